Background: an optimization exercise with open tools, aiming at small area and a short achievable clock period. Do not read the settings as production practice. Function was checked by simulation only, so behaviour that the tests miss may differ from the original. The runs stand in the order in which they began. Some may have run side by side, so a run need not build on the results above it, and the first need not be the original design. Some runs may be left out. An edit can pass the tests and still lose a function that they never use. No activity file was given, so power comes from the tool's default toggle rates.

$ cat design/flow/design.v
module dataplane_top #(
    parameter DATA_WIDTH = 64
)(
    input  logic                    clk,
    input  logic                    rst_n,
    input  logic [31:0]             AWADDR,
    input  logic [ 2:0]             AWPROT,
    input  logic                    AWVALID,
    output logic                    AWREADY,
    input  logic [31:0]             WDATA,
    input  logic [ 3:0]             WSTRB,
    input  logic                    WVALID,
    output logic                    WREADY,
    input  logic                    BREADY,
    output logic                    BVALID,
    output logic [ 1:0]             BRESP,
    input  logic [31:0]             ARADDR,
    input  logic [ 2:0]             ARPROT,
    input  logic                    ARVALID,
    output logic                    ARREADY,
    input  logic                    RREADY,
    output logic                    RVALID,
    output logic [31:0]             RDATA,
    output logic [ 1:0]             RRESP,
    input  logic                    tvalid,
    input  logic [DATA_WIDTH-1:0]   tdata,
    input  logic [DATA_WIDTH/8-1:0] tkeep,
    input  logic                    tlast,
    output logic                    tready
);
assign tready = 1'b1;
assign BRESP  = 2'b00;
assign RRESP  = 2'b00;
logic        we_r;       
logic        wdone_r;    
logic        w_ctrl;     
logic        w_ok;       
logic [31:0] wdata_r;
wire         awv   = ~AWREADY;
wire         wdv   = ~WREADY;
wire         wdone = we_r & wdone_r;
always_ff @(posedge clk or negedge rst_n) begin
    if (!rst_n) begin
        AWREADY <= 1'b1;
        WREADY  <= 1'b1;
        BVALID  <= 1'b0;
        we_r    <= 1'b0;
        wdone_r <= 1'b0;
    end
    else begin
        if (AWVALID && AWREADY) AWREADY <= 1'b0;
        if (WVALID && WREADY)   WREADY  <= 1'b0;
        if (wdone && awv && wdv) begin
            BVALID  <= 1'b1;
            AWREADY <= 1'b1;
            WREADY  <= 1'b1;
            we_r    <= 1'b0;
        end
        if (BVALID && BREADY) BVALID <= 1'b0;
        if (awv && wdv && !wdone) we_r <= 1'b1;
        wdone_r <= we_r & w_ok;
    end
end
always_ff @(posedge clk) begin
    if (AWVALID && AWREADY) begin
        w_ctrl <= (AWADDR[31:30] == 2'b00) && (AWADDR[5:2] == 4'h1);
        w_ok   <= (AWADDR[31:30] != 2'b11);
    end
    if (WVALID && WREADY) wdata_r <= WDATA;
end
logic        rv;
logic [63:0] rd;
logic [7:0]  rk;
logic        rl;
always_ff @(posedge clk or negedge rst_n) begin
    if (!rst_n) rv <= 1'b0;
    else        rv <= tvalid;
end
always_ff @(posedge clk) begin
    rd <= tdata;
    rk <= tkeep;
    rl <= tlast;
end
logic       in_pkt;
logic [6:0] off;         
wire        sop = rv & ~in_pkt;
wire [6:0]  B   = sop ? 7'd0 : off;
logic [3:0] n;
logic [2:0] q [0:7];     
always_comb begin
    q[0] = 3'd0;
    for (int l = 1; l < 8; l++) q[l] = q[l-1] + {2'b00, rk[l-1]};
    n = {1'b0, q[7]} + {3'b000, rk[7]};
end
wire [7:0] cur = {1'b0, B} + {4'b0000, n};
always_ff @(posedge clk or negedge rst_n) begin
    if (!rst_n) begin
        in_pkt <= 1'b0;
        off    <= 7'd0;
    end
    else if (rv) begin
        in_pkt <= ~rl;
        off    <= (B[6:5] == 2'b11) ? B : cur[6:0];
    end
end
logic [7:0] D [0:7];
always_comb begin
    for (int s = 0; s < 8; s++) begin
        D[s] = 8'h00;
        for (int l = 0; l < 8; l++)
            if (rk[l] && ((B[2:0] + q[l]) == s[2:0])) D[s] = D[s] | rd[l*8 +: 8];
    end
end
function automatic logic in_beat(input logic [7:0] p, input logic [6:0] b, input logic [7:0] c);
    in_beat = ({1'b0, b} <= p) && (p < c);
endfunction
logic [7:0]  eth_s [0:13];
logic [3:0]  ihl_s;
logic [7:0]  proto_s;
logic [31:0] sip_s, dip_s;
logic [15:0] udp_src_s, udp_dst_s, tcp_src_s, tcp_dst_s;
wire [3:0] ihl_eff = (ihl_s >= 4'd5) ? ihl_s : 4'd5;
wire [7:0] l4_base = 8'd14 + {2'b00, ihl_eff, 2'b00};
always_ff @(posedge clk) begin
    if (rv) begin
        for (int p = 0; p < 14; p++)
            if (in_beat(8'(p), B, cur)) eth_s[p] <= D[p % 8];
        if (in_beat(8'd14, B, cur)) ihl_s   <= D[6][3:0];
        if (in_beat(8'd23, B, cur)) proto_s <= D[7];
        for (int k = 0; k < 4; k++) begin
            if (in_beat(8'(26 + k), B, cur)) sip_s[(3-k)*8 +: 8] <= D[(26 + k) % 8];
            if (in_beat(8'(30 + k), B, cur)) dip_s[(3-k)*8 +: 8] <= D[(30 + k) % 8];
        end
    end
end
logic [7:0] l4b [0:3];
logic [3:0] l4en;
always_comb begin
    for (int k = 0; k < 4; k++) begin
        l4b[k]  = D[(6 + k + (ihl_eff[0] ? 4 : 0)) % 8];
        l4en[k] = rv && in_beat(l4_base + 8'(k), B, cur);
    end
end
always_ff @(posedge clk or negedge rst_n) begin
    if (!rst_n) begin
        udp_src_s <= '0;
        udp_dst_s <= '0;
        tcp_src_s <= '0;
        tcp_dst_s <= '0;
    end
    else begin
        if (proto_s == 8'd6) begin
            if (l4en[0]) tcp_src_s[15:8] <= l4b[0];
            if (l4en[1]) tcp_src_s[7:0]  <= l4b[1];
            if (l4en[2]) tcp_dst_s[15:8] <= l4b[2];
            if (l4en[3]) tcp_dst_s[7:0]  <= l4b[3];
        end
        if (proto_s == 8'd17) begin
            if (l4en[0]) udp_src_s[15:8] <= l4b[0];
            if (l4en[1]) udp_src_s[7:0]  <= l4b[1];
            if (l4en[2]) udp_dst_s[15:8] <= l4b[2];
            if (l4en[3]) udp_dst_s[7:0]  <= l4b[3];
        end
    end
end
wire       eth_rdy = (off >= 7'd14);
wire       ip_now  = ({1'b0, off} >= l4_base);
wire       l4_now  = ((proto_s == 8'd6)  && ({1'b0, off} >= l4_base + 8'd20)) ||
                     ((proto_s == 8'd17) && ({1'b0, off} >= l4_base + 8'd8));
logic      ip_rdy, l4_d, l4_rdy;
always_ff @(posedge clk or negedge rst_n) begin
    if (!rst_n) begin
        ip_rdy <= 1'b0;
        l4_d   <= 1'b0;
        l4_rdy <= 1'b0;
    end
    else begin
        ip_rdy <= ip_now;
        l4_d   <= l4_now;
        l4_rdy <= l4_d;
    end
end
logic ec, ic, uc, ks, is4, vfk;
wire  gen = ec && is4 && ic && uc && !ks;
always_ff @(posedge clk or negedge rst_n) begin
    if (!rst_n) begin
        ec  <= 1'b0;
        ic  <= 1'b0;
        uc  <= 1'b0;
        ks  <= 1'b0;
        is4 <= 1'b0;
        vfk <= 1'b0;
    end
    else begin
        vfk <= gen;
        if (ec && !is4) begin
            ec <= 1'b0;
            ic <= 1'b0;
            uc <= 1'b0;
        end
        if (eth_rdy && !ec) begin
            is4 <= ({eth_s[12], eth_s[13]} == 16'h0800);
            ec  <= 1'b1;
        end
        if (ip_rdy && ec && !ic) ic <= 1'b1;
        if (l4_rdy && ic && !uc) uc <= 1'b1;
        if (gen) ks <= 1'b1;
        if (!eth_rdy) begin
            ec <= 1'b0;
            ic <= 1'b0;
            uc <= 1'b0;
            ks <= 1'b0;
        end
    end
end
logic [31:0] ctrl;
logic [47:0] rf_dmac, rf_smac;
logic [15:0] rf_et;
logic [31:0] rf_sip, rf_dip;
logic [7:0]  rf_pr;
logic [31:0] rf_udp, rf_tcp;
logic [31:0] fk_sip, fk_dip;
logic [15:0] fk_sp, fk_dp;
logic        fk_tcp, fk_udp;
always_ff @(posedge clk or negedge rst_n) begin
    if (!rst_n) begin
        ctrl    <= '0;
        rf_dmac <= '0;
        rf_smac <= '0;
        rf_et   <= '0;
        rf_sip  <= '0;
        rf_dip  <= '0;
        rf_pr   <= '0;
        rf_udp  <= '0;
        rf_tcp  <= '0;
        fk_sip  <= '0;
        fk_dip  <= '0;
        fk_sp   <= '0;
        fk_dp   <= '0;
        fk_tcp  <= 1'b0;
        fk_udp  <= 1'b0;
    end
    else begin
        if (eth_rdy) begin
            rf_dmac <= {eth_s[0], eth_s[1], eth_s[2], eth_s[3], eth_s[4], eth_s[5]};
            rf_smac <= {eth_s[6], eth_s[7], eth_s[8], eth_s[9], eth_s[10], eth_s[11]};
            rf_et   <= {eth_s[12], eth_s[13]};
        end
        if (ip_rdy) begin
            rf_sip <= sip_s;
            rf_dip <= dip_s;
            rf_pr  <= proto_s;
        end
        if (l4_rdy) begin
            rf_udp <= {udp_src_s, udp_dst_s};
            rf_tcp <= {tcp_src_s, tcp_dst_s};
        end
        if (vfk) begin
            fk_sip <= sip_s;
            fk_dip <= dip_s;
            fk_udp <= (proto_s == 8'd17);
            fk_tcp <= (proto_s != 8'd17);
            fk_sp  <= (proto_s == 8'd17) ? udp_src_s : tcp_src_s;
            fk_dp  <= (proto_s == 8'd17) ? udp_dst_s : tcp_dst_s;
        end
        if (we_r && w_ctrl) ctrl <= wdata_r;
    end
end
wire [127:0] fk = {24'h0, fk_sip, fk_dip, fk_sp, fk_dp,
                   3'b000, fk_udp, 1'b0, fk_tcp, fk_tcp, fk_udp};
logic       re_r, rdone_r;
logic [3:0] raddr;
logic [31:0] rdata_r;
logic [31:0] rmux;
always_comb begin
    case (raddr)
        4'h0: rmux = 32'hDEADBEEF;
        4'h1: rmux = ctrl;
        4'h2: rmux = rf_dmac[31:0];
        4'h3: rmux = {16'h0, rf_dmac[47:32]};
        4'h4: rmux = rf_smac[31:0];
        4'h5: rmux = {16'h0, rf_smac[47:32]};
        4'h6: rmux = {16'h0, rf_et};
        4'h7: rmux = rf_sip;
        4'h8: rmux = rf_dip;
        4'h9: rmux = {24'h0, rf_pr};
        4'ha: rmux = rf_udp;
        4'hb: rmux = rf_tcp;
        4'hc: rmux = fk[31:0];
        4'hd: rmux = fk[63:32];
        4'he: rmux = fk[95:64];
        default: rmux = fk[127:96];
    endcase
end
always_ff @(posedge clk or negedge rst_n) begin
    if (!rst_n) begin
        ARREADY <= 1'b1;
        RVALID  <= 1'b0;
        RDATA   <= 32'b0;
        re_r    <= 1'b0;
        rdone_r <= 1'b0;
    end
    else begin
        re_r    <= ARVALID && ARREADY;
        rdone_r <= re_r;
        if (ARVALID && ARREADY) ARREADY <= 1'b0;
        if (rdone_r) begin
            RDATA  <= rdata_r;
            RVALID <= 1'b1;
        end
        if (RVALID && RREADY) begin
            RVALID  <= 1'b0;
            ARREADY <= 1'b1;
        end
    end
end
always_ff @(posedge clk) begin
    if (ARVALID && ARREADY) raddr <= ARADDR[5:2];
    rdata_r <= rmux;
end
endmodule
$ cat design/flow/constraint.sdc
create_clock -name core_clock -period 15.0 [get_ports {clk}]
set_input_delay 3.0000 -clock core_clock [delete_from_list [all_inputs] [get_ports {clk}]]
set_output_delay 3.0000 -clock core_clock [all_outputs]
set_load 0.01 [all_outputs]
$ cat design/flow/run.sh
#!/bin/bash
# synth_recipe.tcl (not shown) runs the flow's synth.tcl, then flattens the netlist and writes it again
# the make line also repeats each setting of config.mk as NAME=value (left out here)
make -C /OpenROAD-flow-scripts/flow DESIGN_CONFIG=/design/flow/config.mk WORK_HOME=/design/flow/orfs CLKGATE_MAP_FILE= SYNTH_SCRIPT=/design/flow/synth_recipe.tcl finish
$ cat design/flow/config.mk
export PLATFORM = sky130hd
export DESIGN_NAME = dataplane_top
export DESIGN_NICKNAME = dataplane_top
export VERILOG_FILES = /design/flow/design.v
export SDC_FILE = /design/flow/constraint.sdc
export NUM_CORES = 4
export LEC_CHECK = 0
export CAP_MARGIN = 20
export CORE_MARGIN = 2
export CORE_UTILIZATION = 25
export SLEW_MARGIN = 20
==> results of run 1 <==
==> per-stage QoR <==
| step | setup WS (ns) | hold slack, ns | utilization | power [W] | instance area [µm²] |
|---|---|---|---|---|---|
| final | 8.62 | 0.340 | 0.297 | 0.00956 | 43900 |
| after global placement | 8.71 | 0.333 | 0.278 | 0.00726 | 41000 |
| after floorplan | 9.86 | 0.331 | - | 0.00555 | 37100 |
| after CTS | 8.65 | 0.340 | 0.297 | 0.00949 | 43800 |
| after global routing | 8.41 | 0.355 | 0.297 | 0.00996 | 43900 |
| after detailed placement | 8.71 | 0.337 | 0.278 | 0.00730 | 41000 |
==> final cells by class <==
type,count,area share
clock buffer,120,0.0547
antenna,2,0.000114
tap,1930,0.0551
timing repair buffer,239,0.0506
clock inverter,36,0.0103
inverter,53,0.00454
multi-input combinational,2077,0.336
sequential,832,0.489
==> placed cells by master, fill, tap and decap left out, types with 79 or more instances in the layout <==
| cell | Yosys | final |
|---|---|---|
| nor2_1 | 114 | 105 |
| dfrtp_1 | 498 | 495 |
| clkbuf_16 | 0 | 85 |
| edfxtp_1 | 226 | 226 |
| a22oi_1 | 84 | 84 |
| dfxtp_1 | 105 | 105 |
| clkdlybuf4s50_1 | 0 | 158 |
| buf_4 | 6 | 79 |
| nand3_1 | 128 | 128 |
| nand2_1 | 518 | 518 |
| a221oi_1 | 79 | 79 |
| a21oi_1 | 101 | 94 |
| mux2_2 | 350 | 350 |
==> power breakdown <==
group | switching, W | leakage (nW) | internal, W
Sequential | 0.000459 | 9.49 | 0.00316
Combinational | 0.00258 | 7.59 | 0.00118
Clock | 0.000960 | 1.38 | 0.00122
==> sequential cells by signal, summed over array words and instances (netlist names), 16 cells and up <==
signal	cells
eth_s	112
rd	64
rf_dmac	48
rf_smac	48
RDATA	32
ctrl	32
dip_s	32
fk_dip	32
fk_sip	32
rdata_r	32
rf_dip	32
rf_sip	32
rf_tcp	32
rf_udp	32
sip_s	32
wdata_r	32
fk_dp	16
fk_sp	16
rf_et	16
tcp_dst_s	16
tcp_src_s	16
udp_dst_s	16
udp_src_s	16
==> synthesized netlist by cell type (all sizes together), types with 6 or more instances <==
| cell | number | area, µm² |
|---|---|---|
| a211oi | 16 | 120 |
| a21o | 20 | 150 |
| a21oi | 101 | 505 |
| a221o | 8 | 80.1 |
| a221oi | 79 | 692 |
| a222oi | 35 | 350 |
| a22o | 40 | 350 |
| a22oi | 84 | 631 |
| a311oi | 6 | 52.6 |
| a31oi | 34 | 213 |
| a32oi | 64 | 561 |
| and2 | 37 | 231 |
| and3 | 20 | 125 |
| and4 | 11 | 96.3 |
| buf | 67 | 309 |
| clkbuf | 164 | 616 |
| dfrtp | 498 | 12500 |
| dfxtp | 105 | 2100 |
| edfxtp | 226 | 6790 |
| fa | 9 | 180 |
| ha | 58 | 726 |
| inv | 53 | 199 |
| mux2 | 350 | 3940 |
| mux2i | 38 | 380 |
| nand2 | 518 | 1940 |
| nand2b | 23 | 144 |
| nand3 | 128 | 641 |
| nand4 | 38 | 238 |
| nor2 | 115 | 439 |
| nor2b | 21 | 131 |
| nor3 | 39 | 205 |
| nor3b | 10 | 75.1 |
| nor4 | 7 | 43.8 |
| o211ai | 7 | 52.6 |
| o21ai | 47 | 235 |
| o22a | 9 | 78.8 |
| o2bb2ai | 9 | 78.8 |
| or3 | 8 | 50.1 |
| xnor2 | 9 | 86.3 |
| xnor3 | 6 | 138 |
==> cells by family after synthesis <==
| kind of cell | Yosys count |
|---|---|
| multiplexers | 388 |
| other | 2 |
| buffers and inverters | 284 |
| XOR/XNOR | 20 |
| flip-flops | 832 |
| AND/OR/NAND/NOR | 992 |
| AO/OA/AOI/OAI | 605 |
| adder cells (fa/ha/maj) | 67 |
==> worst max-delay path by stage <==
stage	to	slack, ns	depth (start not counted)
after floorplan	udp_src_s[0]	9.86	20
after global placement	tcp_src_s[1]	8.71	18
after detailed placement	tcp_src_s[4]	8.71	18
after CTS	tcp_src_s[0]	8.65	18
after global routing	tcp_src_s[4]	8.41	18
final	tcp_src_s[5]	8.62	18
==> layer usage <==
| metal | vias to the layer above | track usage | part of all wire |
|---|---|---|---|
| li1 | 12000 | - | - |
| met1 | 14300 | 0.258 | 0.44 |
| met2 | 1493 | 0.274 | 0.44 |
| met3 | 231 | 0.0430 | 0.094 |
| met4 | 6 | 0.0456 | 0.028 |
| met5 | - | 0 | 0.00029 |
==> worst max-delay path, cell delays in order, from the launching register on <==
cell      delay, ns
dfxtp_1        0.52
fa_1           0.51
ha_1           0.21
ha_1           0.29
ha_1           0.34
ha_1           0.21
xnor3_2        0.44
xor2_1         0.17
ha_1           0.41
o21ai_0        0.17
nand2_1        0.13
xnor2_1        0.47
inv_1          0.28
ha_1           0.36
nor2b_1        0.12
o21ai_0        0.10
o311ai_0       0.60
or3_1          0.53
mux2_2         0.39
==> metrics.md, run 1 <==
| Metric | Value |
|---|---|
| Synth Area in Adders | 0.0244 |
| Storage element area | ~0.021 mm² |
| Yosys warns | 5 |
| H-tree levels | 3 |
| Avg Cell Area, Syn | approximately 12 µm² |
| HPWL Detailed | between 100000 and 150000 µm |
| Power per cell area | ~220 mW/mm² |
| R2r endpoint | tcp_src_s[5] |
| Hold path depth | 0 |
| Core area | approximately 0.15 mm² |
| Max IR drop VDD | 0.102 mV |
| Synth Register Bits | approximately 830 |
| Mux cell area share after synthesis | 0.116 |
| Hold Buf Count CTS | 0 |
| Synth cell types | roughly 80 |
| I/O pins | ~230 |
| Maximum buffer depth of the clock tree | 3 |
| Dpl cells | a little over 5000 |
| Worst-Skew Late Latency | 0.70 ns |
| Initial antenna violation count | 10 |
| Synthesized cell area | between 0.03 and 0.04 mm² |
| Reg2reg start | rk[2] |
| Worst-margin pin slew | 1.26 ns |
| First-pass GRT wire length | about 200000 µm |
| Routed vias/inst | ~5.3 |
| Vias | ~28000 |
| Slew HR | 0.157 |
| Worst R2R Path Depth | 18 |
| TritonRoute pass-1 iters | 6 |
| Largest net degree at the start of global routing | 102 |
| Worst hold path startpoint | l4_d |
| Post-CTS sizing | 0 |
| Final setup violation count | 0 |
| CTS tree | done |
| Final Non-Filler Cells | between 5000 and 6000 |
| Hold EP | l4_rdy |
| CTS Sinks | between 800 and 900 |
| DRT Wirelength | 140000 µm |
| FF-to-FF setup slack | ~8.6 ns |
| Syn-to-layout area delta | 18.2% |
| Synth Area in XOR/XNOR | 0.00762 |
| Main combinational cell family by area after synthesis | compound AO/OA/AOI/OAI gates |
| Final hold violation count | 0 |
| Layout cells sized above 1 | 0.185 |
| Std cell rows | 141 |
| WP data arrival | ~6.9 ns |
| Port buffer count | about 160 |
| Final Max Tran Viols | 0 |
| Multi-input gate area | 0.0147 mm² |
| Die H | just under 400 µm |
| Compound-Gate Fraction of Synth Area | 0.123 |
| Setup tns final | 0 ns |
| RSZ-0062 raised after global routing | no |
| Max Fclk | 0.157 GHz |
| Initial core utilization | 0.252 |
| Nets | between 3000 and 4000 |
| Final setup skew | between 0.04 and 0.05 ns |
| CTS clock-pin slew for the worst setup and hold paths | about 0.070 ns |
| Most used DFF post-synth | dfrtp_1 |
| GR Util All Layers | 0.181 |
| Pleak | about 18 nW |
| Max Cap Viol | 0 |
| Post-CTS Setup Bufs | 0 |
| Vias in the first global route | 26800 |
| Startpoint types | flip-flop |
| Tightest Hold Check Type | reg -> reg |
| Critical path required time | approximately 16 ns |
| Crit-path max FO | 8 |
| Clock root cell | clkbuf_16 |
| DRT iter0 DRCs | between 3000 and 4000 |
| Final Critical Period | 6.38 ns |
| TritonCTS Buffers | 83 |
| Post-synth EDFFs | between 200 and 250 |
| Crit path kind | reg -> reg |
| Post-synthesis sequential area ratio | 0.577 |
| Setup crit start | rk[2] |
| Total grt overflow | 0 |
| Ys async rst share | 0.602 |
| Die ar. | about 0.15 mm² |
| Die W | 389 µm |
| # fillers | 15100 |
| Drt wl/cell | around 27 µm |
| Synth Area in Simple Gates | 0.121 |
| Routability cong. | 0.929 |
| Routed Antenna Nets | 0 |
| Remaining DRCs | 0 |
| CP endpoint kind | flip-flop |
| Status | complete, no violations |
| Period Utilization, post-route | 0.425 |
| Syn Inst Count | 3190 |
==> run 2: changes to the inputs <==
==> design/flow/design.v (replaced) <==
module dataplane_top #(
    parameter DATA_WIDTH = 64
)(
    input  logic                    clk,
    input  logic                    rst_n,
    input  logic [31:0]             AWADDR,
    input  logic [ 2:0]             AWPROT,
    input  logic                    AWVALID,
    output logic                    AWREADY,
    input  logic [31:0]             WDATA,
    input  logic [ 3:0]             WSTRB,
    input  logic                    WVALID,
    output logic                    WREADY,
    input  logic                    BREADY,
    output logic                    BVALID,
    output logic [ 1:0]             BRESP,
    input  logic [31:0]             ARADDR,
    input  logic [ 2:0]             ARPROT,
    input  logic                    ARVALID,
    output logic                    ARREADY,
    input  logic                    RREADY,
    output logic                    RVALID,
    output logic [31:0]             RDATA,
    output logic [ 1:0]             RRESP,
    input  logic                    tvalid,
    input  logic [DATA_WIDTH-1:0]   tdata,
    input  logic [DATA_WIDTH/8-1:0] tkeep,
    input  logic                    tlast,
    output logic                    tready
);
assign tready = 1'b1;
assign BRESP  = 2'b00;
assign RRESP  = 2'b00;
logic        we_r;       
logic        wdone_r;    
logic        w_ctrl;     
logic        w_ok;       
logic [31:0] wdata_r;
logic        awv, wdv;   
wire         wdone = we_r & wdone_r;
always_ff @(posedge clk or negedge rst_n) begin
    if (!rst_n) begin
        AWREADY <= 1'b1;
        WREADY  <= 1'b1;
        awv     <= 1'b0;
        wdv     <= 1'b0;
        BVALID  <= 1'b0;
        we_r    <= 1'b0;
        wdone_r <= 1'b0;
    end
    else begin
        if (AWVALID && !awv) begin
            AWREADY <= 1'b0;
            awv     <= 1'b1;
        end
        if (WVALID && !wdv) begin
            WREADY <= 1'b0;
            wdv    <= 1'b1;
        end
        if (wdone && awv && wdv) begin
            BVALID  <= 1'b1;
            AWREADY <= 1'b1;
            WREADY  <= 1'b1;
            awv     <= 1'b0;
            wdv     <= 1'b0;
            we_r    <= 1'b0;
        end
        if (BVALID && BREADY) BVALID <= 1'b0;
        if (awv && wdv && !wdone) we_r <= 1'b1;
        wdone_r <= we_r & w_ok;
    end
end
always_ff @(posedge clk) begin
    if (!awv) begin
        w_ctrl <= (AWADDR[31:30] == 2'b00) && (AWADDR[5:2] == 4'h1);
        w_ok   <= (AWADDR[31:30] != 2'b11);
    end
    if (!wdv) wdata_r <= WDATA;
end
logic        rv;
logic [63:0] rd;
logic        rl;
logic [7:0]  f [0:7];
function automatic logic [2:0] oh2(input logic [1:0] x);
    oh2 = {x[1] & x[0], x[1] ^ x[0], ~x[1] & ~x[0]};
endfunction
function automatic logic [8:0] ohc(input logic [8:0] a, input logic [8:0] b);
    ohc = '0;
    for (int i = 0; i < 9; i++)
        for (int j = 0; j < 9; j++)
            if (i + j < 9) ohc[i + j] = ohc[i + j] | (a[i] & b[j]);
endfunction
logic [8:0] pc [0:7];    
logic [7:0] fin [0:7];
always_comb begin
    logic [8:0] k0, k2, k4, k6, p4;
    k0 = {6'b0, oh2(tkeep[1:0])};
    k2 = {6'b0, oh2(tkeep[3:2])};
    k4 = {6'b0, oh2(tkeep[5:4])};
    k6 = {7'b0, tkeep[6], ~tkeep[6]};
    p4 = ohc(k0, k2);
    pc[0] = 9'd1;
    pc[1] = {7'b0, tkeep[0], ~tkeep[0]};
    pc[2] = k0;
    pc[3] = ohc(k0, {7'b0, tkeep[2], ~tkeep[2]});
    pc[4] = p4;
    pc[5] = ohc(p4, {7'b0, tkeep[4], ~tkeep[4]});
    pc[6] = ohc(p4, k4);
    pc[7] = ohc(pc[6], k6);
    for (int l = 0; l < 8; l++) fin[l] = pc[l][7:0] & {8{tkeep[l]}};
end
always_ff @(posedge clk or negedge rst_n) begin
    if (!rst_n) rv <= 1'b0;
    else        rv <= tvalid;
end
always_ff @(posedge clk) begin
    rd <= tdata;
    rl <= tlast;
    for (int l = 0; l < 8; l++) f[l] <= fin[l];
end
logic [3:0] ohi;
logic [7:0] olo;
wire        sop = (ohi == 4'd0) && olo[0];
logic [9:1] T;
logic [8:1] N;
always_comb begin
    T[9] = 1'b0;
    for (int k = 1; k <= 8; k++) begin
        T[k] = 1'b0;
        for (int l = k - 1; l < 8; l++) T[k] = T[k] | f[l][k-1];
    end
    for (int k = 1; k <= 8; k++) N[k] = T[k] & ~T[k+1];
end
logic [7:0] sv;
logic [7:0] sel [0:7];
logic [7:0] D [0:7];
logic [7:0] olo_nx;
logic       ocy;
always_comb begin
    for (int s = 0; s < 8; s++) begin
        sv[s] = 1'b0;
        for (int lo = 0; lo < 8; lo++)
            if (olo[lo]) sv[s] = sv[s] | T[((s - lo + 8) % 8) + 1];
        for (int l = 0; l < 8; l++) begin
            sel[s][l] = 1'b0;
            for (int j = 0; j <= l; j++)
                sel[s][l] = sel[s][l] | (f[l][j] & olo[(s - j + 8) % 8]);
        end
        D[s] = 8'h00;
        for (int l = 0; l < 8; l++)
            D[s] = D[s] | (rd[l*8 +: 8] & {8{sel[s][l]}});
        olo_nx[s] = 1'b0;
        for (int k = 1; k <= 8; k++)
            olo_nx[s] = olo_nx[s] | (N[k] & olo[(s - k + 16) % 8]);
    end
    ocy = 1'b0;
    for (int lo = 0; lo < 8; lo++) ocy = ocy | (olo[lo] & T[8 - lo]);
end
always_ff @(posedge clk or negedge rst_n) begin
    if (!rst_n) begin
        ohi <= 4'd0;
        olo <= 8'd1;
    end
    else if (rv) begin
        if (rl) begin
            ohi <= 4'd0;
            olo <= 8'd1;
        end
        else if (ohi[3:2] != 2'b11) begin
            ohi <= ohi + {3'b000, ocy};
            olo <= olo_nx;
        end
    end
end
function automatic logic cov(input logic [6:0] p, input logic [3:0] hi, input logic [7:0] lo,
                             input logic [7:0] v);
    logic le, gt;
    le = 1'b0;
    gt = 1'b0;
    for (int i = 0; i < 8; i++) begin
        if (i <= p[2:0]) le = le | lo[i];
        else             gt = gt | lo[i];
    end
    cov = v[p[2:0]] && (((hi == p[6:3]) && le) || ((hi + 4'd1 == p[6:3]) && gt));
endfunction
logic [7:0]  eth_s [0:13];
logic [3:0]  ihl_s;
logic [7:0]  proto_s;
logic [31:0] sip_s, dip_s;
logic [15:0] udp_src_s, udp_dst_s, tcp_src_s, tcp_dst_s;
wire [3:0] ihl_eff = (ihl_s >= 4'd5) ? ihl_s : 4'd5;
wire [6:0] l4_base = 7'd14 + {1'b0, ihl_eff, 2'b00};
wire       p6      = (proto_s == 8'd6);
wire       p17     = (proto_s == 8'd17);
always_ff @(posedge clk) begin
    if (rv) begin
        for (int p = 0; p < 14; p++)
            if (cov(7'(p), ohi, olo, sv)) eth_s[p] <= D[p % 8];
        if (cov(7'd14, ohi, olo, sv)) ihl_s   <= D[6][3:0];
        if (cov(7'd23, ohi, olo, sv)) proto_s <= D[7];
        for (int k = 0; k < 4; k++) begin
            if (cov(7'(26 + k), ohi, olo, sv)) sip_s[(3-k)*8 +: 8] <= D[(26 + k) % 8];
            if (cov(7'(30 + k), ohi, olo, sv)) dip_s[(3-k)*8 +: 8] <= D[(30 + k) % 8];
        end
    end
end
logic [7:0] l4b [0:3];
logic [3:0] l4en;
always_comb begin
    for (int k = 0; k < 4; k++) begin
        l4b[k]  = D[(6 + k + (ihl_eff[0] ? 4 : 0)) % 8];
        l4en[k] = rv && cov(l4_base + 7'(k), ohi, olo, sv);
    end
end
always_ff @(posedge clk or negedge rst_n) begin
    if (!rst_n) begin
        udp_src_s <= '0;
        udp_dst_s <= '0;
        tcp_src_s <= '0;
        tcp_dst_s <= '0;
    end
    else begin
        if (p6) begin
            if (l4en[0]) tcp_src_s[15:8] <= l4b[0];
            if (l4en[1]) tcp_src_s[7:0]  <= l4b[1];
            if (l4en[2]) tcp_dst_s[15:8] <= l4b[2];
            if (l4en[3]) tcp_dst_s[7:0]  <= l4b[3];
        end
        if (p17) begin
            if (l4en[0]) udp_src_s[15:8] <= l4b[0];
            if (l4en[1]) udp_src_s[7:0]  <= l4b[1];
            if (l4en[2]) udp_dst_s[15:8] <= l4b[2];
            if (l4en[3]) udp_dst_s[7:0]  <= l4b[3];
        end
    end
end
logic      eth_rdy, ip_now, l4_now;
logic      ip_rdy, l4_d, l4_rdy;
always_ff @(posedge clk or negedge rst_n) begin
    if (!rst_n) begin
        eth_rdy <= 1'b0;
        ip_now  <= 1'b0;
        l4_now  <= 1'b0;
        ip_rdy  <= 1'b0;
        l4_d    <= 1'b0;
        l4_rdy  <= 1'b0;
    end
    else begin
        if (rv) begin
            eth_rdy <= (eth_rdy & ~sop) | cov(7'd13, ohi, olo, sv);
            ip_now  <= (ip_now & ~sop) | cov(l4_base - 7'd1, ohi, olo, sv);
            l4_now  <= (l4_now & ~sop) | (p6 & cov(l4_base + 7'd19, ohi, olo, sv)) |
                                         (p17 & cov(l4_base + 7'd7, ohi, olo, sv));
        end
        ip_rdy <= ip_now;
        l4_d   <= l4_now;
        l4_rdy <= l4_d;
    end
end
logic ec, ic, uc, ks, is4, vfk;
wire  gen = ec && is4 && ic && uc && !ks;
always_ff @(posedge clk or negedge rst_n) begin
    if (!rst_n) begin
        ec  <= 1'b0;
        ic  <= 1'b0;
        uc  <= 1'b0;
        ks  <= 1'b0;
        is4 <= 1'b0;
        vfk <= 1'b0;
    end
    else begin
        vfk <= gen;
        if (eth_rdy && !ec) begin
            is4 <= ({eth_s[12], eth_s[13]} == 16'h0800);
            ec  <= 1'b1;
        end
        if (ip_rdy && ec && !ic) ic <= 1'b1;
        if (l4_rdy && ic && !uc) uc <= 1'b1;
        if (gen) ks <= 1'b1;
        if (!eth_rdy) begin
            ec <= 1'b0;
            ic <= 1'b0;
            uc <= 1'b0;
            ks <= 1'b0;
        end
    end
end
logic [31:0] ctrl;
logic [47:0] rf_dmac, rf_smac;
logic [15:0] rf_et;
logic [31:0] rf_sip, rf_dip;
logic [7:0]  rf_pr;
logic [31:0] rf_udp, rf_tcp;
logic [31:0] fk_sip, fk_dip;
logic [15:0] fk_sp, fk_dp;
logic        fk_udp;
logic        v_ctrl, v_eth, v_ip, v_l4, v_fk;
always_ff @(posedge clk or negedge rst_n) begin
    if (!rst_n) begin
        v_ctrl <= 1'b0;
        v_eth  <= 1'b0;
        v_ip   <= 1'b0;
        v_l4   <= 1'b0;
        v_fk   <= 1'b0;
    end
    else begin
        if (we_r && w_ctrl) v_ctrl <= 1'b1;
        if (eth_rdy)        v_eth  <= 1'b1;
        if (ip_rdy)         v_ip   <= 1'b1;
        if (l4_rdy)         v_l4   <= 1'b1;
        if (vfk)            v_fk   <= 1'b1;
    end
end
always_ff @(posedge clk) begin
    if (eth_rdy) begin
        rf_dmac <= {eth_s[0], eth_s[1], eth_s[2], eth_s[3], eth_s[4], eth_s[5]};
        rf_smac <= {eth_s[6], eth_s[7], eth_s[8], eth_s[9], eth_s[10], eth_s[11]};
        rf_et   <= {eth_s[12], eth_s[13]};
    end
    if (ip_rdy) begin
        rf_sip <= sip_s;
        rf_dip <= dip_s;
        rf_pr  <= proto_s;
    end
    if (l4_rdy) begin
        rf_udp <= {udp_src_s, udp_dst_s};
        rf_tcp <= {tcp_src_s, tcp_dst_s};
    end
    if (vfk) begin
        fk_sip <= sip_s;
        fk_dip <= dip_s;
        fk_udp <= (proto_s == 8'd17);
        fk_sp  <= (proto_s == 8'd17) ? udp_src_s : tcp_src_s;
        fk_dp  <= (proto_s == 8'd17) ? udp_dst_s : tcp_dst_s;
    end
    if (we_r && w_ctrl) ctrl <= wdata_r;
end
wire [127:0] fk = {24'h0, fk_sip, fk_dip, fk_sp, fk_dp,
                   3'b000, fk_udp, 1'b0, ~fk_udp, ~fk_udp, fk_udp};
logic       re_r, rdone_r;
logic       arv;         
logic [3:0] raddr;
logic [31:0] rdata_r;
logic [31:0] rmux;
always_comb begin
    case (raddr)
        4'h0: rmux = 32'hDEADBEEF;
        4'h1: rmux = {32{v_ctrl}} & ctrl;
        4'h2: rmux = {32{v_eth}} & rf_dmac[31:0];
        4'h3: rmux = {32{v_eth}} & {16'h0, rf_dmac[47:32]};
        4'h4: rmux = {32{v_eth}} & rf_smac[31:0];
        4'h5: rmux = {32{v_eth}} & {16'h0, rf_smac[47:32]};
        4'h6: rmux = {32{v_eth}} & {16'h0, rf_et};
        4'h7: rmux = {32{v_ip}} & rf_sip;
        4'h8: rmux = {32{v_ip}} & rf_dip;
        4'h9: rmux = {32{v_ip}} & {24'h0, rf_pr};
        4'ha: rmux = {32{v_l4}} & rf_udp;
        4'hb: rmux = {32{v_l4}} & rf_tcp;
        4'hc: rmux = {32{v_fk}} & fk[31:0];
        4'hd: rmux = {32{v_fk}} & fk[63:32];
        4'he: rmux = {32{v_fk}} & fk[95:64];
        default: rmux = {32{v_fk}} & fk[127:96];
    endcase
end
always_ff @(posedge clk or negedge rst_n) begin
    if (!rst_n) begin
        ARREADY <= 1'b1;
        arv     <= 1'b0;
        RVALID  <= 1'b0;
        RDATA   <= 32'b0;
        re_r    <= 1'b0;
        rdone_r <= 1'b0;
    end
    else begin
        re_r    <= ARVALID && !arv;
        rdone_r <= re_r;
        if (ARVALID && !arv) begin
            ARREADY <= 1'b0;
            arv     <= 1'b1;
        end
        if (rdone_r) begin
            RDATA  <= rdata_r;
            RVALID <= 1'b1;
        end
        if (RVALID && RREADY) begin
            RVALID  <= 1'b0;
            ARREADY <= 1'b1;
            arv     <= 1'b0;
        end
    end
end
always_ff @(posedge clk) begin
    if (!arv) raddr <= ARADDR[5:2];
    rdata_r <= rmux;
end
endmodule
==> run 2 against run 1 <==
Effect of this change: fmax grew 20%; utilization fell by 0.15 points; total power decreased by 27%; sequential power fell by 9.7%; worst hold slack improved by 0.0053 ns; global-route usage decreased by 2.2 points; flip-flop and latch count increased by 42; setup slack better by 1.1 ns; synthesized area fell by 1.6%; clock-buffer cell count down 9; die area fell by 1.5%; critical endpoint is now udp_dst_s[10]; largest power group is now registers; highest routed layer is now met4.
==> metrics.md, run 2 <==
| Metric | Value |
|---|---|
| Status | complete, no violations (unchanged) |
| GR peak layer | met2 (unchanged) |
| DRT Wirelength | 122000 µm (was 140000 µm) |
| Most frequent cells in the layout | 603 x edfxtp_1, 316 x nand2_1, 292 x a22oi_1, 158 x clkdlybuf4s50_1, 133 x dfxtp_1 (was 518 x nand2_1, 495 x dfrtp_1, 350 x mux2_2, 226 x edfxtp_1, 158 x clkdlybuf4s50_1) |
| Worst-margin pin slew | 1.15 ns (was 1.26 ns) |
| Drt wl/cell | 25.1 µm (was 26.6 µm) |
| Reg2reg start | ihl_s[3] (was rk[2]) |
| Final hold violation count | 0 (unchanged) |
| CP cell instances | a21oi_1, or2_2, clkinv_1, ha_1, xnor2_1, inv_1, ha_1, nand2b_1, a21oi_1, nor3_1, or4_1, o22ai_1, nand3_2, mux2i_1 (was fa_1, ha_1, ha_1, ha_1, ha_1, xnor3_2, xor2_1, ha_1, o21ai_0, nand2_1, xnor2_1, inv_1, ha_1, nor2b_1, o21ai_0, o311ai_0, or3_1, mux2_2) |
| RSZ-0062 raised after global routing | no (unchanged) |
| WP data arrival | 5.90 ns (was 6.94 ns) |
| Dpl cells | 4684 (was 5130) |
| Maximum buffer depth of the clock tree | 3 (unchanged) |
| Remaining DRCs | 0 (unchanged) |
| Final Non-Filler Cells | 4842 (was 5289) |
| Final setup violation count | 0 (unchanged) |
| Final Critical Period | 5.30 ns (was 6.38 ns) |
| Final hold slack | 0.345 ns (was 0.340 ns) |
| Initial core utilization | 0.251 (was 0.252) |
| CP bufs+invs | 2 (was 1) |
| Largest regs | eth_s (112), rd (64) (unchanged) |
| Critical path required time | 15.61 ns (was 15.56 ns) |
| Area leader, netlist | edfxtp_1 (was dfrtp_1) |
| Nets | 3058 (was 3540) |
| Final setup skew | 0.0531 ns (was 0.0424 ns) |
| Most used DFF post-synth | edfxtp_1 (was dfrtp_1) |
| Startpoint types | flip-flop (unchanged) |
| Worst R2R Path Depth | 14 (was 18) |
| CP endpoint kind | flip-flop (unchanged) |
| Largest stage delay, worst path | 0.83 ns (was 0.60 ns) |
| Clock root cell | clkbuf_16 (unchanged) |
| Hold EP | l4_rdy (unchanged) |
| Final Max Tran Viols | 0 (unchanged) |
| First-pass GRT wire length | 173000 µm (was 200000 µm) |
| Worst hold path startpoint | l4_d (unchanged) |
| Crit-path max FO | 29 (was 8) |
| Post-synth EDFFs | 603 (was 226) |
| Slew HR | 0.230 (was 0.157) |
| Met1 Use GR | 0.230 (was 0.258) |
| Hold Buf Count CTS | 0 (unchanged) |
| Commonest non-fill, non-tap cell in the layout | edfxtp_1 (was nand2_1) |
| DRT iter0 DRCs | 4680 (was 3165) |
| Power per cell area | 162 mW/mm² (was 218 mW/mm²) |
| Die H | 386 µm (was 389 µm) |
| Initial antenna violation count | 11 (was 10) |
| Pleak | 15.1 nW (was 18.5 nW) |
| Synth area leaders | edfxtp_1 50%, dfrtp_1 9.2%, dfxtp_1 7.3% (was dfrtp_1 34%, edfxtp_1 18%, mux2_2 11%) |
| Routed vias/inst | 5.26 (was 5.30) |
| Max IR drop VDD | 0.0875 mV (was 0.102 mV) |
| FF-to-FF setup slack | 9.70 ns (was 8.62 ns) |
| Total grt overflow | 0 (unchanged) |
| Max reg flops | 112 (unchanged) |
| HPWL Detailed | 84300 µm (was 101000 µm) |
| Slowest CP cell | or2_2 (was o311ai_0) |
| Syn-to-layout area delta | 17.7% (was 18.2%) |
| Post-CTS sizing | 0 (unchanged) |
| Avg Cell Area, Syn | 13.0 µm² (was 11.6 µm²) |
| Max Fclk | 0.189 GHz (was 0.157 GHz) |
| TritonRoute pass-1 iters | 12 (was 6) |
| GRT met2 Usage | 0.236 (was 0.274) |
| Setup WS post-layout | 9.70 ns (was 8.62 ns) |
| CTS clock-pin slew for the worst setup and hold paths | 0.07 ns (about the same) |
| Max Cap Viol | 0 (unchanged) |
| Hold path depth | 0 (unchanged) |
| CTS Sinks | 874 (was 832) |
| H-tree levels | 3 (unchanged) |
| Syn Inst Count | 2806 (was 3190) |
| Worst-Skew Late Latency | 0.70 ns (about the same) |
| Routability cong. | 0.945 (was 0.929) |
| Largest register by flop count | eth_s (unchanged) |
| Std cell rows | 140 (was 141) |
| Area share of the largest cell type after synthesis | 0.496 (was 0.336) |
| Die ar. | 0.149 mm² (was 0.152 mm²) |
| Core area | 0.145 mm² (was 0.147 mm²) |
| Synthesized cell area | 0.0365 mm² (was 0.0371 mm²) |
| R2r endpoint | udp_dst_s[10] (was tcp_src_s[5]) |
| I/O pins | 229 (unchanged) |
| Synth cell types | 73 (was 78) |
| Vias in the first global route | 24000 (was 26800) |
| Vias | 25500 (was 28000) |
| Critical path's top delay family | simple AND/OR/NAND/NOR gates (was adder cells) |
| TritonCTS Buffers | 84 (was 83) |
| Setup tns final | 0 ns (unchanged) |
| Die W | 386 µm (was 389 µm) |
| Tightest Hold Check Type | reg -> reg (unchanged) |
| Yosys warns | 8 (was 5) |
| Met3 usage in global routing | 0.0437 (was 0.0430) |
| Routed Antenna Nets | 0 (unchanged) |
| Crit path kind | reg -> reg (unchanged) |
| GR Util All Layers | 0.158 (was 0.181) |
| Post-synthesis sequential area ratio | 0.663 (was 0.577) |
| Post-CTS Setup Bufs | 0 (unchanged) |
| Layout cells sized above 1 | 0.109 (was 0.185) |
| CTS tree | done (unchanged) |
| Port buffer count | 159 (unchanged) |
| Largest net degree at the start of global routing | 84 (was 102) |
| Pre-CTS WS | 9.72 ns (was 8.71 ns) |
| Layout Utilization | 0.296 (was 0.297) |
| Synth Register Bits | 874 (was 832) |
| Period Utilization, post-route | 0.353 (was 0.425) |
| Most frequent cells after synthesis | 603 x edfxtp_1, 317 x nand2_1, 292 x a22oi_1 (was 518 x nand2_1, 498 x dfrtp_1, 350 x mux2_2) |
| Ys async rst share | 0.158 (was 0.602) |
| Count leader, synth | edfxtp_1 (was nand2_1) |
-- run 2: cell types whose count changed in the layout (fill, tap and decap cells not counted), sizes merged, moves of 54 or more --
| cell | change |
|---|---|
| edfxtp | +377 |
| dfrtp | -364 |
| mux2 | -285 |
| a22oi | +208 |
| nand2 | -201 |
| mux2i | +88 |
| nand3 | -81 |
| a221oi | -65 |
| a32oi | -61 |
| a222oi | +56 |
| nand4 | +54 |
-- run 2: metal layers --
layer  share of wire  vias up
li1                -    11000
met1            0.43    12700
met2            0.43     1645
met3            0.12      165
met4           0.017        0
met5               0        -
-- run 2: worst max path at each step --
| stage | from | end | slack (ns) | depth (start not counted) |
|---|---|---|---|---|
| after floorplan | ihl_s[2] | tcp_dst_s[10] | 10.60 | 18 |
| after global placement | ihl_s[3] | tcp_dst_s[11] | 9.75 | 14 |
| after global routing | ihl_s[2] | tcp_dst_s[13] | 9.41 | 14 |
| after detailed placement | ihl_s[3] | tcp_dst_s[11] | 9.72 | 14 |
| after CTS | ihl_s[3] | udp_dst_s[10] | 9.68 | 14 |
| final | ihl_s[3] | udp_dst_s[10] | 9.70 | 14 |
-- run 2: logic make-up after synthesis --
kind of cell,Yosys count,synth area share
flip-flops,874,0.663
AND/OR/NAND/NOR,661,0.0871
other,2,0.000206
XOR/XNOR,24,0.00575
buffers and inverters,332,0.0358
AO/OA/AOI/OAI,705,0.146
adder cells (fa/ha/maj),17,0.00582
multiplexers,191,0.0562
-- run 2: final cells by class --
class	instances	area [µm²]
clock inverters	45	468
repair buffers	214	2030
flip-flops and latches	874	24200
well taps	1917	2400
fillers	14600	102000
multi-input cells	1603	11100
diodes	1	2.50
inverters	77	289
clock buffers	111	2470
-- run 2: power by group --
part	switching [W]	internal, W
logic	0.00105	0.000425
registers	0.000195	0.00307
clock network	0.000962	0.00125
-- run 2: per-stage QoR --
step / area (µm²) / power (W)
floorplan: 36500 / 0.00399
global placement: 40000 / 0.00474
detailed placement: 40000 / 0.00475
CTS: 43000 / 0.00696
global route: 43000 / 0.00719
finish: 43000 / 0.00695
==> run 3: changes to the inputs <==
--- a/design/flow/config.mk
+++ b/design/flow/config.mk
@@ -8,4 +8,4 @@
 export CAP_MARGIN = 20
 export CORE_MARGIN = 2
-export CORE_UTILIZATION = 25
+export CORE_UTILIZATION = 50
 export SLEW_MARGIN = 20
==> run 3 against run 2 <==
Effect of this change: critical endpoint is now udp_dst_s[14]; still clean on timing, DRC and antenna; die area down 50%; via count increased by 1.7%; fmax grew 4.1%; largest cell class unchanged.
==> metrics.md, run 3 <==
| Metric | Value |
|---|---|
| Syn-to-layout area delta | 14.2% (was 17.7%) |
| Max Cap Viol | 0 (unchanged) |
| Period Utilization, post-route | 0.339 (was 0.353) |
| First-pass GRT wire length | 177000 µm (was 173000 µm) |
| Worst-Skew Late Latency | 0.65 ns (was 0.70 ns) |
| Clock root cell | clkbuf_16 (unchanged) |
| Vias | 25900 (was 25500) |
| Largest regs | eth_s (112), rd (64) (unchanged) |
| Ys async rst share | 0.158 (unchanged) |
| HPWL Detailed | 88600 µm (was 84300 µm) |
| Maximum buffer depth of the clock tree | 3 (unchanged) |
| Power per cell area | 167 mW/mm² (was 162 mW/mm²) |
| Initial antenna violation count | 11 (unchanged) |
| WP data arrival | 5.58 ns (was 5.90 ns) |
| Post-synthesis sequential area ratio | 0.663 (unchanged) |
| Pleak | 15.1 nW (about the same) |
| CTS tree | done (unchanged) |
| Hold Buf Count CTS | 0 (unchanged) |
| Std cell rows | 99 (was 140) |
| Startpoint types | flip-flop (unchanged) |
| Tightest Hold Check Type | reg -> reg (unchanged) |
| Largest register by flop count | eth_s (unchanged) |
| I/O pins | 229 (unchanged) |
| Final Critical Period | 5.09 ns (was 5.30 ns) |
| Count leader, synth | edfxtp_1 (unchanged) |
| Setup tns final | 0 ns (unchanged) |
| Synthesized cell area | 0.0365 mm² (unchanged) |
| Commonest non-fill, non-tap cell in the layout | edfxtp_1 (unchanged) |
| Final hold violation count | 0 (unchanged) |
| CTS clock-pin slew for the worst setup and hold paths | 0.06 ns (was 0.07 ns) |
| Routed vias/inst | 6.65 (was 5.26) |
| Die H | 274 µm (was 386 µm) |
| Post-CTS sizing | 0 (unchanged) |
| TritonCTS Buffers | 89 (was 84) |
| Area share of the largest cell type after synthesis | 0.496 (unchanged) |
| CTS Sinks | 874 (unchanged) |
| Final Max Tran Viols | 0 (unchanged) |
| Most frequent cells after synthesis | 603 x edfxtp_1, 317 x nand2_1, 292 x a22oi_1 (unchanged) |
| # fillers | 5860 (was 14600) |
| Core area | 0.0727 mm² (was 0.145 mm²) |
| TritonRoute pass-1 iters | 11 (was 12) |
| Total grt overflow | 0 (unchanged) |
| Vias in the first global route | 24800 (was 24000) |
| Synth Register Bits | 874 (unchanged) |
| Largest net degree at the start of global routing | 67 (was 84) |
| Synth area leaders | edfxtp_1 50%, dfrtp_1 9.2%, dfxtp_1 7.3% (unchanged) |
| GR Util All Layers | 0.330 (was 0.158) |
| Max Fclk | 0.196 GHz (was 0.189 GHz) |
| Drt wl/cell | 32.0 µm (was 25.1 µm) |
| Layout cells sized above 1 | 0.103 (was 0.109) |
| Slew HR | 0.262 (was 0.230) |
| Post-synth EDFFs | 603 (unchanged) |
| Status | complete, no violations (unchanged) |
| Post-CTS Setup Bufs | 0 (unchanged) |
| Yosys warns | 8 (unchanged) |
| Die W | 274 µm (was 386 µm) |
| DRT iter0 DRCs | 4292 (was 4680) |
| Remaining DRCs | 0 (unchanged) |
| Avg Cell Area, Syn | 13.0 µm² (unchanged) |
| Initial core utilization | 0.502 (was 0.251) |
| Max reg flops | 112 (unchanged) |
| Crit-path max FO | 29 (unchanged) |
| Synth cell types | 73 (unchanged) |
| Routed Antenna Nets | 0 (unchanged) |
| Final hold slack | 0.352 ns (was 0.345 ns) |
| Final setup violation count | 0 (unchanged) |
| RSZ-0062 raised after global routing | no (unchanged) |
| H-tree levels | 3 (unchanged) |
| Nets | 3062 (was 3058) |
| Most frequent cells in the layout | 603 x edfxtp_1, 317 x nand2_1, 292 x a22oi_1, 158 x clkdlybuf4s50_1, 133 x dfxtp_1 (was 603 x edfxtp_1, 316 x nand2_1, 292 x a22oi_1, 158 x clkdlybuf4s50_1, 133 x dfxtp_1) |
| Die ar. | 0.0753 mm² (was 0.149 mm²) |
| Routability cong. | 0.951 (was 0.945) |
| Critical path required time | 15.49 ns (was 15.61 ns) |
| Crit path kind | reg -> reg (unchanged) |
| Max IR drop VDD | 0.114 mV (was 0.0875 mV) |
| DRT Wirelength | 125000 µm (was 122000 µm) |
| Most used DFF post-synth | edfxtp_1 (unchanged) |
| Worst-margin pin slew | 1.11 ns (was 1.15 ns) |
| Syn Inst Count | 2806 (unchanged) |
| Port buffer count | 159 (unchanged) |
| Final setup skew | 0.0213 ns (was 0.0531 ns) |
| Area leader, netlist | edfxtp_1 (unchanged) |
| CP endpoint kind | flip-flop (unchanged) |
## run 3: cell counts after synthesis
Identical to the previous run, type by type.
## run 3: through the flow
stage,power (W),instance area (µm²),cells,util,setup slack [ns]
global route,0.00717,41700,3893,0.574,9.61
detailed placement,0.00477,38800,3725,0.534,9.82
CTS,0.00695,41700,3892,0.574,9.91
finish,0.00696,41700,3895,0.574,9.91
global placement,0.00474,38800,3725,0.534,9.83
floorplan,0.00399,36500,2809,-,10.60
## run 3: final cells by class
cell class	count	area, µm²	share of cell area
clock buffer	121	2430	0.0582
antenna	2	5.00	0.000120
multi-input combinational	1603	11100	0.267
timing repair buffer	213	2000	0.0479
inverter	77	289	0.00692
sequential	874	24200	0.581
clock inverter	46	455	0.0109
tap	959	1200	0.0287
## run 3: power by group
group	switching, W	leakage, nW	internal (W)
combinational	0.00103	5.08	0.000421
sequential	0.000235	8.59	0.00307
clock	0.000933	1.41	0.00126
## run 3: worst paths after layout
| check | from | endpoint | slack (ns) | depth (start not counted) |
|---|---|---|---|---|
| worst min-delay path | re_r | rdone_r | 0.35 | 0 |
| worst min register to register | re_r | rdone_r | 0.35 | 0 |
| worst max register to register | ihl_s[2] | udp_dst_s[14] | 9.91 | 16 |
| max in group asynchronous | rst_n | eth_rdy | 10.97 | 3 |
| worst max-delay path | ihl_s[2] | udp_dst_s[14] | 9.91 | 16 |
| min in group asynchronous | rst_n | RDATA[10] | 2.30 | 1 |
## run 3: cell families after synthesis
kind of cell	synth area share
xor+xnor	0.00575
other cells	0.000206
fa+ha+maj	0.00582
simple gates	0.0871
mux	0.0562
buf+inv	0.0358
compound gates	0.146
flops	0.663
## run 3: worst max-delay path: stages (launching register included)
cell and delay [ns]:
edfxtp_1 0.60, a21oi_1 0.19, or2_2 0.12, buf_4 0.47, clkinv_1 0.13, buf_4 0.30, ha_1 0.39, xnor2_1 0.32
inv_1 0.08, ha_1 0.27, nand2b_1 0.19, a21oi_1 0.25, nor3_1 0.07, or4_1 0.63, o22ai_1 0.29, nand3_2 0.39
mux2i_1 0.23
## run 3: metal layers
layer	vias up	share of wire	track usage
met1	13100	0.40	0.452
li1	11000	-	-
met2	1523	0.47	0.524
met3	246	0.092	0.0599
met5	-	0.00022	0
met4	4	0.040	0.126
==> run 4: changes to the inputs <==
--- a/design/flow/design.v
+++ b/design/flow/design.v
@@ -184,9 +184,11 @@
     cov = v[p[2:0]] && (((hi == p[6:3]) && le) || ((hi + 4'd1 == p[6:3]) && gt));
 endfunction
-logic [7:0]  eth_s [0:13];
+logic [7:0]  hs [0:13];
+logic [7:0]  dip_h [0:1];    
 logic [3:0]  ihl_s;
 logic [7:0]  proto_s;
-logic [31:0] sip_s, dip_s;
 logic [15:0] udp_src_s, udp_dst_s, tcp_src_s, tcp_dst_s;
+wire  [31:0] sip_s = {hs[10], hs[11], hs[12], hs[13]};
+wire  [31:0] dip_s = {dip_h[0], dip_h[1], hs[8], hs[9]};
 wire [3:0] ihl_eff = (ihl_s >= 4'd5) ? ihl_s : 4'd5;
 wire [6:0] l4_base = 7'd14 + {1'b0, ihl_eff, 2'b00};
@@ -195,12 +197,13 @@
 always_ff @(posedge clk) begin
     if (rv) begin
-        for (int p = 0; p < 14; p++)
-            if (cov(7'(p), ohi, olo, sv)) eth_s[p] <= D[p % 8];
-        if (cov(7'd14, ohi, olo, sv)) ihl_s   <= D[6][3:0];
-        if (cov(7'd23, ohi, olo, sv)) proto_s <= D[7];
-        for (int k = 0; k < 4; k++) begin
-            if (cov(7'(26 + k), ohi, olo, sv)) sip_s[(3-k)*8 +: 8] <= D[(26 + k) % 8];
-            if (cov(7'(30 + k), ohi, olo, sv)) dip_s[(3-k)*8 +: 8] <= D[(30 + k) % 8];
-        end
+        for (int p = 0; p < 8; p++)
+            if (cov(7'(p), ohi, olo, sv)) hs[p] <= D[p];
+        for (int p = 8; p < 14; p++)
+            if (cov(7'(p), ohi, olo, sv) || cov((p < 10) ? 7'(p + 24) : 7'(p + 16), ohi, olo, sv))
+                hs[p] <= D[p % 8];
+        if (cov(7'd14, ohi, olo, sv)) ihl_s    <= D[6][3:0];
+        if (cov(7'd23, ohi, olo, sv)) proto_s  <= D[7];
+        if (cov(7'd30, ohi, olo, sv)) dip_h[0] <= D[6];
+        if (cov(7'd31, ohi, olo, sv)) dip_h[1] <= D[7];
     end
 end
@@ -272,5 +275,5 @@
         vfk <= gen;
         if (eth_rdy && !ec) begin
-            is4 <= ({eth_s[12], eth_s[13]} == 16'h0800);
+            is4 <= ({hs[12], hs[13]} == 16'h0800);
             ec  <= 1'b1;
         end
@@ -313,10 +316,10 @@
 end
 always_ff @(posedge clk) begin
-    if (eth_rdy) begin
-        rf_dmac <= {eth_s[0], eth_s[1], eth_s[2], eth_s[3], eth_s[4], eth_s[5]};
-        rf_smac <= {eth_s[6], eth_s[7], eth_s[8], eth_s[9], eth_s[10], eth_s[11]};
-        rf_et   <= {eth_s[12], eth_s[13]};
+    if (eth_rdy && !ec) begin
+        rf_dmac <= {hs[0], hs[1], hs[2], hs[3], hs[4], hs[5]};
+        rf_smac <= {hs[6], hs[7], hs[8], hs[9], hs[10], hs[11]};
+        rf_et   <= {hs[12], hs[13]};
     end
-    if (ip_rdy) begin
+    if (ip_rdy && !ic) begin
         rf_sip <= sip_s;
         rf_dip <= dip_s;
@@ -328,9 +331,9 @@
     end
     if (vfk) begin
-        fk_sip <= sip_s;
-        fk_dip <= dip_s;
-        fk_udp <= (proto_s == 8'd17);
-        fk_sp  <= (proto_s == 8'd17) ? udp_src_s : tcp_src_s;
-        fk_dp  <= (proto_s == 8'd17) ? udp_dst_s : tcp_dst_s;
+        fk_sip <= rf_sip;
+        fk_dip <= rf_dip;
+        fk_udp <= (rf_pr == 8'd17);
+        fk_sp  <= (rf_pr == 8'd17) ? udp_src_s : tcp_src_s;
+        fk_dp  <= (rf_pr == 8'd17) ? udp_dst_s : tcp_dst_s;
     end
     if (we_r && w_ctrl) ctrl <= wdata_r;
==> run 4 against run 3 <==
Effect of this change: highest routed layer unchanged; clock-buffer cell count decreased by 6; via count fell by 3.1%; register-to-register slack worse by 0.83 ns; setup slack got worse by 0.83 ns; wire length down 4.6%; synthesized area shrank 4.2%; still clean on timing, DRC and antenna; flip-flop and latch count is 48 lower.
==> metrics.md, run 4 <==
| Metric | Value |
|---|---|
| Pleak | 14.3 nW (was 15.1 nW) |
| CP endpoint kind | flip-flop (unchanged) |
| Post-layout power | 0.00638 W (was 0.00696 W) |
| TritonCTS Buffers | 83 (was 89) |
| Routability cong. | 0.925 (was 0.951) |
| Setup tns final | 0 ns (unchanged) |
| Post-synthesis sequential area ratio | 0.651 (was 0.663) |
| Largest net degree at the start of global routing | 73 (was 67) |
| Drt wl/cell | 31.2 µm (was 32.0 µm) |
| Std cell rows | 97 (was 99) |
| Synth Register Bits | 826 (was 874) |
| Hold path depth | 0 (unchanged) |
| Int Power | 0.00443 W (was 0.00476 W) |
| Final setup skew | 0.0332 ns (was 0.0213 ns) |
| Flop pwr share | 0.474 (was 0.475) |
| Routed vias/inst | 6.59 (was 6.65) |
| Die W | 269 µm (was 274 µm) |
| CTS clock-pin slew for the worst setup and hold paths | 0.06 ns (about the same) |
| Startpoint types | flip-flop (unchanged) |
| Slew HR | 0.283 (was 0.262) |
| Most used DFF post-synth | edfxtp_1 (unchanged) |
| Synth area leaders | edfxtp_1 48%, dfrtp_1 9.6%, dfxtp_1 7.6% (was edfxtp_1 50%, dfrtp_1 9.2%, dfxtp_1 7.3%) |
| CTS Sinks | 826 (was 874) |
| Yosys warns | 9 (was 8) |
| Die ar. | 0.0721 mm² (was 0.0753 mm²) |
| Vias in the first global route | 23900 (was 24800) |
| Total grt overflow | 0 (unchanged) |
| Tightest Hold Check Type | reg -> reg (unchanged) |
| H-tree levels | 3 (unchanged) |
| Syn-to-layout area delta | 14.2% (about the same) |
| Synth cell types | 78 (was 73) |
| Final setup violation count | 0 (unchanged) |
| Hold EP | l4_rdy (was rdone_r) |
| Layout cells sized above 1 | 0.0959 (was 0.103) |
| RSZ-0062 raised after global routing | no (unchanged) |
| Worst R2R Path Depth | 15 (was 16) |
| Hold Buf Count CTS | 0 (unchanged) |
| Worst-margin pin slew | 1.07 ns (was 1.11 ns) |
| GR Util All Layers | 0.330 (about the same) |
| Max reg flops | 112 (unchanged) |
| Count leader, synth | edfxtp_1 (unchanged) |
| Ys async rst share | 0.167 (was 0.158) |
| R2r endpoint | tcp_dst_s[14] (was udp_dst_s[14]) |
| Max Fclk | 0.169 GHz (was 0.196 GHz) |
| Final hold violation count | 0 (unchanged) |
| Maximum buffer depth of the clock tree | 3 (unchanged) |
| Clock root cell | clkbuf_16 (unchanged) |
| Period Utilization, post-route | 0.395 (was 0.339) |
| Vias | 25100 (was 25900) |
| Layout Utilization | 0.574 (about the same) |
| Post-CTS Setup Bufs | 0 (unchanged) |
| Die H | 269 µm (was 274 µm) |
| Max IR drop VDD | 0.0900 mV (was 0.114 mV) |
| Largest register by flop count | hs (was eth_s) |
| First-pass GRT wire length | 170000 µm (was 177000 µm) |
| TritonRoute pass-1 iters | 11 (unchanged) |
| Core area | 0.0697 mm² (was 0.0727 mm²) |
| WP data arrival | 6.43 ns (was 5.58 ns) |
| Routed Antenna Nets | 0 (unchanged) |
| Crit-path max FO | 33 (was 29) |
| Worst-Skew Late Latency | 0.65 ns (about the same) |
| Syn Inst Count | 2757 (was 2806) |
| DRT iter0 DRCs | 4232 (was 4292) |
| Placed Area | 0.0372 mm² (was 0.0388 mm²) |
| Critical path required time | 15.51 ns (was 15.49 ns) |
| Synthesized cell area | 0.0350 mm² (was 0.0365 mm²) |
| FF-to-FF setup slack | 9.08 ns (was 9.91 ns) |
| Crit path kind | reg -> reg (unchanged) |
| Post-CTS sizing | 0 (unchanged) |
| Area leader, netlist | edfxtp_1 (unchanged) |
| Most frequent cells in the layout | 555 x edfxtp_1, 325 x nand2_1, 260 x a22oi_1, 158 x clkdlybuf4s50_1, 133 x dfxtp_1 (was 603 x edfxtp_1, 317 x nand2_1, 292 x a22oi_1, 158 x clkdlybuf4s50_1, 133 x dfxtp_1) |
| Avg Cell Area, Syn | 12.7 µm² (was 13.0 µm²) |
| NetSw | 0.00195 W (was 0.00220 W) |
| Final Max Tran Viols | 0 (unchanged) |
| I/O pins | 229 (unchanged) |
| Gate power share | 0.198 (was 0.209) |
| Nets | 3001 (was 3062) |
| Largest regs | hs (112), rd (64) (was eth_s (112), rd (64)) |
| Initial core utilization | 0.502 (about the same) |
| Final Critical Period | 5.92 ns (was 5.09 ns) |
| Commonest non-fill, non-tap cell in the layout | edfxtp_1 (unchanged) |
| Reg2reg start | ihl_s[3] (was ihl_s[2]) |
| HPWL Detailed | 86800 µm (was 88600 µm) |
| Worst hold path startpoint | l4_d (was re_r) |
| Max Cap Viol | 0 (unchanged) |
| Power per cell area | 159 mW/mm² (was 167 mW/mm²) |
| Sw Ratio | 0.305 (was 0.317) |
| Port buffer count | 159 (unchanged) |
| # fillers | 5688 (was 5860) |
| Area share of the largest cell type after synthesis | 0.476 (was 0.496) |
| Remaining DRCs | 0 (unchanged) |
| Most frequent cells after synthesis | 555 x edfxtp_1, 325 x nand2_1, 260 x a22oi_1 (was 603 x edfxtp_1, 317 x nand2_1, 292 x a22oi_1) |
| Post-synth EDFFs | 555 (was 603) |
| Initial antenna violation count | 14 (was 11) |
| Status | complete, no violations (unchanged) |
| Clk pwr share | 0.328 (was 0.316) |
| Design area | 0.0400 mm² (was 0.0417 mm²) |
| DRT Wirelength | 119000 µm (was 125000 µm) |
| CTS tree | done (unchanged) |
run 4: worst max-delay path by stage:
stage	from	end	slack (ns)	cells past startpoint
5_1_grt	ihl_s[3]	tcp_dst_s[14]	8.78	15
6_report	ihl_s[3]	tcp_dst_s[14]	9.08	15
4_1_cts	ihl_s[3]	tcp_dst_s[14]	8.99	15
3_5_place_dp	ihl_s[3]	tcp_dst_s[14]	9.04	15
2_1_floorplan	ec	is4	8.93	2
3_3_place_gp	ihl_s[3]	udp_dst_s[9]	9.09	15
run 4: critical path: stages (launching register included):
cell and delay, ns:
edfxtp_1 0.64, a21oi_1 0.20, or2_2 0.12, buf_4 0.47
clkinv_1 0.73, ha_1 0.55, inv_1 0.13, xnor2_1 0.15
ha_1 0.27, nor2b_1 0.06, o211ai_1 0.16, o211ai_1 0.21
xnor2_1 0.20, o22ai_1 0.84, nand3_2 0.55, mux2_1 0.48
run 4: logic make-up (layout without fill, tap and decap cells):
| kind of cell | count (synthesis) | count (layout) | synth area share |
|---|---|---|---|
| simple gates | 690 | 690 | 0.0945 |
| flops | 826 | 826 | 0.651 |
| xor+xnor | 28 | 28 | 0.00779 |
| compound gates | 711 | 711 | 0.153 |
| buf+inv | 317 | 424 | 0.0360 |
| fa+ha+maj | 17 | 17 | 0.00608 |
| other cells | 2 | 8 | 0.000215 |
| mux | 166 | 166 | 0.0517 |
run 4: cell type report:
class | count | area, µm² | area share
flip-flops and latches | 826 | 22800 | 0.570
diodes | 3 | 7.51 | 0.000188
multi-input cells | 1617 | 11100 | 0.277
clock buffers | 115 | 2350 | 0.0587
clock inverters | 40 | 424 | 0.0106
inverters | 68 | 255 | 0.00639
well taps | 940 | 1180 | 0.0294
repair buffers | 201 | 1910 | 0.0477
run 4: stage by stage:
step | setup WS [ns] | hold WS, ns | std cells
after floorplan | 8.93 | 0.331 | 2760
after global placement | 9.09 | 0.333 | 3651
after detailed placement | 9.04 | 0.336 | 3651
after CTS | 8.99 | 0.350 | 3806
after global routing | 8.78 | 0.356 | 3807
final | 9.08 | 0.348 | 3810
run 4: per-layer routing:
| layer | track usage | wire length [µm] |
|---|---|---|
| met5 | 0 | 26 |
| met4 | 0.133 | 5180 |
| met3 | 0.0503 | 10900 |
| met2 | 0.512 | 54400 |
| met1 | 0.468 | 48400 |
run 4: power groups by stage:
stage	Sequential, W	Combinational, W	Clock [W]
detailed placement	0.00307	0.00124	0
floorplan	0.00300	0.000683	0
global route	0.00305	0.00133	0.00220
finish	0.00302	0.00126	0.00209
CTS	0.00302	0.00124	0.00211
global placement	0.00305	0.00122	0
==> run 5: changes to the inputs <==
--- a/design/flow/config.mk
+++ b/design/flow/config.mk
@@ -6,6 +6,6 @@
 export NUM_CORES = 4
 export LEC_CHECK = 0
-export CAP_MARGIN = 20
+export CAP_MARGIN = 40
 export CORE_MARGIN = 2
 export CORE_UTILIZATION = 50
-export SLEW_MARGIN = 20
+export SLEW_MARGIN = 60
==> run 5 against run 4 <==
Effect of this change: still clean; total power grew 1.4%; critical path depth is the same; combinational power grew 5%.
==> metrics.md, run 5 <==
| Metric | Value |
|---|---|
| Int Power | 0.00450 W (was 0.00443 W) |
| Post-synthesis sequential area ratio | 0.651 (unchanged) |
| Max reg flops | 112 (unchanged) |
| Final hold violation count | 0 (unchanged) |
| Met3 usage in global routing | 0.0470 (was 0.0503) |
| Final Non-Filler Cells | 3842 (was 3810) |
| GRT met2 Usage | 0.519 (was 0.512) |
| Most frequent cells in the layout | 555 x edfxtp_1, 325 x nand2_1, 260 x a22oi_1, 158 x clkdlybuf4s50_1, 132 x dfxtp_1 (was 555 x edfxtp_1, 325 x nand2_1, 260 x a22oi_1, 158 x clkdlybuf4s50_1, 133 x dfxtp_1) |
| Post-CTS Setup Bufs | 0 (unchanged) |
| Syn Inst Count | 2757 (unchanged) |
| Area share of the largest cell type after synthesis | 0.476 (unchanged) |
| Status | complete, no violations (unchanged) |
| I/O pins | 229 (unchanged) |
| Die H | 269 µm (unchanged) |
| HPWL Detailed | 87300 µm (was 86800 µm) |
| Met1 Use GR | 0.463 (was 0.468) |
| Critical path required time | 15.52 ns (was 15.51 ns) |
| Port buffer count | 159 (unchanged) |
| Placed Area | 0.0377 mm² (was 0.0372 mm²) |
| Crit-path max FO | 33 (unchanged) |
| Clock root cell | clkbuf_16 (unchanged) |
| Initial core utilization | 0.502 (unchanged) |
| Largest register by flop count | hs (unchanged) |
| NetSw | 0.00196 W (was 0.00195 W) |
| Count leader, synth | edfxtp_1 (unchanged) |
| CP bufs+invs | 3 (unchanged) |
| CTS clock-pin slew for the worst setup and hold paths | 0.06 ns (about the same) |
| Flop pwr share | 0.468 (was 0.474) |
| Largest regs | hs (112), rd (64) (unchanged) |
| Synth cell types | 78 (unchanged) |
| Initial antenna violation count | 9 (was 14) |
| Yosys warns | 9 (unchanged) |
| CP cell instances | a21oi_1, or2_2, buf_6, clkinv_2, ha_1, inv_1, xnor2_1, ha_1, nor2b_1, o211ai_1, o211ai_1, xnor2_1, o22ai_4, nand3_2, mux2_1 (was a21oi_1, or2_2, buf_4, clkinv_1, ha_1, inv_1, xnor2_1, ha_1, nor2b_1, o211ai_1, o211ai_1, xnor2_1, o22ai_1, nand3_2, mux2_1) |
| Routability cong. | 0.925 (unchanged) |
| Largest net degree at the start of global routing | 73 (unchanged) |
| Final setup violation count | 0 (unchanged) |
| TritonRoute pass-1 iters | 9 (was 11) |
| Commonest non-fill, non-tap cell in the layout | edfxtp_1 (unchanged) |
| Final Max Tran Viols | 0 (unchanged) |
| Syn-to-layout area delta | 16.4% (was 14.2%) |
| GR peak layer | met2 (unchanged) |
| H-tree levels | 3 (unchanged) |
| Design area | 0.0408 mm² (was 0.0400 mm²) |
| Slowest CP cell | edfxtp_1 (was o22ai_1) |
| Worst-Skew Late Latency | 0.65 ns (about the same) |
| CP endpoint kind | flip-flop (unchanged) |
| Std cell rows | 97 (unchanged) |
| Synth area leaders | edfxtp_1 48%, dfrtp_1 9.6%, dfxtp_1 7.6% (unchanged) |
| DRT iter0 DRCs | 4180 (was 4232) |
| Remaining DRCs | 0 (unchanged) |
| GR Util All Layers | 0.328 (was 0.330) |
| Avg Cell Area, Syn | 12.7 µm² (unchanged) |
| Gate power share | 0.205 (was 0.198) |
| Synth Register Bits | 826 (unchanged) |
| Dpl cells | 3668 (was 3651) |
| CTS tree | done (unchanged) |
| Critical path's top delay family | compound AO/OA/AOI/OAI gates (unchanged) |
| WP data arrival | 5.29 ns (was 6.43 ns) |
| Hold Buf Count CTS | 0 (unchanged) |
| Worst-margin pin slew | 0.650 ns (was 1.07 ns) |
| Most used DFF post-synth | edfxtp_1 (unchanged) |
| Die ar. | 0.0721 mm² (unchanged) |
| Sw Ratio | 0.304 (was 0.305) |
| Routed vias/inst | 6.59 (about the same) |
| Final Critical Period | 4.77 ns (was 5.92 ns) |
| DRT Wirelength | 119000 µm (about the same) |
| Core area | 0.0697 mm² (unchanged) |
| Vias | 25300 (was 25100) |
| Post-synth EDFFs | 555 (unchanged) |
| Max Fclk | 0.210 GHz (was 0.169 GHz) |
| Tightest Hold Check Type | reg -> reg (unchanged) |
| Layout cells sized above 1 | 0.128 (was 0.0959) |
| CTS Sinks | 826 (unchanged) |
| Maximum buffer depth of the clock tree | 3 (unchanged) |
| Largest stage delay, worst path | 0.61 ns (was 0.84 ns) |
| Post-CTS sizing | 0 (unchanged) |
| Ys async rst share | 0.167 (unchanged) |
| Power per cell area | 159 mW/mm² (about the same) |
| Max Cap Viol | 0 (unchanged) |
| Pre-CTS WS | 9.80 ns (was 9.04 ns) |
| Final setup skew | 0.0327 ns (was 0.0332 ns) |
| Startpoint types | flip-flop (unchanged) |
| Setup WS post-layout | 10.23 ns (was 9.08 ns) |
| Area leader, netlist | edfxtp_1 (unchanged) |
| Most frequent cells after synthesis | 555 x edfxtp_1, 325 x nand2_1, 260 x a22oi_1 (unchanged) |
| Period Utilization, post-route | 0.318 (was 0.395) |
| Max IR drop VDD | 0.151 mV (was 0.0900 mV) |
| Nets | 3034 (was 3001) |
| Synthesized cell area | 0.0350 mm² (unchanged) |
| Vias in the first global route | 24000 (was 23900) |
| TritonCTS Buffers | 85 (was 83) |
| Slew HR | 0.566 (was 0.283) |
| Pleak | 14.6 nW (was 14.3 nW) |
| Crit path kind | reg -> reg (unchanged) |
| RSZ-0062 raised after global routing | no (unchanged) |
| Total grt overflow | 0 (unchanged) |
| Clk pwr share | 0.328 (about the same) |
| Setup tns final | 0 ns (unchanged) |
| Die W | 269 µm (unchanged) |
| First-pass GRT wire length | 169000 µm (was 170000 µm) |
| Routed Antenna Nets | 0 (unchanged) |
| Drt wl/cell | 31.1 µm (was 31.2 µm) |
run 5: logic make-up (layout without fill, tap and decap cells):
logic type      count (synthesis)  after routing  synth area share
other cells                     2              6          0.000215
xor+xnor                       28             28           0.00779
mux                           166            166            0.0517
flops                         826            826             0.651
fa+ha+maj                      17             17           0.00608
compound gates                711            711             0.153
buf+inv                       317            458            0.0360
simple gates                  690            690            0.0945
run 5: final cells by class:
class | instances | area [µm²]
Inverter | 68 | 258
Antenna cell | 1 | 2.50
Clock buffer | 124 | 2490
Timing Repair Buffer | 232 | 2270
Clock inverter | 34 | 367
Multi-Input combinational cell | 1617 | 11400
Tap cell | 940 | 1180
Sequential cell | 826 | 22800
Fill cell | 5582 | 28900
run 5: per-stage QoR:
stage               power [W]   util  hold slack [ns]
global placement      0.00427  0.534            0.333
detailed placement    0.00435  0.541            0.337
global route          0.00668  0.585            0.370
floorplan             0.00368      -            0.331
CTS                   0.00645  0.582            0.350
finish                0.00647  0.585            0.349
run 5: final timing paths:
path	slack (ns)	end	cells after the start	from
max reg2reg	10.23	tcp_dst_s[14]	15	ihl_s[2]
min	0.35	l4_rdy	0	l4_d
min reg2reg	0.35	l4_rdy	0	l4_d
max	10.23	tcp_dst_s[14]	15	ihl_s[2]
min in group asynchronous	2.20	ip_now	1	rst_n
max in group asynchronous	11.68	tcp_src_s[1]	4	rst_n
run 5: layer usage:
| layer | wire (µm) | up-vias |
|---|---|---|
| met5 | 30 | - |
| met4 | 4720 | 4 |
| met3 | 11100 | 229 |
| met2 | 55000 | 1620 |
| met1 | 48500 | 12700 |
| li1 | - | 10800 |
run 5: power by group through the flow:
stage               registers (W)  clock network, W  logic, W
global placement          0.00305                 0   0.00122
CTS                       0.00302           0.00215   0.00129
detailed placement        0.00306                 0   0.00128
finish                    0.00302           0.00212   0.00132
floorplan                 0.00300                 0  0.000683
global route              0.00305           0.00224   0.00139
run 5: worst reg2reg max path, stage by stage, from the launching register on:
cell and delay [ns]:
edfxtp_1 0.61, a21oi_1 0.20, or2_2 0.12, buf_6 0.35, clkinv_2 0.44, ha_1 0.44
inv_1 0.14, xnor2_1 0.16, ha_1 0.28, nor2b_1 0.07, o211ai_1 0.15, o211ai_1 0.19
xnor2_1 0.24, o22ai_4 0.42, nand3_2 0.40, mux2_1 0.44
==> run 6: changes to the inputs <==
--- a/design/flow/design.v
+++ b/design/flow/design.v
@@ -187,4 +187,6 @@
 logic [7:0]  dip_h [0:1];    
 logic [3:0]  ihl_s;
+logic [3:0]  lb_h;         
+logic        lb_par;
 logic [7:0]  proto_s;
 logic [15:0] udp_src_s, udp_dst_s, tcp_src_s, tcp_dst_s;
@@ -192,5 +194,17 @@
 wire  [31:0] dip_s = {dip_h[0], dip_h[1], hs[8], hs[9]};
 wire [3:0] ihl_eff = (ihl_s >= 4'd5) ? ihl_s : 4'd5;
-wire [6:0] l4_base = 7'd14 + {1'b0, ihl_eff, 2'b00};
+wire [6:0] l4_in   = 7'd14 + {1'b0, ihl_eff, 2'b00};
+wire [3:0] dh      = ohi - lb_h;
+logic [7:0] ole, ogt;
+always_comb begin
+    for (int x = 0; x < 8; x++) begin
+        ole[x] = 1'b0;
+        ogt[x] = 1'b0;
+        for (int i = 0; i < 8; i++) begin
+            if (i <= x) ole[x] = ole[x] | olo[i];
+            else        ogt[x] = ogt[x] | olo[i];
+        end
+    end
+end
 wire       p6      = (proto_s == 8'd6);
 wire       p17     = (proto_s == 8'd17);
@@ -202,5 +216,5 @@
             if (cov(7'(p), ohi, olo, sv) || cov((p < 10) ? 7'(p + 24) : 7'(p + 16), ohi, olo, sv))
                 hs[p] <= D[p % 8];
-        if (cov(7'd14, ohi, olo, sv)) ihl_s    <= D[6][3:0];
+        if (cov(7'd14, ohi, olo, sv)) ihl_s <= D[6][3:0];
         if (cov(7'd23, ohi, olo, sv)) proto_s  <= D[7];
         if (cov(7'd30, ohi, olo, sv)) dip_h[0] <= D[6];
@@ -208,11 +222,22 @@
     end
 end
+always_ff @(posedge clk or negedge rst_n) begin
+    if (!rst_n) begin
+        lb_h   <= 4'd4;
+        lb_par <= 1'b1;
+    end
+    else begin
+        lb_h   <= l4_in[6:3];
+        lb_par <= ihl_eff[0];
+    end
+end
 logic [7:0] l4b [0:3];
 logic [3:0] l4en;
 always_comb begin
-    for (int k = 0; k < 4; k++) begin
-        l4b[k]  = D[(6 + k + (ihl_eff[0] ? 4 : 0)) % 8];
-        l4en[k] = rv && cov(l4_base + 7'(k), ohi, olo, sv);
-    end
+    for (int k = 0; k < 4; k++) l4b[k] = lb_par ? D[2 + k] : D[(6 + k) % 8];
+    l4en[0] = rv && (lb_par ? (sv[2] && (((dh == 4'd0) && ole[2]) || ((dh == 4'd15) && ogt[2]))) : (sv[6] && (((dh == 4'd0) && ole[6]) || ((dh == 4'd15) && ogt[6]))));
+    l4en[1] = rv && (lb_par ? (sv[3] && (((dh == 4'd0) && ole[3]) || ((dh == 4'd15) && ogt[3]))) : (sv[7] && (((dh == 4'd0) && ole[7]) || ((dh == 4'd15) && ogt[7]))));
+    l4en[2] = rv && (lb_par ? (sv[4] && (((dh == 4'd0) && ole[4]) || ((dh == 4'd15) && ogt[4]))) : (sv[0] && (((dh == 4'd1) && ole[0]) || ((dh == 4'd0) && ogt[0]))));
+    l4en[3] = rv && (lb_par ? (sv[5] && (((dh == 4'd0) && ole[5]) || ((dh == 4'd15) && ogt[5]))) : (sv[1] && (((dh == 4'd1) && ole[1]) || ((dh == 4'd0) && ogt[1]))));
 end
 always_ff @(posedge clk or negedge rst_n) begin
@@ -252,7 +277,7 @@
         if (rv) begin
             eth_rdy <= (eth_rdy & ~sop) | cov(7'd13, ohi, olo, sv);
-            ip_now  <= (ip_now & ~sop) | cov(l4_base - 7'd1, ohi, olo, sv);
-            l4_now  <= (l4_now & ~sop) | (p6 & cov(l4_base + 7'd19, ohi, olo, sv)) |
-                                         (p17 & cov(l4_base + 7'd7, ohi, olo, sv));
+            ip_now  <= (ip_now & ~sop) | (lb_par ? (sv[1] && (((dh == 4'd0) && ole[1]) || ((dh == 4'd15) && ogt[1]))) : (sv[5] && (((dh == 4'd0) && ole[5]) || ((dh == 4'd15) && ogt[5]))));
+            l4_now  <= (l4_now & ~sop) | (p6 & (lb_par ? (sv[5] && (((dh == 4'd2) && ole[5]) || ((dh == 4'd1) && ogt[5]))) : (sv[1] && (((dh == 4'd3) && ole[1]) || ((dh == 4'd2) && ogt[1]))))) |
+                                         (p17 & (lb_par ? (sv[1] && (((dh == 4'd1) && ole[1]) || ((dh == 4'd0) && ogt[1]))) : (sv[5] && (((dh == 4'd1) && ole[5]) || ((dh == 4'd0) && ogt[5])))));
         end
         ip_rdy <= ip_now;
==> run 6 against run 5 <==
Effect of this change: die area is 0.14% higher; sequential share of layout area is 0.16 points lower; clock power is 3% lower; total power is 1.3% higher; synthesized cell count is 1.2% lower; via count is 0.66% higher; fmax is 0.96% higher; first-iteration DRC count is 7.6% higher; clock-buffer cell count is 13 lower; largest cell class unchanged; wire length is 2.3% higher; global-route usage is 0.83 points higher.
==> metrics.md, run 6 <==
| Metric | Value |
|---|---|
| Setup tns final | 0 ns (unchanged) |
| CTS clock-pin slew for the worst setup and hold paths | 0.06 ns (about the same) |
| Ys async rst share | 0.172 (was 0.167) |
| Final Max Tran Viols | 0 (unchanged) |
| WP data arrival | 1.72 ns (was 5.29 ns) |
| Synthesized cell area | 0.0351 mm² (was 0.0350 mm²) |
| Core area | 0.0697 mm² (unchanged) |
| Final setup violation count | 0 (unchanged) |
| Post-CTS Setup Bufs | 0 (unchanged) |
| Status | complete, no violations (unchanged) |
| GR Util All Layers | 0.336 (was 0.328) |
| Final Non-Filler Cells | 3837 (was 3842) |
| Largest regs | hs (112), rd (64) (unchanged) |
| Maximum buffer depth of the clock tree | 3 (unchanged) |
| CTS Sinks | 831 (was 826) |
| DRT Wirelength | 122000 µm (was 119000 µm) |
| Synth area leaders | edfxtp_1 48%, dfrtp_1 9.8%, dfxtp_1 7.6% (was edfxtp_1 48%, dfrtp_1 9.6%, dfxtp_1 7.6%) |
| Placed Area | 0.0381 mm² (was 0.0377 mm²) |
| Area share of the largest cell type after synthesis | 0.475 (was 0.476) |
| HPWL Detailed | 88800 µm (was 87300 µm) |
| Vias | 25500 (was 25300) |
| Area leader, netlist | edfxtp_1 (unchanged) |
| Tightest Hold Check Type | reg -> reg (unchanged) |
| Largest net degree at the start of global routing | 66 (was 73) |
| Syn Inst Count | 2723 (was 2757) |
| Storage element area | 0.0229 mm² (was 0.0228 mm²) |
| CP endpoint kind | output port (was flip-flop) |
| Most frequent cells after synthesis | 555 x edfxtp_1, 293 x nand2_1, 239 x a22oi_1 (was 555 x edfxtp_1, 325 x nand2_1, 260 x a22oi_1) |
| Hold Buf Count CTS | 0 (unchanged) |
| Routability cong. | 0.978 (was 0.925) |
| Most used DFF post-synth | edfxtp_1 (unchanged) |
| Power per cell area | 159 mW/mm² (about the same) |
| Layout cells sized above 1 | 0.133 (was 0.128) |
| Routed vias/inst | 6.65 (was 6.59) |
| Post-CTS sizing | 0 (unchanged) |
| Synth Register Bits | 831 (was 826) |
| Syn-to-layout area delta | 17.2% (was 16.4%) |
| Commonest non-fill, non-tap cell in the layout | edfxtp_1 (unchanged) |
| Vias in the first global route | 23900 (was 24000) |
| Port buffer count | 159 (unchanged) |
| Yosys warns | 9 (unchanged) |
| First-pass GRT wire length | 172000 µm (was 169000 µm) |
| Critical path required time | 12.00 ns (was 15.52 ns) |
| Total grt overflow | 0 (unchanged) |
| Multi-input gate area | 0.0113 mm² (was 0.0114 mm²) |
| Largest stage delay, worst path | 0.55 ns (was 0.61 ns) |
| Worst-Skew Late Latency | 0.65 ns (about the same) |
| Initial antenna violation count | 12 (was 9) |
| # fillers | 5516 (was 5582) |
| Max Cap Viol | 0 (unchanged) |
| Worst R2R Path Depth | 9 (was 15) |
| Std cell rows | 97 (unchanged) |
| Crit-path max FO | 2 (was 33) |
| Worst-margin pin slew | 0.674 ns (was 0.650 ns) |
| Remaining DRCs | 0 (unchanged) |
| H-tree levels | 3 (unchanged) |
| TritonRoute pass-1 iters | 14 (was 9) |
| Max Fclk | 0.212 GHz (was 0.210 GHz) |
| Crit path kind | reg -> out (was reg -> reg) |
| Period Utilization, post-route | 0.315 (was 0.318) |
| Post-synth EDFFs | 555 (unchanged) |
| Final hold violation count | 0 (unchanged) |
| CTS tree | done (unchanged) |
| Post-synthesis sequential area ratio | 0.654 (was 0.651) |
| Max IR drop VDD | 0.105 mV (was 0.151 mV) |
| Initial core utilization | 0.503 (was 0.502) |
| Hold path depth | 0 (unchanged) |
| Pleak | 14.4 nW (was 14.6 nW) |
| I/O pins | 229 (unchanged) |
| Startpoint types | flip-flop (unchanged) |
| CP bufs+invs | 1 (was 3) |
| CP cell instances | clkdlybuf4s50_1 (was a21oi_1, or2_2, buf_6, clkinv_2, ha_1, inv_1, xnor2_1, ha_1, nor2b_1, o211ai_1, o211ai_1, xnor2_1, o22ai_4, nand3_2, mux2_1) |
| TritonCTS Buffers | 83 (was 85) |
| Routed Antenna Nets | 0 (unchanged) |
| DRT iter0 DRCs | 4499 (was 4180) |
| Critical path's top delay family | buffers and inverters (was compound AO/OA/AOI/OAI gates) |
| Crit path depth | 1 (was 15) |
| Design area | 0.0411 mm² (was 0.0408 mm²) |
| Final setup skew | 0.0481 ns (was 0.0327 ns) |
| Largest register by flop count | hs (unchanged) |
| Nets | 3025 (was 3034) |
| Dpl cells | 3664 (was 3668) |
| Die H | 269 µm (about the same) |
| Clock root cell | clkbuf_16 (unchanged) |
| Drt wl/cell | 31.8 µm (was 31.1 µm) |
| Die ar. | 0.0722 mm² (was 0.0721 mm²) |
| Max reg flops | 112 (unchanged) |
| Die W | 269 µm (about the same) |
| Synth cell types | 76 (was 78) |
| RSZ-0062 raised after global routing | no (unchanged) |
| Final Critical Period | 4.72 ns (was 4.77 ns) |
| Count leader, synth | edfxtp_1 (unchanged) |
| Slowest CP cell | clkdlybuf4s50_1 (was edfxtp_1) |
| Post-layout power | 0.00655 W (was 0.00647 W) |
| Most frequent cells in the layout | 555 x edfxtp_1, 292 x nand2_1, 239 x a22oi_1, 158 x clkdlybuf4s50_1, 134 x dfrtp_1 (was 555 x edfxtp_1, 325 x nand2_1, 260 x a22oi_1, 158 x clkdlybuf4s50_1, 132 x dfxtp_1) |
| Slew HR | 0.549 (was 0.566) |
| Avg Cell Area, Syn | 12.9 µm² (was 12.7 µm²) |
run 6: cell types whose count changed after synthesis, moves of 15 or more:
cell,change
nand2_1,-32
mux2i_1,+30
nand4_1,-29
inv_1,+26
nor2_1,-24
o2111ai_1,+22
a222oi_1,-21
a22oi_1,-21
a221oi_1,+20
o21ai_0,+18
a22o_1,+16
mux2_1,-16
xnor2_1,-15
run 6: layout make-up:
type | count | area share
flip-flops and latches | 831 | 0.558
multi-input cells | 1556 | 0.276
repair buffers | 259 | 0.0632
clock buffers | 111 | 0.0561
well taps | 940 | 0.0286
clock inverters | 40 | 0.00974
inverters | 93 | 0.00849
diodes | 7 | 0.000426
run 6: power by group:
part / switching (W) / leakage [nW] / internal, W
clock: 0.000883 / 1.33 / 0.00118
sequential: 0.000175 / 8.09 / 0.00288
combinational: 0.000972 / 4.97 / 0.000457
total: 0.00203 / 14.4 / 0.00452
run 6: cell families after synthesis:
logic type	after synthesis	share of synthesized area
muxes	181	0.0554
other	2	0.000214
buffers and inverters	339	0.0381
DFF	831	0.654
AOI/OAI and AO/OA	751	0.164
xor gates and xnor gates	5	0.00125
and+or+nand+nor	600	0.0817
adders and majority gates	14	0.00521
run 6: metal layers:
layer | up-vias | global-route usage | part of all wire
li1 | 10800 | - | -
met1 | 12700 | 0.485 | 0.41
met2 | 1651 | 0.507 | 0.44
met3 | 270 | 0.0606 | 0.10
met4 | 8 | 0.130 | 0.044
met5 | - | 0 | 0.00040
run 6: through the flow:
stage          hold slack, ns  utilization  setup WS (ns)
4_1_cts                 0.348        0.586          10.25
3_3_place_gp            0.333        0.537           9.83
2_1_floorplan           0.331            -           8.93
6_report                0.347        0.590          10.28
3_5_place_dp            0.335        0.547           9.72
5_1_grt                 0.368        0.590          10.24
run 6: final timing paths:
| kind | startpoint | to | slack (ns) |
|---|---|---|---|
| worst max-delay path | ARREADY | ARREADY | 10.28 |
| worst min-delay path | l4_d | l4_rdy | 0.35 |
| worst max register to register | ohi[1] | udp_dst_s[10] | 10.73 |
| worst min register to register | l4_d | l4_rdy | 0.35 |
| max in group asynchronous | rst_n | udp_dst_s[7] | 11.66 |
| min in group asynchronous | rst_n | olo[4] | 2.22 |
==> run 7: changes to the inputs <==
--- a/design/flow/design.v
+++ b/design/flow/design.v
@@ -39,7 +39,7 @@
 logic        awv, wdv;   
 wire         wdone = we_r & wdone_r;
+assign AWREADY = ~awv;
 always_ff @(posedge clk or negedge rst_n) begin
     if (!rst_n) begin
-        AWREADY <= 1'b1;
         WREADY  <= 1'b1;
         awv     <= 1'b0;
@@ -50,8 +50,5 @@
     end
     else begin
-        if (AWVALID && !awv) begin
-            AWREADY <= 1'b0;
-            awv     <= 1'b1;
-        end
+        if (AWVALID && !awv) awv <= 1'b1;
         if (WVALID && !wdv) begin
             WREADY <= 1'b0;
@@ -60,5 +57,4 @@
         if (wdone && awv && wdv) begin
             BVALID  <= 1'b1;
-            AWREADY <= 1'b1;
             WREADY  <= 1'b1;
             awv     <= 1'b0;
@@ -195,5 +191,16 @@
 wire [3:0] ihl_eff = (ihl_s >= 4'd5) ? ihl_s : 4'd5;
 wire [6:0] l4_in   = 7'd14 + {1'b0, ihl_eff, 2'b00};
-wire [3:0] dh      = ohi - lb_h;
+wire [3:0] lbn  = l4_in[6:3];
+wire [3:0] dcur = ohi - lbn;
+wire [3:0] dclr = 4'd0 - lbn;
+wire       oinc = rv & ~rl & (ohi[3:2] != 2'b11) & ocy;
+wire       oclr = rv & rl;
+logic [4:0] dhe;
+always_ff @(posedge clk or negedge rst_n) begin
+    if (!rst_n) dhe <= 5'd0;
+    else
+        for (int i = 0; i < 5; i++)
+            dhe[i] <= oclr ? (dclr == 4'(i - 1)) : oinc ? (dcur == 4'(i - 2)) : (dcur == 4'(i - 1));
+end
 logic [7:0] ole, ogt;
 always_comb begin
@@ -236,8 +243,8 @@
 always_comb begin
     for (int k = 0; k < 4; k++) l4b[k] = lb_par ? D[2 + k] : D[(6 + k) % 8];
-    l4en[0] = rv && (lb_par ? (sv[2] && (((dh == 4'd0) && ole[2]) || ((dh == 4'd15) && ogt[2]))) : (sv[6] && (((dh == 4'd0) && ole[6]) || ((dh == 4'd15) && ogt[6]))));
-    l4en[1] = rv && (lb_par ? (sv[3] && (((dh == 4'd0) && ole[3]) || ((dh == 4'd15) && ogt[3]))) : (sv[7] && (((dh == 4'd0) && ole[7]) || ((dh == 4'd15) && ogt[7]))));
-    l4en[2] = rv && (lb_par ? (sv[4] && (((dh == 4'd0) && ole[4]) || ((dh == 4'd15) && ogt[4]))) : (sv[0] && (((dh == 4'd1) && ole[0]) || ((dh == 4'd0) && ogt[0]))));
-    l4en[3] = rv && (lb_par ? (sv[5] && (((dh == 4'd0) && ole[5]) || ((dh == 4'd15) && ogt[5]))) : (sv[1] && (((dh == 4'd1) && ole[1]) || ((dh == 4'd0) && ogt[1]))));
+    l4en[0] = rv && (lb_par ? (sv[2] && ((dhe[(0) + 1] && ole[2]) || (dhe[(-1) + 1] && ogt[2]))) : (sv[6] && ((dhe[(0) + 1] && ole[6]) || (dhe[(-1) + 1] && ogt[6]))));
+    l4en[1] = rv && (lb_par ? (sv[3] && ((dhe[(0) + 1] && ole[3]) || (dhe[(-1) + 1] && ogt[3]))) : (sv[7] && ((dhe[(0) + 1] && ole[7]) || (dhe[(-1) + 1] && ogt[7]))));
+    l4en[2] = rv && (lb_par ? (sv[4] && ((dhe[(0) + 1] && ole[4]) || (dhe[(-1) + 1] && ogt[4]))) : (sv[0] && ((dhe[(1) + 1] && ole[0]) || (dhe[(0) + 1] && ogt[0]))));
+    l4en[3] = rv && (lb_par ? (sv[5] && ((dhe[(0) + 1] && ole[5]) || (dhe[(-1) + 1] && ogt[5]))) : (sv[1] && ((dhe[(1) + 1] && ole[1]) || (dhe[(0) + 1] && ogt[1]))));
 end
 always_ff @(posedge clk or negedge rst_n) begin
@@ -277,7 +284,7 @@
         if (rv) begin
             eth_rdy <= (eth_rdy & ~sop) | cov(7'd13, ohi, olo, sv);
-            ip_now  <= (ip_now & ~sop) | (lb_par ? (sv[1] && (((dh == 4'd0) && ole[1]) || ((dh == 4'd15) && ogt[1]))) : (sv[5] && (((dh == 4'd0) && ole[5]) || ((dh == 4'd15) && ogt[5]))));
-            l4_now  <= (l4_now & ~sop) | (p6 & (lb_par ? (sv[5] && (((dh == 4'd2) && ole[5]) || ((dh == 4'd1) && ogt[5]))) : (sv[1] && (((dh == 4'd3) && ole[1]) || ((dh == 4'd2) && ogt[1]))))) |
-                                         (p17 & (lb_par ? (sv[1] && (((dh == 4'd1) && ole[1]) || ((dh == 4'd0) && ogt[1]))) : (sv[5] && (((dh == 4'd1) && ole[5]) || ((dh == 4'd0) && ogt[5])))));
+            ip_now  <= (ip_now & ~sop) | (lb_par ? (sv[1] && ((dhe[(0) + 1] && ole[1]) || (dhe[(-1) + 1] && ogt[1]))) : (sv[5] && ((dhe[(0) + 1] && ole[5]) || (dhe[(-1) + 1] && ogt[5]))));
+            l4_now  <= (l4_now & ~sop) | (p6 & (lb_par ? (sv[5] && ((dhe[(2) + 1] && ole[5]) || (dhe[(1) + 1] && ogt[5]))) : (sv[1] && ((dhe[(3) + 1] && ole[1]) || (dhe[(2) + 1] && ogt[1]))))) |
+                                         (p17 & (lb_par ? (sv[1] && ((dhe[(1) + 1] && ole[1]) || (dhe[(0) + 1] && ogt[1]))) : (sv[5] && ((dhe[(1) + 1] && ole[5]) || (dhe[(0) + 1] && ogt[5])))));
         end
         ip_rdy <= ip_now;
@@ -368,4 +375,5 @@
 logic       re_r, rdone_r;
 logic       arv;         
+assign ARREADY = ~arv;
 logic [3:0] raddr;
 logic [31:0] rdata_r;
@@ -393,5 +401,4 @@
 always_ff @(posedge clk or negedge rst_n) begin
     if (!rst_n) begin
-        ARREADY <= 1'b1;
         arv     <= 1'b0;
         RVALID  <= 1'b0;
@@ -403,8 +410,5 @@
         re_r    <= ARVALID && !arv;
         rdone_r <= re_r;
-        if (ARVALID && !arv) begin
-            ARREADY <= 1'b0;
-            arv     <= 1'b1;
-        end
+        if (ARVALID && !arv) arv <= 1'b1;
         if (rdone_r) begin
             RDATA  <= rdata_r;
@@ -413,5 +417,4 @@
         if (RVALID && RREADY) begin
             RVALID  <= 1'b0;
-            ARREADY <= 1'b1;
             arv     <= 1'b0;
         end
==> design/flow/flow/run.sh (new file) <==
#!/bin/bash
export BUFFER_PORTS_ARGS="-buffer_cell sky130_fd_sc_hd__buf_2"
bash standard.sh > standard.log 2>&1
==> design/flow/standard.sh (new file) <==
#!/bin/bash
# synth_recipe.tcl (not shown) runs the flow's synth.tcl, then flattens the netlist and writes it again
# the make line also repeats each setting of config.mk as NAME=value (left out here)
make -C /OpenROAD-flow-scripts/flow DESIGN_CONFIG=/design/flow/config.mk WORK_HOME=/design/flow/orfs CLKGATE_MAP_FILE= SYNTH_SCRIPT=/design/flow/synth_recipe.tcl "${@:-finish}"
--- a/design/flow/config.mk
+++ b/design/flow/config.mk
@@ -9,3 +9,5 @@
 export CORE_MARGIN = 2
 export CORE_UTILIZATION = 50
+export CTS_CLUSTER_DIAMETER = 80
+export CTS_CLUSTER_SIZE = 24
 export SLEW_MARGIN = 60
removed: design/flow/run.sh
==> run 7 against run 6 <==
Effect of this change: via count down 5.6%; final area down 6.1%; largest cell class unchanged; setup slack better by 0.38 ns; register-to-register slack better by 1.0 ns; die area down 0.41%; synthesized cell count down 0.59%; fmax up 8.7%.
==> metrics.md, run 7 <==
| Metric | Value |
|---|---|
| RSZ-0062 raised after global routing | no (unchanged) |
| Placed Area | 0.0370 mm² (was 0.0381 mm²) |
| WP data arrival | 1.34 ns (was 1.72 ns) |
| Status | complete, no violations (unchanged) |
| CP endpoint kind | output port (unchanged) |
| TritonCTS Buffers | 44 (was 83) |
| H-tree levels | 2 (was 3) |
| Slew HR | 0.563 (was 0.549) |
| Post-synth EDFFs | 555 (unchanged) |
| Final Non-Filler Cells | 3715 (was 3837) |
| Setup tns final | 0 ns (unchanged) |
| Commonest non-fill, non-tap cell in the layout | edfxtp_1 (unchanged) |
| Synth Register Bits | 830 (was 831) |
| Syn-to-layout area delta | 10.6% (was 17.2%) |
| Critical path's top delay family | flip-flops (was buffers and inverters) |
| Yosys warns | 9 (unchanged) |
| DRT Wirelength | 112000 µm (was 122000 µm) |
| Remaining DRCs | 0 (unchanged) |
| Nets | 2952 (was 3025) |
| Critical path required time | 12.00 ns (about the same) |
| Area leader, netlist | edfxtp_1 (unchanged) |
| Slowest CP cell | dfrtp_1 (was clkdlybuf4s50_1) |
| Std cell rows | 96 (was 97) |
| Largest register by flop count | hs (unchanged) |
| Crit-path max FO | 5 (was 2) |
| CP bufs+invs | 2 (was 1) |
| Largest net degree at the start of global routing | 70 (was 66) |
| Vias | 24100 (was 25500) |
| Final Max Tran Viols | 0 (unchanged) |
| Initial antenna violation count | 1 (was 12) |
| Ant diodes | 0 (was 7) |
| Die W | 268 µm (was 269 µm) |
| Worst-Skew Late Latency | 0.64 ns (was 0.65 ns) |
| Avg Cell Area, Syn | 12.9 µm² (about the same) |
| Post-CTS sizing | 0 (unchanged) |
| Synth cell types | 79 (was 76) |
| Pleak | 13.7 nW (was 14.4 nW) |
| Max reg flops | 112 (unchanged) |
| Startpoint types | flip-flop (unchanged) |
| Total grt overflow | 0 (unchanged) |
| Final setup skew | 0.0359 ns (was 0.0481 ns) |
| Clock root cell | clkbuf_16 (unchanged) |
| Design area | 0.0386 mm² (was 0.0411 mm²) |
| Max IR drop VDD | 0.0992 mV (was 0.105 mV) |
| Final hold violation count | 0 (unchanged) |
| Most used DFF post-synth | edfxtp_1 (unchanged) |
| Max Fclk | 0.230 GHz (was 0.212 GHz) |
| Final Critical Period | 4.34 ns (was 4.72 ns) |
| Maximum buffer depth of the clock tree | 3 (unchanged) |
| Crit path kind | reg -> out (unchanged) |
| Vias in the first global route | 22700 (was 23900) |
| Worst-margin pin slew | 0.655 ns (was 0.674 ns) |
| CTS tree | done (unchanged) |
| Dpl cells | 3629 (was 3664) |
| Post-CTS Setup Bufs | 0 (unchanged) |
| Largest stage delay, worst path | 0.40 ns (was 0.55 ns) |
| Core area | 0.0688 mm² (was 0.0697 mm²) |
| Tightest Hold Check Type | reg -> reg (unchanged) |
| Die H | 268 µm (was 269 µm) |
| Largest regs | hs (112), rd (64) (unchanged) |
| DRT iter0 DRCs | 3668 (was 4499) |
| HPWL Detailed | 81400 µm (was 88800 µm) |
| Layout cells sized above 1 | 0.169 (was 0.133) |
| Count leader, synth | edfxtp_1 (unchanged) |
| Power per cell area | 154 mW/mm² (was 159 mW/mm²) |
| I/O pins | 229 (unchanged) |
| Most frequent cells after synthesis | 555 x edfxtp_1, 302 x nand2_1, 225 x a22oi_1 (was 555 x edfxtp_1, 293 x nand2_1, 239 x a22oi_1) |
| GR Util All Layers | 0.310 (was 0.336) |
| Layout Utilization | 0.561 (was 0.590) |
| CTS clock-pin slew for the worst setup and hold paths | 0.09 ns (was 0.06 ns) |
| Post-synthesis sequential area ratio | 0.656 (was 0.654) |
| Routed vias/inst | 6.48 (was 6.65) |
| Synth area leaders | edfxtp_1 48%, dfrtp_1 10%, dfxtp_1 7.6% (was edfxtp_1 48%, dfrtp_1 9.8%, dfxtp_1 7.6%) |
| Period Utilization, post-route | 0.290 (was 0.315) |
| Ys async rst share | 0.171 (was 0.172) |
| CTS Sinks | 830 (was 831) |
| Drt wl/cell | 30.1 µm (was 31.8 µm) |
| Synthesized cell area | 0.0349 mm² (was 0.0351 mm²) |
| Hold Buf Count CTS | 0 (unchanged) |
| Routed Antenna Nets | 0 (unchanged) |
| Port buffer count | 159 (unchanged) |
| First-pass GRT wire length | 160000 µm (was 172000 µm) |
| Routability cong. | 0.951 (was 0.978) |
| Initial core utilization | 0.507 (was 0.503) |
| Most frequent cells in the layout | 555 x edfxtp_1, 301 x nand2_1, 225 x a22oi_1, 165 x buf_2, 134 x dfrtp_1 (was 555 x edfxtp_1, 292 x nand2_1, 239 x a22oi_1, 158 x clkdlybuf4s50_1, 134 x dfrtp_1) |
| CP cell instances | inv_1, buf_2 (was clkdlybuf4s50_1) |
| Final setup violation count | 0 (unchanged) |
| Die ar. | 0.0720 mm² (was 0.0722 mm²) |
| TritonRoute pass-1 iters | 8 (was 14) |
| Max Cap Viol | 0 (unchanged) |
| Area share of the largest cell type after synthesis | 0.477 (was 0.475) |
| Syn Inst Count | 2707 (was 2723) |
## run 7: where the power goes
part	total, W	internal, W	switching, W	leakage [nW]
clock	0.00136	0.000610	0.000746	0.683
combinational	0.00143	0.000432	0.000997	4.89
sequential	0.00315	0.00294	0.000207	8.13
## run 7: layout make-up
cell class / instances / area (µm²)
Clock buffer: 64 / 1230
Clock inverter: 15 / 184
Inverter: 85 / 319
Sequential cell: 830 / 22900
Fill cell: 5681 / 30200
Tap cell: 931 / 1160
Multi-Input combinational cell: 1548 / 11200
Timing Repair Buffer: 242 / 1590
## run 7: through the flow
step | hold WS, ns | worst slack, ns | power, W
finish | 0.357 | 10.66 | 0.00593
global route | 0.367 | 10.59 | 0.00614
CTS | 0.360 | 10.62 | 0.00593
detailed placement | 0.340 | 10.31 | 0.00459
global placement | 0.336 | 10.34 | 0.00450
floorplan | 0.331 | 8.93 | 0.00387
## run 7: worst paths after layout
| path | start | cells past startpoint | slack (ns) | endpoint |
|---|---|---|---|---|
| worst max-delay path | arv | 2 | 10.66 | ARREADY |
| worst min-delay path | re_r | 0 | 0.36 | rdone_r |
| worst max register to register | f[4][1] | 6 | 11.73 | dip_h[0][1] |
| worst min register to register | re_r | 0 | 0.36 | rdone_r |
| max in group asynchronous | rst_n | 3 | 11.93 | WREADY |
| min in group asynchronous | rst_n | 1 | 2.22 | udp_src_s[0] |
## run 7: routing by layer
layer,up-vias,wire length (µm),global-route usage
met3,183,8280,0.0362
met5,-,0,0
met4,0,5000,0.128
met1,12100,44700,0.417
met2,1256,53900,0.513
li1,10600,-,-
## run 7: cells by family after synthesis
| kind of cell | after synthesis | share of synthesized area |
|---|---|---|
| other | 2 | 0.000215 |
| xor gates and xnor gates | 6 | 0.00151 |
| buffers and inverters | 332 | 0.0369 |
| DFF | 830 | 0.656 |
| muxes | 178 | 0.0548 |
| and+or+nand+nor | 588 | 0.0799 |
| adders and majority gates | 14 | 0.00523 |
| AOI/OAI and AO/OA | 757 | 0.166 |
==> run 8: changes to the inputs <==
--- a/design/flow/config.mk
+++ b/design/flow/config.mk
@@ -6,8 +6,8 @@
 export NUM_CORES = 4
 export LEC_CHECK = 0
-export CAP_MARGIN = 40
+export CAP_MARGIN = 20
 export CORE_MARGIN = 2
 export CORE_UTILIZATION = 50
 export CTS_CLUSTER_DIAMETER = 80
 export CTS_CLUSTER_SIZE = 24
-export SLEW_MARGIN = 60
+export SLEW_MARGIN = 30
==> run 8 against run 7 <==
Effect of this change: die area stayed put; largest power group unchanged; non-clock buffer count is 24 lower; wire length hardly changed; largest cell class unchanged; via count hardly changed; global-route usage hardly changed; first-iteration DRC count is 0.49% higher; still clean; critical path depth stayed put; critical endpoint unchanged; cell count is 0.54% lower; sequential power hardly changed; utilization is 1.1 points lower.
==> metrics.md, run 8 <==
| Metric | Value |
|---|---|
| Drt wl/cell | 30.3 µm (was 30.1 µm) |
| Startpoint types | flip-flop (unchanged) |
| Commonest non-fill, non-tap cell in the layout | edfxtp_1 (unchanged) |
| GR peak layer | met2 (unchanged) |
| Post-layout power | 0.00581 W (was 0.00593 W) |
| Synth cell types | 79 (unchanged) |
| Layout cells sized above 1 | 0.138 (was 0.169) |
| Final Max Tran Viols | 0 (unchanged) |
| RSZ-0062 raised after global routing | no (unchanged) |
| DRT Wirelength | 112000 µm (about the same) |
| Ys async rst share | 0.171 (unchanged) |
| Crit-path max FO | 5 (unchanged) |
| Syn-to-layout area delta | 8.44% (was 10.6%) |
| Die W | 268 µm (unchanged) |
| GRT met2 Usage | 0.522 (was 0.513) |
| Die ar. | 0.0720 mm² (unchanged) |
| Remaining DRCs | 0 (unchanged) |
| Synthesized cell area | 0.0349 mm² (unchanged) |
| Crit path kind | reg -> out (unchanged) |
| Pre-CTS WS | 10.31 ns (about the same) |
| Most used DFF post-synth | edfxtp_1 (unchanged) |
| Most frequent cells after synthesis | 555 x edfxtp_1, 302 x nand2_1, 225 x a22oi_1 (unchanged) |
| Placed Area | 0.0365 mm² (was 0.0370 mm²) |
| Maximum buffer depth of the clock tree | 3 (unchanged) |
| Met3 usage in global routing | 0.0375 (was 0.0362) |
| Die H | 268 µm (unchanged) |
| Power per cell area | 153 mW/mm² (was 154 mW/mm²) |
| Vias in the first global route | 22600 (was 22700) |
| Period Utilization, post-route | 0.289 (was 0.290) |
| Final hold violation count | 0 (unchanged) |
| Area share of the largest cell type after synthesis | 0.477 (unchanged) |
| Critical path required time | 12.00 ns (about the same) |
| Design area | 0.0379 mm² (was 0.0386 mm²) |
| GR Util All Layers | 0.310 (about the same) |
| Port buffer count | 159 (unchanged) |
| Final setup skew | 0.0370 ns (was 0.0359 ns) |
| Worst-margin pin slew | 1.11 ns (was 0.655 ns) |
| Layout Utilization | 0.550 (was 0.561) |
| Syn Inst Count | 2707 (unchanged) |
| Post-synth EDFFs | 555 (unchanged) |
| First-pass GRT wire length | 160000 µm (about the same) |
| TritonRoute pass-1 iters | 9 (was 8) |
| Met1 Use GR | 0.415 (was 0.417) |
| Slew HR | 0.260 (was 0.563) |
| Largest regs | hs (112), rd (64) (unchanged) |
| Max IR drop VDD | 0.114 mV (was 0.0992 mV) |
| Tightest Hold Check Type | reg -> reg (unchanged) |
| Nets | 2927 (was 2952) |
| Core area | 0.0688 mm² (unchanged) |
| Synth Register Bits | 830 (unchanged) |
| Pleak | 13.4 nW (was 13.7 nW) |
| Status | complete, no violations (unchanged) |
| Routed vias/inst | 6.52 (was 6.48) |
| Setup WS post-layout | 10.67 ns (was 10.66 ns) |
| Max Cap Viol | 0 (unchanged) |
| Worst-Skew Late Latency | 0.63 ns (was 0.64 ns) |
| Post-CTS sizing | 0 (unchanged) |
| Routability cong. | 0.951 (unchanged) |
| Total grt overflow | 0 (unchanged) |
| CTS clock-pin slew for the worst setup and hold paths | 0.09 ns (about the same) |
| Post-synthesis sequential area ratio | 0.656 (unchanged) |
| Hold Buf Count CTS | 0 (unchanged) |
| Count leader, synth | edfxtp_1 (unchanged) |
| Max reg flops | 112 (unchanged) |
| Largest net degree at the start of global routing | 76 (was 70) |
| Final Critical Period | 4.33 ns (was 4.34 ns) |
| Final setup violation count | 0 (unchanged) |
| Initial core utilization | 0.507 (unchanged) |
| Routed Antenna Nets | 0 (unchanged) |
| CP endpoint kind | output port (unchanged) |
| DRT iter0 DRCs | 3686 (was 3668) |
| Largest register by flop count | hs (unchanged) |
| Post-CTS Setup Bufs | 0 (unchanged) |
| CTS Sinks | 830 (unchanged) |
| TritonCTS Buffers | 43 (was 44) |
| Setup tns final | 0 ns (unchanged) |
| WP data arrival | 1.33 ns (was 1.34 ns) |
| Synth area leaders | edfxtp_1 48%, dfrtp_1 10%, dfxtp_1 7.6% (unchanged) |
| Avg Cell Area, Syn | 12.9 µm² (unchanged) |
| Area leader, netlist | edfxtp_1 (unchanged) |
| Clock root cell | clkbuf_16 (unchanged) |
| I/O pins | 229 (unchanged) |
| Initial antenna violation count | 2 (was 1) |
| Yosys warns | 9 (unchanged) |
| Std cell rows | 96 (unchanged) |
| Vias | 24100 (about the same) |
| CTS tree | done (unchanged) |
| Most frequent cells in the layout | 555 x edfxtp_1, 302 x nand2_1, 225 x a22oi_1, 158 x buf_2, 137 x dfrtp_1 (was 555 x edfxtp_1, 301 x nand2_1, 225 x a22oi_1, 165 x buf_2, 134 x dfrtp_1) |
| H-tree levels | 2 (unchanged) |
| Max Fclk | 0.231 GHz (was 0.230 GHz) |
| HPWL Detailed | 80600 µm (was 81400 µm) |
run 8: cell count changes in the layout (fill, tap and decap cells not counted), moves of 5 or more:
cell	delta
buf_12	-5
buf_2	-7
buf_8	-7
clkbuf_1	+6
mux2i_1	+13
mux2i_2	-11
nor2_1	+7
nor2_2	-5
o2111ai_1	+20
o2111ai_2	-20
run 8: worst max-delay path, cell delays in order, from the launching register on:
cell	delay (ns)
dfrtp_1	0.40
inv_1	0.15
buf_2	0.16
run 8: layout make-up:
cell class / count / area [µm²]
inverters: 85 / 319
flip-flops and latches: 830 / 22900
well taps: 931 / 1160
clock inverters: 11 / 116
fillers: 5685 / 31000
diodes: 4 / 10.0
multi-input cells: 1548 / 10900
repair buffers: 218 / 1260
clock buffers: 68 / 1210
run 8: per-stage QoR:
step	std cells	hold slack, ns
floorplan	2710	0.331
global placement	3612	0.336
finish	3695	0.356
detailed placement	3612	0.335
global route	3691	0.365
CTS	3691	0.356
run 8: per-layer routing:
metal | share of wire | up-vias | routed length (µm)
met5 | 0 | - | 0
met2 | 0.49 | 1303 | 54800
met3 | 0.075 | 198 | 8420
li1 | - | 10600 | -
met1 | 0.40 | 12000 | 44200
met4 | 0.040 | 0 | 4500
run 8: path summary, 6_finish.rpt:
kind,cells after the start,end,slack [ns],startpoint
setup / recovery,2,ARREADY,10.67,arv
hold reg to reg,0,l4_rdy,0.36,l4_d
setup reg to reg,9,rdata_r[30],11.39,raddr[1]
hold / removal,0,l4_rdy,0.36,l4_d
max in group asynchronous,2,vfk,11.51,rst_n
min in group asynchronous,1,udp_src_s[0],2.37,rst_n
run 8: cell families (layout without fill, tap and decap cells):
family | after synthesis | after routing | share of synthesized area
AO/OA/AOI/OAI | 757 | 757 | 0.166
XOR/XNOR | 6 | 6 | 0.00151
adder cells (fa/ha/maj) | 14 | 14 | 0.00523
buffers and inverters | 332 | 382 | 0.0369
flip-flops | 830 | 830 | 0.656
multiplexers | 178 | 178 | 0.0548
other | 2 | 9 | 0.000215
AND/OR/NAND/NOR | 588 | 588 | 0.0799
run 8: power breakdown:
group          internal [W]  leakage (nW)  switching, W
Clock              0.000577         0.630      0.000736
Sequential          0.00294          8.13      0.000208
Combinational      0.000380          4.65      0.000969
Total               0.00390          13.4       0.00191
==> run 9: changes to the inputs <==
--- a/design/flow/design.v
+++ b/design/flow/design.v
@@ -37,12 +37,15 @@
 logic        w_ok;       
 logic [31:0] wdata_r;
-logic        awv, wdv;   
+logic        awr, wrr;
+logic        awo, wro;
 wire         wdone = we_r & wdone_r;
-assign AWREADY = ~awv;
+assign AWREADY = ~awo;
+assign WREADY  = ~wro;
 always_ff @(posedge clk or negedge rst_n) begin
     if (!rst_n) begin
-        WREADY  <= 1'b1;
-        awv     <= 1'b0;
-        wdv     <= 1'b0;
+        awr     <= 1'b1;
+        wrr     <= 1'b1;
+        awo     <= 1'b0;
+        wro     <= 1'b0;
         BVALID  <= 1'b0;
         we_r    <= 1'b0;
@@ -50,27 +53,31 @@
     end
     else begin
-        if (AWVALID && !awv) awv <= 1'b1;
-        if (WVALID && !wdv) begin
-            WREADY <= 1'b0;
-            wdv    <= 1'b1;
-        end
-        if (wdone && awv && wdv) begin
-            BVALID  <= 1'b1;
-            WREADY  <= 1'b1;
-            awv     <= 1'b0;
-            wdv     <= 1'b0;
-            we_r    <= 1'b0;
+        if (AWVALID && awr) begin
+            awr <= 1'b0;
+            awo <= 1'b1;
+        end
+        if (WVALID && wrr) begin
+            wrr <= 1'b0;
+            wro <= 1'b1;
+        end
+        if (wdone && !awr && !wrr) begin
+            BVALID <= 1'b1;
+            awr    <= 1'b1;
+            wrr    <= 1'b1;
+            awo    <= 1'b0;
+            wro    <= 1'b0;
+            we_r   <= 1'b0;
         end
         if (BVALID && BREADY) BVALID <= 1'b0;
-        if (awv && wdv && !wdone) we_r <= 1'b1;
+        if (!awr && !wrr && !wdone) we_r <= 1'b1;
         wdone_r <= we_r & w_ok;
     end
 end
 always_ff @(posedge clk) begin
-    if (!awv) begin
+    if (awr) begin
         w_ctrl <= (AWADDR[31:30] == 2'b00) && (AWADDR[5:2] == 4'h1);
         w_ok   <= (AWADDR[31:30] != 2'b11);
     end
-    if (!wdv) wdata_r <= WDATA;
+    if (wrr) wdata_r <= WDATA;
 end
 logic        rv;
@@ -374,6 +381,7 @@
                    3'b000, fk_udp, 1'b0, ~fk_udp, ~fk_udp, fk_udp};
 logic       re_r, rdone_r;
-logic       arv;         
-assign ARREADY = ~arv;
+logic       arr;         
+logic       aro;         
+assign ARREADY = ~aro;
 logic [3:0] raddr;
 logic [31:0] rdata_r;
@@ -401,5 +409,6 @@
 always_ff @(posedge clk or negedge rst_n) begin
     if (!rst_n) begin
-        arv     <= 1'b0;
+        arr     <= 1'b1;
+        aro     <= 1'b0;
         RVALID  <= 1'b0;
         RDATA   <= 32'b0;
@@ -408,7 +417,10 @@
     end
     else begin
-        re_r    <= ARVALID && !arv;
+        re_r    <= ARVALID && arr;
         rdone_r <= re_r;
-        if (ARVALID && !arv) arv <= 1'b1;
+        if (ARVALID && arr) begin
+            arr <= 1'b0;
+            aro <= 1'b1;
+        end
         if (rdone_r) begin
             RDATA  <= rdata_r;
@@ -417,10 +429,11 @@
         if (RVALID && RREADY) begin
             RVALID  <= 1'b0;
-            arv     <= 1'b0;
+            arr     <= 1'b1;
+            aro     <= 1'b0;
         end
     end
 end
 always_ff @(posedge clk) begin
-    if (!arv) raddr <= ARADDR[5:2];
+    if (arr) raddr <= ARADDR[5:2];
     rdata_r <= rmux;
 end
==> run 9 against run 8 <==
Effect of this change: utilization decreased by 0.51 points; wire length increased by 2.7%; synthesized area increased by 0.63%; highest routed layer unchanged; largest cell class unchanged; critical path depth increased by 6; via count increased by 1.8%; worst hold slack improved by 0.00083 ns; synthesized cell count increased by 2.7%; flip-flop and latch count increased by 2; non-clock buffer count decreased by 6; clock power about the same; final area increased by 0.46%; sequential share of layout area decreased by 0.13 points.
==> metrics.md, run 9 <==
| Metric | Value |
|---|---|
| Status | complete, no violations (unchanged) |
| Synth Register Bits | 832 (was 830) |
| Hold path depth | 0 (unchanged) |
| Vias in the first global route | 23500 (was 22600) |
| Final hold violation count | 0 (unchanged) |
| Layout cells sized above 1 | 0.130 (was 0.138) |
| Die ar. | 0.0724 mm² (was 0.0720 mm²) |
| Setup tns final | 0 ns (unchanged) |
| Routed Antenna Nets | 0 (unchanged) |
| Ys async rst share | 0.173 (was 0.171) |
| Worst hold path startpoint | l4_d (unchanged) |
| Max reg flops | 112 (unchanged) |
| Critical path required time | 15.49 ns (was 12.00 ns) |
| WP data arrival | 4.73 ns (was 1.33 ns) |
| Core area | 0.0698 mm² (was 0.0688 mm²) |
| H-tree levels | 2 (unchanged) |
| First-pass GRT wire length | 164000 µm (was 160000 µm) |
| Setup crit start | tkeep[0] (was arv) |
| Max Cap Viol | 0 (unchanged) |
| I/O pins | 229 (unchanged) |
| TritonCTS Buffers | 42 (was 43) |
| Initial core utilization | 0.503 (was 0.507) |
| Area share of the largest cell type after synthesis | 0.474 (was 0.477) |
| Commonest non-fill, non-tap cell in the layout | edfxtp_1 (unchanged) |
| Most frequent cells after synthesis | 555 x edfxtp_1, 349 x nand2_1, 226 x a22oi_1 (was 555 x edfxtp_1, 302 x nand2_1, 225 x a22oi_1) |
| Nets | 2987 (was 2927) |
| GR Util All Layers | 0.315 (was 0.310) |
| Post-synth EDFFs | 555 (unchanged) |
| Std cell rows | 97 (was 96) |
| Hold EP | l4_rdy (unchanged) |
| Largest net degree at the start of global routing | 85 (was 76) |
| Post-CTS Setup Bufs | 0 (unchanged) |
| RSZ-0062 raised after global routing | no (unchanged) |
| Hold Buf Count CTS | 0 (unchanged) |
| Synthesized cell area | 0.0351 mm² (was 0.0349 mm²) |
| Crit-path max FO | 5 (unchanged) |
| CTS tree | done (unchanged) |
| R2r endpoint | rdata_r[3] (was rdata_r[30]) |
| DRT Wirelength | 115000 µm (was 112000 µm) |
| Worst-margin pin slew | 1.07 ns (was 1.11 ns) |
| DRT iter0 DRCs | 3289 (was 3686) |
| Avg Cell Area, Syn | 12.6 µm² (was 12.9 µm²) |
| Worst-Skew Late Latency | 0.61 ns (was 0.63 ns) |
| Largest stage delay, worst path | 0.43 ns (was 0.40 ns) |
| Final Critical Period | 4.24 ns (was 4.33 ns) |
| Drt wl/cell | 30.6 µm (was 30.3 µm) |
| Syn-to-layout area delta | 8.26% (was 8.44%) |
| FF-to-FF setup slack | 11.37 ns (was 11.39 ns) |
| CP endpoint kind | flip-flop (was output port) |
| Post-synthesis sequential area ratio | 0.653 (was 0.656) |
| Routed vias/inst | 6.52 (about the same) |
| CTS Sinks | 832 (was 830) |
| Routability cong. | 0.914 (was 0.951) |
| Remaining DRCs | 0 (unchanged) |
| Tightest Hold Check Type | reg -> reg (unchanged) |
| Largest regs | hs (112), rd (64) (unchanged) |
| Port buffer count | 159 (unchanged) |
| CP cell instances | buf_2, inv_1, ha_1, a22oi_1, nand2_1, a222oi_1, nor2_1, o21a_1 (was inv_1, buf_2) |
| Count leader, synth | edfxtp_1 (unchanged) |
| Final setup violation count | 0 (unchanged) |
| # fillers | 5883 (was 5685) |
| Crit path kind | in -> reg (was reg -> out) |
| Slew HR | 0.284 (was 0.260) |
| Pleak | 13.6 nW (was 13.4 nW) |
| Period Utilization, post-route | 0.283 (was 0.289) |
| CTS clock-pin slew for the worst setup and hold paths | 0.09 ns (about the same) |
| Critical path's top delay family | compound AO/OA/AOI/OAI gates (was flip-flops) |
| Worst R2R Path Depth | 7 (was 9) |
| Slowest CP cell | a222oi_1 (was dfrtp_1) |
| Clock root cell | clkbuf_16 (unchanged) |
| Total grt overflow | 0 (unchanged) |
| Final setup skew | 0.0261 ns (was 0.0370 ns) |
| Setup WS post-layout | 10.76 ns (was 10.67 ns) |
| Crit path depth | 8 (was 2) |
| TritonRoute pass-1 iters | 10 (was 9) |
| Reg2reg start | raddr[1] (unchanged) |
| Yosys warns | 9 (unchanged) |
| Final Max Tran Viols | 0 (unchanged) |
| Die W | 269 µm (was 268 µm) |
| Largest register by flop count | hs (unchanged) |
| Most used DFF post-synth | edfxtp_1 (unchanged) |
| Initial antenna violation count | 3 (was 2) |
| Area leader, netlist | edfxtp_1 (unchanged) |
| Post-CTS sizing | 0 (unchanged) |
| Vias | 24500 (was 24100) |
| Max Fclk | 0.236 GHz (was 0.231 GHz) |
| Most frequent cells in the layout | 555 x edfxtp_1, 348 x nand2_1, 226 x a22oi_1, 158 x buf_2, 137 x dfrtp_1 (was 555 x edfxtp_1, 302 x nand2_1, 225 x a22oi_1, 158 x buf_2, 137 x dfrtp_1) |
| Max IR drop VDD | 0.101 mV (was 0.114 mV) |
| Startpoint types | input port (was flip-flop) |
| Power per cell area | 153 mW/mm² (about the same) |
| Synth area leaders | edfxtp_1 47%, dfrtp_1 9.9%, dfxtp_1 7.6% (was edfxtp_1 48%, dfrtp_1 10%, dfxtp_1 7.6%) |
| HPWL Detailed | 81400 µm (was 80600 µm) |
| Die H | 269 µm (was 268 µm) |
| Pre-CTS WS | 10.21 ns (was 10.31 ns) |
| Synth cell types | 76 (was 79) |
| CP bufs+invs | 2 (unchanged) |
| Syn Inst Count | 2780 (was 2707) |
| Maximum buffer depth of the clock tree | 3 (unchanged) |
## run 9: cell count changes after synthesis, sizes merged, moves of 10 or more
cell	previous run	this run
nand2	302	349
o22ai	54	24
mux2	57	33
o21ai	59	79
o221ai	26	43
inv	83	99
mux2i	121	136
nand4	39	51
a2111oi	18	7
nor3	17	27
## run 9: how the worst max path moves through the flow
stage	end	slack [ns]
floorplan	is4	8.93
global placement	f[7][4]	10.28
detailed placement	f[7][4]	10.21
CTS	AWREADY	10.79
global route	f[7][4]	10.68
finish	f[7][4]	10.76
## run 9: stage by stage
stage | total power (W) | utilization | hold slack (ns) | cell area [µm²] | cells
global route | 0.00601 | 0.545 | 0.363 | 38000 | 3760
floorplan | 0.00387 | - | 0.331 | 35100 | 2783
detailed placement | 0.00453 | 0.526 | 0.339 | 36700 | 3680
CTS | 0.00580 | 0.544 | 0.359 | 38000 | 3758
finish | 0.00580 | 0.545 | 0.357 | 38000 | 3761
global placement | 0.00449 | 0.525 | 0.336 | 36700 | 3680
## run 9: area by class of cell
| class | count | area, µm² | area share |
|---|---|---|---|
| diodes | 1 | 2.50 | 0.0000658 |
| clock buffers | 69 | 1190 | 0.0314 |
| clock inverters | 9 | 103 | 0.00270 |
| inverters | 100 | 375 | 0.00987 |
| multi-input cells | 1598 | 11000 | 0.290 |
| flip-flops and latches | 832 | 22900 | 0.603 |
| well taps | 940 | 1180 | 0.0309 |
| repair buffers | 212 | 1210 | 0.0319 |
## run 9: power breakdown
group	leakage, nW	internal, W	switching [W]
logic	4.67	0.000371	0.000965
registers	8.27	0.00295	0.000232
clock network	0.618	0.000563	0.000726
## run 9: layer usage
layer / share of wire / vias up / wire (µm) / global-route usage
met5: 0 / - / 0 / 0
met4: 0.050 / 0 / 5750 / 0.138
met2: 0.48 / 1326 / 54700 / 0.516
met3: 0.083 / 198 / 9520 / 0.0477
li1: - / 10700 / - / -
met1: 0.39 / 12300 / 44900 / 0.417
## run 9: cells by family (layout without fill, tap and decap cells)
family	Yosys count	in the layout	share of synthesized area
AOI/OAI and AO/OA	756	756	0.165
xor gates and xnor gates	6	6	0.00150
adders and majority gates	14	14	0.00520
buffers and inverters	353	390	0.0399
DFF	832	832	0.653
muxes	169	169	0.0493
other	2	6	0.000214
and+or+nand+nor	648	648	0.0861
## run 9: worst register-to-register path: cells and delay by family, from the launching register on
kind                   cells  cell delay [ns]
multiplexers               1             0.27
AND/OR/NAND/NOR            2             0.88
buffers and inverters      1             0.47
flip-flops                 1             0.77
AO/OA/AOI/OAI              3             1.08
==> run 10: changes to the inputs <==
--- a/design/flow/config.mk
+++ b/design/flow/config.mk
@@ -11,3 +11,3 @@
 export CTS_CLUSTER_DIAMETER = 80
 export CTS_CLUSTER_SIZE = 24
-export SLEW_MARGIN = 30
+export SLEW_MARGIN = 20
==> run 10 against run 9 <==
Effect of this change: still clean; utilization decreased by 0.063 points; worst hold slack worse by 0.0032 ns; die area unchanged; non-clock buffer count decreased by 2; register-to-register slack got worse by 0.09 ns; total power up 0.34%; first-iteration DRC count increased by 0.12%; via count rose by 0.22%; largest cell class unchanged; highest routed layer unchanged.
==> metrics.md, run 10 <==
| Metric | Value |
|---|---|
| Most used DFF post-synth | edfxtp_1 (unchanged) |
| Critical path required time | 15.51 ns (was 15.49 ns) |
| Period Utilization, post-route | 0.283 (about the same) |
| Die ar. | 0.0724 mm² (unchanged) |
| DRT Wirelength | 115000 µm (about the same) |
| Hold Buf Count CTS | 0 (unchanged) |
| Yosys warns | 9 (unchanged) |
| Slew HR | 0.203 (was 0.284) |
| Drt wl/cell | 30.6 µm (about the same) |
| H-tree levels | 2 (unchanged) |
| CTS Sinks | 832 (unchanged) |
| Max reg flops | 112 (unchanged) |
| Layout cells sized above 1 | 0.129 (was 0.130) |
| Nets | 2986 (was 2987) |
| Pleak | 13.5 nW (was 13.6 nW) |
| GR Util All Layers | 0.316 (was 0.315) |
| Routed Antenna Nets | 0 (unchanged) |
| Status | complete, no violations (unchanged) |
| Crit-path max FO | 6 (was 5) |
| Syn Inst Count | 2780 (unchanged) |
| Post-layout power | 0.00582 W (was 0.00580 W) |
| Clock root cell | clkbuf_16 (unchanged) |
| Final Critical Period | 4.24 ns (about the same) |
| Largest register by flop count | hs (unchanged) |
| Count leader, synth | edfxtp_1 (unchanged) |
| R2r endpoint | udp_dst_s[13] (was rdata_r[3]) |
| Avg Cell Area, Syn | 12.6 µm² (unchanged) |
| Startpoint types | input port (unchanged) |
| FF-to-FF setup slack | 11.28 ns (was 11.37 ns) |
| Final setup violation count | 0 (unchanged) |
| CTS clock-pin slew for the worst setup and hold paths | 0.09 ns (about the same) |
| TritonCTS Buffers | 43 (was 42) |
| Final hold violation count | 0 (unchanged) |
| Area share of the largest cell type after synthesis | 0.474 (unchanged) |
| # fillers | 5899 (was 5883) |
| Crit path kind | in -> reg (unchanged) |
| Largest net degree at the start of global routing | 85 (unchanged) |
| Max IR drop VDD | 0.117 mV (was 0.101 mV) |
| Synth cell types | 76 (unchanged) |
| Worst-Skew Late Latency | 0.63 ns (was 0.61 ns) |
| Initial antenna violation count | 4 (was 3) |
| Max Fclk | 0.236 GHz (about the same) |
| Port buffer count | 159 (unchanged) |
| Largest regs | hs (112), rd (64) (unchanged) |
| Max Cap Viol | 0 (unchanged) |
| Post-synth EDFFs | 555 (unchanged) |
| Post-synthesis sequential area ratio | 0.653 (unchanged) |
| Std cell rows | 97 (unchanged) |
| Vias | 24600 (was 24500) |
| Commonest non-fill, non-tap cell in the layout | edfxtp_1 (unchanged) |
| Setup tns final | 0 ns (unchanged) |
| Die W | 269 µm (unchanged) |
| CP endpoint kind | flip-flop (unchanged) |
| Area leader, netlist | edfxtp_1 (unchanged) |
| Post-CTS Setup Bufs | 0 (unchanged) |
| I/O pins | 229 (unchanged) |
| First-pass GRT wire length | 165000 µm (was 164000 µm) |
| Final Max Tran Viols | 0 (unchanged) |
| Core area | 0.0698 mm² (unchanged) |
| Vias in the first global route | 23500 (about the same) |
| Hold EP | l4_rdy (unchanged) |
| TritonRoute pass-1 iters | 9 (was 10) |
| Worst-margin pin slew | 1.19 ns (was 1.07 ns) |
| Most frequent cells in the layout | 555 x edfxtp_1, 348 x nand2_1, 226 x a22oi_1, 158 x buf_2, 137 x dfrtp_1 (unchanged) |
| CTS tree | done (unchanged) |
| Die H | 269 µm (unchanged) |
| Tightest Hold Check Type | reg -> reg (unchanged) |
| Worst hold path startpoint | l4_d (unchanged) |
| Synth Register Bits | 832 (unchanged) |
| RSZ-0062 raised after global routing | no (unchanged) |
| Synthesized cell area | 0.0351 mm² (unchanged) |
| Ys async rst share | 0.173 (unchanged) |
| Total grt overflow | 0 (unchanged) |
| Synth area leaders | edfxtp_1 47%, dfrtp_1 9.9%, dfxtp_1 7.6% (unchanged) |
| DRT iter0 DRCs | 3293 (was 3289) |
| Routed vias/inst | 6.54 (was 6.52) |
| Final setup skew | 0.0288 ns (was 0.0261 ns) |
| Post-CTS sizing | 0 (unchanged) |
| Power per cell area | 153 mW/mm² (about the same) |
| WP data arrival | 4.76 ns (was 4.73 ns) |
| Maximum buffer depth of the clock tree | 3 (unchanged) |
| Reg2reg start | olo[0] (was raddr[1]) |
| Routability cong. | 0.914 (unchanged) |
| Setup crit start | tkeep[2] (was tkeep[0]) |
| Syn-to-layout area delta | 8.13% (was 8.26%) |
| Hold path depth | 0 (unchanged) |
| Remaining DRCs | 0 (unchanged) |
| HPWL Detailed | 81300 µm (was 81400 µm) |
| Worst R2R Path Depth | 6 (was 7) |
| Most frequent cells after synthesis | 555 x edfxtp_1, 349 x nand2_1, 226 x a22oi_1 (unchanged) |
| Initial core utilization | 0.503 (unchanged) |
| Final hold slack | 0.353 ns (was 0.357 ns) |
-- run 10: cell count changes in the layout (fill, tap and decap cells not counted), moves of 2 or more --
cell      change
nor2_2        +2
clkinv_2      -2
clkinv_8      -2
nor2_4        -2
-- run 10: logic make-up after synthesis --
logic type                 synth area share
DFF                                   0.653
muxes                                0.0493
and+or+nand+nor                      0.0861
adders and majority gates           0.00520
other                              0.000214
AOI/OAI and AO/OA                     0.165
xor gates and xnor gates            0.00150
buffers and inverters                0.0399
-- run 10: critical path, cell delays in order --
cell,delay [ns]
buf_2,0.12
inv_1,0.09
ha_1,0.34
a22oi_1,0.29
nand2_1,0.17
a222oi_1,0.43
nor2_1,0.12
o21a_1,0.20
-- run 10: worst max path at each step --
| stage | end |
|---|---|
| 4_1_cts | RVALID |
| 6_report | f[7][4] |
| 3_3_place_gp | f[7][4] |
| 2_1_floorplan | is4 |
| 3_5_place_dp | f[7][4] |
| 5_1_grt | f[7][4] |
-- run 10: report_power, final --
part / switching, W / total [W] / internal, W
sequential: 0.000231 / 0.00318 / 0.00295
combinational: 0.000962 / 0.00133 / 0.000368
clock: 0.000743 / 0.00132 / 0.000573
-- run 10: metrics by stage --
step            util  area (µm²)  worst slack [ns]  cells
6_report       0.544       38000             10.76   3760
5_1_grt        0.544       38000             10.68   3759
4_1_cts        0.544       38000             10.79   3759
3_5_place_dp   0.525       36700             10.19   3680
3_3_place_gp   0.525       36700             10.28   3680
2_1_floorplan      -       35100              8.93   2783
-- run 10: cell type report --
class | count | area [µm²] | area share
Tap cell | 940 | 1180 | 0.0310
Sequential cell | 832 | 22900 | 0.604
Clock buffer | 67 | 1170 | 0.0307
Inverter | 100 | 375 | 0.00988
Antenna cell | 1 | 2.50 | 0.0000659
Timing Repair Buffer | 210 | 1180 | 0.0312
Clock inverter | 12 | 158 | 0.00415
Multi-Input combinational cell | 1598 | 11000 | 0.289
-- run 10: routing by layer --
layer / share of wire / wire (µm) / vias up / global-route usage
li1: - / - / 10700 / -
met4: 0.050 / 5770 / 0 / 0.139
met5: 0 / 0 / - / 0
met3: 0.083 / 9590 / 208 / 0.0420
met1: 0.39 / 45000 / 12300 / 0.423
met2: 0.47 / 54600 / 1430 / 0.520
==> run 11: changes to the inputs <==
--- a/design/flow/config.mk
+++ b/design/flow/config.mk
@@ -9,5 +9,5 @@
 export CORE_MARGIN = 2
 export CORE_UTILIZATION = 50
-export CTS_CLUSTER_DIAMETER = 80
-export CTS_CLUSTER_SIZE = 24
-export SLEW_MARGIN = 20
+export CTS_CLUSTER_DIAMETER = 70
+export CTS_CLUSTER_SIZE = 27
+export SLEW_MARGIN = 30
==> run 11 against run 10 <==
Effect of this change: fmax is 0.57% higher; synthesized area stayed put; combinational power hardly changed; sequential share of layout area is 0.46 points lower; utilization is 0.42 points higher; critical endpoint unchanged; highest routed layer unchanged.
==> metrics.md, run 11 <==
| Metric | Value |
|---|---|
| Status | complete, no violations (unchanged) |
| Syn Inst Count | 2780 (unchanged) |
| Port buffer count | 159 (unchanged) |
| Max reg flops | 112 (unchanged) |
| Most used DFF post-synth | edfxtp_1 (unchanged) |
| Final hold violation count | 0 (unchanged) |
| Crit path kind | in -> reg (unchanged) |
| Die H | 269 µm (unchanged) |
| Hold Buf Count CTS | 0 (unchanged) |
| Final Critical Period | 4.22 ns (was 4.24 ns) |
| Worst-Skew Late Latency | 0.66 ns (was 0.63 ns) |
| Initial antenna violation count | 4 (unchanged) |
| Ys async rst share | 0.173 (unchanged) |
| Std cell rows | 97 (unchanged) |
| Avg Cell Area, Syn | 12.6 µm² (unchanged) |
| Critical path required time | 15.54 ns (was 15.51 ns) |
| Worst-margin pin slew | 1.05 ns (was 1.19 ns) |
| Drt wl/cell | 30.6 µm (about the same) |
| Tightest Hold Check Type | reg -> reg (unchanged) |
| R2r endpoint | udp_dst_s[13] (unchanged) |
| Routed vias/inst | 6.56 (was 6.54) |
| Layout cells sized above 1 | 0.136 (was 0.129) |
| Flop pwr share | 0.534 (was 0.545) |
| Setup crit start | tkeep[0] (was tkeep[2]) |
| Largest net degree at the start of global routing | 85 (unchanged) |
| Vias in the first global route | 23500 (about the same) |
| Yosys warns | 9 (unchanged) |
| Area leader, netlist | edfxtp_1 (unchanged) |
| Synth Register Bits | 832 (unchanged) |
| Setup tns final | 0 ns (unchanged) |
| Max Fclk | 0.237 GHz (was 0.236 GHz) |
| Crit path to | f[7][4] (unchanged) |
| Post-CTS Setup Bufs | 0 (unchanged) |
| Routed Antenna Nets | 0 (unchanged) |
| Largest register by flop count | hs (unchanged) |
| Power per cell area | 156 mW/mm² (was 153 mW/mm²) |
| CTS Sinks | 832 (unchanged) |
| NetSw | 0.00200 W (was 0.00194 W) |
| Period Utilization, post-route | 0.281 (was 0.283) |
| TritonCTS Buffers | 44 (was 43) |
| Sw Ratio | 0.336 (was 0.333) |
| CP endpoint kind | flip-flop (unchanged) |
| CTS tree | done (unchanged) |
| Total grt overflow | 0 (unchanged) |
| Gate power share | 0.224 (was 0.228) |
| WP data arrival | 4.76 ns (about the same) |
| CTS clock-pin slew for the worst setup and hold paths | 0.10 ns (was 0.09 ns) |
| Syn-to-layout area delta | 8.97% (was 8.13%) |
| Post-synthesis sequential area ratio | 0.653 (unchanged) |
| DRT iter0 DRCs | 3134 (was 3293) |
| Max Cap Viol | 0 (unchanged) |
| Most frequent cells in the layout | 555 x edfxtp_1, 348 x nand2_1, 226 x a22oi_1, 158 x buf_2, 137 x dfrtp_1 (unchanged) |
| Final Max Tran Viols | 0 (unchanged) |
| Routability cong. | 0.914 (unchanged) |
| Die ar. | 0.0724 mm² (unchanged) |
| Post-synth EDFFs | 555 (unchanged) |
| Clock root cell | clkbuf_16 (unchanged) |
| Commonest non-fill, non-tap cell in the layout | edfxtp_1 (unchanged) |
| DRT Wirelength | 115000 µm (about the same) |
| Nets | 2989 (was 2986) |
| Largest regs | hs (112), rd (64) (unchanged) |
| Final setup violation count | 0 (unchanged) |
| GR Util All Layers | 0.317 (was 0.316) |
| Reg2reg start | olo[4] (was olo[0]) |
| Core area | 0.0698 mm² (unchanged) |
| Design area | 0.0383 mm² (was 0.0380 mm²) |
| Int Power | 0.00395 W (was 0.00389 W) |
| Clk pwr share | 0.242 (was 0.226) |
| Most frequent cells after synthesis | 555 x edfxtp_1, 349 x nand2_1, 226 x a22oi_1 (unchanged) |
| H-tree levels | 2 (unchanged) |
| Count leader, synth | edfxtp_1 (unchanged) |
| Vias | 24700 (was 24600) |
| Remaining DRCs | 0 (unchanged) |
| Worst R2R Path Depth | 7 (was 6) |
| First-pass GRT wire length | 165000 µm (about the same) |
| I/O pins | 229 (unchanged) |
| FF-to-FF setup slack | 11.36 ns (was 11.28 ns) |
| Max IR drop VDD | 0.107 mV (was 0.117 mV) |
| Placed Area | 0.0367 mm² (about the same) |
| Synthesized cell area | 0.0351 mm² (unchanged) |
| Die W | 269 µm (unchanged) |
| Post-CTS sizing | 0 (unchanged) |
| Maximum buffer depth of the clock tree | 3 (unchanged) |
| Synth cell types | 76 (unchanged) |
| Final setup skew | 0.0428 ns (was 0.0288 ns) |
| Area share of the largest cell type after synthesis | 0.474 (unchanged) |
| Post-layout power | 0.00596 W (was 0.00582 W) |
| RSZ-0062 raised after global routing | no (unchanged) |
| Initial core utilization | 0.503 (unchanged) |
| Pleak | 13.7 nW (was 13.5 nW) |
| TritonRoute pass-1 iters | 9 (unchanged) |
| Slew HR | 0.300 (was 0.203) |
| Synth area leaders | edfxtp_1 47%, dfrtp_1 9.9%, dfxtp_1 7.6% (unchanged) |
| Startpoint types | input port (unchanged) |
| Crit-path max FO | 5 (was 6) |
| HPWL Detailed | 81400 µm (was 81300 µm) |
## run 11: changes by cell type in the layout (fill, tap and decap cells not counted), moves of 2 or more
cell,change
diode_2,+2
inv_12,+2
inv_6,+8
clkbuf_1,-13
nor2_4,+2
clkbuf_16,+2
inv_16,+3
nor2_2,-2
## run 11: through the flow
stage                     cells  setup WS [ns]  hold slack [ns]   util
final                      3767          10.78            0.357  0.549
after global routing       3764          10.72            0.364  0.548
after CTS                  3762          10.76            0.361  0.548
after detailed placement   3680          10.21            0.339  0.526
after global placement     3680          10.28            0.336  0.525
after floorplan            2783           8.93            0.331      -
## run 11: kinds of logic (layout without fill, tap and decap cells)
kind of cell / after synthesis / after routing / synth area share
AO/OA/AOI/OAI: 756 / 756 / 0.165
other: 2 / 8 / 0.000214
flip-flops: 832 / 832 / 0.653
AND/OR/NAND/NOR: 648 / 648 / 0.0861
multiplexers: 169 / 169 / 0.0493
XOR/XNOR: 6 / 6 / 0.00150
buffers and inverters: 353 / 394 / 0.0399
adder cells (fa/ha/maj): 14 / 14 / 0.00520
## run 11: area by class of cell
class | instances | area [µm²]
multi-input combinational | 1598 | 11000
tap | 940 | 1180
inverter | 100 | 375
sequential | 832 | 22900
antenna | 3 | 7.51
timing repair buffer | 212 | 1220
clock inverter | 25 | 355
fill | 5856 | 31500
clock buffer | 57 | 1180
## run 11: routing by layer
metal / track usage / wire length (µm)
met5: 0 / 0
met3: 0.0417 / 9400
met2: 0.515 / 54700
met4: 0.147 / 5990
met1: 0.424 / 45300
## run 11: worst min-delay path by stage
stage / startpoint / to / slack, ns / depth (start not counted)
global placement: l4_d / l4_rdy / 0.34 / 0
detailed placement: l4_d / l4_rdy / 0.34 / 0
floorplan: l4_d / l4_rdy / 0.33 / 0
CTS: l4_d / l4_rdy / 0.36 / 0
finish: re_r / rdone_r / 0.36 / 0
global route: re_r / rdone_r / 0.36 / 0
## run 11: worst max-delay path: stages
cell      delay [ns]
buf_2           0.12
inv_1           0.06
ha_1            0.36
a22oi_1         0.28
nand2_1         0.17
a222oi_1        0.43
nor2_1          0.13
o21a_1          0.21
## run 11: power by group through the flow
stage / logic [W] / registers, W / clock network [W]
after CTS: 0.00132 / 0.00317 / 0.00146
after detailed placement: 0.00131 / 0.00322 / 0
after global placement: 0.00129 / 0.00321 / 0
after global routing: 0.00141 / 0.00321 / 0.00154
after floorplan: 0.000739 / 0.00313 / 0
final: 0.00134 / 0.00318 / 0.00144

[separate check: timing with driven ports]
No port has a modelled driver above. Below, the same layouts with a new extraction and two added sets of constraints. Step 1, drivers: a clkbuf_16 drives clk and a buf_2 each remaining input, both assumed. Step 2 times the ports against the registers' clock, not the clock port: input delays grow and output delays shrink by t, the midpoint of the rising clock arrivals with the driver on. a / b / c = ideal / step 1 / step 2; a / b = the first two.
| run | t, ns | slack for setup (ns) | worst setup path at the end | worst data-port slew with drivers (ns) |
|---|---|---|---|---|
| run 1 | 0.740 | 8.622 / 8.622 / 8.622 | register to register | 0.08 |
| run 2 | 0.742 | 9.702 / 9.702 / 9.702 | register to register | 0.08 |
| run 3 | 0.706 | 9.911 / 9.911 / 9.801 | input to register | 0.10 |
| run 4 | 0.701 | 9.078 / 9.078 / 9.078 | register to register | 0.06 |
| run 5 | 0.700 | 10.234 / 10.212 / 9.726 | input to register | 0.06 |
| run 6 | 0.693 | 10.280 / 10.213 / 9.701 | input to register | 0.08 |
| run 7 | 0.691 | 10.657 / 10.592 / 10.298 | input to register | 0.07 |
| run 8 | 0.674 | 10.667 / 10.604 / 10.285 | input to register | 0.05 |
| run 9 | 0.661 | 10.760 / 10.766 / 10.121 | input to register | 0.04 |
| run 10 | 0.683 | 10.757 / 10.744 / 10.099 | input to register | 0.05 |
| run 11 | 0.702 | 10.781 / 10.723 / 10.104 | input to register | 0.04 |
After both steps every run listed still meets setup and hold. For run 11, which loses most, drivers alone change the setup slack by -0.058 ns; drivers and shift together by -0.677 ns.
